What follows belongs to an exercise in optimizing a design on an open flow for a short achievable clock period and few clock cycles; a production flow would make more cautious choices.
At most, simulation tests tie the RTL to the original design; equivalence was not proved.
The runs stand in the order in which they began. Some may have run side by side, so a run need not build on the results above it, and the first need not be the original design.
Some runs may be left out. An edit can pass the tests and still lose a function that they never use.
No functional check of the RTL was part of runs 2, 3, 6, 7 and 11.
Power is estimated from default activity; no workload was simulated.

**flow/config.mk**
```make
export PLATFORM = sky130hd
export DESIGN_NAME = core
export DESIGN_NICKNAME = core
export VERILOG_FILES = /design/flow/design.v
export SDC_FILE = /design/flow/constraint.sdc
export NUM_CORES = 4
export LEC_CHECK = 0
export CAP_MARGIN = 35
export CORE_MARGIN = 2
export CORE_UTILIZATION = 40
export PLACE_DENSITY = 0.6
export SLEW_MARGIN = 35
```
**flow/constraint.sdc**
```tcl
create_clock -name core_clock -period 10.0 [get_ports {clk}]
set_input_delay 2.0000 -clock core_clock [delete_from_list [all_inputs] [get_ports {clk}]]
set_output_delay 2.0000 -clock core_clock [all_outputs]
set_load 0.01 [all_outputs]
```
**flow/design.v**
```verilog
module alu(
	input logic [5:0] alucode,
	input logic [31:0] op1,
	input logic [31:0] op2,
	output logic [31:0] alu_result,
	output logic br_taken
	);
	always_comb begin
		alu_result = 32'b0;
		br_taken = 1'b0;
		case (alucode)
		6'd17, 6'd9, 6'd10, 6'd11, 6'd12, 6'd13, 6'd14, 6'd15, 6'd16: begin
			alu_result = op1 + op2;
			br_taken = 1'b0;
		end
		6'd18: begin
			alu_result = op1 - op2;
			br_taken = 1'b0;
		end
		6'd24: begin
			alu_result = op1 <<  op2[4:0];  
			br_taken = 1'b0;
		end
		6'd19: begin
			alu_result = {31'b0, $signed(op1) < $signed(op2)};
			br_taken = 1'b0;
		end
		6'd20: begin
			alu_result = {31'b0, op1 < op2};
			br_taken = 1'b0;
		end
		6'd21: begin
			alu_result = op1 ^ op2;
			br_taken = 1'b0;
		end
		6'd25: begin
			alu_result = op1 >> op2[4:0];  
			br_taken = 1'b0;
		end
		6'd26: begin
			alu_result = $signed(op1) >>> $signed(op2[4:0]);  
			br_taken = 1'b0;
		end
		6'd22: begin
			alu_result = op1 | op2;
			br_taken = 1'b0;
		end
		6'd23: begin
			alu_result = op1 & op2;
			br_taken = 1'b0;
		end
		6'd0: begin
			alu_result = op2;
			br_taken = 1'b0;
		end
		6'd1: begin
			alu_result = op2 + 32'h4;
			br_taken = 1'b1;
		end
		6'd2: begin
			alu_result = op2 + 32'h4;
			br_taken = 1'b1;
		end
		6'd3, 6'd4, 6'd5, 6'd6, 6'd7, 6'd8: begin
			alu_result = 32'b0;
			case (alucode)
				6'd3: br_taken = op1 == op2 ? 1'b1 : 1'b0;
				6'd4: br_taken = op1 == op2 ? 1'b0 : 1'b1;
				6'd5: br_taken = $signed(op1) < $signed(op2) ?  1'b1 : 1'b0;
				6'd6: br_taken = $signed(op1) < $signed(op2) ? 1'b0 : 1'b1;
				6'd7: br_taken = op1 < op2 ? 1'b1 : 1'b0;
				6'd8: br_taken = op1 < op2 ?  1'b0 : 1'b1;
				default: ;
			endcase
		end
		default: ;
		endcase
	end
endmodule
module decoder(
	input logic clk,
	input logic en,
	input logic [31:0] inst,
	output logic [4:0] rs1_src,
	output logic [4:0] rs2_src,
	output logic [4:0] rd_src,
	output logic [31:0] imm,
	output logic [5:0] alucode,
	output logic [1:0] aluop1_type,
	output logic [1:0] aluop2_type,
	output logic reg_we,
	output logic is_load,
	output logic is_store,
	output logic is_halt
	);
	always_ff @(posedge clk) begin
		if (en == 1'b1)
		case(inst[6:0])
			7'b0110011: begin
				rs1_src <= inst[19:15];
				rs2_src <= inst[24:20];
				rd_src <= inst[11:7];
				imm <= 32'b0;
				case ({inst[31:25], inst[14:12]})
					10'b0000000000:  alucode <= 6'd17;
					10'b0100000000: alucode <= 6'd18;
					10'b0000000010: alucode <= 6'd19;
					10'b0000000011: alucode <= 6'd20;
					10'b0000000100: alucode <= 6'd21;
					10'b0000000110: alucode <= 6'd22;
					10'b0000000111: alucode <= 6'd23;
					10'b0000000001: alucode <= 6'd24;
					10'b0000000101: alucode <= 6'd25;
					10'b0100000101: alucode <= 6'd26;
					default: alucode <= 6'd63;
				endcase
				aluop1_type <= 2'd1;
				aluop2_type <= 2'd1;
				reg_we <= 1'b1;
				is_load <= 1'b0;
				is_store <= 1'b0;
				is_halt <= 1'b0;
			end
			7'b0010011: begin
				rs1_src <= inst[19:15];
				rs2_src <= 5'b0;
				rd_src <= inst[11:7];
				case ({inst[31:25], inst[14:12]})
					10'b0000000001, 10'b0000000101, 10'b0100000101: begin
						imm <=  {{27'b0}, inst[24:20]};
						case ({inst[31:25], inst[14:12]})
							10'b0000000001: alucode <= 6'd24;
							10'b0000000101: alucode <= 6'd25;
							10'b0100000101: alucode <= 6'd26;
							default: alucode <= 6'd63;
						endcase
					 end
					 default: begin
						imm <= {{20{inst[31]}}, inst[31:20]};
						case (inst[14:12])
							3'b000: alucode <= 6'd17;
							3'b010: alucode <= 6'd19;
							3'b011: alucode <= 6'd20;
							3'b100: alucode <= 6'd21;
							3'b110: alucode <= 6'd22;
							3'b111: alucode <= 6'd23;
							default: alucode <= 6'd63;
						endcase
					 end
				endcase
				aluop1_type <= 2'd1;
				aluop2_type <= 2'd2;
				reg_we <= 1'b1;
				is_load <= 1'b0;
				is_store <= 1'b0;
				is_halt <= 1'b0;
			end
			7'b0110111: begin
				rs1_src <= 5'b0;
				rs2_src <= 5'b0;
				rd_src <= inst[11:7];
				imm <= {inst[31:12], 12'b0};
				alucode <= 6'd0;
				aluop1_type <= 2'd0;
				aluop2_type <= 2'd2; 
				reg_we <= 1'b1;
				is_load <= 1'b0;
				is_store <= 1'b0;
				is_halt <= 1'b0;
			end
			7'b0010111: begin
				rs1_src <= 5'b0;
				rs2_src <= 5'b0;
				rd_src <= inst[11:7];
				imm <= {inst[31:12], 12'b0};
				alucode <= 6'd17;
				aluop1_type <= 2'd2; 
				aluop2_type <= 2'd3;
				reg_we <= 1'b1;
				is_load <= 1'b0;
				is_store <= 1'b0;
				is_halt <= 1'b0;
			end
			7'b1101111: begin
				rs1_src <= 5'b0;
				rs2_src <= 5'b0;
				rd_src <= inst[11:7];
				imm <= {{11{inst[31]}}, inst[31], inst[19:12], inst[20], inst[30:21], 1'b0};
				alucode <= 6'd1;
				aluop1_type <= 2'd0;
				aluop2_type <= 2'd3;
				reg_we <= inst[11:7] != 5'b0 ? 1'b1 : 1'b0;  
				is_load <= 1'b0;
				is_store <= 1'b0;
				is_halt <= 1'b0;
			end
			7'b1100111: begin
				rs1_src <= inst[19:15];
				rs2_src <= 5'b0;
				rd_src <= inst[11:7];
				imm <= {{20{inst[31]}}, inst[31:20]};
				alucode <= 6'd2;
				aluop1_type <= 2'd1;
				aluop2_type <= 2'd3;
				reg_we <= inst[11:7] != 5'b0 ? 1'b1 : 1'b0;  
				is_load <= 1'b0;
				is_store <= 1'b0;
				is_halt <= 1'b0;
			end
			7'b1100011: begin
				rs1_src <= inst[19:15];
				rs2_src <= inst[24:20];
				rd_src <= 5'b0;
				imm <= {{19{inst[31]}}, inst[31], inst[7], inst[30:25], inst[11:8], 1'b0};
				case (inst[14:12])
					3'b000: alucode <= 6'd3;
					3'b001: alucode <= 6'd4;
					3'b100: alucode <= 6'd5;
					3'b101: alucode <= 6'd6;
					3'b110: alucode <= 6'd7;
					3'b111: alucode <= 6'd8;
					default: alucode <= 6'd63;
				endcase
				aluop1_type <= 2'd1;
				aluop2_type <= 2'd1;
				reg_we <= 1'b0;
				is_load <= 1'b0;
				is_store <= 1'b0;
				is_halt <= 1'b0;
			end
			7'b0100011: begin
				rs1_src <= inst[19:15];
				rs2_src <= inst[24:20];
				rd_src <= 5'b0;
				imm <= {{20{inst[31]}}, inst[31:25], inst[11:7]};
				case (inst[14:12])
					3'b000: alucode <= 6'd14;
					3'b001: alucode <= 6'd15;
					3'b010: alucode <= 6'd16;
					default: alucode <= 6'd63;
			   endcase
			   aluop1_type <= 2'd1;
			   aluop2_type <= 2'd2;
			   reg_we <= 1'b0;
			   is_load <= 1'b0;
			   is_store <= 1'b1;
			   is_halt <= 1'b0;
			 end
			7'b0000011: begin
				rs1_src <= inst[19:15];
				rs2_src <= 5'b0;
				rd_src <= inst[11:7];
				imm <= {{20{inst[31]}}, inst[31:20]};
				case (inst[14:12])
					3'b000: alucode <= 6'd9;
					3'b001: alucode <= 6'd10;
					3'b010: alucode <= 6'd11;
					3'b100: alucode <= 6'd12;
					3'b101: alucode <= 6'd13;
					default: alucode <= 6'd63;
				endcase
			   aluop1_type <= 2'd1;
			   aluop2_type <= 2'd2;
			   reg_we <= 1'b1;
			   is_load <= 1'b1;
			   is_store <= 1'b0;
			   is_halt <= 1'b0;
			end
			default: ;
		endcase
	end
endmodule
module execute(
	input logic clk,
	input logic en,
	input logic [31:0] pc,
	input logic [5:0] alucode,
	input logic [1:0] aluop1_type,
	input logic [1:0] aluop2_type,
	input logic [31:0] rs1,
	input logic [31:0] rs2,
	input logic [31:0] imm,
	output logic [31:0] pc_next,
	output logic [31:0] alu_result
	);
	logic [31:0] op1;
	logic [31:0] op2;
	logic br_taken;
	logic [31:0] alu_result_rg;
	alu alu(
		.alucode,
		.op1,
		.op2,
		.alu_result(alu_result_rg),
		.br_taken
	);
	always_comb begin
		op1 = 32'b0;
		op2 = 32'b0;
		case(aluop1_type)
			2'd1: op1 = rs1;
			2'd2: op1 = imm;
			2'd3: op1 = pc;
			default: ;
		endcase
		case(aluop2_type)
			2'd1: op2 = rs2;
			2'd2: op2 = imm;
			2'd3: op2 = pc;
			default: ;
		endcase
	end
	always_ff @(posedge clk) begin
		if (en == 1'b1) begin
		alu_result <= alu_result_rg;
		if (br_taken == 1'b1) begin
			pc_next <= alucode != 6'd2 ? pc + imm : rs1 + imm;
		end else begin
			pc_next <= pc + 32'b100;
		end
		end
	end
endmodule
module regfile(
	input logic clk,
	input logic en,
	input logic reg_we,
	input logic [4:0] rd_src,
	input logic [31:0] rd,
	input logic [4:0] rs1_src,
	input logic [4:0] rs2_src,
	output logic [31:0] rs1,
	output logic [31:0] rs2
	);
	logic [31:0] register [1:31];
	assign rs1 = rs1_src == 5'b0 ? 32'b0 : register[rs1_src];
	assign rs2 = rs2_src == 5'b0 ? 32'b0 : register[rs2_src];
	always_ff @( posedge clk) begin
	    if (en == 1'b1 && reg_we == 1'b1 && rd_src != 5'b0) begin
			register[rd_src] <= rd;
		end
	end
endmodule
module data_mem(
	input logic en,
	input logic [5:0] alucode,
	input logic is_load,
	input logic is_store,
	input logic [31:0] addr_w, addr_r,
	input [31:0] data_w,
	output logic [31:0] data_r,
	output logic [31:0] dmem_addr,
	output logic [31:0] dmem_wdata,
	output logic [3:0] dmem_wstrb,
	output logic dmem_ren,
	input logic [31:0] dmem_rdata
	);
	assign dmem_addr = addr_w;
	assign dmem_ren = en & is_load;
	always_comb begin
		dmem_wstrb = 4'b0000;
		dmem_wdata = data_w;
		if (en == 1'b1 && is_store == 1'b1) begin
			case(alucode)
				6'd14: begin
					case(addr_w[1:0])
						2'b00: begin dmem_wstrb = 4'b0001; dmem_wdata[7:0] = data_w[7:0]; end
						2'b01: begin dmem_wstrb = 4'b0010; dmem_wdata[15:8] = data_w[7:0]; end
						2'b10: begin dmem_wstrb = 4'b0100; dmem_wdata[23:16] = data_w[7:0]; end
						2'b11: begin dmem_wstrb = 4'b1000; dmem_wdata[31:24] = data_w[7:0]; end
						default: ;
					endcase
				end
				6'd15: begin
					case(addr_w[1:0])
						2'b00: begin dmem_wstrb = 4'b0011; dmem_wdata[15:0] = data_w[15:0]; end
						2'b01: begin dmem_wstrb = 4'b0110; dmem_wdata[23:8] = data_w[15:0]; end
						2'b10: begin dmem_wstrb = 4'b1100; dmem_wdata[31:16] = data_w[15:0]; end
						default: ;
					endcase
				end
				6'd16: begin
					dmem_wstrb = 4'b1111;
				end
				default: ;
			endcase
		end
	end
	logic [31:0] word;
	assign word = dmem_rdata;
	always_comb begin
		data_r = 32'b0;
		if (is_load == 1'b1) begin
			case(alucode)
				6'd9: begin
					case (addr_r[1:0])
						2'b00: data_r = {{24{word[7]}}, word[7:0]};
						2'b01: data_r = {{24{word[15]}}, word[15:8]};
						2'b10: data_r = {{24{word[23]}}, word[23:16]};
						2'b11: data_r = {{24{word[31]}}, word[31:24]};
						default: ;
					endcase
				end
				6'd12: begin
					case (addr_r[1:0])
						2'b00: data_r = {24'b0, word[7:0]};
						2'b01: data_r = {24'b0, word[15:8]};
						2'b10: data_r = {24'b0, word[23:16]};
						2'b11: data_r = {24'b0, word[31:24]};
						default: ;
					endcase
				end
				6'd10: begin
					case (addr_r[1:0])
						2'b00: data_r = {{16{word[15]}}, word[15:0]};
						2'b01: data_r = {{16{word[23]}}, word[23:8]};
						2'b10: data_r = {{16{word[31]}}, word[31:16]};
						2'b11: data_r = {24'b0, word[31:24]};
						default: ;
					endcase
				end
				6'd13: begin
					case (addr_r[1:0])
						2'b00: data_r = {16'b0, word[15:0]};
						2'b01: data_r = {16'b0, word[23:8]};
						2'b10: data_r = {16'b0, word[31:16]};
						2'b11: data_r = {24'b0, word[31:24]};
						default: ;
					endcase
				end
				6'd11: begin
					data_r = word;
				end
				default: ;
			endcase
		end
	end
endmodule
module write(
	input logic clk,
	input logic en,
	input logic rst,
	input logic [31:0] pc_next,
	output logic [31:0] pc
	);
	always_ff @(negedge rst or posedge clk) begin
		if (rst == '0) begin
			pc <= 'h08000;
		end else begin
			if (en == 1'b1) pc <= pc_next;
		end
	end
endmodule
module core(
	input logic clk,
	input logic rst,
	output logic [31:0] imem_addr,
	input logic [31:0] imem_rdata,
	output logic [31:0] dmem_addr,
	output logic [31:0] dmem_wdata,
	output logic [3:0] dmem_wstrb,
	output logic dmem_ren,
	input logic [31:0] dmem_rdata
	);
	logic [4:0] pipeline_clk;
	logic [31:0] pc;
	logic [31:0] inst;
	always_ff @(posedge clk or negedge rst) begin
		if(!rst) begin
			pipeline_clk <= 5'b10000;
		end else begin
			pipeline_clk <= pipeline_clk != 5'b10000 ? (pipeline_clk << 1) : 5'b00001;
		end
	end
	assign imem_addr = pc;
	assign inst = imem_rdata;
	logic reg_we;
	logic [31:0] rs1;
	logic [31:0] rs2;
	logic [31:0] rd;
	logic [4:0] rs1_src;
	logic [4:0] rs2_src;
	logic [4:0] rd_src;
	regfile regfile(
		.clk,
		.en(pipeline_clk[3]),
		.*
	);
	logic [31:0] imm;
	logic [5:0] alucode;
	logic [1:0] aluop1_type;
	logic [1:0] aluop2_type;
	logic is_load;
	logic is_store;
	logic is_halt;
	decoder decoder(
		.clk,
		.en(pipeline_clk[0]),
		.*
	);
	logic [31:0] pc_next;
	logic [31:0] alu_result;
	execute execute(
		.clk,
		.en(pipeline_clk[1]),
		.*
	);
	logic [31:0] data_r;
	logic [31:0] data_w;
	assign data_w = rs2;
	logic [31:0] addr_w, addr_r;
	assign addr_w = alu_result;
	assign addr_r = alu_result;
	data_mem data_mem(
		.en(pipeline_clk[2]),
		.*
	);
	write write(
		.clk,
		.en(pipeline_clk[3]),
		.*
	);
	assign rd = is_load == 1'b1 ? data_r : alu_result;
endmodule
```
**flow/run.sh**
```bash
#!/bin/bash
# synth_recipe.tcl (not shown) runs the flow's synth.tcl, then flattens the netlist and writes it again
# the make line also repeats each setting of config.mk as NAME=value (left out here)
make -C /OpenROAD-flow-scripts/flow DESIGN_CONFIG=/design/flow/config.mk WORK_HOME=/design/flow/orfs CLKGATE_MAP_FILE= SYNTH_SCRIPT=/design/flow/synth_recipe.tcl finish
```
==> impl_metrics.env, run 1 <==
export IMPL_portBuffers=166
export IMPL_drc=0
export IMPL_grt_pass1_wl_mm=424
export IMPL_layout_min_cycle_time_ns=8.43
export IMPL_drt_pass1_iterations=7
export IMPL_cap_viol_max_count=0
export IMPL_synth_edf_count=1116
export IMPL_htreeDepth=3
export IMPL_cp_required_ns=10.47
export IMPL_drtAntennaViolNets=0
export IMPL_start_kind="flop"
export IMPL_crit_chain="buf_4, nor2b_4, buf_4, a22oi_1, a21oi_1, a211oi_1, a22o_1, inv_1, ha_1, fa_1, o21bai_1, a221oi_1, buf_4, nand3_1, a41oi_1, o311a_1, o31ai_1, a211oi_1, nor4b_1, a31oi_1, nand2_4, mux2_2"
export IMPL_drtIter0Drc=7914
export IMPL_vias=55131
export IMPL_ys_seq_area_share_pct=50.0
export IMPL_clk_latency_ns=0.78
export IMPL_path_class="reg2reg"
export IMPL_wirelength_mm=310
export IMPL_finClkSkew_ns=0.0633
export IMPL_syn_cell_area_mm2=0.0693
export IMPL_grt_pass1_vias=52677
export IMPL_setup_violations=0
export IMPL_final_cell_mix="edfxtp_1, mux2i_1, a21oi_1, nor2_1, a22oi_1"
export IMPL_hold_violations=0
export IMPL_grtUsageTotal_pct=34.3
export IMPL_syn_to_final_growth_pct=13.0
export IMPL_post_route_cell_area_mm2=0.0783
export IMPL_cts_root_buf="clkbuf_16"
export IMPL_critical_path_max_stage_delay_ns=0.83
export IMPL_clock_sinks=1163
export IMPL_cts_path_max_buffers=3
export IMPL_cts_buffers=121
export IMPL_gr_total_overflow=0
export IMPL_cts_clk_slew_worst_paths_ns=0.06
export IMPL_nets=5883
export IMPL_period_share_pct=84.3
export IMPL_fin_cells=8095
export IMPL_placed_area_mm2=0.0742
export IMPL_initial_core_util_pct=40.3
export IMPL_gp_congestion=1.06
export IMPL_cp_end_kind="flop"
export IMPL_io_pins=167
export IMPL_status="no timing/DRC/antenna violations"
export IMPL_antenna_found_initial=9
export IMPL_fmax_ghz=0.119
export IMPL_grt_max_degree=110
export IMPL_cts_tree="built"
export IMPL_rows=152
export IMPL_yosysUniqueCellTypes=113
export IMPL_crit_buf_inv=4
export IMPL_die_h_um=420
export IMPL_cp_top_family="compound AO/OA/AOI/OAI gates"
export IMPL_viasPerCell=6.81
export IMPL_place_hpwl_mm=211
export IMPL_reg2reg_setup_slack_ns=1.57
export IMPL_hold_path_class="reg2reg"
export IMPL_rsz0062_at_grt="false"
export IMPL_arrival_ns=8.90
export IMPL_slew_headroom_pct=21.8
export IMPL_fin_tns_setup_ns=0
export IMPL_dieArea_mm2=0.177
export IMPL_die_w_um=420
export IMPL_worst_pin_slew_ns=1.16
export IMPL_syn_nets=5781
export IMPL_layout_commonest_cell="edfxtp_1"
export IMPL_dp_cells=7859
export IMPL_crit_fanout=32
export IMPL_holdWs_ns=0.464
export IMPL_yosys_most_used_dff="edfxtp_1"
export IMPL_cts_resized=0
export IMPL_drive_gt1_share_pct=15.6
export IMPL_yosys_warnings=7
export IMPL_slew_viol_final=0
export IMPL_critPathSlowestCell="a211oi_1"
export IMPL_ys_seq_elements=1163
export IMPL_core_area_mm2=0.172
export IMPL_cts_hold_buf=0
export IMPL_avgRoutedWirePerCell_um=38.2
export IMPL_postCtsSetupBuffers=0
export IMPL_synth_async_reset_ratio_pct=3.18
export IMPL_avgSynthCellArea_um2=12.4
export IMPL_cpMostUsedCell="buf_4"
export IMPL_syn_inst=5573
[path summary, 6_finish.rpt]
check | from | cells after the start | endpoint
setup / recovery | flop | 22 | execute.pc_next[0]$_DFFE_PP_
hold / removal | execute.pc_next[24]$_DFFE_PP_ | 2 | write.pc[24]$_DFFE_PN0P_
setup reg to reg | flop | 22 | execute.pc_next[0]$_DFFE_PP_
hold reg to reg | execute.pc_next[24]$_DFFE_PP_ | 2 | write.pc[24]$_DFFE_PN0P_
max in group asynchronous | rst | 2 | write.pc[26]$_DFFE_PN0P_
min in group asynchronous | rst | 2 | write.pc[7]$_DFFE_PN0P_
[cells in the mapped netlist (65+ instances only)]
library cell | number | area share [%]
nand2_1 | 249 | 1.3
a22oi_1 | 264 | 2.9
mux2_2 | 117 | 1.9
edfxtp_1 | 1116 | 48
ha_1 | 139 | 2.5
nor2_1 | 383 | 2.1
a21oi_1 | 391 | 2.8
mux2i_1 | 698 | 10
nand3_1 | 65 | 0.47
mux4_2 | 192 | 6.2
inv_1 | 126 | 0.68
o22ai_1 | 119 | 1.1
a211oi_1 | 108 | 1.2
clkbuf_1 | 205 | 1.1
buf_2 | 82 | 0.59
o21ai_0 | 158 | 1.1
a22o_1 | 69 | 0.87
[sequential cells by signal (all words and copies together), names as in the netlist, named ones only]
signal               count
decoder.alucode          6
decoder.aluop1_type      2
decoder.aluop2_type      2
decoder.imm             32
decoder.is_load          1
decoder.is_store         1
decoder.rd_src           5
decoder.reg_we           1
decoder.rs1_src          5
decoder.rs2_src          5
execute.alu_result      32
execute.pc_next         32
pipeline_clk             5
regfile.register       992
write.pc                32
[metal layers]
metal	up-vias	global-route usage (%)	wire length (um)
met5	-	0	33
met3	951	6.86	30300
li1	22436	-	-
met2	3707	53.9	140000
met1	28031	42.1	112000
met4	6	24.6	27100
[final cells by class]
cell class	count	area (um^2)
Antenna cell	8	20.0
Inverter	133	502
Multi-Input combinational cell	3868	32600
Clock inverter	78	841
Clock buffer	147	3190
Sequential cell	1163	34700
Tap cell	2310	2890
Fill cell	15573	93600
Timing Repair Buffer	388	3640
[tightest hold or removal path, delay by kind of cell (launching register included)]
kind / cells / cell delay (ns)
flip-flops: 1 / 0.33
AO/OA/AOI/OAI: 1 / 0.06
AND/OR/NAND/NOR: 1 / 0.05
[metrics by stage]
step	worst slack [ns]	utilization, %
finish	1.57	45.6
global route	1.43	45.6
CTS	1.84	45.5
detailed placement	1.88	43.2
global placement	1.32	42.9
floorplan	3.52	-
[cells by family after synthesis]
family / count (synthesis) / synth area share (%)
flops: 1163 / 50.0
xor+xnor: 86 / 1.09
buf+inv: 542 / 4.10
simple gates: 1060 / 7.34
compound gates: 1534 / 15.2
fa+ha+maj: 142 / 2.60
mux: 1046 / 19.7
Power of run 1 is not shown: the default activity estimate is doubtful for this run.
==> run 2, diff against run 1 <==
==> flow/design.v (replaced) <==
module core(
	input logic clk,
	input logic rst,
	output logic [31:0] imem_addr,
	input logic [31:0] imem_rdata,
	output logic [31:0] dmem_addr,
	output logic [31:0] dmem_wdata,
	output logic [3:0] dmem_wstrb,
	output logic dmem_ren,
	input logic [31:0] dmem_rdata
	);
	logic [31:0] fpc;
	logic        d_valid;
	logic [31:0] d_pc;
	logic        e_valid;
	logic [31:0] e_a, e_b, e_sd;
	logic [3:0]  fa, fb, fs;         
	logic [4:0]  e_rd;
	logic        e_we, e_load, e_store, e_branch, e_jalr, e_pred;
	logic [2:0]  e_f3;
	logic        e_sub;
	logic [6:0]  e_rsel;             
	logic        e_slt_s;            
	logic [1:0]  e_shk;              
	logic [31:0] e_pc4, e_alt;
	logic [31:0] m_res;
	logic [4:0]  m_rd;
	logic        m_we, m_load;
	logic [2:0]  m_f3;
	logic [31:0] m_wdata;
	logic [3:0]  m_wstrb;
	logic [31:0] w_res;
	logic [4:0]  w_rd;
	logic        w_we, w_load;
	logic [2:0]  w_f3;
	logic [1:0]  w_alow;
	logic [31:0] x_val;
	logic [31:0] rf [1:31];
	assign imem_addr  = fpc;
	assign dmem_addr  = m_res;
	assign dmem_wdata = m_wdata;
	assign dmem_wstrb = m_wstrb;
	assign dmem_ren   = m_load;
	logic [31:0] ld;
	logic [31:0] wb_val;
	always_comb begin
		logic [7:0] by;
		logic [15:0] hw;
		case (w_alow)
			2'd0: by = dmem_rdata[7:0];
			2'd1: by = dmem_rdata[15:8];
			2'd2: by = dmem_rdata[23:16];
			default: by = dmem_rdata[31:24];
		endcase
		case (w_alow)
			2'd0: hw = dmem_rdata[15:0];
			2'd1: hw = dmem_rdata[23:8];
			default: hw = dmem_rdata[31:16];
		endcase
		ld = 32'b0;
		case (w_f3)
			3'b000: ld = {{24{by[7]}}, by};
			3'b100: ld = {24'b0, by};
			3'b001: ld = (w_alow == 2'd3) ? {24'b0, by} : {{16{hw[15]}}, hw};
			3'b101: ld = (w_alow == 2'd3) ? {24'b0, by} : {16'b0, hw};
			3'b010: ld = dmem_rdata;
			default: ld = 32'b0;
		endcase
		wb_val = w_load ? ld : w_res;
	end
	always_ff @(posedge clk) begin
		if (w_we) rf[w_rd] <= wb_val;
	end
	logic [31:0] a, b, sd;
	assign a  = ({32{fa[0]}} & m_res) | ({32{fa[1]}} & w_res) | ({32{fa[2]}} & x_val) | ({32{fa[3]}} & e_a);
	assign b  = ({32{fb[0]}} & m_res) | ({32{fb[1]}} & w_res) | ({32{fb[2]}} & x_val) | ({32{fb[3]}} & e_b);
	assign sd = ({32{fs[0]}} & m_res) | ({32{fs[1]}} & w_res) | ({32{fs[2]}} & x_val) | ({32{fs[3]}} & e_sd);
	logic [32:0] sum33;
	logic [31:0] sum;
	assign sum33 = {1'b0, a} + {1'b0, b ^ {32{e_sub}}} + {32'b0, e_sub};
	assign sum = sum33[31:0];
	logic eq, ltu, lts;
	assign eq  = (a == b);
	assign ltu = ~sum33[32];
	assign lts = (a[31] ^ b[31]) ? a[31] : sum[31];
	logic [31:0] shl, shr;
	assign shl = a << b[4:0];
	assign shr = $unsigned($signed({e_shk[0] & a[31], a}) >>> b[4:0]);
	logic [31:0] res;
	assign res = ({32{e_rsel[0]}} & sum)
	           | {31'b0, e_rsel[1] & (e_slt_s ? lts : ltu)}
	           | ({32{e_rsel[2]}} & (a ^ b))
	           | ({32{e_rsel[3]}} & (a | b))
	           | ({32{e_rsel[4]}} & (a & b))
	           | ({32{e_rsel[5]}} & (e_shk[1] ? shr : shl))
	           | ({32{e_rsel[6]}} & e_pc4);
	logic taken;
	always_comb begin
		case (e_f3)
			3'b000: taken = eq;
			3'b001: taken = ~eq;
			3'b100: taken = lts;
			3'b101: taken = ~lts;
			3'b110: taken = ltu;
			default: taken = ~ltu;
		endcase
	end
	logic e_redir;
	logic [31:0] e_tgt;
	assign e_redir = e_valid & (e_jalr | (e_branch & (taken ^ e_pred)));
	assign e_tgt = e_jalr ? sum : e_alt;
	logic [3:0] st_strb;
	logic [31:0] st_data;
	always_comb begin
		st_strb = 4'b0000;
		case (e_f3[1:0])
			2'b00: st_strb = 4'b0001 << sum[1:0];
			2'b01: st_strb = (sum[1:0] == 2'd3) ? 4'b0000 : (4'b0011 << sum[1:0]);
			2'b10: st_strb = 4'b1111;
			default: st_strb = 4'b0000;
		endcase
		if (e_f3[2]) st_strb = 4'b0000;
		if (e_f3[1]) st_data = sd;
		else case (sum[1:0])
			2'd0: st_data = sd;
			2'd1: st_data = {sd[23:0], 8'b0};
			2'd2: st_data = {sd[15:0], 16'b0};
			default: st_data = {sd[7:0], 24'b0};
		endcase
	end
	logic [31:0] inst;
	assign inst = imem_rdata;
	logic [6:0] opc;
	logic [2:0] f3;
	logic [4:0] rs1, rs2, rd;
	assign opc = inst[6:0];
	assign f3  = inst[14:12];
	assign rs1 = inst[19:15];
	assign rs2 = inst[24:20];
	assign rd  = inst[11:7];
	logic is_op, is_opimm, is_lui, is_auipc, is_jal, is_jalr, is_br, is_ld, is_st;
	assign is_op    = opc == 7'b0110011;
	assign is_opimm = opc == 7'b0010011;
	assign is_lui   = opc == 7'b0110111;
	assign is_auipc = opc == 7'b0010111;
	assign is_jal   = opc == 7'b1101111;
	assign is_jalr  = opc == 7'b1100111;
	assign is_br    = opc == 7'b1100011;
	assign is_ld    = opc == 7'b0000011;
	assign is_st    = opc == 7'b0100011;
	logic use1, use2, b_is_rs2, wr;
	assign use1 = is_op | is_opimm | is_jalr | is_br | is_ld | is_st;
	assign b_is_rs2 = is_op | is_br;
	assign use2 = is_op | is_br | is_st;
	assign wr = (is_op | is_opimm | is_lui | is_auipc | is_jal | is_jalr | is_ld) & (rd != 5'd0);
	logic [31:0] imm_i, imm_s, imm_u, imm;
	assign imm_i = {{20{inst[31]}}, inst[31:20]};
	assign imm_s = {{20{inst[31]}}, inst[31:25], inst[11:7]};
	assign imm_u = {inst[31:12], 12'b0};
	assign imm = is_st ? imm_s : (is_lui | is_auipc) ? imm_u : imm_i;
	logic [31:0] r1, r2;
	assign r1 = (rs1 == 5'd0) ? 32'b0 : rf[rs1];
	assign r2 = (rs2 == 5'd0) ? 32'b0 : rf[rs2];
	logic m1, w1, x1, m2, w2, x2;
	assign m1 = e_valid & e_we & (e_rd == rs1);
	assign w1 = m_we & (m_rd == rs1);
	assign x1 = w_we & (w_rd == rs1);
	assign m2 = e_valid & e_we & (e_rd == rs2);
	assign w2 = m_we & (m_rd == rs2);
	assign x2 = w_we & (w_rd == rs2);
	logic [3:0] fa_n, f2_n;
	assign fa_n = use1 ? {~(m1 | w1 | x1), x1 & ~m1 & ~w1, w1 & ~m1, m1} : 4'b1000;
	assign f2_n = {~(m2 | w2 | x2), x2 & ~m2 & ~w2, w2 & ~m2, m2};
	logic hazard;
	assign hazard = (use1 & ((m1 & e_load) | (~m1 & w1 & m_load)))
	              | (use2 & ((m2 & e_load) | (~m2 & w2 & m_load)));
	logic alu_sub, alu_slt, alu_sltu, alu_xor, alu_or, alu_and, alu_sh, alu_add;
	logic is_alu;
	assign is_alu = is_op | is_opimm;
	assign alu_sub  = (is_op & f3 == 3'b000 & inst[30]) | (is_alu & (f3 == 3'b010 | f3 == 3'b011)) | is_br;
	assign alu_slt  = is_alu & (f3 == 3'b010 | f3 == 3'b011);
	assign alu_xor  = is_alu & f3 == 3'b100;
	assign alu_or   = is_alu & f3 == 3'b110;
	assign alu_and  = is_alu & f3 == 3'b111;
	assign alu_sh   = is_alu & (f3 == 3'b001 | f3 == 3'b101);
	assign alu_add  = (is_alu & f3 == 3'b000) | is_ld | is_st | is_lui | is_auipc;
	logic [20:0] off;
	assign off = is_jal ? {inst[31], inst[19:12], inst[20], inst[30:21], 1'b0}
	                    : {{8{inst[31]}}, inst[31], inst[7], inst[30:25], inst[11:8], 1'b0};
	logic [21:0] lo_sum;
	assign lo_sum = {1'b0, d_pc[20:0]} + {1'b0, off};
	logic [10:0] hi;
	always_comb begin
		case ({lo_sum[21], off[20]})
			2'b10: hi = d_pc[31:21] + 11'd1;
			2'b01: hi = d_pc[31:21] - 11'd1;
			default: hi = d_pc[31:21];
		endcase
	end
	logic [31:0] d_tgt, d_pc4;
	assign d_tgt = {hi, lo_sum[20:0]};
	assign d_pc4 = d_pc + 32'd4;
	logic d_pred;
	assign d_pred = is_br & inst[31];
	logic d_replay, d_redir;
	assign d_replay = d_valid & hazard;
	assign d_redir = d_valid & (hazard | is_jal | d_pred);
	always_ff @(posedge clk or negedge rst) begin
		if (!rst) begin
			fpc <= 32'h0000_8000;
			d_valid <= 1'b0;
			e_valid <= 1'b0;
			m_we <= 1'b0;
			m_load <= 1'b0;
			m_wstrb <= 4'b0;
			w_we <= 1'b0;
			w_load <= 1'b0;
		end else begin
			if (e_redir) fpc <= e_tgt;
			else if (d_redir) fpc <= hazard ? d_pc : d_tgt;
			else fpc <= fpc + 32'd4;
			d_valid <= ~(e_redir | d_redir);
			e_valid <= d_valid & ~e_redir & ~hazard;
			m_we <= e_valid & e_we;
			m_load <= e_valid & e_load;
			m_wstrb <= (e_valid & e_store) ? st_strb : 4'b0;
			w_we <= m_we;
			w_load <= m_load;
		end
	end
	always_ff @(posedge clk) begin
		d_pc <= fpc;
		e_a <= is_auipc ? d_pc : is_lui ? 32'b0 : r1;
		e_b <= b_is_rs2 ? r2 : imm;
		e_sd <= r2;
		fa <= fa_n;
		fb <= b_is_rs2 ? f2_n : 4'b1000;
		fs <= f2_n;
		e_rd <= rd;
		e_we <= wr;
		e_load <= is_ld;
		e_store <= is_st;
		e_branch <= is_br;
		e_jalr <= is_jalr;
		e_pred <= d_pred;
		e_f3 <= f3;
		e_sub <= alu_sub;
		e_rsel <= {is_jal | is_jalr, alu_sh, alu_and, alu_or, alu_xor, alu_slt, alu_add};
		e_slt_s <= ~f3[0];
		e_shk <= {f3[2], inst[30]};
		e_pc4 <= d_pc4;
		e_alt <= d_pred ? d_pc4 : d_tgt;
		m_res <= res;
		m_rd <= e_rd;
		m_f3 <= e_f3;
		m_wdata <= st_data;
		w_res <= m_res;
		w_rd <= m_rd;
		w_f3 <= m_f3;
		w_alow <= m_res[1:0];
		x_val <= wb_val;
	end
endmodule
--- a/flow/config.mk
+++ b/flow/config.mk
@@ -7,2 +7,3 @@
 export LEC_CHECK = 0
+export ABC_CLOCK_PERIOD_IN_PS = 3500
 export CAP_MARGIN = 35
@@ -11,2 +12,3 @@
 export PLACE_DENSITY = 0.6
+export SETUP_SLACK_MARGIN = 5
 export SLEW_MARGIN = 35
==> impl_metrics.env, run 2 <==
export IMPL_status="no timing/DRC/antenna violations"
export IMPL_use_met2_pct=45.6
export IMPL_core_area_mm2=0.176
export IMPL_period_share_pct=66.5
export IMPL_syn_to_final_growth_pct=15.7
export IMPL_arrival_ns=7.35
export IMPL_syn_cell_area_mm2=0.0713
export IMPL_fmax_ghz=0.150
export IMPL_grt_max_degree=88
export IMPL_layout_commonest_cell="edfxtp_1"
export IMPL_p_clk_share_pct=34.7
export IMPL_hold_violations=0
export IMPL_cp_end_kind="flop"
export IMPL_fin_cells=8018
export IMPL_cts_hold_buf=0
export IMPL_syn_inst=5416
export IMPL_finClkSkew_ns=0.0677
export IMPL_switching_power_mw=5.20
export IMPL_cap_viol_max_count=0
export IMPL_cts_clk_slew_worst_paths_ns=0.06
export IMPL_clk_latency_ns=0.82
export IMPL_reg2reg_setup_slack_ns=4.72
export IMPL_cts_path_max_buffers=3
export IMPL_yosys_warnings=1
export IMPL_synthTopCellsByArea="edfxtp_1, mux4_2, dfxtp_1"
export IMPL_ys_seq_area_share_pct=53.7
export IMPL_swShare_pct=31.5
export IMPL_synthTopCellsByCount="edfxtp_1, mux4_2, nand2_1"
export IMPL_cts_root_buf="clkbuf_16"
export IMPL_fin_tns_setup_ns=0
export IMPL_dieArea_mm2=0.182
export IMPL_drive_gt1_share_pct=21.0
export IMPL_yosys_most_used_dff="edfxtp_1"
export IMPL_crit_fanout=4
export IMPL_drtIter0Drc=7348
export IMPL_antenna_found_initial=17
export IMPL_rows=154
export IMPL_grtUsageTotal_pct=29.1
export IMPL_netlist_area_leader_share_pct=41.8
export IMPL_slew_headroom_pct=32.4
export IMPL_top_register="rf"
export IMPL_slew_viol_final=0
export IMPL_final_cell_mix="edfxtp_1, mux4_2, nand2_1, mux2i_1, dfxtp_1"
export IMPL_vias=51894
export IMPL_viasPerCell=6.47
export IMPL_worst_pin_slew_ns=1.01
export IMPL_die_h_um=426
export IMPL_cpMostUsedCell="o21ai_2"
export IMPL_p_leak_nw=29.2
export IMPL_path_class="in2reg"
export IMPL_critical_path_max_stage_delay_ns=0.41
export IMPL_place_hpwl_mm=178
export IMPL_avgSynthCellArea_um2=13.2
export IMPL_largest_reg_flops=992
export IMPL_fin_ws_ns=3.35
export IMPL_drc=0
export IMPL_cp_required_ns=10.69
export IMPL_portBuffers=166
export IMPL_met1_usage_pct=38.0
export IMPL_drtAntennaViolNets=0
export IMPL_wirelength_mm=271
export IMPL_synth_most_common_cell="edfxtp_1"
export IMPL_rsz0062_at_grt="true"
export IMPL_gp_congestion=0.972
export IMPL_intPower_mw=11.3
export IMPL_io_pins=167
export IMPL_yosysUniqueCellTypes=86
export IMPL_layout_min_cycle_time_ns=6.65
export IMPL_dp_cells=7679
export IMPL_synth_edf_count=992
export IMPL_clock_sinks=1405
export IMPL_grt_pass1_wl_mm=375
export IMPL_hold_path_class="reg2reg"
export IMPL_cts_tree="built"
export IMPL_die_w_um=426
export IMPL_drt_pass1_iterations=7
export IMPL_critPathSlowestCell="a2111oi_4"
export IMPL_grt_pass1_vias=49979
export IMPL_gr_total_overflow=0
export IMPL_synth_async_reset_ratio_pct=2.99
export IMPL_htreeDepth=4
export IMPL_pre_cts_ws_ns=1.09
export IMPL_max_vdd_ir_drop_mv=0.159
export IMPL_comb_power_share_pct=22.2
export IMPL_p_seq_share_pct=43.1
export IMPL_yosys_area_top_type="edfxtp_1"
export IMPL_power_density_mw_per_mm2=200
export IMPL_avgRoutedWirePerCell_um=33.8
export IMPL_syn_nets=5619
export IMPL_nets=5743
export IMPL_setup_violations=0
export IMPL_top_usage_layer="met2"
export IMPL_gr_usage_met3_pct=5.85
export IMPL_initial_core_util_pct=40.4
export IMPL_ys_seq_elements=1405
export IMPL_start_kind="input pin"
export IMPL_cts_buffers=152
[run 2: cell count changes in the layout (fill, tap and decap cells not counted), sizes merged, moves of 62 or more]
cell / previous run / this run
dfxtp: 10 / 371
mux2i: 698 / 378
mux4: 230 / 438
nand2: 249 / 430
nor2: 387 / 243
edfxtp: 1116 / 992
a21oi: 391 / 293
a211oi: 117 / 34
o22ai: 119 / 42
o21ai: 163 / 228
a22o: 69 / 7
[run 2: cells by family after synthesis]
logic type | Yosys count | synth area share (%)
DFF | 1405 | 53.7
AOI/OAI and AO/OA | 1218 | 11.6
and+or+nand+nor | 1006 | 6.29
muxes | 926 | 20.9
buffers and inverters | 553 | 3.03
xor gates and xnor gates | 171 | 2.10
adders and majority gates | 137 | 2.44
[run 2: power groups by stage]
stage | clock (mW) | combinational, mW | sequential (mW)
4_1_cts | 5.77 | 3.50 | 7.10
3_3_place_gp | 0 | 3.27 | 7.22
2_1_floorplan | 0 | 2.10 | 6.95
5_1_grt | 6.02 | 3.88 | 7.13
6_report | 5.73 | 3.66 | 7.12
3_5_place_dp | 0 | 3.28 | 7.21
[run 2: final timing paths]
kind	endpoint	startpoint	cells past startpoint
setup / recovery	fpc[31]$_DFF_PN0_	imem_rdata[4]	30
setup reg to reg	fpc[31]$_DFF_PN0_	d_pc[2]$_DFF_P_	25
hold / removal	w_f3[0]$_DFF_P_	m_f3[0]$_DFF_P_	0
max in group asynchronous	w_load$_DFF_PN0_	rst	2
min in group asynchronous	fpc[21]$_DFF_PN0_	rst	2
hold reg to reg	w_f3[0]$_DFF_P_	m_f3[0]$_DFF_P_	0
[run 2: per-stage QoR]
| step | cell area (um^2) | utilization (%) | hold slack, ns | power, mW |
|---|---|---|---|---|
| floorplan | 71500 | - | 0.310 | 9.05 |
| global placement | 76100 | 43.1 | 0.314 | 10.5 |
| detailed placement | 76400 | 43.3 | 0.318 | 10.5 |
| CTS | 82100 | 46.5 | 0.329 | 16.4 |
| global route | 82400 | 46.7 | 0.338 | 17.0 |
| finish | 82500 | 46.7 | 0.331 | 16.5 |
[run 2: timing repair]
item                                    4_1_cts  5_1_grt
resized for setup                           112       34
cloned                                        2        3
pin swaps                                    27       21
setup buffers                                22       19
endpoints found under the setup margin      108       66
[run 2: per-layer routing]
layer / wire [um] / vias up
li1: - / 21542
met1: 103000 / 26593
met2: 126000 / 3126
met3: 25500 / 631
met4: 16000 / 2
met5: 13 / -
[run 2: critical path: cells and delay by family]
kind | cells | cell delay (ns)
and+or+nand+nor | 6 | 0.83
muxes | 3 | 0.59
adders and majority gates | 4 | 0.94
buffers and inverters | 3 | 0.20
AOI/OAI and AO/OA | 14 | 2.78
[run 2: cell type report]
cell class	count	area, um^2
clock inverter	94	1090
inverter	147	558
sequential	1405	38300
timing repair buffer	375	3650
antenna	11	27.5
multi-input combinational	3459	31900
fill	15597	94000
clock buffer	187	4000
tap	2340	2930
==> run 3, diff against run 2 <==
--- a/flow/design.v
+++ b/flow/design.v
@@ -12,2 +12,5 @@
 	logic [31:0] fpc;
+	logic        btb_v, d_bp;      
+	logic [31:0] btb_pc, btb_tgt;
+	logic        e_bpfix;
 	logic        d_valid;
@@ -109,3 +112,3 @@
 	logic [31:0] e_tgt;
-	assign e_redir = e_valid & (e_jalr | (e_branch & (taken ^ e_pred)));
+	assign e_redir = e_valid & (e_jalr | (e_branch & (taken ^ e_pred)) | e_bpfix);
 	assign e_tgt = e_jalr ? sum : e_alt;
@@ -186,17 +189,17 @@
 	assign alu_add  = (is_alu & f3 == 3'b000) | is_ld | is_st | is_lui | is_auipc;
-	logic [20:0] off;
-	assign off = is_jal ? {inst[31], inst[19:12], inst[20], inst[30:21], 1'b0}
-	                    : {{8{inst[31]}}, inst[31], inst[7], inst[30:25], inst[11:8], 1'b0};
-	logic [21:0] lo_sum;
-	assign lo_sum = {1'b0, d_pc[20:0]} + {1'b0, off};
-	logic [10:0] hi;
-	always_comb begin
-		case ({lo_sum[21], off[20]})
-			2'b10: hi = d_pc[31:21] + 11'd1;
-			2'b01: hi = d_pc[31:21] - 11'd1;
-			default: hi = d_pc[31:21];
-		endcase
-	end
-	logic [31:0] d_tgt, d_pc4;
-	assign d_tgt = {hi, lo_sum[20:0]};
+	logic [13:0] bl;
+	assign bl = {1'b0, d_pc[12:0]} + {1'b0, inst[31], inst[7], inst[30:25], inst[11:8], 1'b0};
+	logic [18:0] bh_p, bh_m, bh;
+	assign bh_p = d_pc[31:13] + 19'd1;
+	assign bh_m = d_pc[31:13] - 19'd1;
+	assign bh = (bl[13] & ~inst[31]) ? bh_p : (~bl[13] & inst[31]) ? bh_m : d_pc[31:13];
+	logic [21:0] jl;
+	assign jl = {1'b0, d_pc[20:0]} + {1'b0, inst[31], inst[19:12], inst[20], inst[30:21], 1'b0};
+	logic [10:0] jh_p, jh_m, jh;
+	assign jh_p = d_pc[31:21] + 11'd1;
+	assign jh_m = d_pc[31:21] - 11'd1;
+	assign jh = (jl[21] & ~inst[31]) ? jh_p : (~jl[21] & inst[31]) ? jh_m : d_pc[31:21];
+	logic [31:0] d_bt, d_jt, d_pc4;
+	assign d_bt = {bh, bl[12:0]};
+	assign d_jt = {jh, jl[20:0]};
 	assign d_pc4 = d_pc + 32'd4;
@@ -206,3 +209,5 @@
 	assign d_replay = d_valid & hazard;
-	assign d_redir = d_valid & (hazard | is_jal | d_pred);
+	assign d_redir = d_valid & (hazard | is_jal | (d_pred & ~d_bp));
+	logic f_hit;
+	assign f_hit = btb_v & (fpc == btb_pc);
 	always_ff @(posedge clk or negedge rst) begin
@@ -211,2 +216,3 @@
 			d_valid <= 1'b0;
+			btb_v <= 1'b0;
 			e_valid <= 1'b0;
@@ -219,4 +225,6 @@
 			if (e_redir) fpc <= e_tgt;
-			else if (d_redir) fpc <= hazard ? d_pc : d_tgt;
+			else if (d_redir) fpc <= hazard ? d_pc : is_jal ? d_jt : d_bt;
+			else if (f_hit) fpc <= btb_tgt;
 			else fpc <= fpc + 32'd4;
+			if (d_valid & d_pred & ~d_bp) btb_v <= 1'b1;
 			d_valid <= ~(e_redir | d_redir);
@@ -232,2 +240,8 @@
 		d_pc <= fpc;
+		d_bp <= f_hit;
+		if (d_valid & d_pred & ~d_bp) begin
+			btb_pc <= d_pc;
+			btb_tgt <= d_bt;
+		end
+		e_bpfix <= d_bp & ~d_pred;
 		e_a <= is_auipc ? d_pc : is_lui ? 32'b0 : r1;
@@ -251,3 +265,3 @@
 		e_pc4 <= d_pc4;
-		e_alt <= d_pred ? d_pc4 : d_tgt;
+		e_alt <= (d_pred | d_bp) ? d_pc4 : d_bt;
 		m_res <= res;
==> impl_metrics.env, run 3 <==
export IMPL_antenna_found_initial=18
export IMPL_comb_power_share_pct=21.4
export IMPL_layout_commonest_cell="edfxtp_1"
export IMPL_start_kind="input pin"
export IMPL_fin_cells=8390
export IMPL_reg2reg_setup_slack_ns=5.09
export IMPL_yosysUniqueCellTypes=85
export IMPL_vias=54051
export IMPL_dieArea_mm2=0.190
export IMPL_clk_latency_ns=0.84
export IMPL_drtIter0Drc=7497
export IMPL_cp_end_kind="flop"
export IMPL_min_path_cells=0
export IMPL_synth_edf_count=1055
export IMPL_nets=5969
export IMPL_grt_pass1_wl_mm=392
export IMPL_final_cell_mix="edfxtp_1, mux4_2, nand2_1, dfxtp_1, nor2_1"
export IMPL_power_density_mw_per_mm2=199
export IMPL_gp_congestion=0.997
export IMPL_r2r_worst_path_cells=14
export IMPL_p_seq_share_pct=42.4
export IMPL_dp_cells=8051
export IMPL_portBuffers=166
export IMPL_netlist_area_leader_share_pct=42.5
export IMPL_cts_root_buf="clkbuf_16"
export IMPL_p_clk_share_pct=36.2
export IMPL_critPathSlowestCell="o21ai_0"
export IMPL_avgSynthCellArea_um2=13.2
export IMPL_critical_path_max_stage_delay_ns=0.79
export IMPL_grt_pass1_vias=51953
export IMPL_finClkSkew_ns=0.0444
export IMPL_crit_chain="clkdlybuf4s50_1, o21ai_0, nand2_1, o22ai_4, clkbuf_8, nand2b_4, o21a_1, buf_4, a211oi_1, a31oi_1, o21ai_1, mux2_4"
export IMPL_initial_core_util_pct=40.2
export IMPL_syn_nets=5867
export IMPL_period_share_pct=49.9
export IMPL_avgRoutedWirePerCell_um=33.7
export IMPL_cts_clk_slew_worst_paths_ns=0.06
export IMPL_worst_pin_slew_ns=0.996
export IMPL_htreeDepth=4
export IMPL_syn_inst=5664
export IMPL_slew_headroom_pct=33.4
export IMPL_synth_adder_area_share_pct=2.33
export IMPL_hold_violations=0
export IMPL_top_register="rf"
export IMPL_syn_cell_area_mm2=0.0745
export IMPL_cap_viol_max_count=0
export IMPL_yosys_warnings=1
export IMPL_cp_required_ns=10.69
export IMPL_slew_viol_final=0
export IMPL_rows=158
export IMPL_cts_buffers=160
export IMPL_cts_tree="built"
export IMPL_post_route_cell_area_mm2=0.0861
export IMPL_worstHoldStart="m_f3[1]$_DFF_P_"
export IMPL_gr_total_overflow=0
export IMPL_intPower_mw=11.8
export IMPL_synthTopCellsByCount="edfxtp_1, mux4_2, nand2_1"
export IMPL_die_w_um=436
export IMPL_synth_compound_area_share_pct=11.0
export IMPL_cts_path_max_buffers=3
export IMPL_rsz0062_at_grt="true"
export IMPL_drive_gt1_share_pct=19.4
export IMPL_yosys_most_used_dff="edfxtp_1"
export IMPL_hold_path_class="reg2reg"
export IMPL_io_pins=167
export IMPL_largest_reg_flops=992
export IMPL_max_vdd_ir_drop_mv=0.198
export IMPL_synth_simple_gate_area_share_pct=7.16
export IMPL_fin_tns_setup_ns=0
export IMPL_setup_violations=0
export IMPL_cp_top_family="compound AO/OA/AOI/OAI gates"
export IMPL_grtUsageTotal_pct=28.9
export IMPL_crit_cells=12
export IMPL_synth_area_mux_share_pct=20.0
export IMPL_synth_most_common_cell="edfxtp_1"
export IMPL_yosys_area_top_type="edfxtp_1"
export IMPL_core_area_mm2=0.185
export IMPL_reg2reg_from="fa[0]$_SDFF_PN0_"
export IMPL_placed_area_mm2=0.0796
export IMPL_wirelength_mm=282
export IMPL_swShare_pct=31.0
export IMPL_grt_max_degree=117
export IMPL_clock_sinks=1471
export IMPL_holdPathEnd="w_f3[1]$_DFF_P_"
export IMPL_synth_xor_area_share_pct=2.72
export IMPL_crit_fanout=43
export IMPL_fin_ws_ns=5.01
export IMPL_layout_min_cycle_time_ns=4.99
export IMPL_pre_cts_ws_ns=3.65
export IMPL_place_hpwl_mm=185
export IMPL_syn_to_final_growth_pct=15.6
export IMPL_fmax_ghz=0.200
export IMPL_arrival_ns=5.69
export IMPL_ys_seq_elements=1471
export IMPL_drtAntennaViolNets=0
export IMPL_synth_top_family_by_area="multiplexers"
export IMPL_drc=0
export IMPL_p_leak_nw=30.4
export IMPL_status="no timing/DRC/antenna violations"
export IMPL_synthTopCellsByArea="edfxtp_1, mux4_2, dfxtp_1"
export IMPL_switching_power_mw=5.33
export IMPL_ys_seq_area_share_pct=54.0
export IMPL_crit_buf_inv=3
export IMPL_viasPerCell=6.44
export IMPL_drt_pass1_iterations=6
export IMPL_path_class="in2reg"
export IMPL_r2r_end="fpc[9]$_DFF_PN0_"
export IMPL_die_h_um=436
export IMPL_synth_async_reset_ratio_pct=2.92
==> run 3: kinds of logic after synthesis <==
group                      Yosys count
and+or+nand+nor                   1206
AOI/OAI and AO/OA                 1222
muxes                              852
xor gates and xnor gates           231
DFF                               1471
adders and majority gates          137
buffers and inverters              545
==> run 3: area by class of cell <==
type / instances / area, um^2
fill: 16313 / 99100
sequential: 1471 / 40200
multi-input combinational: 3649 / 33000
clock buffer: 209 / 4410
timing repair buffer: 365 / 3780
tap: 2480 / 3100
clock inverter: 91 / 1150
inverter: 119 / 457
antenna: 6 / 15.0
==> run 3: metrics by stage <==
stage / total power [mW] / hold slack [ns] / utilization, %
floorplan: 9.26 / 0.310 / -
global placement: 10.8 / 0.314 / 42.8
detailed placement: 10.8 / 0.315 / 42.9
CTS: 17.1 / 0.328 / 46.2
global route: 17.6 / 0.334 / 46.5
finish: 17.2 / 0.327 / 46.5
==> run 3: how the worst max path moves through the flow <==
stage	slack (ns)	endpoint	startpoint
floorplan	4.86	fpc[24]$_DFF_PN0_	imem_rdata[22]
global placement	3.69	fpc[24]$_DFF_PN0_	imem_rdata[21]
detailed placement	3.65	fpc[17]$_DFF_PN0_	imem_rdata[21]
CTS	4.99	fpc[9]$_DFF_PN0_	fb[1]$_SDFF_PN0_
global route	4.99	fpc[24]$_DFF_PN0_	imem_rdata[5]
finish	5.01	fpc[24]$_DFF_PN0_	imem_rdata[6]
==> run 3: metal layers <==
metal  track usage [%]  vias to the layer above  part of all wire [%]  wire length [um]
met3              5.19                      761                   8.9             25100
met2              46.5                     3276                    47            133000
met4              16.9                       10                   6.7             18900
met5                 0                        -                 0.024                68
met1              36.6                    27635                    37            106000
li1                  -                    22369                     -                 -
==> run 3: power groups by stage <==
| stage | combinational, mW | clock (mW) | sequential (mW) |
|---|---|---|---|
| 4_1_cts | 3.53 | 6.27 | 7.27 |
| 5_1_grt | 3.85 | 6.50 | 7.29 |
| 3_5_place_dp | 3.44 | 0 | 7.39 |
| 3_3_place_gp | 3.43 | 0 | 7.39 |
| 6_report | 3.67 | 6.21 | 7.28 |
| 2_1_floorplan | 2.06 | 0 | 7.20 |
==> run 3: repair_timing <==
item	4_1_cts	5_1_grt
resized for setup	66	45
endpoints found under the setup margin	79	102
pin swaps	5	8
gates cloned	5	6
buffers inserted	11	7
hold buffers	0	0
==> run 4, diff against run 3 <==
--- a/flow/design.v
+++ b/flow/design.v
@@ -89,4 +89,6 @@
 	logic [31:0] shl, shr;
+	logic [32:0] shr33;
 	assign shl = a << b[4:0];
-	assign shr = $unsigned($signed({e_shk[0] & a[31], a}) >>> b[4:0]);
+	assign shr33 = $signed({e_shk[0] & a[31], a}) >>> b[4:0];
+	assign shr = shr33[31:0];
 	logic [31:0] res;
==> impl_metrics.env, run 4 <==
export IMPL_grtUsageTotal_pct=29.0
export IMPL_slew_headroom_pct=28.6
export IMPL_cap_viol_max_count=0
export IMPL_seqCellArea_mm2=0.0403
export IMPL_worstHoldStart="m_f3[1]$_DFF_P_"
export IMPL_r2r_end="fpc[21]$_DFF_PN0_"
export IMPL_grt_max_degree=87
export IMPL_path_class="reg2reg"
export IMPL_synth_edf_count=1055
export IMPL_fmax_ghz=0.201
export IMPL_holdPathEnd="w_f3[1]$_DFF_P_"
export IMPL_fin_cells=8352
export IMPL_synthTopCellsByCount="edfxtp_1, mux4_2, nand2_1"
export IMPL_status="no timing/DRC/antenna violations"
export IMPL_synth_async_reset_ratio_pct=2.92
export IMPL_synth_most_common_cell="edfxtp_1"
export IMPL_min_path_cells=0
export IMPL_cp_required_ns=10.71
export IMPL_fin_tns_setup_ns=0
export IMPL_syn_nets=5832
export IMPL_wirelength_mm=282
export IMPL_power_density_mw_per_mm2=196
export IMPL_cp_end_kind="flop"
export IMPL_ys_seq_area_share_pct=53.9
export IMPL_slew_viol_final=0
export IMPL_ys_seq_elements=1471
export IMPL_vias=53883
export IMPL_io_pins=167
export IMPL_setup_violations=0
export IMPL_cts_clk_slew_worst_paths_ns=0.07
export IMPL_portBuffers=166
export IMPL_finClkSkew_ns=0.0680
export IMPL_initial_core_util_pct=40.3
export IMPL_largest_reg_flops=992
export IMPL_grt_pass1_vias=52002
export IMPL_fillers=16331
export IMPL_syn_inst=5629
export IMPL_cts_path_max_buffers=3
export IMPL_multi_input_area_mm2=0.0331
export IMPL_period_share_pct=49.8
export IMPL_gp_congestion=0.991
export IMPL_top_register="rf"
export IMPL_avgSynthCellArea_um2=13.2
export IMPL_clock_sinks=1471
export IMPL_reg2reg_from="fa[3]$_SDFF_PN1_"
export IMPL_rsz0062_at_grt="true"
export IMPL_die_h_um=436
export IMPL_place_hpwl_mm=183
export IMPL_drc=0
export IMPL_rows=158
export IMPL_grt_pass1_wl_mm=394
export IMPL_yosys_warnings=1
export IMPL_layout_min_cycle_time_ns=4.98
export IMPL_viasPerCell=6.45
export IMPL_cts_buffers=157
export IMPL_core_area_mm2=0.185
export IMPL_hold_violations=0
export IMPL_drt_pass1_iterations=9
export IMPL_final_cell_mix="edfxtp_1, mux4_2, nand2_1, dfxtp_1, nor2_1"
export IMPL_dieArea_mm2=0.190
export IMPL_cts_tree="built"
export IMPL_p_leak_nw=30.2
export IMPL_die_w_um=436
export IMPL_synthTopCellsByArea="edfxtp_1, mux4_2, dfxtp_1"
export IMPL_hold_path_class="reg2reg"
export IMPL_avgRoutedWirePerCell_um=33.8
export IMPL_syn_cell_area_mm2=0.0746
export IMPL_cts_root_buf="clkbuf_16"
export IMPL_clk_latency_ns=0.84
export IMPL_drive_gt1_share_pct=19.8
export IMPL_gr_total_overflow=0
export IMPL_arrival_ns=5.69
export IMPL_nets=5937
export IMPL_netlist_area_leader_share_pct=42.5
export IMPL_htreeDepth=4
export IMPL_yosys_most_used_dff="edfxtp_1"
export IMPL_yosys_area_top_type="edfxtp_1"
export IMPL_antenna_found_initial=13
export IMPL_start_kind="flop"
export IMPL_drtIter0Drc=7467
export IMPL_max_vdd_ir_drop_mv=0.177
export IMPL_reg2reg_setup_slack_ns=5.02
export IMPL_yosysUniqueCellTypes=87
export IMPL_crit_fanout=32
export IMPL_layout_commonest_cell="edfxtp_1"
export IMPL_drtAntennaViolNets=0
export IMPL_syn_to_final_growth_pct=14.8
export IMPL_r2r_worst_path_cells=14
export IMPL_dp_cells=8027
export IMPL_worst_pin_slew_ns=1.06
run 4: cell count changes in the layout (fill, tap and decap cells not counted), sizes merged, moves of 17 or more:
cell,before,now
a221o,48,66
a31oi,41,16
nand2b,51,25
xor2,131,114
a22o,27,9
nand2,474,455
mux2i,323,340
mux2,21,48
run 4: how the worst max path moves through the flow:
stage / start / end / cells after the start
2_1_floorplan: imem_rdata[22] / fpc[28]$_DFF_PN0_ / 16
3_3_place_gp: imem_rdata[23] / fpc[27]$_DFF_PN0_ / 15
3_5_place_dp: imem_rdata[23] / fpc[27]$_DFF_PN0_ / 14
4_1_cts: fb[2]$_SDFF_PN0_ / fpc[14]$_DFF_PN0_ / 19
5_1_grt: imem_rdata[20] / e_b[10]$_DFF_P_ / 9
6_report: fa[3]$_SDFF_PN1_ / fpc[21]$_DFF_PN0_ / 14
run 4: power by group:
group | internal, mW | switching (mW) | leakage, nW
clock network | 3.31 | 2.56 | 2.49
logic | 1.35 | 2.23 | 14.3
registers | 6.87 | 0.468 | 13.4
run 4: metal layers:
layer  GRT usage, %  part of all wire, %  up-vias
li1               -                    -    22226
met1           37.4                   37    27547
met2           45.4                   46     3408
met3           6.20                   10      696
met4           16.5                  6.5        6
met5              0                0.014        -
run 4: worst max-delay path, stage by stage (launching register included):
cell       delay (ns)
dfxtp_1          0.30
buf_4            0.27
a22oi_1          0.52
nand2_2          0.33
ha_1             0.41
nor4_1           0.45
nand4_1          0.20
nor2_1           0.34
xnor2_1          0.11
a221oi_1         0.49
o311ai_4         0.20
nor3b_2          0.20
and4bb_4         0.43
bufbuf_16        0.35
mux2i_1          0.20
run 4: per-stage QoR:
stage / util (%) / worst slack, ns / power, mW / hold WS [ns] / area (um^2)
after global placement: 42.9 / 3.60 / 10.8 / 0.316 / 79500
after detailed placement: 43.0 / 3.66 / 10.9 / 0.315 / 79600
after global routing: 46.2 / 4.94 / 17.3 / 0.332 / 85600
after CTS: 46.0 / 5.00 / 16.7 / 0.330 / 85200
after floorplan: - / 4.95 / 9.30 / 0.310 / 74700
final: 46.2 / 5.02 / 16.8 / 0.330 / 85600
run 4: cell type report:
class | count | share of cell area, %
Antenna cell | 5 | 0.0146
Clock buffer | 217 | 4.98
Clock inverter | 75 | 1.05
Inverter | 122 | 0.539
Multi-Input combinational cell | 3619 | 38.6
Sequential cell | 1471 | 47.0
Tap cell | 2480 | 3.62
Timing Repair Buffer | 363 | 4.19
run 4: repair_timing:
item	in CTS	in global routing
buffers inserted	5	14
gates cloned	5	2
gates resized for setup	59	63
pin swaps	5	10
setup endpoints to repair	99	85
hold buffers	0	0
run 4: cells by family (layout without fill, tap and decap cells):
| logic type | Yosys count | count (layout) | share of synthesized area [%] |
|---|---|---|---|
| buffers and inverters | 539 | 777 | 2.78 |
| adder cells (fa/ha/maj) | 138 | 138 | 2.34 |
| flip-flops | 1471 | 1471 | 53.9 |
| XOR/XNOR | 228 | 228 | 2.68 |
| AND/OR/NAND/NOR | 1160 | 1160 | 6.85 |
| multiplexers | 899 | 899 | 20.7 |
| AO/OA/AOI/OAI | 1194 | 1194 | 10.7 |
| other | 0 | 5 | 0 |
Testbench counts for the RTL of run 4, summed over its fixed seeds: cycles 33,886.
==> run 5, diff against run 4 <==
==> flow/design.v (replaced) <==
module core(
	input logic clk,
	input logic rst,
	output logic [31:0] imem_addr,
	input logic [31:0] imem_rdata,
	output logic [31:0] dmem_addr,
	output logic [31:0] dmem_wdata,
	output logic [3:0] dmem_wstrb,
	output logic dmem_ren,
	input logic [31:0] dmem_rdata
	);
	logic [31:0] fpc;
	logic        btb_v;
	logic [31:0] btb_pc, btb_tgt;
	logic        i_valid, i_bp;
	logic [31:0] i_pc;
	logic        d_valid, d_bp;
	logic [31:0] d_inst, d_pc;
	logic [13:0] d_bl;
	logic [21:0] d_jl;
	logic        e_valid;
	logic [31:0] e_a, e_b, e_sd;
	logic        fa, fb, fs;         
	logic [4:0]  e_rd;
	logic        e_we, e_load, e_store, e_jalr;
	logic [6:0]  e_rc;               
	logic [2:0]  e_f3;
	logic        e_sub;
	logic [6:0]  e_rsel;             
	logic        e_slt_s;
	logic [1:0]  e_shk;              
	logic [31:0] e_pc4, e_alt;
	logic [31:0] m_res;
	logic [4:0]  m_rd;
	logic        m_we, m_load;
	logic [2:0]  m_f3;
	logic [31:0] m_wdata;
	logic [3:0]  m_wstrb;
	logic [31:0] w_res;
	logic [4:0]  w_rd;
	logic        w_we, w_load;
	logic [3:0]  w_b0, w_b1, w_sg;   
	logic        w_b1s, w_hs, w_wd;  
	logic [31:0] rf [1:31];
	assign imem_addr  = fpc;
	assign dmem_addr  = m_res;
	assign dmem_wdata = m_wdata;
	assign dmem_wstrb = m_wstrb;
	assign dmem_ren   = m_load;
	logic [7:0] by0, by1, by2, by3;
	assign {by3, by2, by1, by0} = dmem_rdata;
	logic sgn;
	assign sgn = (w_sg[0] & by0[7]) | (w_sg[1] & by1[7]) | (w_sg[2] & by2[7]) | (w_sg[3] & by3[7]);
	logic [31:0] ld;
	assign ld[7:0]   = ({8{w_b0[0]}} & by0) | ({8{w_b0[1]}} & by1) | ({8{w_b0[2]}} & by2) | ({8{w_b0[3]}} & by3);
	assign ld[15:8]  = ({8{w_b1[0]}} & by0) | ({8{w_b1[1]}} & by1) | ({8{w_b1[2]}} & by2) | ({8{w_b1[3]}} & by3)
	                 | {8{w_b1s & sgn}};
	assign ld[31:16] = ({16{w_wd}} & dmem_rdata[31:16]) | {16{w_hs & sgn}};
	logic [31:0] wb_val;
	assign wb_val = w_load ? ld : w_res;
	always_ff @(posedge clk) begin
		if (w_we) rf[w_rd] <= wb_val;
	end
	logic [31:0] a, b, sd;
	assign a  = fa ? m_res : e_a;
	assign b  = fb ? m_res : e_b;
	assign sd = fs ? m_res : e_sd;
	logic [31:0] sum;
	assign sum = a + (b ^ {32{e_sub}}) + {31'b0, e_sub};
	logic eq, ltu, lts;
	assign eq  = a == b;
	assign ltu = a < b;
	assign lts = $signed(a) < $signed(b);
	logic [31:0] shl, shr;
	logic [32:0] shr33;
	assign shl = a << b[4:0];
	assign shr33 = $signed({e_shk[0] & a[31], a}) >>> b[4:0];
	assign shr = shr33[31:0];
	logic [31:0] res;
	assign res = ({32{e_rsel[0]}} & sum)
	           | {31'b0, e_rsel[1] & (e_slt_s ? lts : ltu)}
	           | ({32{e_rsel[2]}} & (a ^ b))
	           | ({32{e_rsel[3]}} & (a | b))
	           | ({32{e_rsel[4]}} & (a & b))
	           | ({32{e_rsel[5]}} & (e_shk[1] ? shr : shl))
	           | ({32{e_rsel[6]}} & e_pc4);
	logic e_redir;
	logic [31:0] e_tgt;
	assign e_redir = e_valid & ((e_rc[0] & eq) | (e_rc[1] & ~eq) | (e_rc[2] & lts) | (e_rc[3] & ~lts)
	                          | (e_rc[4] & ltu) | (e_rc[5] & ~ltu) | e_rc[6]);
	assign e_tgt = e_jalr ? sum : e_alt;
	logic [3:0] st_strb;
	logic [31:0] st_data;
	always_comb begin
		case (e_f3[1:0])
			2'b00: st_strb = 4'b0001 << sum[1:0];
			2'b01: st_strb = (sum[1:0] == 2'd3) ? 4'b0000 : (4'b0011 << sum[1:0]);
			2'b10: st_strb = 4'b1111;
			default: st_strb = 4'b0000;
		endcase
		if (e_f3[2]) st_strb = 4'b0000;
		if (e_f3[1]) st_data = sd;
		else case (sum[1:0])
			2'd0: st_data = sd;
			2'd1: st_data = {sd[23:0], 8'b0};
			2'd2: st_data = {sd[15:0], 16'b0};
			default: st_data = {sd[7:0], 24'b0};
		endcase
	end
	logic [1:0] ma;
	assign ma = m_res[1:0];
	logic m_w, m_h, m_hs, m_b, m_bs, m_h3;
	assign m_w  = m_f3[1:0] == 2'b10;
	assign m_h  = m_f3[1:0] == 2'b01;
	assign m_b  = m_f3[1:0] == 2'b00;
	assign m_h3 = m_h & (ma == 2'd3);              
	assign m_hs = m_h & ~m_f3[2] & ~m_h3;
	assign m_bs = m_b & ~m_f3[2];
	logic [3:0] ma1h;
	assign ma1h = 4'b0001 << ma;
	logic [6:0] opc;
	logic [2:0] f3;
	logic [4:0] rs1, rs2, rd;
	assign opc = d_inst[6:0];
	assign f3  = d_inst[14:12];
	assign rs1 = d_inst[19:15];
	assign rs2 = d_inst[24:20];
	assign rd  = d_inst[11:7];
	logic is_op, is_opimm, is_lui, is_auipc, is_jal, is_jalr, is_br, is_ld, is_st;
	assign is_op    = opc == 7'b0110011;
	assign is_opimm = opc == 7'b0010011;
	assign is_lui   = opc == 7'b0110111;
	assign is_auipc = opc == 7'b0010111;
	assign is_jal   = opc == 7'b1101111;
	assign is_jalr  = opc == 7'b1100111;
	assign is_br    = opc == 7'b1100011;
	assign is_ld    = opc == 7'b0000011;
	assign is_st    = opc == 7'b0100011;
	logic use1, use2, b_is_rs2, wr;
	assign use1 = is_op | is_opimm | is_jalr | is_br | is_ld | is_st;
	assign b_is_rs2 = is_op | is_br;
	assign use2 = is_op | is_br | is_st;
	assign wr = (is_op | is_opimm | is_lui | is_auipc | is_jal | is_jalr | is_ld) & (rd != 5'd0);
	logic [31:0] imm_i, imm_s, imm_u, imm;
	assign imm_i = {{20{d_inst[31]}}, d_inst[31:20]};
	assign imm_s = {{20{d_inst[31]}}, d_inst[31:25], d_inst[11:7]};
	assign imm_u = {d_inst[31:12], 12'b0};
	assign imm = is_st ? imm_s : (is_lui | is_auipc) ? imm_u : imm_i;
	logic e1, m1, w1, e2, m2, w2;
	assign e1 = e_valid & e_we & (e_rd == rs1);
	assign m1 = m_we & (m_rd == rs1);
	assign w1 = w_we & (w_rd == rs1);
	assign e2 = e_valid & e_we & (e_rd == rs2);
	assign m2 = m_we & (m_rd == rs2);
	assign w2 = w_we & (w_rd == rs2);
	logic [31:0] rf1, rf2;
	assign rf1 = (rs1 == 5'd0) ? 32'b0 : rf[rs1];
	assign rf2 = (rs2 == 5'd0) ? 32'b0 : rf[rs2];
	logic s1m, s1a, s1l, s1r, s2m, s2a, s2l, s2r;
	assign s1m = m1;
	assign s1a = ~m1 & w1 & ~w_load;
	assign s1l = ~m1 & w1 & w_load;
	assign s1r = ~m1 & ~w1;
	assign s2m = m2;
	assign s2a = ~m2 & w2 & ~w_load;
	assign s2l = ~m2 & w2 & w_load;
	assign s2r = ~m2 & ~w2;
	logic [31:0] r1, r2;
	assign r1 = ({32{s1m}} & m_res) | ({32{s1a}} & w_res) | ({32{s1l}} & ld) | ({32{s1r}} & rf1);
	assign r2 = ({32{s2m}} & m_res) | ({32{s2a}} & w_res) | ({32{s2l}} & ld) | ({32{s2r}} & rf2);
	logic hazard;
	assign hazard = (use1 & ((e1 & e_load) | (~e1 & m1 & m_load)))
	              | (use2 & ((e2 & e_load) | (~e2 & m2 & m_load)));
	logic alu_sub, alu_slt, alu_xor, alu_or, alu_and, alu_sh, alu_add;
	logic is_alu;
	assign is_alu = is_op | is_opimm;
	assign alu_sub  = is_op & f3 == 3'b000 & d_inst[30];
	assign alu_slt  = is_alu & (f3 == 3'b010 | f3 == 3'b011);
	assign alu_xor  = is_alu & f3 == 3'b100;
	assign alu_or   = is_alu & f3 == 3'b110;
	assign alu_and  = is_alu & f3 == 3'b111;
	assign alu_sh   = is_alu & (f3 == 3'b001 | f3 == 3'b101);
	assign alu_add  = (is_alu & f3 == 3'b000) | is_ld | is_st | is_lui | is_auipc;
	logic [31:0] d_pc4;
	assign d_pc4 = d_pc + 32'd4;
	logic s_hi;
	assign s_hi = d_inst[31];
	logic [18:0] bh;
	assign bh = (d_bl[13] & ~s_hi) ? d_pc[31:13] + 19'd1 : (~d_bl[13] & s_hi) ? d_pc[31:13] - 19'd1 : d_pc[31:13];
	logic [10:0] jh;
	assign jh = (d_jl[21] & ~s_hi) ? d_pc[31:21] + 11'd1 : (~d_jl[21] & s_hi) ? d_pc[31:21] - 11'd1 : d_pc[31:21];
	logic [31:0] d_tgt;
	assign d_tgt = is_jal ? {jh, d_jl[20:0]} : {bh, d_bl[12:0]};
	logic d_pred, d_taken_pred;
	assign d_pred = is_br & d_inst[31];
	assign d_taken_pred = d_pred | d_bp;
	logic [2:0] bc;                     
	assign bc = f3 ^ {2'b00, d_taken_pred};
	logic [6:0] rc;
	assign rc = {is_jalr | (d_bp & ~is_br),
	             is_br & bc == 3'b111, is_br & bc == 3'b110, is_br & bc == 3'b101,
	             is_br & bc == 3'b100, is_br & bc == 3'b001, is_br & bc == 3'b000};
	logic d_replay, d_redir;
	assign d_replay = d_valid & hazard;
	assign d_redir  = d_valid & (is_jal | (d_pred & ~d_bp));
	logic [31:0] inst;
	assign inst = imem_rdata;
	logic [13:0] bl;
	assign bl = {1'b0, i_pc[12:0]} + {1'b0, inst[31], inst[7], inst[30:25], inst[11:8], 1'b0};
	logic [21:0] jl;
	assign jl = {1'b0, i_pc[20:0]} + {1'b0, inst[31], inst[19:12], inst[20], inst[30:21], 1'b0};
	logic f_hit;
	assign f_hit = btb_v & (fpc == btb_pc);
	always_ff @(posedge clk or negedge rst) begin
		if (!rst) begin
			fpc <= 32'h0000_8000;
			btb_v <= 1'b0;
			i_valid <= 1'b0;
			d_valid <= 1'b0;
			e_valid <= 1'b0;
			m_we <= 1'b0;
			m_load <= 1'b0;
			m_wstrb <= 4'b0;
			w_we <= 1'b0;
			w_load <= 1'b0;
		end else begin
			if (e_redir) fpc <= e_tgt;
			else if (d_replay) fpc <= d_pc;
			else if (d_redir) fpc <= d_tgt;
			else if (f_hit) fpc <= btb_tgt;
			else fpc <= fpc + 32'd4;
			if (d_valid & d_pred & ~d_bp) btb_v <= 1'b1;
			i_valid <= ~(e_redir | d_replay | d_redir);
			d_valid <= i_valid & ~(e_redir | d_replay | d_redir);
			e_valid <= d_valid & ~e_redir & ~hazard;
			m_we <= e_valid & e_we;
			m_load <= e_valid & e_load;
			m_wstrb <= (e_valid & e_store) ? st_strb : 4'b0;
			w_we <= m_we;
			w_load <= m_load;
		end
	end
	always_ff @(posedge clk) begin
		i_pc <= fpc;
		i_bp <= f_hit;
		d_inst <= inst;
		d_pc <= i_pc;
		d_bp <= i_bp;
		d_bl <= bl;
		d_jl <= jl;
		if (d_valid & d_pred & ~d_bp) begin
			btb_pc <= d_pc;
			btb_tgt <= d_tgt;
		end
		e_a <= is_auipc ? d_pc : is_lui ? 32'b0 : r1;
		e_b <= b_is_rs2 ? r2 : imm;
		e_sd <= r2;
		fa <= use1 & e1;
		fb <= b_is_rs2 & e2;
		fs <= e2;
		e_rd <= rd;
		e_we <= wr;
		e_load <= is_ld;
		e_store <= is_st;
		e_jalr <= is_jalr;
		e_rc <= rc;
		e_f3 <= f3;
		e_sub <= alu_sub;
		e_rsel <= {is_jal | is_jalr, alu_sh, alu_and, alu_or, alu_xor, alu_slt, alu_add};
		e_slt_s <= ~f3[0];
		e_shk <= {f3[2], d_inst[30]};
		e_pc4 <= d_pc4;
		e_alt <= d_taken_pred ? d_pc4 : d_tgt;
		m_res <= res;
		m_rd <= e_rd;
		m_f3 <= e_f3;
		m_wdata <= st_data;
		w_res <= m_res;
		w_rd <= m_rd;
		w_b0 <= m_w ? 4'b0001 : ma1h;
		w_b1 <= m_w ? 4'b0010 : m_h & ~m_h3 ? {ma1h[2:0], 1'b0} : 4'b0000;
		w_sg <= m_bs ? ma1h : m_hs ? {ma1h[2:0], 1'b0} : 4'b0000;
		w_b1s <= m_b;
		w_hs <= ~m_w;
		w_wd <= m_w;
	end
endmodule
==> flow/flow/run.sh (new file) <==
#!/bin/bash
# The standard layout (standard.sh), with repair_timing aiming at a larger
# setup slack margin than config.mk may set. Everything else is unchanged.
set -euo pipefail
sed -e 's/ SETUP_SLACK_MARGIN=[0-9.]*/ SETUP_SLACK_MARGIN=8/' standard.sh > standard_margin.sh
grep -q 'SETUP_SLACK_MARGIN=8' standard_margin.sh
bash standard_margin.sh > standard.log 2>&1
==> flow/standard.sh (new file) <==
#!/bin/bash
# synth_recipe.tcl (not shown) runs the flow's synth.tcl, then flattens the netlist and writes it again
# the make line also repeats each setting of config.mk as NAME=value (left out here)
make -C /OpenROAD-flow-scripts/flow DESIGN_CONFIG=/design/flow/config.mk WORK_HOME=/design/flow/orfs CLKGATE_MAP_FILE= SYNTH_SCRIPT=/design/flow/synth_recipe.tcl "${@:-finish}"
removed: flow/run.sh
==> impl_metrics.env, run 5 <==
export IMPL_p_clk_share_pct=32.2
export IMPL_switching_power_mw=6.36
export IMPL_place_hpwl_mm=182
export IMPL_ys_seq_elements=1547
export IMPL_drive_gt1_share_pct=46.8
export IMPL_cp_end_kind="flop"
export IMPL_synth_most_common_cell="edfxtp_1"
export IMPL_grt_max_degree=79
export IMPL_yosys_warnings=1
export IMPL_drc=0
export IMPL_cts_root_buf="clkbuf_16"
export IMPL_layout_min_cycle_time_ns=3.99
export IMPL_cpMostUsedCell="buf_12"
export IMPL_slew_headroom_pct=32.2
export IMPL_power_density_mw_per_mm2=187
export IMPL_drt_pass1_iterations=6
export IMPL_crit_chain="buf_6, buf_12, buf_16, buf_8, buf_12, buf_12, mux2i_4, ha_4, nor4_4, nand4_1, nor3_4, nor3_2, a21oi_2, and3b_2, o31ai_4, buf_4, buf_8, buf_16, mux2i_1"
export IMPL_clock_sinks=1547
export IMPL_dieArea_mm2=0.196
export IMPL_min_path_cells=0
export IMPL_layout_commonest_cell="edfxtp_1"
export IMPL_netlist_area_leader_share_pct=41.3
export IMPL_setup_violations=0
export IMPL_io_pins=167
export IMPL_pre_cts_ws_ns=5.00
export IMPL_synthTopCellsByArea="edfxtp_1, mux4_2, dfxtp_1"
export IMPL_die_h_um=442
export IMPL_htreeDepth=4
export IMPL_grt_pass1_vias=58593
export IMPL_largest_reg_flops=992
export IMPL_ys_seq_area_share_pct=54.4
export IMPL_p_seq_share_pct=40.2
export IMPL_fmax_ghz=0.250
export IMPL_final_cell_mix="edfxtp_1, mux4_2, buf_4, nand2_1, buf_6"
export IMPL_fin_cells=9288
export IMPL_rsz0062_at_grt="true"
export IMPL_cts_clk_slew_worst_paths_ns=0.07
export IMPL_cap_viol_max_count=0
export IMPL_gr_total_overflow=0
export IMPL_crit_fanout=7
export IMPL_post_route_cell_area_mm2=0.107
export IMPL_r2r_worst_path_cells=19
export IMPL_initial_core_util_pct=40.3
export IMPL_cp_required_ns=10.75
export IMPL_fin_tns_setup_ns=0
export IMPL_drtIter0Drc=9575
export IMPL_critical_path_max_stage_delay_ns=0.36
export IMPL_slew_viol_final=0
export IMPL_avgRoutedWirePerCell_um=36.8
export IMPL_synthTopCellsByCount="edfxtp_1, mux4_2, dfxtp_1"
export IMPL_nets=6865
export IMPL_placed_area_mm2=0.0832
export IMPL_core_area_mm2=0.191
export IMPL_top_register="rf"
export IMPL_fillers=14569
export IMPL_cts_hold_buf=0
export IMPL_max_vdd_ir_drop_mv=0.214
export IMPL_grtUsageTotal_pct=33.4
export IMPL_hold_path_class="reg2reg"
export IMPL_power_mw=20.0
export IMPL_comb_power_share_pct=27.6
export IMPL_dp_cells=8008
export IMPL_yosys_most_used_dff="edfxtp_1"
export IMPL_path_class="reg2reg"
export IMPL_p_leak_nw=38.3
export IMPL_hold_violations=0
export IMPL_cts_path_max_buffers=3
export IMPL_syn_nets=5857
export IMPL_holdWs_ns=0.325
export IMPL_intPower_mw=13.6
export IMPL_gp_congestion=0.970
export IMPL_status="no timing/DRC/antenna violations"
export IMPL_yosysUniqueCellTypes=94
export IMPL_synth_async_reset_ratio_pct=2.84
export IMPL_vias=61006
export IMPL_worst_pin_slew_ns=1.02
export IMPL_rows=160
export IMPL_swShare_pct=31.8
export IMPL_grt_pass1_wl_mm=460
export IMPL_synth_edf_count=1056
export IMPL_avgSynthCellArea_um2=13.7
export IMPL_antenna_found_initial=12
export IMPL_clk_latency_ns=0.87
export IMPL_yosys_area_top_type="edfxtp_1"
export IMPL_portBuffers=166
export IMPL_drtAntennaViolNets=0
export IMPL_wirelength_mm=342
export IMPL_syn_to_final_growth_pct=39.3
export IMPL_syn_inst=5623
export IMPL_syn_cell_area_mm2=0.0768
export IMPL_cts_tree="built"
export IMPL_finClkSkew_ns=0.0716
export IMPL_cts_buffers=168
export IMPL_viasPerCell=6.57
export IMPL_fin_ws_ns=6.01
export IMPL_die_w_um=442
export IMPL_final_core_util_pct=56.2
export IMPL_period_share_pct=39.9
export IMPL_critPathSlowestCell="dfxtp_4"
export IMPL_start_kind="flop"
export IMPL_arrival_ns=4.74
run 5: worst paths after layout:
| path | startpoint | to | slack (ns) |
|---|---|---|---|
| worst min register to register | i_pc[22]$_DFF_P_ | d_pc[22]$_DFF_P_ | 0.32 |
| worst max register to register | fb$_DFF_P_ | fpc[16]$_DFF_PN0_ | 6.01 |
| max in group asynchronous | rst | fpc[16]$_DFF_PN0_ | 8.28 |
| worst max-delay path | fb$_DFF_P_ | fpc[16]$_DFF_PN0_ | 6.01 |
| min in group asynchronous | rst | m_wstrb[3]$_DFF_PN0_ | 1.20 |
| worst min-delay path | i_pc[22]$_DFF_P_ | d_pc[22]$_DFF_P_ | 0.32 |
run 5: area by class of cell:
cell class / count / area (um^2) / area share, %
Timing Repair Buffer: 1210 / 16100 / 15.0
Tap cell: 2511 / 3140 / 2.94
Clock buffer: 205 / 4590 / 4.29
Clock inverter: 103 / 1030 / 0.965
Sequential cell: 1547 / 42100 / 39.3
Multi-Input combinational cell: 3571 / 39500 / 36.9
Inverter: 133 / 531 / 0.496
Antenna cell: 8 / 20.0 / 0.0187
run 5: what timing repair did:
action,in CTS,in global routing
buffers inserted,606,191
pin swaps,390,267
cloned,149,17
gates resized for setup,2059,383
endpoints found under the setup margin,2440,1891
run 5: metal layers:
layer	track usage [%]	routed length, um	part of all wire (%)
met4	25.9	32500	9.5
met3	8.17	39300	12
met5	0	101	0.030
met2	52.2	155000	45
met1	39.8	114000	33
run 5: cells by family after synthesis:
| logic type | synth area share [%] |
|---|---|
| flip-flops | 54.4 |
| buffers and inverters | 2.90 |
| XOR/XNOR | 2.50 |
| AO/OA/AOI/OAI | 8.77 |
| AND/OR/NAND/NOR | 6.94 |
| multiplexers | 21.8 |
| adder cells (fa/ha/maj) | 2.77 |
run 5: worst max-delay path, delay by kind of cell, from the launching register on:
family,cells,cell delay [ns]
simple gates,5,1.07
buf+inv,9,1.23
mux,2,0.51
compound gates,2,0.42
fa+ha+maj,1,0.28
flops,1,0.36
run 5: power groups by stage:
stage,Combinational [mW],Sequential [mW],Clock (mW)
floorplan,2.43,7.79,0
global placement,3.43,8.23,0
CTS,4.92,8.01,6.44
finish,5.52,8.03,6.44
global route,5.74,8.04,6.72
detailed placement,3.45,8.23,0
Testbench counts for the RTL of run 5, summed over its fixed seeds: cycles 35,907.
==> run 6, diff against run 5 <==
--- a/flow/design.v
+++ b/flow/design.v
@@ -18,7 +18,7 @@
 	logic [31:0] d_inst, d_pc;
-	logic [13:0] d_bl;
-	logic [21:0] d_jl;
+	logic [12:0] d_bl, d_jl;           
 	logic        e_valid;
-	logic [31:0] e_a, e_b, e_sd;
+	logic [31:0] e_a, e_b, e_bx, e_sd;       
 	logic        fa, fb, fs;         
+	logic [3:0]  fsel;               
 	logic [4:0]  e_rd;
@@ -67,8 +67,24 @@
 	assign sd = fs ? m_res : e_sd;
+	logic [31:0] s_nn, s_mn, s_nm, s_mm;
+	logic [3:0]  eq4, ltu4, lts4;
+	logic [31:0] s_nm_a, s_nm_s, s_mm_a;
+	assign s_nn   = e_a + e_bx + {31'b0, e_sub};
+	assign s_mn   = m_res + e_bx + {31'b0, e_sub};
+	assign s_nm_a = e_a + m_res;
+	assign s_nm_s = e_a - m_res;
+	assign s_nm   = e_sub ? s_nm_s : s_nm_a;
+	assign s_mm_a = {m_res[30:0], 1'b0};
+	assign s_mm   = e_sub ? 32'b0 : s_mm_a;
+	cmp u_nn(.a(e_a),   .b(e_b),   .eq(eq4[0]), .ltu(ltu4[0]), .lts(lts4[0]));
+	cmp u_mn(.a(m_res), .b(e_b),   .eq(eq4[1]), .ltu(ltu4[1]), .lts(lts4[1]));
+	cmp u_nm(.a(e_a),   .b(m_res), .eq(eq4[2]), .ltu(ltu4[2]), .lts(lts4[2]));
+	assign eq4[3] = 1'b1;
+	assign ltu4[3] = 1'b0;
+	assign lts4[3] = 1'b0;
 	logic [31:0] sum;
-	assign sum = a + (b ^ {32{e_sub}}) + {31'b0, e_sub};
 	logic eq, ltu, lts;
-	assign eq  = a == b;
-	assign ltu = a < b;
-	assign lts = $signed(a) < $signed(b);
+	assign sum = ({32{fsel[0]}} & s_nn) | ({32{fsel[1]}} & s_mn) | ({32{fsel[2]}} & s_nm) | ({32{fsel[3]}} & s_mm);
+	assign eq  = |(fsel & eq4);
+	assign ltu = |(fsel & ltu4);
+	assign lts = |(fsel & lts4);
 	logic [31:0] shl, shr;
@@ -185,10 +201,7 @@
 	assign d_pc4 = d_pc + 32'd4;
-	logic s_hi;
-	assign s_hi = d_inst[31];
-	logic [18:0] bh;
-	assign bh = (d_bl[13] & ~s_hi) ? d_pc[31:13] + 19'd1 : (~d_bl[13] & s_hi) ? d_pc[31:13] - 19'd1 : d_pc[31:13];
-	logic [10:0] jh;
-	assign jh = (d_jl[21] & ~s_hi) ? d_pc[31:21] + 11'd1 : (~d_jl[21] & s_hi) ? d_pc[31:21] - 11'd1 : d_pc[31:21];
+	logic [19:0] bh, jh;
+	assign bh = d_pc[31:12] + {20{d_inst[31]}} + {19'b0, d_bl[12]};
+	assign jh = d_pc[31:12] + {{12{d_inst[31]}}, d_inst[19:12]} + {19'b0, d_jl[12]};
 	logic [31:0] d_tgt;
-	assign d_tgt = is_jal ? {jh, d_jl[20:0]} : {bh, d_bl[12:0]};
+	assign d_tgt = is_jal ? {jh, d_jl[11:0]} : {bh, d_bl[11:0]};
 	logic d_pred, d_taken_pred;
@@ -207,6 +220,6 @@
 	assign inst = imem_rdata;
-	logic [13:0] bl;
-	assign bl = {1'b0, i_pc[12:0]} + {1'b0, inst[31], inst[7], inst[30:25], inst[11:8], 1'b0};
-	logic [21:0] jl;
-	assign jl = {1'b0, i_pc[20:0]} + {1'b0, inst[31], inst[19:12], inst[20], inst[30:21], 1'b0};
+	logic [12:0] bl;
+	assign bl = {1'b0, i_pc[11:0]} + {1'b0, inst[7], inst[30:25], inst[11:8], 1'b0};
+	logic [12:0] jl;
+	assign jl = {1'b0, i_pc[11:0]} + {1'b0, inst[20], inst[30:21], 1'b0};
 	logic f_hit;
@@ -256,2 +269,3 @@
 		e_b <= b_is_rs2 ? r2 : imm;
+		e_bx <= (b_is_rs2 ? r2 : imm) ^ {32{alu_sub}};
 		e_sd <= r2;
@@ -260,2 +274,3 @@
 		fs <= e2;
+		fsel <= {use1 & e1 & b_is_rs2 & e2, ~(use1 & e1) & b_is_rs2 & e2, use1 & e1 & ~(b_is_rs2 & e2), ~(use1 & e1) & ~(b_is_rs2 & e2)};
 		e_rd <= rd;
@@ -287 +302,12 @@
 endmodule
+module cmp(
+	input logic [31:0] a,
+	input logic [31:0] b,
+	output logic eq,
+	output logic ltu,
+	output logic lts
+	);
+	assign eq  = a == b;
+	assign ltu = a < b;
+	assign lts = $signed(a) < $signed(b);
+endmodule
==> impl_metrics.env, run 6 <==
export IMPL_cap_viol_max_count=0
export IMPL_yosysUniqueCellTypes=91
export IMPL_io_pins=167
export IMPL_p_seq_share_pct=39.4
export IMPL_ys_seq_area_share_pct=50.6
export IMPL_grt_max_degree=63
export IMPL_die_w_um=461
export IMPL_finClkSkew_ns=0.0767
export IMPL_pre_cts_ws_ns=5.03
export IMPL_grtUsageTotal_pct=36.2
export IMPL_hold_path_class="reg2reg"
export IMPL_rows=167
export IMPL_critical_path_max_stage_delay_ns=0.61
export IMPL_drt_pass1_iterations=7
export IMPL_dieArea_mm2=0.213
export IMPL_cp_end_kind="flop"
export IMPL_switching_power_mw=6.97
export IMPL_arrival_ns=4.62
export IMPL_fmax_ghz=0.257
export IMPL_gp_congestion=1.02
export IMPL_crit_chain="buf_4, buf_4, ha_4, a21oi_1, o21a_1, a211oi_4, o41ai_4, o31ai_2, a211oi_2, xor2_1, nor2_1, or4b_4, a221o_1"
export IMPL_dp_cells=9450
export IMPL_slew_viol_final=0
export IMPL_synthTopCellsByArea="edfxtp_1, mux4_2, dfxtp_1"
export IMPL_cp_required_ns=10.73
export IMPL_yosys_most_used_dff="edfxtp_1"
export IMPL_wirelength_mm=403
export IMPL_drc=0
export IMPL_avgSynthCellArea_um2=12.3
export IMPL_cts_tree="built"
export IMPL_slew_headroom_pct=23.5
export IMPL_gr_total_overflow=0
export IMPL_p_clk_share_pct=30.5
export IMPL_swShare_pct=33.4
export IMPL_max_vdd_ir_drop_mv=0.188
export IMPL_fillers=15939
export IMPL_status="no timing/DRC/antenna violations"
export IMPL_power_density_mw_per_mm2=178
export IMPL_syn_to_final_growth_pct=40.4
export IMPL_synth_edf_count=1056
export IMPL_cpMostUsedCell="buf_4"
export IMPL_core_area_mm2=0.207
export IMPL_fin_ws_ns=6.11
export IMPL_antenna_found_initial=17
export IMPL_layout_min_cycle_time_ns=3.89
export IMPL_cts_path_max_buffers=3
export IMPL_setup_violations=0
export IMPL_cts_root_buf="clkbuf_16"
export IMPL_yosys_warnings=1
export IMPL_vias=72606
export IMPL_portBuffers=166
export IMPL_viasPerCell=6.70
export IMPL_fin_cells=10830
export IMPL_die_h_um=461
export IMPL_synth_most_common_cell="edfxtp_1"
export IMPL_grt_pass1_vias=68512
export IMPL_start_kind="flop"
export IMPL_fin_tns_setup_ns=0
export IMPL_layout_commonest_cell="edfxtp_1"
export IMPL_synth_async_reset_ratio_pct=2.80
export IMPL_hold_violations=0
export IMPL_cts_clk_slew_worst_paths_ns=0.07
export IMPL_cts_hold_buf=0
export IMPL_path_class="reg2reg"
export IMPL_yosys_area_top_type="edfxtp_1"
export IMPL_critPathSlowestCell="or4b_4"
export IMPL_rsz0062_at_grt="true"
export IMPL_nets=8266
export IMPL_p_leak_nw=43.2
export IMPL_drtAntennaViolNets=0
export IMPL_comb_power_share_pct=30.1
export IMPL_largest_reg_flops=992
export IMPL_netlist_area_leader_share_pct=37.9
export IMPL_clk_latency_ns=0.89
export IMPL_syn_cell_area_mm2=0.0836
export IMPL_intPower_mw=13.9
export IMPL_syn_inst=6795
export IMPL_period_share_pct=38.9
export IMPL_crit_fanout=6
export IMPL_clock_sinks=1573
export IMPL_ys_seq_elements=1573
export IMPL_avgRoutedWirePerCell_um=37.2
export IMPL_worst_pin_slew_ns=1.14
export IMPL_drive_gt1_share_pct=43.0
export IMPL_drtIter0Drc=10467
export IMPL_cts_buffers=170
export IMPL_grt_pass1_wl_mm=538
export IMPL_synthTopCellsByCount="edfxtp_1, mux4_2, nor2_1"
export IMPL_initial_core_util_pct=40.3
export IMPL_htreeDepth=4
export IMPL_syn_nets=7175
export IMPL_place_hpwl_mm=216
export IMPL_final_cell_mix="edfxtp_1, mux4_2, buf_4, nand2_1, nor2_1"
export IMPL_holdWs_ns=0.303
export IMPL_top_register="rf"
[run 6: cell count changes after synthesis, moves of 81 or more]
cell / delta
a211oi_1: +226
a21oi_1: +175
ha_1: +137
inv_1: +92
nor2_1: +87
o21ai_1: +81
[run 6: worst paths after layout]
path | start | endpoint | slack, ns | cells after the start
worst max-delay path | m_res[9]$_DFF_P_ | m_res[30]$_DFF_P_ | 6.11 | 13
worst min-delay path | i_bp$_DFF_P_ | d_bp$_DFF_P_ | 0.30 | 0
worst max register to register | m_res[9]$_DFF_P_ | m_res[30]$_DFF_P_ | 6.11 | 13
worst min register to register | i_bp$_DFF_P_ | d_bp$_DFF_P_ | 0.30 | 0
max in group asynchronous | rst | w_we$_DFF_PN0_ | 8.17 | 2
min in group asynchronous | rst | fpc[31]$_DFF_PN0_ | 1.24 | 2
[run 6: timing repair]
| item | in CTS | in global routing |
|---|---|---|
| pin swaps | 427 | 347 |
| gates cloned | 159 | 33 |
| setup endpoints to repair | 2510 | 1796 |
| setup buffers | 630 | 229 |
| resized for setup | 2247 | 516 |
[run 6: final cells by class]
cell class	instances	area, um^2	share of cell area [%]
Antenna cell	10	25.0	0.0213
Clock buffer	215	4590	3.91
Clock inverter	103	963	0.821
Inverter	238	992	0.845
Multi-Input combinational cell	4547	46400	39.5
Sequential cell	1573	42600	36.3
Tap cell	2788	3490	2.97
Timing Repair Buffer	1355	18300	15.6
Timing Repair inverter	1	11.3	0.00959
[run 6: through the flow]
step | instance area [um^2] | total power [mW] | utilization (%)
after global placement | 90300 | 12.3 | 43.5
final | 117000 | 20.8 | 56.6
after CTS | 112000 | 20.0 | 54.1
after detailed placement | 90600 | 12.3 | 43.7
after floorplan | 86300 | 10.6 | -
after global routing | 117000 | 21.3 | 56.6
[run 6: power by group through the flow]
stage / sequential, mW / combinational (mW) / clock [mW]
finish: 8.20 / 6.28 / 6.35
CTS: 8.16 / 5.51 / 6.35
floorplan: 7.94 / 2.67 / 0
global route: 8.20 / 6.52 / 6.62
global placement: 8.36 / 3.93 / 0
detailed placement: 8.36 / 3.97 / 0
[run 6: critical path, delay by kind of cell, from the launching register on]
kind | cells | cell delay [ns]
fa+ha+maj | 1 | 0.27
compound gates | 7 | 1.64
xor+xnor | 1 | 0.16
simple gates | 2 | 0.70
buf+inv | 2 | 0.49
flops | 1 | 0.47
[run 6: cell families (layout without fill, tap and decap cells)]
family	count (synthesis)	count (layout)	synth area share (%)
compound gates	1701	1727	13.4
xor+xnor	273	273	2.86
fa+ha+maj	314	314	4.80
buf+inv	709	1912	3.30
flops	1573	1573	50.6
mux	800	800	17.3
other cells	0	10	0
simple gates	1425	1433	7.77
[run 6: per-layer routing]
metal	global-route usage (%)	wire length (um)	vias to the layer above	part of all wire, %
met2	53.5	173000	5871	43
met3	10.6	50700	1650	13
met1	44.1	137000	36404	34
met5	0	57	-	0.014
met4	29.0	41500	8	10
li1	-	-	28673	-
==> run 7, diff against run 6 <==
--- a/flow/design.v
+++ b/flow/design.v
@@ -20,3 +20,3 @@
 	logic        e_valid;
-	logic [31:0] e_a, e_b, e_bx, e_sd;       
+	logic [31:0] e_a, e_b, e_sd;
 	logic        fa, fb, fs;         
@@ -70,4 +70,9 @@
 	logic [31:0] s_nm_a, s_nm_s, s_mm_a;
-	assign s_nn   = e_a + e_bx + {31'b0, e_sub};
-	assign s_mn   = m_res + e_bx + {31'b0, e_sub};
+	logic [31:0] s_nn_a, s_nn_s, s_mn_a, s_mn_s;
+	assign s_nn_a = e_a + e_b;
+	assign s_nn_s = e_a - e_b;
+	assign s_mn_a = m_res + e_b;
+	assign s_mn_s = m_res - e_b;
+	assign s_nn   = e_sub ? s_nn_s : s_nn_a;
+	assign s_mn   = e_sub ? s_mn_s : s_mn_a;
 	assign s_nm_a = e_a + m_res;
@@ -215,4 +220,4 @@
 	             is_br & bc == 3'b100, is_br & bc == 3'b001, is_br & bc == 3'b000};
-	logic d_replay, d_redir;
-	assign d_replay = d_valid & hazard;
+	logic d_stall, d_redir;
+	assign d_stall = d_valid & hazard;
 	assign d_redir  = d_valid & (is_jal | (d_pred & ~d_bp));
@@ -240,3 +245,3 @@
 			if (e_redir) fpc <= e_tgt;
-			else if (d_replay) fpc <= d_pc;
+			else if (d_stall) fpc <= i_valid ? i_pc : fpc;
 			else if (d_redir) fpc <= d_tgt;
@@ -245,4 +250,4 @@
 			if (d_valid & d_pred & ~d_bp) btb_v <= 1'b1;
-			i_valid <= ~(e_redir | d_replay | d_redir);
-			d_valid <= i_valid & ~(e_redir | d_replay | d_redir);
+			i_valid <= ~(e_redir | d_stall | d_redir);
+			d_valid <= ~e_redir & (d_stall | (i_valid & ~d_redir));
 			e_valid <= d_valid & ~e_redir & ~hazard;
@@ -258,7 +263,9 @@
 		i_bp <= f_hit;
-		d_inst <= inst;
-		d_pc <= i_pc;
-		d_bp <= i_bp;
-		d_bl <= bl;
-		d_jl <= jl;
+		if (~d_stall) begin
+			d_inst <= inst;
+			d_pc <= i_pc;
+			d_bp <= i_bp;
+			d_bl <= bl;
+			d_jl <= jl;
+		end
 		if (d_valid & d_pred & ~d_bp) begin
@@ -269,3 +276,2 @@
 		e_b <= b_is_rs2 ? r2 : imm;
-		e_bx <= (b_is_rs2 ? r2 : imm) ^ {32{alu_sub}};
 		e_sd <= r2;
==> impl_metrics.env, run 7 <==
export IMPL_status="no timing/DRC/antenna violations"
export IMPL_grt_max_degree=65
export IMPL_antenna_found_initial=20
export IMPL_cts_clk_slew_worst_paths_ns=0.07
export IMPL_period_share_pct=38.7
export IMPL_ys_seq_elements=1551
export IMPL_syn_cell_area_mm2=0.0862
export IMPL_drive_gt1_share_pct=43.9
export IMPL_max_vdd_ir_drop_mv=0.214
export IMPL_fin_cells=11253
export IMPL_vias=76116
export IMPL_cts_buffers=168
export IMPL_ys_seq_area_share_pct=49.6
export IMPL_grt_pass1_vias=71400
export IMPL_cp_end_kind="flop"
export IMPL_hold_violations=0
export IMPL_drc=0
export IMPL_syn_nets=7456
export IMPL_drtIter0Drc=11972
export IMPL_drt_pass1_iterations=10
export IMPL_dp_cells=9678
export IMPL_die_h_um=468
export IMPL_cts_tree="built"
export IMPL_setup_violations=0
export IMPL_fmax_ghz=0.258
export IMPL_finClkSkew_ns=0.0866
export IMPL_largest_reg_flops=992
export IMPL_rsz0062_at_grt="true"
export IMPL_avgRoutedWirePerCell_um=37.7
export IMPL_slew_headroom_pct=23.2
export IMPL_clk_latency_ns=0.92
export IMPL_htreeDepth=4
export IMPL_slew_viol_final=0
export IMPL_power_density_mw_per_mm2=177
export IMPL_final_cell_mix="edfxtp_1, buf_4, mux4_2, nor2_1, nand2_1"
export IMPL_avgSynthCellArea_um2=12.2
export IMPL_fillers=16377
export IMPL_grt_pass1_wl_mm=561
export IMPL_drtAntennaViolNets=0
export IMPL_layout_commonest_cell="edfxtp_1"
export IMPL_syn_inst=7074
export IMPL_arrival_ns=4.67
export IMPL_synth_most_common_cell="edfxtp_1"
export IMPL_die_w_um=468
export IMPL_place_hpwl_mm=224
export IMPL_path_class="reg2reg"
export IMPL_fin_tns_setup_ns=0
export IMPL_worst_pin_slew_ns=1.15
export IMPL_yosys_most_used_dff="edfxtp_1"
export IMPL_clock_sinks=1551
export IMPL_viasPerCell=6.76
export IMPL_dieArea_mm2=0.219
export IMPL_start_kind="flop"
export IMPL_initial_core_util_pct=40.2
export IMPL_cts_hold_buf=0
export IMPL_nets=8640
export IMPL_top_register="rf"
export IMPL_cap_viol_max_count=0
export IMPL_p_leak_nw=44.7
export IMPL_synth_async_reset_ratio_pct=2.84
export IMPL_yosys_area_top_type="edfxtp_1"
export IMPL_hold_path_class="reg2reg"
export IMPL_final_core_util_pct=56.9
export IMPL_layout_min_cycle_time_ns=3.87
export IMPL_gp_congestion=1.01
export IMPL_yosys_warnings=1
export IMPL_cts_path_max_buffers=3
export IMPL_crit_fanout=4
export IMPL_portBuffers=166
export IMPL_syn_to_final_growth_pct=41.6
export IMPL_wirelength_mm=424
export IMPL_io_pins=167
export IMPL_grtUsageTotal_pct=36.6
export IMPL_synthTopCellsByCount="edfxtp_1, mux4_2, nor2_1"
export IMPL_core_area_mm2=0.214
export IMPL_yosysUniqueCellTypes=107
export IMPL_rows=170
export IMPL_synth_edf_count=1145
export IMPL_netlist_area_leader_share_pct=39.9
export IMPL_cts_root_buf="clkbuf_16"
export IMPL_cp_required_ns=10.80
export IMPL_gr_total_overflow=0
export IMPL_synthTopCellsByArea="edfxtp_1, mux4_2, dfxtp_1"
run 7: cell families (layout without fill, tap and decap cells):
family                   after synthesis  in the layout  synth area share (%)
AO/OA/AOI/OAI                       1800           1839                  14.0
flip-flops                          1551           1551                  49.6
AND/OR/NAND/NOR                     1503           1512                  7.92
multiplexers                         835            835                  17.6
buffers and inverters                823           2103                  3.70
adder cells (fa/ha/maj)              316            316                  4.69
XOR/XNOR                             246            246                  2.50
other                                  0             13                     0
run 7: worst max-delay path: stages, from the launching register on:
cell	delay, ns
dfxtp_4	0.38
buf_12	0.12
ha_4	0.13
inv_2	0.04
fa_2	0.35
a21o_1	0.18
a21o_1	0.21
a21o_1	0.24
a22o_4	0.28
o41ai_4	0.32
buf_4	0.20
o21ai_4	0.07
a311oi_2	0.24
xor2_1	0.34
o221a_2	0.30
a21oi_2	0.09
a211o_1	0.28
run 7: layout make-up:
type	instances	area [um^2]	area share, %
Antenna cell	13	32.5	0.0266
Multi-Input combinational cell	4748	48900	40.0
Clock buffer	222	4640	3.80
Inverter	299	1220	0.996
Tap cell	2838	3550	2.91
Clock inverter	92	960	0.786
Timing Repair Buffer	1490	19800	16.2
Sequential cell	1551	43100	35.3
run 7: power by group:
part / total, mW / switching [mW] / leakage, nW / internal [mW]
clock: 6.40 / 2.90 / 2.74 / 3.50
sequential: 8.22 / 0.737 / 14.4 / 7.48
combinational: 7.05 / 3.81 / 27.6 / 3.24
total: 21.7 / 7.45 / 44.7 / 14.2
run 7: path summary, 6_finish.rpt:
check | startpoint | to | slack, ns | depth (start not counted)
setup reg to reg | m_res[0]$_DFF_P_ | m_res[30]$_DFF_P_ | 6.13 | 16
setup / recovery | m_res[0]$_DFF_P_ | m_res[30]$_DFF_P_ | 6.13 | 16
hold / removal | m_rd[4]$_DFF_P_ | w_rd[4]$_DFF_P_ | 0.39 | 0
hold reg to reg | m_rd[4]$_DFF_P_ | w_rd[4]$_DFF_P_ | 0.39 | 0
max in group asynchronous | rst | w_we$_DFF_PN0_ | 8.26 | 2
min in group asynchronous | rst | i_valid$_DFF_PN0_ | 1.19 | 2
run 7: metrics by stage:
| step | area [um^2] | worst slack [ns] | hold slack, ns | power (mW) |
|---|---|---|---|---|
| after floorplan | 88900 | 6.43 | 0.346 | 10.8 |
| after global placement | 92400 | 5.11 | 0.382 | 12.6 |
| after detailed placement | 92700 | 5.22 | 0.383 | 12.6 |
| after CTS | 116000 | 6.18 | 0.388 | 20.6 |
| after global routing | 122000 | 6.09 | 0.401 | 22.2 |
| final | 122000 | 6.13 | 0.390 | 21.7 |
run 7: per-layer routing:
metal | GRT usage [%] | vias to the layer above | wire length (um)
li1 | - | 30013 | -
met1 | 43.7 | 37845 | 140000
met2 | 54.9 | 6390 | 183000
met3 | 10.3 | 1860 | 54600
met4 | 30.1 | 8 | 46200
met5 | 0.351 | - | 52
run 7: repair_timing:
action,4_1_cts,5_1_grt
buffers inserted,726,303
endpoints found under the setup margin,2493,1927
pin swaps,415,394
resized for setup,2325,594
gates cloned,184,32
hold endpoints to repair,0,0
==> run 8, diff against run 7 <==
--- a/flow/design.v
+++ b/flow/design.v
@@ -19,3 +19,5 @@
 	logic [12:0] d_bl, d_jl;           
+	logic        e_vpre, e_kill;     
 	logic        e_valid;
+	assign e_valid = e_vpre & ~e_kill;
 	logic [31:0] e_a, e_b, e_sd;
@@ -23,5 +25,8 @@
 	logic [3:0]  fsel;               
+	logic [6:0]  e_ks, e_kr;         
+	logic [5:0]  e_rk [0:2];         
+	logic        e_ralw;             
+	logic [2:0]  e_js;               
 	logic [4:0]  e_rd;
 	logic        e_we, e_load, e_store, e_jalr;
-	logic [6:0]  e_rc;               
 	logic [2:0]  e_f3;
@@ -33,2 +38,3 @@
 	logic [31:0] m_res;
+	logic [31:0] m_addr;             
 	logic [4:0]  m_rd;
@@ -45,3 +51,3 @@
 	assign imem_addr  = fpc;
-	assign dmem_addr  = m_res;
+	assign dmem_addr  = m_addr;
 	assign dmem_wdata = m_wdata;
@@ -67,3 +73,2 @@
 	assign sd = fs ? m_res : e_sd;
-	logic [31:0] s_nn, s_mn, s_nm, s_mm;
 	logic [3:0]  eq4, ltu4, lts4;
@@ -75,9 +80,5 @@
 	assign s_mn_s = m_res - e_b;
-	assign s_nn   = e_sub ? s_nn_s : s_nn_a;
-	assign s_mn   = e_sub ? s_mn_s : s_mn_a;
 	assign s_nm_a = e_a + m_res;
 	assign s_nm_s = e_a - m_res;
-	assign s_nm   = e_sub ? s_nm_s : s_nm_a;
 	assign s_mm_a = {m_res[30:0], 1'b0};
-	assign s_mm   = e_sub ? 32'b0 : s_mm_a;
 	cmp u_nn(.a(e_a),   .b(e_b),   .eq(eq4[0]), .ltu(ltu4[0]), .lts(lts4[0]));
@@ -90,3 +91,7 @@
 	logic eq, ltu, lts;
-	assign sum = ({32{fsel[0]}} & s_nn) | ({32{fsel[1]}} & s_mn) | ({32{fsel[2]}} & s_nm) | ({32{fsel[3]}} & s_mm);
+	assign sum = ({32{e_ks[0]}} & s_nn_a) | ({32{e_ks[1]}} & s_nn_s) | ({32{e_ks[2]}} & s_mn_a) | ({32{e_ks[3]}} & s_mn_s)
+	           | ({32{e_ks[4]}} & s_nm_a) | ({32{e_ks[5]}} & s_nm_s) | ({32{e_ks[6]}} & s_mm_a);
+	logic [31:0] sum_r;                 
+	assign sum_r = ({32{e_kr[0]}} & s_nn_a) | ({32{e_kr[1]}} & s_nn_s) | ({32{e_kr[2]}} & s_mn_a) | ({32{e_kr[3]}} & s_mn_s)
+	             | ({32{e_kr[4]}} & s_nm_a) | ({32{e_kr[5]}} & s_nm_s) | ({32{e_kr[6]}} & s_mm_a);
 	assign eq  = |(fsel & eq4);
@@ -100,3 +105,3 @@
 	logic [31:0] res;
-	assign res = ({32{e_rsel[0]}} & sum)
+	assign res = sum_r
 	           | {31'b0, e_rsel[1] & (e_slt_s ? lts : ltu)}
@@ -109,5 +114,12 @@
 	logic [31:0] e_tgt;
-	assign e_redir = e_valid & ((e_rc[0] & eq) | (e_rc[1] & ~eq) | (e_rc[2] & lts) | (e_rc[3] & ~lts)
-	                          | (e_rc[4] & ltu) | (e_rc[5] & ~ltu) | e_rc[6]);
-	assign e_tgt = e_jalr ? sum : e_alt;
+	logic [2:0] rk;
+	genvar gk;
+	generate
+		for (gk = 0; gk < 3; gk++) begin : g_rk
+			assign rk[gk] = (e_rk[gk][0] & eq4[gk]) | (e_rk[gk][1] & ~eq4[gk]) | (e_rk[gk][2] & lts4[gk])
+			              | (e_rk[gk][3] & ~lts4[gk]) | (e_rk[gk][4] & ltu4[gk]) | (e_rk[gk][5] & ~ltu4[gk]);
+		end
+	endgenerate
+	assign e_redir = ~e_kill & ((|rk) | e_ralw);
+	assign e_tgt = ({32{e_js[0]}} & s_nn_a) | ({32{e_js[1]}} & s_mn_a) | ({32{e_js[2]}} & e_alt);
 	logic [3:0] st_strb;
@@ -220,2 +232,9 @@
 	             is_br & bc == 3'b100, is_br & bc == 3'b001, is_br & bc == 3'b000};
+	logic [3:0] fsel_n;
+	assign fsel_n = {use1 & e1 & b_is_rs2 & e2, ~(use1 & e1) & b_is_rs2 & e2, use1 & e1 & ~(b_is_rs2 & e2), ~(use1 & e1) & ~(b_is_rs2 & e2)};
+	logic [6:0] ks_n;
+	assign ks_n = {fsel_n[3] & ~alu_sub, fsel_n[2] & alu_sub, fsel_n[2] & ~alu_sub, fsel_n[1] & alu_sub,
+	               fsel_n[1] & ~alu_sub, fsel_n[0] & alu_sub, fsel_n[0] & ~alu_sub};
+	logic ev_n;                         
+	assign ev_n = d_valid & ~hazard;
 	logic d_stall, d_redir;
@@ -237,3 +256,4 @@
 			d_valid <= 1'b0;
-			e_valid <= 1'b0;
+			e_vpre <= 1'b0;
+			e_kill <= 1'b0;
 			m_we <= 1'b0;
@@ -252,3 +272,4 @@
 			d_valid <= ~e_redir & (d_stall | (i_valid & ~d_redir));
-			e_valid <= d_valid & ~e_redir & ~hazard;
+			e_vpre <= ev_n;
+			e_kill <= e_redir;
 			m_we <= e_valid & e_we;
@@ -280,3 +301,10 @@
 		fs <= e2;
-		fsel <= {use1 & e1 & b_is_rs2 & e2, ~(use1 & e1) & b_is_rs2 & e2, use1 & e1 & ~(b_is_rs2 & e2), ~(use1 & e1) & ~(b_is_rs2 & e2)};
+		fsel <= fsel_n;
+		e_ks <= ks_n;
+		e_kr <= ks_n & {7{alu_add}};
+		e_rk[0] <= rc[5:0] & {6{fsel_n[0] & ev_n}};
+		e_rk[1] <= rc[5:0] & {6{fsel_n[1] & ev_n}};
+		e_rk[2] <= rc[5:0] & {6{fsel_n[2] & ev_n}};
+		e_ralw <= ev_n & (rc[6] | (fsel_n[3] & (rc[0] | rc[3] | rc[5])));
+		e_js <= {~is_jalr, is_jalr & use1 & e1, is_jalr & ~(use1 & e1)};
 		e_rd <= rd;
@@ -286,3 +314,2 @@
 		e_jalr <= is_jalr;
-		e_rc <= rc;
 		e_f3 <= f3;
@@ -295,2 +322,3 @@
 		m_res <= res;
+		if (e_load | e_store) m_addr <= sum;
 		m_rd <= e_rd;
==> impl_metrics.env, run 8 <==
export IMPL_rows=174
export IMPL_fin_tns_setup_ns=0
export IMPL_io_pins=167
export IMPL_hold_path_class="reg2reg"
export IMPL_synth_most_common_cell="edfxtp_1"
export IMPL_slew_viol_final=0
export IMPL_p_leak_nw=46.8
export IMPL_syn_to_final_growth_pct=42.7
export IMPL_crit_fanout=5
export IMPL_final_core_util_pct=57.5
export IMPL_placed_area_mm2=0.0980
export IMPL_cp_required_ns=10.74
export IMPL_largest_reg_flops=992
export IMPL_cts_path_max_buffers=3
export IMPL_core_area_mm2=0.225
export IMPL_synthTopCellsByCount="edfxtp_1, mux4_2, nor2_1"
export IMPL_crit_chain="clkinvlp_4, ha_4, nand4_1, nor3_4, buf_6, nand4_1, mux2_4, nor4_4, nand3_2, a211oi_4, a41oi_4, buf_6, buf_16, buf_4, a21oi_2, a21oi_2"
export IMPL_fin_ws_ns=5.92
export IMPL_top_usage_layer="met2"
export IMPL_cts_clk_slew_worst_paths_ns=0.06
export IMPL_switching_power_mw=9.13
export IMPL_setup_violations=0
export IMPL_path_class="reg2reg"
export IMPL_dieArea_mm2=0.230
export IMPL_drt_pass1_iterations=10
export IMPL_grt_pass1_vias=76763
export IMPL_status="no timing/DRC/antenna violations"
export IMPL_reg2reg_setup_slack_ns=5.92
export IMPL_arrival_ns=4.82
export IMPL_syn_cell_area_mm2=0.0906
export IMPL_grt_max_degree=59
export IMPL_ys_seq_elements=1609
export IMPL_synth_edf_count=1177
export IMPL_final_cell_mix="edfxtp_1, buf_4, mux4_2, buf_6, nand2_1"
export IMPL_grt_pass1_wl_mm=658
export IMPL_power_density_mw_per_mm2=194
export IMPL_die_w_um=480
export IMPL_met1_usage_pct=51.2
export IMPL_grtUsageTotal_pct=41.6
export IMPL_drtIter0Drc=13695
export IMPL_viasPerCell=6.94
export IMPL_period_share_pct=40.8
export IMPL_avgRoutedWirePerCell_um=42.2
export IMPL_layout_commonest_cell="edfxtp_1"
export IMPL_synth_async_reset_ratio_pct=2.80
export IMPL_rsz0062_at_grt="true"
export IMPL_slew_headroom_pct=29.1
export IMPL_cts_root_buf="clkbuf_16"
export IMPL_critical_path_max_stage_delay_ns=0.49
export IMPL_finClkSkew_ns=0.112
export IMPL_initial_core_util_pct=40.3
export IMPL_vias=82315
export IMPL_use_met2_pct=60.6
export IMPL_place_hpwl_mm=290
export IMPL_yosysUniqueCellTypes=101
export IMPL_nets=9074
export IMPL_cp_end_kind="flop"
export IMPL_comb_power_share_pct=37.3
export IMPL_syn_inst=7391
export IMPL_clock_sinks=1609
export IMPL_netlist_area_leader_share_pct=39.0
export IMPL_ys_seq_area_share_pct=48.8
export IMPL_pre_cts_ws_ns=4.37
export IMPL_drive_gt1_share_pct=45.6
export IMPL_gr_usage_met3_pct=14.1
export IMPL_intPower_mw=15.9
export IMPL_cp_top_family="simple AND/OR/NAND/NOR gates"
export IMPL_p_clk_share_pct=28.3
export IMPL_p_seq_share_pct=34.4
export IMPL_worst_pin_slew_ns=1.06
export IMPL_cap_viol_max_count=0
export IMPL_layout_min_cycle_time_ns=4.08
export IMPL_htreeDepth=4
export IMPL_hold_violations=0
export IMPL_gp_congestion=1.07
export IMPL_cts_buffers=177
export IMPL_avgSynthCellArea_um2=12.3
export IMPL_portBuffers=166
export IMPL_yosys_area_top_type="edfxtp_1"
export IMPL_dp_cells=10203
export IMPL_start_kind="flop"
export IMPL_fin_cells=11865
export IMPL_wirelength_mm=500
export IMPL_critPathSlowestCell="mux2_4"
export IMPL_max_vdd_ir_drop_mv=0.185
export IMPL_fmax_ghz=0.245
export IMPL_gr_total_overflow=0
export IMPL_cts_hold_buf=0
export IMPL_yosys_warnings=2
export IMPL_drc=0
export IMPL_post_route_cell_area_mm2=0.129
export IMPL_die_h_um=480
export IMPL_clk_latency_ns=0.92
export IMPL_top_register="rf"
export IMPL_swShare_pct=36.4
export IMPL_drtAntennaViolNets=0
export IMPL_antenna_found_initial=44
export IMPL_cts_tree="built"
export IMPL_yosys_most_used_dff="edfxtp_1"
export IMPL_crit_buf_inv=5
export IMPL_syn_nets=7773
export IMPL_synthTopCellsByArea="edfxtp_1, mux4_2, dfxtp_1"
export IMPL_fillers=17507
==> run 8: cell types whose count changed after synthesis, moves of 37 or more <==
cell and delta:
a21oi_1 -47, o21ai_0 -63, a222oi_1 +62, xnor2_1 +54
a221oi_1 +37, a22oi_1 +62, mux2i_1 +125
==> run 8: worst paths after layout <==
path,start,to,cells past startpoint
worst max-delay path,e_b[23]$_DFF_P_,fpc[4]$_DFFE_PN0P_,16
worst min-delay path,m_rd[4]$_DFF_P_,w_rd[4]$_DFF_P_,0
worst max register to register,e_b[23]$_DFF_P_,fpc[4]$_DFFE_PN0P_,16
worst min register to register,m_rd[4]$_DFF_P_,w_rd[4]$_DFF_P_,0
max in group asynchronous,rst,m_wstrb[2]$_DFF_PN0_,3
min in group asynchronous,rst,fpc[28]$_DFFE_PN0P_,2
==> run 8: layer usage <==
metal | up-vias | share of wire [%]
li1 | 31772 | -
met4 | 30 | 9.8
met1 | 41458 | 34
met5 | - | 0.062
met2 | 7136 | 42
met3 | 1919 | 14
==> run 8: kinds of logic after synthesis <==
family | share of synthesized area, %
compound gates | 13.9
xor+xnor | 3.04
fa+ha+maj | 4.46
buf+inv | 3.72
flops | 48.8
mux | 18.2
simple gates | 7.86
==> run 8: timing repair <==
item,in CTS,in global routing
setup buffers,793,313
resized for setup,2567,693
setup endpoints to repair,2587,2118
pin swaps,476,444
cloned,162,30
==> run 8: stage by stage <==
step                      power (mW)  hold slack (ns)
final                           25.1            0.385
after global routing            25.5            0.393
after CTS                       23.5            0.390
after detailed placement        14.4            0.385
after global placement          14.4            0.384
after floorplan                 11.9            0.329
==> run 8: layout make-up <==
class / count / area (um^2) / share of cell area [%]
Antenna cell: 29 / 72.6 / 0.0561
Clock buffer: 215 / 4690 / 3.63
Clock inverter: 116 / 1550 / 1.20
Inverter: 301 / 1310 / 1.01
Multi-Input combinational cell: 4956 / 52900 / 40.9
Sequential cell: 1609 / 44600 / 34.5
Tap cell: 2992 / 3740 / 2.89
Timing Repair Buffer: 1641 / 20400 / 15.8
Timing Repair inverter: 6 / 75.1 / 0.0580
==> run 8: power groups by stage <==
stage	clock (mW)	sequential, mW	combinational (mW)
after floorplan	0	8.33	3.53
after global placement	0	8.81	5.61
after detailed placement	0	8.81	5.63
after CTS	7.07	8.54	7.92
after global routing	7.34	8.61	9.52
final	7.09	8.61	9.35
Testbench counts for the RTL of run 8, summed over its fixed seeds: cycles 35,802.
==> run 9, diff against run 8 <==
--- a/flow/design.v
+++ b/flow/design.v
@@ -19,14 +19,9 @@
 	logic [12:0] d_bl, d_jl;           
-	logic        e_vpre, e_kill;     
 	logic        e_valid;
-	assign e_valid = e_vpre & ~e_kill;
-	logic [31:0] e_a, e_b, e_sd;
+	logic [31:0] e_a, e_b, e_bx, e_sd;       
 	logic        fa, fb, fs;         
 	logic [3:0]  fsel;               
-	logic [6:0]  e_ks, e_kr;         
-	logic [5:0]  e_rk [0:2];         
-	logic        e_ralw;             
-	logic [2:0]  e_js;               
 	logic [4:0]  e_rd;
 	logic        e_we, e_load, e_store, e_jalr;
+	logic [6:0]  e_rc;               
 	logic [2:0]  e_f3;
@@ -38,3 +33,2 @@
 	logic [31:0] m_res;
-	logic [31:0] m_addr;             
 	logic [4:0]  m_rd;
@@ -51,3 +45,3 @@
 	assign imem_addr  = fpc;
-	assign dmem_addr  = m_addr;
+	assign dmem_addr  = m_res;
 	assign dmem_wdata = m_wdata;
@@ -73,12 +67,12 @@
 	assign sd = fs ? m_res : e_sd;
+	logic [31:0] s_nn, s_mn, s_nm, s_mm;
 	logic [3:0]  eq4, ltu4, lts4;
 	logic [31:0] s_nm_a, s_nm_s, s_mm_a;
-	logic [31:0] s_nn_a, s_nn_s, s_mn_a, s_mn_s;
-	assign s_nn_a = e_a + e_b;
-	assign s_nn_s = e_a - e_b;
-	assign s_mn_a = m_res + e_b;
-	assign s_mn_s = m_res - e_b;
+	assign s_nn   = e_a + e_bx + {31'b0, e_sub};
+	assign s_mn   = m_res + e_bx + {31'b0, e_sub};
 	assign s_nm_a = e_a + m_res;
 	assign s_nm_s = e_a - m_res;
+	assign s_nm   = e_sub ? s_nm_s : s_nm_a;
 	assign s_mm_a = {m_res[30:0], 1'b0};
+	assign s_mm   = e_sub ? 32'b0 : s_mm_a;
 	cmp u_nn(.a(e_a),   .b(e_b),   .eq(eq4[0]), .ltu(ltu4[0]), .lts(lts4[0]));
@@ -91,7 +85,3 @@
 	logic eq, ltu, lts;
-	assign sum = ({32{e_ks[0]}} & s_nn_a) | ({32{e_ks[1]}} & s_nn_s) | ({32{e_ks[2]}} & s_mn_a) | ({32{e_ks[3]}} & s_mn_s)
-	           | ({32{e_ks[4]}} & s_nm_a) | ({32{e_ks[5]}} & s_nm_s) | ({32{e_ks[6]}} & s_mm_a);
-	logic [31:0] sum_r;                 
-	assign sum_r = ({32{e_kr[0]}} & s_nn_a) | ({32{e_kr[1]}} & s_nn_s) | ({32{e_kr[2]}} & s_mn_a) | ({32{e_kr[3]}} & s_mn_s)
-	             | ({32{e_kr[4]}} & s_nm_a) | ({32{e_kr[5]}} & s_nm_s) | ({32{e_kr[6]}} & s_mm_a);
+	assign sum = ({32{fsel[0]}} & s_nn) | ({32{fsel[1]}} & s_mn) | ({32{fsel[2]}} & s_nm) | ({32{fsel[3]}} & s_mm);
 	assign eq  = |(fsel & eq4);
@@ -105,3 +95,3 @@
 	logic [31:0] res;
-	assign res = sum_r
+	assign res = ({32{e_rsel[0]}} & sum)
 	           | {31'b0, e_rsel[1] & (e_slt_s ? lts : ltu)}
@@ -114,12 +104,5 @@
 	logic [31:0] e_tgt;
-	logic [2:0] rk;
-	genvar gk;
-	generate
-		for (gk = 0; gk < 3; gk++) begin : g_rk
-			assign rk[gk] = (e_rk[gk][0] & eq4[gk]) | (e_rk[gk][1] & ~eq4[gk]) | (e_rk[gk][2] & lts4[gk])
-			              | (e_rk[gk][3] & ~lts4[gk]) | (e_rk[gk][4] & ltu4[gk]) | (e_rk[gk][5] & ~ltu4[gk]);
-		end
-	endgenerate
-	assign e_redir = ~e_kill & ((|rk) | e_ralw);
-	assign e_tgt = ({32{e_js[0]}} & s_nn_a) | ({32{e_js[1]}} & s_mn_a) | ({32{e_js[2]}} & e_alt);
+	assign e_redir = e_valid & ((e_rc[0] & eq) | (e_rc[1] & ~eq) | (e_rc[2] & lts) | (e_rc[3] & ~lts)
+	                          | (e_rc[4] & ltu) | (e_rc[5] & ~ltu) | e_rc[6]);
+	assign e_tgt = e_jalr ? sum : e_alt;
 	logic [3:0] st_strb;
@@ -232,9 +215,2 @@
 	             is_br & bc == 3'b100, is_br & bc == 3'b001, is_br & bc == 3'b000};
-	logic [3:0] fsel_n;
-	assign fsel_n = {use1 & e1 & b_is_rs2 & e2, ~(use1 & e1) & b_is_rs2 & e2, use1 & e1 & ~(b_is_rs2 & e2), ~(use1 & e1) & ~(b_is_rs2 & e2)};
-	logic [6:0] ks_n;
-	assign ks_n = {fsel_n[3] & ~alu_sub, fsel_n[2] & alu_sub, fsel_n[2] & ~alu_sub, fsel_n[1] & alu_sub,
-	               fsel_n[1] & ~alu_sub, fsel_n[0] & alu_sub, fsel_n[0] & ~alu_sub};
-	logic ev_n;                         
-	assign ev_n = d_valid & ~hazard;
 	logic d_stall, d_redir;
@@ -256,4 +232,3 @@
 			d_valid <= 1'b0;
-			e_vpre <= 1'b0;
-			e_kill <= 1'b0;
+			e_valid <= 1'b0;
 			m_we <= 1'b0;
@@ -272,4 +247,3 @@
 			d_valid <= ~e_redir & (d_stall | (i_valid & ~d_redir));
-			e_vpre <= ev_n;
-			e_kill <= e_redir;
+			e_valid <= d_valid & ~e_redir & ~hazard;
 			m_we <= e_valid & e_we;
@@ -297,2 +271,3 @@
 		e_b <= b_is_rs2 ? r2 : imm;
+		e_bx <= (b_is_rs2 ? r2 : imm) ^ {32{alu_sub}};
 		e_sd <= r2;
@@ -301,10 +276,3 @@
 		fs <= e2;
-		fsel <= fsel_n;
-		e_ks <= ks_n;
-		e_kr <= ks_n & {7{alu_add}};
-		e_rk[0] <= rc[5:0] & {6{fsel_n[0] & ev_n}};
-		e_rk[1] <= rc[5:0] & {6{fsel_n[1] & ev_n}};
-		e_rk[2] <= rc[5:0] & {6{fsel_n[2] & ev_n}};
-		e_ralw <= ev_n & (rc[6] | (fsel_n[3] & (rc[0] | rc[3] | rc[5])));
-		e_js <= {~is_jalr, is_jalr & use1 & e1, is_jalr & ~(use1 & e1)};
+		fsel <= {use1 & e1 & b_is_rs2 & e2, ~(use1 & e1) & b_is_rs2 & e2, use1 & e1 & ~(b_is_rs2 & e2), ~(use1 & e1) & ~(b_is_rs2 & e2)};
 		e_rd <= rd;
@@ -314,2 +282,3 @@
 		e_jalr <= is_jalr;
+		e_rc <= rc;
 		e_f3 <= f3;
@@ -322,3 +291,2 @@
 		m_res <= res;
-		if (e_load | e_store) m_addr <= sum;
 		m_rd <= e_rd;
==> impl_metrics.env, run 9 <==
export IMPL_clk_latency_ns=0.89
export IMPL_worstHoldStart="e_rd[1]$_DFF_P_"
export IMPL_fin_cells=10829
export IMPL_drc=0
export IMPL_max_vdd_ir_drop_mv=0.182
export IMPL_grt_pass1_wl_mm=536
export IMPL_viasPerCell=6.70
export IMPL_swShare_pct=33.0
export IMPL_intPower_mw=14.4
export IMPL_gp_congestion=1.10
export IMPL_dieArea_mm2=0.218
export IMPL_cp_end_kind="flop"
export IMPL_synth_simple_gate_area_share_pct=7.33
export IMPL_synth_area_mux_share_pct=18.7
export IMPL_synth_edf_count=1145
export IMPL_ys_seq_elements=1583
export IMPL_yosys_area_top_type="edfxtp_1"
export IMPL_hold_violations=0
export IMPL_yosys_most_used_dff="edfxtp_1"
export IMPL_min_path_cells=0
export IMPL_vias=72509
export IMPL_worst_pin_slew_ns=1.08
export IMPL_fmax_ghz=0.275
export IMPL_placed_area_mm2=0.0920
export IMPL_power_density_mw_per_mm2=180
export IMPL_holdPathEnd="m_rd[1]$_DFF_P_"
export IMPL_switching_power_mw=7.09
export IMPL_drtIter0Drc=11002
export IMPL_crit_fanout=8
export IMPL_ys_seq_area_share_pct=50.7
export IMPL_path_class="reg2reg"
export IMPL_holdWs_ns=0.373
export IMPL_r2r_end="fpc[1]$_DFFE_PN0P_"
export IMPL_rows=169
export IMPL_gr_total_overflow=0
export IMPL_synth_top_family_by_area="multiplexers"
export IMPL_place_hpwl_mm=219
export IMPL_synth_xor_area_share_pct=2.72
export IMPL_p_clk_share_pct=31.0
export IMPL_comb_power_share_pct=30.4
export IMPL_yosysUniqueCellTypes=99
export IMPL_cts_path_max_buffers=3
export IMPL_avgSynthCellArea_um2=12.7
export IMPL_fin_tns_setup_ns=0
export IMPL_power_mw=21.5
export IMPL_htreeDepth=4
export IMPL_r2r_worst_path_cells=18
export IMPL_syn_to_final_growth_pct=39.2
export IMPL_synth_async_reset_ratio_pct=2.78
export IMPL_pre_cts_ws_ns=5.09
export IMPL_period_share_pct=36.3
export IMPL_p_leak_nw=44.2
export IMPL_hold_path_class="reg2reg"
export IMPL_syn_cell_area_mm2=0.0856
export IMPL_synth_adder_area_share_pct=4.70
export IMPL_slew_viol_final=0
export IMPL_rsz0062_at_grt="true"
export IMPL_syn_nets=7138
export IMPL_slew_headroom_pct=28.0
export IMPL_initial_core_util_pct=40.3
export IMPL_drive_gt1_share_pct=42.2
export IMPL_status="no timing/DRC/antenna violations"
export IMPL_drtAntennaViolNets=0
export IMPL_cts_hold_buf=0
export IMPL_start_kind="flop"
export IMPL_reg2reg_setup_slack_ns=6.37
export IMPL_synthTopCellsByCount="edfxtp_1, mux4_2, nor2_1"
export IMPL_cts_root_buf="clkbuf_16"
export IMPL_layout_commonest_cell="edfxtp_1"
export IMPL_cts_buffers=172
export IMPL_yosys_warnings=1
export IMPL_synth_compound_area_share_pct=12.6
export IMPL_top_register="rf"
export IMPL_arrival_ns=4.42
export IMPL_grt_max_degree=73
export IMPL_drt_pass1_iterations=9
export IMPL_die_w_um=467
export IMPL_cts_tree="built"
export IMPL_cap_viol_max_count=0
export IMPL_synth_most_common_cell="edfxtp_1"
export IMPL_final_cell_mix="edfxtp_1, mux4_2, buf_4, nor2_1, nand2_1"
export IMPL_setup_violations=0
export IMPL_cts_clk_slew_worst_paths_ns=0.07
export IMPL_largest_reg_flops=992
export IMPL_nets=8231
export IMPL_portBuffers=166
export IMPL_dp_cells=9411
export IMPL_avgRoutedWirePerCell_um=36.8
export IMPL_final_core_util_pct=56.1
export IMPL_syn_inst=6758
export IMPL_grt_pass1_vias=68292
export IMPL_cp_required_ns=10.79
export IMPL_post_route_cell_area_mm2=0.119
export IMPL_synthTopCellsByArea="edfxtp_1, mux4_2, dfxtp_1"
export IMPL_core_area_mm2=0.212
export IMPL_fin_ws_ns=6.37
export IMPL_grtUsageTotal_pct=35.0
export IMPL_p_seq_share_pct=38.6
export IMPL_antenna_found_initial=16
export IMPL_wirelength_mm=398
export IMPL_io_pins=167
export IMPL_die_h_um=467
export IMPL_layout_min_cycle_time_ns=3.63
export IMPL_finClkSkew_ns=0.114
export IMPL_netlist_area_leader_share_pct=40.2
export IMPL_clock_sinks=1583
export IMPL_reg2reg_from="m_res[18]$_DFF_P_"
run 9: cell count changes in the layout (fill, tap and decap cells not counted), sizes merged, moves of 30 or more:
cell    change
xor2       +31
edfxtp     -32
buf       -286
mux2i      -74
a222oi     -63
a22oi      -45
xnor2      -80
inv        -44
a221oi     -36
a21oi      -54
o21ai      +69
nand2      -30
run 9: cell families after synthesis:
group                      count (synthesis)
muxes                                    908
AOI/OAI and AO/OA                       1605
DFF                                     1583
and+or+nand+nor                         1365
adders and majority gates                314
buffers and inverters                    717
xor gates and xnor gates                 266
run 9: worst max-delay path, stage by stage (launching register included):
cell,delay [ns]
dfxtp_4,0.41
buf_12,0.13
inv_8,0.04
ha_4,0.30
buf_12,0.11
nand2_4,0.05
o21a_4,0.23
o31ai_4,0.24
a21o_1,0.19
a31oi_4,0.05
buf_12,0.15
a221oi_4,0.39
mux2i_1,0.29
a31o_4,0.35
buf_12,0.16
buf_6,0.10
buf_16,0.15
a211oi_2,0.04
a31oi_1,0.14
run 9: metal layers:
layer	routed length [um]	track usage, %	up-vias
met5	38	0	-
met4	38800	26.6	4
met3	48800	10.7	1625
met2	176000	53.1	5816
met1	134000	41.7	36311
li1	-	-	28753
run 9: cell type report:
class | count | area [um^2]
tap | 2821 | 3530
antenna | 10 | 25.0
timing repair buffer | 1366 | 18700
sequential | 1583 | 43700
inverter | 242 | 978
fill | 16324 | 93100
clock buffer | 224 | 4840
clock inverter | 97 | 1030
multi-input combinational | 4486 | 46400
run 9: power by group through the flow:
stage                     clock [mW]  combinational (mW)  sequential (mW)
after floorplan                    0                2.77             8.10
after global placement             0                4.05             8.49
final                           6.65                6.53             8.29
after CTS                       6.65                5.60             8.23
after detailed placement           0                4.10             8.50
after global routing            6.93                6.76             8.29
run 9: worst max-delay path by stage:
stage | end | startpoint | cells past startpoint | slack [ns]
after floorplan | e_bx[21]$_DFF_P_ | dmem_rdata[7] | 9 | 6.23
after global placement | e_bx[29]$_DFF_P_ | dmem_rdata[23] | 11 | 5.04
after detailed placement | e_bx[1]$_DFF_P_ | dmem_rdata[9] | 9 | 5.09
after CTS | imem_addr[15] | fpc[15]$_DFFE_PN1P_ | 1 | 6.34
after global routing | fpc[1]$_DFFE_PN0P_ | m_res[5]$_DFF_P_ | 16 | 6.32
final | fpc[1]$_DFFE_PN0P_ | m_res[18]$_DFF_P_ | 18 | 6.37
run 9: timing repair:
action | CTS | global route
gates resized for setup | 2106 | 611
hold endpoints to repair | 0 | 0
setup endpoints to repair | 2575 | 2137
pin swaps | 382 | 345
gates cloned | 166 | 32
buffers inserted | 592 | 295
Testbench counts for the RTL of run 9, summed over its fixed seeds: cycles 35,802.
==> run 10, diff against run 9 <==
--- a/flow/design.v
+++ b/flow/design.v
@@ -16,2 +16,3 @@
 	logic [31:0] i_pc;
+	logic [19:0] i_pcm;               
 	logic        d_valid, d_bp;
@@ -217,3 +218,3 @@
 	assign d_stall = d_valid & hazard;
-	assign d_redir  = d_valid & (is_jal | (d_pred & ~d_bp));
+	assign d_redir  = d_valid & is_jal;
 	logic [31:0] inst;
@@ -224,2 +225,7 @@
 	assign jl = {1'b0, i_pc[11:0]} + {1'b0, inst[20], inst[30:21], 1'b0};
+	logic i_pred, i_redir;
+	assign i_pred  = inst[6:0] == 7'b1100011 && inst[31];
+	assign i_redir = i_valid & i_pred & ~i_bp;
+	logic [31:0] i_bt;
+	assign i_bt = {bl[12] ? i_pc[31:12] : i_pcm, bl[11:0]};
 	logic f_hit;
@@ -242,6 +248,7 @@
 			else if (d_redir) fpc <= d_tgt;
+			else if (i_redir) fpc <= i_bt;
 			else if (f_hit) fpc <= btb_tgt;
 			else fpc <= fpc + 32'd4;
-			if (d_valid & d_pred & ~d_bp) btb_v <= 1'b1;
-			i_valid <= ~(e_redir | d_stall | d_redir);
+			if (i_redir) btb_v <= 1'b1;
+			i_valid <= ~(e_redir | d_stall | d_redir | i_redir);
 			d_valid <= ~e_redir & (d_stall | (i_valid & ~d_redir));
@@ -258,2 +265,3 @@
 		i_bp <= f_hit;
+		i_pcm <= fpc[31:12] - 20'd1;
 		if (~d_stall) begin
@@ -265,5 +273,5 @@
 		end
-		if (d_valid & d_pred & ~d_bp) begin
-			btb_pc <= d_pc;
-			btb_tgt <= d_tgt;
+		if (i_redir) begin
+			btb_pc <= i_pc;
+			btb_tgt <= i_bt;
 		end
==> impl_metrics.env, run 10 <==
export IMPL_status="no timing/DRC/antenna violations"
export IMPL_core_area_mm2=0.214
export IMPL_holdWs_ns=0.389
export IMPL_grtUsageTotal_pct=35.9
export IMPL_syn_inst=6924
export IMPL_top_register="rf"
export IMPL_ys_seq_area_share_pct=50.7
export IMPL_viasPerCell=6.65
export IMPL_cp_required_ns=10.73
export IMPL_initial_core_util_pct=40.2
export IMPL_seqCellArea_mm2=0.0441
export IMPL_antenna_found_initial=18
export IMPL_cp_end_kind="flop"
export IMPL_multi_input_area_mm2=0.0473
export IMPL_die_w_um=468
export IMPL_clk_latency_ns=0.90
export IMPL_synthTopCellsByCount="edfxtp_1, mux4_2, nand2_1"
export IMPL_ys_seq_elements=1602
export IMPL_crit_chain="buf_12, clkinv_8, fa_2, nand3_4, a21oi_4, o41a_1, o211ai_1, buf_4, a31oi_4, o21ai_4, nor3_4, buf_12, mux2i_4, a31oi_4, buf_12, buf_12, mux2_2"
export IMPL_path_class="reg2reg"
export IMPL_netlist_area_leader_share_pct=39.8
export IMPL_dieArea_mm2=0.219
export IMPL_yosys_area_top_type="edfxtp_1"
export IMPL_start_kind="flop"
export IMPL_period_share_pct=38.3
export IMPL_power_mw=22.7
export IMPL_cts_clk_slew_worst_paths_ns=0.06
export IMPL_nets=8543
export IMPL_cts_path_max_buffers=3
export IMPL_largest_reg_flops=992
export IMPL_min_path_cells=0
export IMPL_clock_sinks=1602
export IMPL_io_pins=167
export IMPL_fin_tns_setup_ns=0
export IMPL_cpMostUsedCell="buf_12"
export IMPL_layout_commonest_cell="edfxtp_1"
export IMPL_avgSynthCellArea_um2=12.5
export IMPL_syn_to_final_growth_pct=41.4
export IMPL_critical_path_max_stage_delay_ns=0.43
export IMPL_htreeDepth=4
export IMPL_reg2reg_setup_slack_ns=6.17
export IMPL_syn_nets=7306
export IMPL_synth_most_common_cell="edfxtp_1"
export IMPL_reg2reg_from="m_res[1]$_DFF_P_"
export IMPL_p_leak_nw=45.1
export IMPL_r2r_end="fpc[18]$_DFFE_PN0P_"
export IMPL_slew_headroom_pct=33.4
export IMPL_fin_cells=11156
export IMPL_cts_buffers=175
export IMPL_r2r_worst_path_cells=17
export IMPL_fillers=16543
export IMPL_place_hpwl_mm=224
export IMPL_final_cell_mix="edfxtp_1, buf_4, mux4_2, nand2_1, buf_6"
export IMPL_worst_pin_slew_ns=0.999
export IMPL_grt_max_degree=83
export IMPL_drive_gt1_share_pct=43.8
export IMPL_setup_violations=0
export IMPL_max_vdd_ir_drop_mv=0.216
export IMPL_hold_violations=0
export IMPL_yosysUniqueCellTypes=97
export IMPL_gr_total_overflow=0
export IMPL_synthTopCellsByArea="edfxtp_1, mux4_2, dfxtp_1"
export IMPL_avgRoutedWirePerCell_um=37.0
export IMPL_synth_edf_count=1144
export IMPL_die_h_um=468
export IMPL_critPathSlowestCell="dfxtp_4"
export IMPL_slew_viol_final=0
export IMPL_cts_hold_buf=0
export IMPL_gp_congestion=1.02
export IMPL_cts_root_buf="clkbuf_16"
export IMPL_cts_tree="built"
export IMPL_holdPathEnd="m_rd[1]$_DFF_P_"
export IMPL_cap_viol_max_count=0
export IMPL_grt_pass1_vias=70282
export IMPL_rsz0062_at_grt="true"
export IMPL_placed_area_mm2=0.0931
export IMPL_finClkSkew_ns=0.0985
export IMPL_rows=170
export IMPL_arrival_ns=4.56
export IMPL_power_density_mw_per_mm2=186
export IMPL_yosys_most_used_dff="edfxtp_1"
export IMPL_drtAntennaViolNets=0
export IMPL_vias=74147
export IMPL_wirelength_mm=413
export IMPL_crit_fanout=8
export IMPL_synth_async_reset_ratio_pct=2.75
export IMPL_yosys_warnings=1
export IMPL_drt_pass1_iterations=9
export IMPL_portBuffers=166
export IMPL_fmax_ghz=0.261
export IMPL_drc=0
export IMPL_hold_path_class="reg2reg"
export IMPL_worstHoldStart="e_rd[1]$_DFF_P_"
export IMPL_syn_cell_area_mm2=0.0863
export IMPL_drtIter0Drc=11106
export IMPL_dp_cells=9585
export IMPL_layout_min_cycle_time_ns=3.83
export IMPL_grt_pass1_wl_mm=552
export IMPL_post_route_cell_area_mm2=0.122
run 10: per-layer routing:
layer  share of wire, %  up-vias  wire length (um)  GRT usage [%]
li1                   -    29471                 -              -
met1                 34    37088            140000           43.4
met2                 43     5946            179000           53.8
met3                 13     1628             51800           10.2
met4                 10       14             42000           28.4
met5              0.053        -               217          0.455
run 10: report_power, final:
group / total (mW) / switching, mW / leakage (nW) / internal (mW)
combinational: 7.22 / 3.87 / 27.4 / 3.34
sequential: 8.56 / 0.790 / 14.7 / 7.77
clock: 6.87 / 2.99 / 2.93 / 3.88
run 10: logic make-up after synthesis:
kind of cell               Yosys count  synth area share (%)
adders and majority gates          316                  4.69
and+or+nand+nor                   1471                  7.75
DFF                               1602                  50.7
buffers and inverters              738                  3.37
muxes                              875                  18.1
AOI/OAI and AO/OA                 1633                  12.5
xor gates and xnor gates           289                  2.93
run 10: final cells by class:
| class | instances | area share [%] |
|---|---|---|
| antenna | 8 | 0.0164 |
| clock buffer | 214 | 3.81 |
| clock inverter | 112 | 1.18 |
| inverter | 241 | 0.862 |
| multi-input combinational | 4622 | 38.8 |
| sequential | 1602 | 36.1 |
| tap | 2838 | 2.91 |
| timing repair buffer | 1504 | 16.1 |
| timing repair inverter | 15 | 0.216 |
run 10: what timing repair did:
item	CTS	global route
gates cloned	174	33
buffers inserted	779	249
pin swaps	453	348
gates resized for setup	2378	518
setup endpoints to repair	2509	1782
run 10: critical path, delay by kind of cell (launching register included):
family,cells,cell delay (ns)
simple gates,2,0.17
buf+inv,6,0.82
compound gates,6,1.33
flops,1,0.43
fa+ha+maj,1,0.42
mux,2,0.53
run 10: per-stage QoR:
step                      setup WS, ns  utilization [%]
after floorplan                   5.87                -
after global placement            3.53             43.3
after detailed placement          3.90             43.4
after CTS                         6.15             54.5
after global routing              6.12             56.9
final                             6.17             56.9
run 10: worst max-delay path by stage:
stage          slack, ns                  end              start  cells after the start
6_report            6.17  fpc[18]$_DFFE_PN0P_   m_res[1]$_DFF_P_                     17
5_1_grt             6.12  fpc[18]$_DFFE_PN0P_  m_res[19]$_DFF_P_                     15
4_1_cts             6.15  fpc[18]$_DFFE_PN0P_     e_a[0]$_DFF_P_                     17
3_5_place_dp        3.90  fpc[13]$_DFFE_PN0P_      imem_rdata[6]                     11
3_3_place_gp        3.53  fpc[13]$_DFFE_PN0P_      imem_rdata[6]                     11
2_1_floorplan       5.87  fpc[13]$_DFFE_PN0P_      imem_rdata[9]                     13
Testbench counts for the RTL of run 10, summed over its fixed seeds: cycles 35,448.
==> run 11, diff against run 10 <==
--- a/flow/design.v
+++ b/flow/design.v
@@ -34,2 +34,3 @@
 	logic [31:0] m_res;
+	logic [31:0] m_addr;             
 	logic [4:0]  m_rd;
@@ -46,3 +47,3 @@
 	assign imem_addr  = fpc;
-	assign dmem_addr  = m_res;
+	assign dmem_addr  = m_addr;
 	assign dmem_wdata = m_wdata;
@@ -299,2 +300,3 @@
 		m_res <= res;
+		if (e_load | e_store) m_addr <= sum;
 		m_rd <= e_rd;
==> impl_metrics.env, run 11 <==
export IMPL_cts_path_max_buffers=3
export IMPL_drtIter0Drc=10858
export IMPL_drive_gt1_share_pct=41.7
export IMPL_power_mw=22.7
export IMPL_viasPerCell=6.69
export IMPL_rows=172
export IMPL_pre_cts_ws_ns=4.20
export IMPL_holdWs_ns=0.392
export IMPL_crit_buf_inv=4
export IMPL_grt_pass1_vias=70446
export IMPL_layout_min_cycle_time_ns=3.84
export IMPL_switching_power_mw=7.60
export IMPL_dp_cells=9677
export IMPL_grtUsageTotal_pct=35.4
export IMPL_final_core_util_pct=55.4
export IMPL_cts_clk_slew_worst_paths_ns=0.07
export IMPL_crit_fanout=7
export IMPL_use_met2_pct=53.1
export IMPL_syn_to_final_growth_pct=38.0
export IMPL_syn_inst=6966
export IMPL_yosys_area_top_type="edfxtp_1"
export IMPL_cp_required_ns=10.72
export IMPL_p_clk_share_pct=30.3
export IMPL_status="no timing/DRC/antenna violations"
export IMPL_ys_seq_area_share_pct=50.9
export IMPL_p_seq_share_pct=38.1
export IMPL_synth_most_common_cell="edfxtp_1"
export IMPL_path_class="reg2reg"
export IMPL_power_density_mw_per_mm2=187
export IMPL_largest_reg_flops=992
export IMPL_finClkSkew_ns=0.103
export IMPL_drc=0
export IMPL_setup_violations=0
export IMPL_cp_top_family="multiplexers"
export IMPL_avgSynthCellArea_um2=12.6
export IMPL_period_share_pct=38.4
export IMPL_grt_max_degree=80
export IMPL_synthTopCellsByArea="edfxtp_1, mux4_2, dfxtp_1"
export IMPL_syn_nets=7348
export IMPL_drt_pass1_iterations=9
export IMPL_worst_pin_slew_ns=1.17
export IMPL_final_cell_mix="edfxtp_1, mux4_2, buf_4, nand2_1, nor2_1"
export IMPL_yosys_warnings=1
export IMPL_die_w_um=473
export IMPL_slew_viol_final=0
export IMPL_fmax_ghz=0.260
export IMPL_top_usage_layer="met2"
export IMPL_place_hpwl_mm=227
export IMPL_cts_root_buf="clkbuf_16"
export IMPL_layout_commonest_cell="edfxtp_1"
export IMPL_clk_latency_ns=0.90
export IMPL_hold_path_class="reg2reg"
export IMPL_yosys_most_used_dff="edfxtp_1"
export IMPL_cts_buffers=174
export IMPL_crit_chain="ha_1, nand4_1, nor4_4, buf_4, buf_4, a21boi_2, nor4_2, mux2_4, o221ai_4, mux2i_2, a31oi_4, buf_12, clkbuf_16, mux2_4"
export IMPL_gr_total_overflow=0
export IMPL_antenna_found_initial=19
export IMPL_clock_sinks=1634
export IMPL_swShare_pct=33.5
export IMPL_arrival_ns=4.56
export IMPL_rsz0062_at_grt="true"
export IMPL_netlist_area_leader_share_pct=40.2
export IMPL_synthTopCellsByCount="edfxtp_1, mux4_2, nor2_1"
export IMPL_hold_violations=0
export IMPL_comb_power_share_pct=31.5
export IMPL_avgRoutedWirePerCell_um=37.5
export IMPL_top_register="rf"
export IMPL_ys_seq_elements=1634
export IMPL_critical_path_max_stage_delay_ns=0.54
export IMPL_yosysUniqueCellTypes=99
export IMPL_wirelength_mm=414
export IMPL_initial_core_util_pct=40.1
export IMPL_start_kind="flop"
export IMPL_slew_headroom_pct=21.9
export IMPL_syn_cell_area_mm2=0.0879
export IMPL_cp_end_kind="flop"
export IMPL_fin_ws_ns=6.16
export IMPL_vias=73906
export IMPL_cap_viol_max_count=0
export IMPL_cts_tree="built"
export IMPL_nets=8408
export IMPL_fin_tns_setup_ns=0
export IMPL_critPathSlowestCell="dfxtp_2"
export IMPL_max_vdd_ir_drop_mv=0.209
export IMPL_intPower_mw=15.1
export IMPL_synth_async_reset_ratio_pct=2.69
export IMPL_die_h_um=473
export IMPL_p_leak_nw=44.6
export IMPL_gp_congestion=1.00
export IMPL_dieArea_mm2=0.223
export IMPL_placed_area_mm2=0.0945
export IMPL_io_pins=167
export IMPL_grt_pass1_wl_mm=557
export IMPL_post_route_cell_area_mm2=0.121
export IMPL_portBuffers=166
export IMPL_fin_cells=11052
export IMPL_met1_usage_pct=43.4
export IMPL_gr_usage_met3_pct=10.2
export IMPL_cts_hold_buf=0
export IMPL_synth_edf_count=1176
export IMPL_core_area_mm2=0.219
export IMPL_drtAntennaViolNets=0
export IMPL_htreeDepth=4
-- run 11: power by group through the flow --
stage | Clock [mW] | Sequential [mW] | Combinational (mW)
3_5_place_dp | 0 | 8.89 | 4.62
3_3_place_gp | 0 | 8.90 | 4.58
5_1_grt | 7.12 | 8.65 | 7.42
6_report | 6.87 | 8.64 | 7.15
2_1_floorplan | 0 | 8.39 | 3.13
4_1_cts | 6.86 | 8.60 | 6.36
-- run 11: cell families (layout without fill, tap and decap cells) --
logic type               Yosys count  count (layout)  share of synthesized area [%]
AO/OA/AOI/OAI                   1592            1636                           12.2
AND/OR/NAND/NOR                 1478            1481                           7.74
other                              0               6                              0
multiplexers                     936             936                           18.6
buffers and inverters            739            1901                           3.32
XOR/XNOR                         271             271                           2.70
flip-flops                      1634            1634                           50.9
adder cells (fa/ha/maj)          316             316                           4.60
-- run 11: worst paths after layout --
check                      cells past startpoint  slack (ns)             from                  end
min                                            0        0.39  m_rd[3]$_DFF_P_      w_rd[3]$_DFF_P_
max reg2reg                                   14        6.16  e_a[31]$_DFF_P_  fpc[22]$_DFFE_PN0P_
max                                           14        6.16  e_a[31]$_DFF_P_  fpc[22]$_DFFE_PN0P_
min reg2reg                                    0        0.39  m_rd[3]$_DFF_P_      w_rd[3]$_DFF_P_
max in group asynchronous                      2        8.17              rst   fpc[6]$_DFFE_PN0P_
min in group asynchronous                      2        1.26              rst     w_load$_DFF_PN0_
-- run 11: layer usage --
metal  up-vias  share of wire, %
met1     37143                34
met4         8               9.5
met2      5818                43
li1      29400                 -
met5         -             0.012
met3      1537                13
-- run 11: final cells by class --
| cell class | instances | area [um^2] |
|---|---|---|
| Antenna cell | 6 | 15.0 |
| Clock buffer | 230 | 4710 |
| Clock inverter | 95 | 1270 |
| Fill cell | 17170 | 97800 |
| Inverter | 243 | 1050 |
| Multi-Input combinational cell | 4640 | 47800 |
| Sequential cell | 1634 | 45000 |
| Tap cell | 2871 | 3590 |
| Timing Repair Buffer | 1327 | 17700 |
| Timing Repair inverter | 6 | 109 |
-- run 11: what timing repair did --
item	in CTS	in global routing
gates cloned	178	26
setup endpoints to repair	2627	1851
resized for setup	2244	561
pin swaps	386	321
setup buffers	623	217
==> run 12, diff against run 11 <==
--- a/flow/design.v
+++ b/flow/design.v
@@ -16,3 +16,2 @@
 	logic [31:0] i_pc;
-	logic [19:0] i_pcm;               
 	logic        d_valid, d_bp;
@@ -34,3 +33,2 @@
 	logic [31:0] m_res;
-	logic [31:0] m_addr;             
 	logic [4:0]  m_rd;
@@ -47,3 +45,3 @@
 	assign imem_addr  = fpc;
-	assign dmem_addr  = m_addr;
+	assign dmem_addr  = m_res;
 	assign dmem_wdata = m_wdata;
@@ -219,3 +217,3 @@
 	assign d_stall = d_valid & hazard;
-	assign d_redir  = d_valid & is_jal;
+	assign d_redir  = d_valid & (is_jal | (d_pred & ~d_bp));
 	logic [31:0] inst;
@@ -226,7 +224,2 @@
 	assign jl = {1'b0, i_pc[11:0]} + {1'b0, inst[20], inst[30:21], 1'b0};
-	logic i_pred, i_redir;
-	assign i_pred  = inst[6:0] == 7'b1100011 && inst[31];
-	assign i_redir = i_valid & i_pred & ~i_bp;
-	logic [31:0] i_bt;
-	assign i_bt = {bl[12] ? i_pc[31:12] : i_pcm, bl[11:0]};
 	logic f_hit;
@@ -249,7 +242,6 @@
 			else if (d_redir) fpc <= d_tgt;
-			else if (i_redir) fpc <= i_bt;
 			else if (f_hit) fpc <= btb_tgt;
 			else fpc <= fpc + 32'd4;
-			if (i_redir) btb_v <= 1'b1;
-			i_valid <= ~(e_redir | d_stall | d_redir | i_redir);
+			if (d_valid & d_pred & ~d_bp) btb_v <= 1'b1;
+			i_valid <= ~(e_redir | d_stall | d_redir);
 			d_valid <= ~e_redir & (d_stall | (i_valid & ~d_redir));
@@ -266,3 +258,2 @@
 		i_bp <= f_hit;
-		i_pcm <= fpc[31:12] - 20'd1;
 		if (~d_stall) begin
@@ -274,5 +265,5 @@
 		end
-		if (i_redir) begin
-			btb_pc <= i_pc;
-			btb_tgt <= i_bt;
+		if (d_valid & d_pred & ~d_bp) begin
+			btb_pc <= d_pc;
+			btb_tgt <= d_tgt;
 		end
@@ -300,3 +291,2 @@
 		m_res <= res;
-		if (e_load | e_store) m_addr <= sum;
 		m_rd <= e_rd;
--- a/flow/config.mk
+++ b/flow/config.mk
@@ -11,3 +11,3 @@
 export CORE_UTILIZATION = 40
-export PLACE_DENSITY = 0.6
+export PLACE_DENSITY = 0.7
 export SETUP_SLACK_MARGIN = 5
==> impl_metrics.env, run 12 <==
export IMPL_status="no timing/DRC/antenna violations"
export IMPL_vias=77569
export IMPL_path_class="reg2reg"
export IMPL_synthTopCellsByArea="edfxtp_1, mux4_2, dfxtp_1"
export IMPL_portBuffers=166
export IMPL_p_seq_share_pct=38.9
export IMPL_fin_tns_setup_ns=0
export IMPL_yosys_warnings=1
export IMPL_die_h_um=467
export IMPL_synth_async_reset_ratio_pct=2.78
export IMPL_htreeDepth=4
export IMPL_nets=8297
export IMPL_cts_clk_slew_worst_paths_ns=0.07
export IMPL_crit_chain="buf_6, inv_1, ha_4, nand3_1, nor3_2, nand4_1, nand3_2, mux2_4, a311oi_2, a31o_2, buf_12, buf_12, buf_16, nor2_4, a31oi_1"
export IMPL_switching_power_mw=7.39
export IMPL_worstHoldStart="e_rd[1]$_DFF_P_"
export IMPL_slew_viol_final=0
export IMPL_gr_total_overflow=0
export IMPL_wirelength_mm=435
export IMPL_final_core_util_pct=56.3
export IMPL_clock_sinks=1583
export IMPL_r2r_worst_path_cells=15
export IMPL_r2r_end="fpc[0]$_DFFE_PN0P_"
export IMPL_drtIter0Drc=14542
export IMPL_cts_path_max_buffers=3
export IMPL_cts_tree="built"
export IMPL_layout_commonest_cell="edfxtp_1"
export IMPL_critPathSlowestCell="dfxtp_4"
export IMPL_crit_fanout=8
export IMPL_rows=169
export IMPL_syn_inst=6758
export IMPL_synth_edf_count=1145
export IMPL_initial_core_util_pct=40.3
export IMPL_critical_path_max_stage_delay_ns=0.41
export IMPL_grt_pass1_vias=71587
export IMPL_viasPerCell=7.12
export IMPL_syn_to_final_growth_pct=39.6
export IMPL_synthTopCellsByCount="edfxtp_1, mux4_2, nor2_1"
export IMPL_swShare_pct=34.4
export IMPL_yosysUniqueCellTypes=99
export IMPL_p_leak_nw=44.1
export IMPL_hold_violations=0
export IMPL_syn_cell_area_mm2=0.0856
export IMPL_yosys_area_top_type="edfxtp_1"
export IMPL_clk_latency_ns=0.98
export IMPL_antenna_found_initial=37
export IMPL_synth_most_common_cell="edfxtp_1"
export IMPL_start_kind="flop"
export IMPL_holdPathEnd="m_rd[1]$_DFF_P_"
export IMPL_ys_seq_elements=1583
export IMPL_drive_gt1_share_pct=43.6
export IMPL_setup_violations=0
export IMPL_die_w_um=467
export IMPL_arrival_ns=4.49
export IMPL_drtAntennaViolNets=0
export IMPL_max_vdd_ir_drop_mv=0.163
export IMPL_core_area_mm2=0.212
export IMPL_comb_power_share_pct=31.0
export IMPL_cpMostUsedCell="buf_12"
export IMPL_intPower_mw=14.1
export IMPL_layout_min_cycle_time_ns=3.70
export IMPL_finClkSkew_ns=0.144
export IMPL_ys_seq_area_share_pct=50.7
export IMPL_p_clk_share_pct=30.1
export IMPL_cts_hold_buf=0
export IMPL_cp_top_family="simple AND/OR/NAND/NOR gates"
export IMPL_syn_nets=7138
export IMPL_place_hpwl_mm=215
export IMPL_largest_reg_flops=992
export IMPL_slew_headroom_pct=16.6
export IMPL_min_path_cells=0
export IMPL_drc=0
export IMPL_dieArea_mm2=0.218
export IMPL_fillers=15606
export IMPL_top_register="rf"
export IMPL_reg2reg_setup_slack_ns=6.30
export IMPL_drt_pass1_iterations=11
export IMPL_gp_congestion=1.07
export IMPL_cap_viol_max_count=0
export IMPL_crit_buf_inv=5
export IMPL_yosys_most_used_dff="edfxtp_1"
export IMPL_cp_end_kind="flop"
export IMPL_grt_max_degree=83
export IMPL_cts_root_buf="clkbuf_16"
export IMPL_grt_pass1_wl_mm=554
export IMPL_io_pins=167
export IMPL_fmax_ghz=0.270
export IMPL_reg2reg_from="m_res[7]$_DFF_P_"
export IMPL_period_share_pct=37.0
export IMPL_cp_required_ns=10.78
export IMPL_avgSynthCellArea_um2=12.7
export IMPL_power_density_mw_per_mm2=180
export IMPL_netlist_area_leader_share_pct=40.2
export IMPL_cts_buffers=166
export IMPL_hold_path_class="reg2reg"
export IMPL_rsz0062_at_grt="true"
export IMPL_worst_pin_slew_ns=1.25
export IMPL_avgRoutedWirePerCell_um=39.9
export IMPL_grtUsageTotal_pct=36.0
export IMPL_final_cell_mix="edfxtp_1, buf_4, mux4_2, buf_6, nor2_1"
[run 12: cell types whose count changed after synthesis, sizes merged, moves of 16 or more]
cell,before,now
o21ai,319,346
mux2i,294,264
clkbuf,347,318
nor4,43,25
nand2,483,397
xnor2,152,136
dfxtp,414,394
edfxtp,1176,1145
o211ai,73,110
nand2b,30,46
[run 12: repair_timing]
item / 4_1_cts / 5_1_grt
buffers inserted: 672 / 308
endpoints found under the setup margin: 2559 / 1831
resized for setup: 2095 / 764
gates cloned: 173 / 27
pin swaps: 416 / 404
[run 12: logic make-up (layout without fill, tap and decap cells)]
kind of cell             after synthesis  in the layout  synth area share, %
AND/OR/NAND/NOR                     1365           1377                 7.33
AO/OA/AOI/OAI                       1605           1643                 12.6
flip-flops                          1583           1583                 50.7
buffers and inverters                717           1963                 3.34
other                                  0             19                    0
XOR/XNOR                             266            266                 2.72
adder cells (fa/ha/maj)              314            314                 4.70
multiplexers                         908            908                 18.7
[run 12: layout make-up]
type / count / area (um^2) / area share, %
Timing Repair Buffer: 1414 / 18400 / 15.4
Antenna cell: 19 / 47.5 / 0.0398
Clock buffer: 214 / 4450 / 3.72
Tap cell: 2821 / 3530 / 2.95
Clock inverter: 91 / 1060 / 0.885
Multi-Input combinational cell: 4508 / 47300 / 39.6
Inverter: 242 / 1000 / 0.838
Timing Repair inverter: 2 / 16.3 / 0.0136
Sequential cell: 1583 / 43700 / 36.6
[run 12: per-layer routing]
layer,routed length [um],GRT usage [%],vias to the layer above
met5,982,0.725,-
met4,54000,31.2,36
met3,72700,15.0,2900
met2,178000,52.3,8209
met1,130000,40.7,37536
li1,-,-,28888
[run 12: metrics by stage]
stage | power, mW | hold WS (ns) | area, um^2 | setup WS, ns | std cells
floorplan | 10.9 | 0.329 | 87800 | 6.23 | 6758
global route | 21.9 | 0.406 | 119000 | 6.24 | 10884
global placement | 12.5 | 0.385 | 91700 | 4.91 | 9380
CTS | 20.2 | 0.394 | 113000 | 6.43 | 10538
finish | 21.5 | 0.394 | 119000 | 6.30 | 10894
detailed placement | 12.6 | 0.380 | 91900 | 5.10 | 9388
[run 12: power by group through the flow]
stage          sequential [mW]  clock [mW]  combinational (mW)
2_1_floorplan             8.10           0                2.77
3_3_place_gp              8.54           0                3.97
3_5_place_dp              8.55           0                4.03
4_1_cts                   8.28        6.29                5.61
5_1_grt                   8.35        6.66                6.84
6_report                  8.37        6.48                6.66
[run 12: how the worst max path moves through the flow]
stage / start / endpoint / depth (start not counted)
2_1_floorplan: dmem_rdata[7] / e_bx[21]$_DFF_P_ / 9
3_3_place_gp: dmem_rdata[23] / e_bx[18]$_DFF_P_ / 10
3_5_place_dp: dmem_rdata[23] / e_bx[18]$_DFF_P_ / 10
4_1_cts: m_res[1]$_DFF_P_ / fpc[28]$_DFFE_PN0P_ / 13
5_1_grt: d_inst[31]$_DFFE_PN_ / fpc[30]$_DFFE_PN0P_ / 17
6_report: m_res[7]$_DFF_P_ / fpc[0]$_DFFE_PN0P_ / 15
Testbench counts for the RTL of run 12, summed over its fixed seeds: cycles 35,802.
==> run 13, diff against run 12 <==
--- a/flow/config.mk
+++ b/flow/config.mk
@@ -10,3 +10,3 @@
 export CORE_MARGIN = 2
-export CORE_UTILIZATION = 40
+export CORE_UTILIZATION = 55
 export PLACE_DENSITY = 0.7
==> impl_metrics.env, run 13 <==
export IMPL_finClkSkew_ns=0.0903
export IMPL_syn_to_final_growth_pct=37.5
export IMPL_cts_hold_buf=0
export IMPL_crit_fanout=20
export IMPL_yosysUniqueCellTypes=99
export IMPL_layout_min_cycle_time_ns=3.66
export IMPL_max_vdd_ir_drop_mv=0.226
export IMPL_synth_async_reset_ratio_pct=2.78
export IMPL_seqCellArea_mm2=0.0437
export IMPL_synth_edf_count=1145
export IMPL_clk_latency_ns=0.91
export IMPL_synthTopCellsByArea="edfxtp_1, mux4_2, dfxtp_1"
export IMPL_avgRoutedWirePerCell_um=44.9
export IMPL_p_leak_nw=44.0
export IMPL_placed_area_mm2=0.0910
export IMPL_worst_pin_slew_ns=1.23
export IMPL_ys_seq_area_share_pct=50.7
export IMPL_cts_tree="built"
export IMPL_final_cell_mix="edfxtp_1, buf_4, mux4_2, nor2_1, nand2_1"
export IMPL_post_route_cell_area_mm2=0.118
export IMPL_syn_inst=6758
export IMPL_antenna_found_initial=50
export IMPL_layout_commonest_cell="edfxtp_1"
export IMPL_cp_required_ns=10.70
export IMPL_cpMostUsedCell="mux4_2"
export IMPL_portBuffers=166
export IMPL_cp_end_kind="flop"
export IMPL_syn_cell_area_mm2=0.0856
export IMPL_drc=0
export IMPL_top_layer_used="met5"
export IMPL_setup_violations=0
export IMPL_yosys_area_top_type="edfxtp_1"
export IMPL_fin_ws_ns=6.34
export IMPL_fmax_ghz=0.273
export IMPL_final_core_util_pct=76.3
export IMPL_power_mw=21.5
export IMPL_crit_chain="buf_8, buf_6, buf_12, bufbuf_16, mux4_2, mux4_2, a21o_1, a222oi_1, o21ai_1"
export IMPL_vias=80176
export IMPL_critPathSlowestCell="mux4_2"
export IMPL_cap_viol_max_count=0
export IMPL_cts_buffers=166
export IMPL_power_density_mw_per_mm2=182
export IMPL_grt_pass1_vias=73930
export IMPL_wl_met3_mm=74.8
export IMPL_viasPerCell=7.92
export IMPL_die_w_um=398
export IMPL_cts_clk_slew_worst_paths_ns=0.07
export IMPL_largest_reg_flops=992
export IMPL_gr_total_overflow=0
export IMPL_slew_headroom_pct=18.0
export IMPL_critical_path_max_stage_delay_ns=0.61
export IMPL_m1WireLength_mm=129
export IMPL_drive_gt1_share_pct=42.3
export IMPL_top_register="rf"
export IMPL_fillers=8612
export IMPL_ys_seq_elements=1583
export IMPL_grt_pass1_wl_mm=575
export IMPL_path_class="reg2reg"
export IMPL_hold_violations=0
export IMPL_nets=8271
export IMPL_period_share_pct=36.6
export IMPL_drtAntennaViolNets=0
export IMPL_rows=144
export IMPL_synth_most_common_cell="edfxtp_1"
export IMPL_pre_cts_ws_ns=5.10
export IMPL_hold_path_class="reg2reg"
export IMPL_cts_path_max_buffers=3
export IMPL_netlist_area_leader_share_pct=40.2
export IMPL_die_h_um=398
export IMPL_core_area_mm2=0.154
export IMPL_multi_input_area_mm2=0.0464
export IMPL_initial_core_util_pct=55.5
export IMPL_io_pins=167
export IMPL_drt_pass1_iterations=12
export IMPL_arrival_ns=4.36
export IMPL_cts_root_buf="clkbuf_16"
export IMPL_fin_tns_setup_ns=0
export IMPL_place_hpwl_mm=215
export IMPL_avgSynthCellArea_um2=12.7
export IMPL_met2_length_mm=185
export IMPL_reg2reg_setup_slack_ns=6.34
export IMPL_slew_viol_final=0
export IMPL_status="no timing/DRC/antenna violations"
export IMPL_rsz0062_at_grt="true"
export IMPL_dieArea_mm2=0.159
export IMPL_clock_sinks=1583
export IMPL_fin_cells=10127
export IMPL_drtIter0Drc=15237
export IMPL_gp_congestion=1.08
export IMPL_htreeDepth=4
export IMPL_dp_cells=8642
export IMPL_grt_max_degree=60
export IMPL_wirelength_mm=455
export IMPL_holdWs_ns=0.381
export IMPL_syn_nets=7138
export IMPL_synthTopCellsByCount="edfxtp_1, mux4_2, nor2_1"
export IMPL_start_kind="flop"
export IMPL_yosys_warnings=1
export IMPL_grtUsageTotal_pct=52.2
export IMPL_yosys_most_used_dff="edfxtp_1"
## run 13: routing by layer
metal | global-route usage, % | vias to the layer above
met2 | 75.4 | 9207
met5 | 2.72 | -
met3 | 23.4 | 3785
met4 | 51.0 | 64
li1 | - | 28842
met1 | 56.1 | 38278
## run 13: kinds of logic after synthesis
logic type | after synthesis | share of synthesized area [%]
muxes | 908 | 18.7
xor gates and xnor gates | 266 | 2.72
buffers and inverters | 717 | 3.34
and+or+nand+nor | 1365 | 7.33
adders and majority gates | 314 | 4.70
DFF | 1583 | 50.7
AOI/OAI and AO/OA | 1605 | 12.6
## run 13: power breakdown
part | internal [mW] | total, mW | switching, mW
sequential | 7.63 | 8.35 | 0.718
clock | 3.52 | 6.52 | 3.00
combinational | 2.94 | 6.60 | 3.66
total | 14.1 | 21.5 | 7.38
## run 13: cell type report
type	count	area share, %
multi-input combinational	4493	39.4
sequential	1583	37.1
timing repair buffer	1405	15.7
clock buffer	220	3.87
tap	2044	2.17
inverter	242	0.857
clock inverter	86	0.808
antenna	54	0.115
## run 13: worst paths after layout
check                      cells past startpoint                   end             from
setup / recovery                               9       e_a[19]$_DFF_P_             flop
hold / removal                                 0       w_rd[2]$_DFF_P_  m_rd[2]$_DFF_P_
setup reg to reg                               9       e_a[19]$_DFF_P_             flop
hold reg to reg                                0       w_rd[2]$_DFF_P_  m_rd[2]$_DFF_P_
max in group asynchronous                      2      m_load$_DFF_PN0_              rst
min in group asynchronous                      2  m_wstrb[1]$_DFF_PN0_              rst
## run 13: worst max-delay path, delay by kind of cell (launching register included)
family / cells / cell delay (ns)
AO/OA/AOI/OAI: 3 / 1.19
multiplexers: 2 / 1.12
buffers and inverters: 4 / 0.77
flip-flops: 1 / 0.37
## run 13: timing repair
| item | in CTS | in global routing |
|---|---|---|
| gates resized for setup | 2149 | 566 |
| cloned | 170 | 24 |
| pin swaps | 424 | 366 |
| endpoints found under the setup margin | 2568 | 2166 |
| endpoints found under the hold margin | 0 | 0 |
| setup buffers | 638 | 290 |

-- port drivers added, routing unchanged --
The flow's constraints put no driver on any port. The routed layouts listed below were extracted and timed again, unchanged, in two steps.
Step 1 sets driving cells, clkbuf_16 on the clock port and buf_2 on the other inputs (assumed; they add their load-dependent delay and slew).
Step 2 times the ports against the registers' clock, not the clock port: input delays grow and output delays shrink by t, the midpoint of the rising clock arrivals with the driver on.
Three values: ideal ports, drivers, drivers and shift; two values: the first two.
| run | t, ns | setup slack, ns | worst register clock-pin slew, ns | worst data-port slew with drivers (ns) | cell pins on the clock port's net |
|---|---|---|---|---|---|
| run 1 | 0.836 | 1.573 / 1.573 / 1.573 | 0.07 / 0.07 | 0.05 | 1 |
| run 2 | 0.885 | 3.345 / 3.385 / 2.499 | 0.07 / 0.07 | 0.15 | 1 |
| run 3 | 0.903 | 5.007 / 5.002 / 4.099 | 0.07 / 0.07 | 0.22 | 1 |
| run 4 | 0.884 | 5.018 / 4.893 / 4.009 | 0.07 / 0.07 | 0.36 | 1 |
| run 5 | 0.928 | 6.006 / 6.006 / 5.791 | 0.07 / 0.07 | 0.07 | 1 |
| run 6 | 0.936 | 6.114 / 6.114 / 5.871 | 0.07 / 0.07 | 0.06 | 1 |
| run 7 | 0.964 | 6.129 / 6.129 / 5.817 | 0.07 / 0.07 | 0.08 | 1 |
| run 8 | 0.947 | 5.924 / 5.924 / 5.357 | 0.07 / 0.07 | 0.07 | 1 |
| run 9 | 0.915 | 6.365 / 6.290 / 5.713 | 0.07 / 0.07 | 0.10 | 1 |
| run 10 | 0.943 | 6.167 / 6.167 / 5.481 | 0.08 / 0.08 | 0.11 | 1 |
| run 11 | 0.934 | 6.161 / 6.161 / 5.338 | 0.07 / 0.07 | 0.09 | 1 |
| run 12 | 1.005 | 6.296 / 6.296 / 5.511 | 0.08 / 0.08 | 0.12 | 1 |
| run 13 | 0.959 | 6.336 / 6.322 / 5.541 | 0.08 / 0.08 | 0.30 | 1 |
After both steps setup and hold are still met in every run listed. The setup slack of run 4, which loses most, moves by -0.125 ns with the drivers and by -1.009 ns with both steps.
